Background: an optimization exercise with open tools, aiming at small area. Do not read the settings as production practice. At most, simulation tests tie the RTL to the original design; equivalence was not proved. The runs stand in the order in which they began. Some may have run side by side, so a run need not build on the results above it, and the first need not be the original design. Not every run is shown, and edits may drop behaviour that the tests do not exercise. For runs 3 to 6, only the layout was checked, not whether the RTL still works. Power figures rest on the tool's default switching activity, not on a simulated workload. The flow treats the clock pin as an ideal source, which a real chip does not have.

==> design/flow/design.v <==
module XHndSk #(parameter D_WIDTH = 16)
(
  input  logic clk,
  input  logic rstn,
  input  logic vldi,
  input  logic rdyo,
  input  logic [D_WIDTH-1:0] datai,
  output logic vldo,
  output logic rdyi,
  output logic [D_WIDTH-1:0] datao
);
  logic nxt_vldo;
  logic [D_WIDTH-1:0] nxt_datao;
  assign nxt_vldo  = vldo ? ~rdyo : vldi;
  assign nxt_datao = vldo ? datao : datai;
always @(posedge clk or negedge rstn) begin
  if (rstn == 1'b0) begin
		vldo  <= 1'b0;
		datao <= {(D_WIDTH){1'b0}};
	end else begin
		vldo  <= nxt_vldo;
		datao <= nxt_datao;
	end
end
assign rdyi = ~vldo;
endmodule
module XSyncer #(parameter DW = 2, N = 2) (
	input logic clk,
	input logic rstn,
	input  logic [DW-1:0] d,
	output logic [DW-1:0] q
);
logic [DW-1:0] sync_ff [0:N-2];
integer i;
always @(posedge clk or negedge rstn) begin
	if (~rstn) begin
		for (i = 0; i < N-1; i++)
			sync_ff [i] <= {DW{1'b0}};		
		q <= {DW{1'b0}};
	end else begin
		sync_ff [0] <= d;
		for (i = 1; i < N-1; i++)
			sync_ff [i] <= sync_ff [i-1];
		q <= sync_ff [N-2];
	end
end
endmodule
module XArbFirstOneBit #(parameter DW = 8, MASK_OUT = 0) (
  input  logic [DW-1:0] i,
  output logic [DW-1:0] o
);
logic [DW-1:0] mask;
localparam N = $clog2(DW);
logic [DW*(N+1)-1:0] comp_grid;
integer k, l;
always @(*) begin
  comp_grid [DW-1:0] = i;
  for (l = 1; l <=N; l++) begin
    for (k = 0; k < DW; k=k+2)
      if (k < (l == 1 ? 0 : 1 << (l-1))) begin
        comp_grid[DW*l + k]   = comp_grid[(l-1)*DW + k];
        if (k < DW-1)
          comp_grid[DW*l + k+1] = comp_grid[(l-1)*DW + k+1];
      end else begin
        comp_grid[l*DW + k]   = comp_grid[(l-1)*DW + k]   | comp_grid[(l-1)*DW + k -( (1 << (l-1))-1 )];
        if (k < DW-1)
          comp_grid[l*DW + k+1] = comp_grid[(l-1)*DW + k+1] | comp_grid[(l-1)*DW + k -( (1 << (l-1))-1 )];
      end
  end
end
assign mask = comp_grid [(N*DW) +: DW];
assign o = MASK_OUT == 0 ? i & ~(mask << 1) : mask << 1;
endmodule
module XArbiter_RR #(parameter REQ_N = 3) (
    input logic clk
  , input logic rstn
  , input  logic [REQ_N-1:0] req
  , output logic [REQ_N-1:0] gnt
);
logic [REQ_N-1:0] mask, nxt_mask;
logic [REQ_N-1:0] masked_req;
XArbFirstOneBit #(.DW(REQ_N), .MASK_OUT(1)) mask_gen (.i(gnt), .o(nxt_mask));
always @(posedge clk or negedge rstn) begin
  if (~rstn) mask <= {REQ_N{1'b1}};
  else       mask <= |gnt ? nxt_mask : mask;
end
assign masked_req = req & mask;
logic [REQ_N-1:0] pre_gnt, pos_gnt;
XArbFirstOneBit #(.DW(REQ_N), .MASK_OUT(0)) pre_gnt_gen (.i(req), .o(pre_gnt));
XArbFirstOneBit #(.DW(REQ_N), .MASK_OUT(0)) pos_gnt_gen (.i(masked_req), .o(pos_gnt));
assign gnt = |masked_req ? pos_gnt : pre_gnt;
endmodule
module XMem #(parameter DW = 8, DEPTH = 4) (
    input  logic clk
  , input  logic we
  , input  logic [$clog2(DEPTH)-1:0] waddr
  , input  logic [$clog2(DEPTH)-1:0] raddr
  , input  logic [DW-1:0] d
  , output logic [DW-1:0] q
);
reg [DW-1:0] mem [0:DEPTH-1];
always @(posedge clk)
  if (we)
    mem[waddr] <= d;
assign q = mem[raddr];
endmodule
module XFifo #(parameter DW = 8, DEPTH = 4) (
    input  logic clk
  , input  logic rstn
  , input  logic we
  , input  logic re
	, input  [DW-1:0] din
	, output [DW-1:0] dout
  , output logic full_n
  , output logic empty_n
);
localparam AW = DEPTH > 1 ? $clog2(DEPTH) : 1;
logic [AW-1:0] rptr, wptr;
logic          we_ok;
XFifoCtrl #(DEPTH)
	Ctrl (.clk(clk), .rstn(rstn), .we(we), .re(re), .full_n(full_n), .empty_n(empty_n),
				.we_ok(we_ok), .wptr(wptr), .rptr(rptr));
XMem #(.DW(DW), .DEPTH(DEPTH))
	Mem (.clk(clk), .we(we_ok), .waddr(wptr), .raddr(rptr), .d(din), .q(dout));
endmodule
module XFifoCtrl #(parameter DEPTH = 4) (
    input  logic clk
  , input  logic rstn
  , input  logic we
  , input  logic re
	, output logic we_ok
	, output logic [$clog2(DEPTH)-1:0] wptr
	, output logic [$clog2(DEPTH)-1:0] rptr
  , output logic full_n
  , output logic empty_n
);
localparam AW = DEPTH > 1 ? $clog2(DEPTH) : 1;
logic re_ok;
logic [AW-1:0] nxt_rptr;
logic r_ovf, nxt_r_ovf, tmp_nxt_r_ovf;
logic [AW-1:0] nxt_wptr;
logic w_ovf, nxt_w_ovf, tmp_nxt_w_ovf;
assign re_ok                     = re & empty_n;
assign {tmp_nxt_r_ovf, nxt_rptr} = re_ok ? rptr + 1'b1 : {1'b0, rptr}; 
assign nxt_r_ovf                 = r_ovf ^ tmp_nxt_r_ovf;
always @(posedge clk or negedge rstn) begin
  if (rstn == 1'b0) begin
    {r_ovf, rptr} <= {1'b0, {AW{1'b0}}};
    empty_n       <= 1'b0;
  end else begin
    {r_ovf, rptr} <= {nxt_r_ovf, nxt_rptr};
		empty_n       <= {nxt_w_ovf, nxt_wptr} == {nxt_r_ovf, nxt_rptr} ? 1'b0 : 1'b1;
  end
end
assign we_ok                     = we & full_n;
assign {tmp_nxt_w_ovf, nxt_wptr} = we_ok ? wptr + 1'b1 : {1'b0, wptr}; 
assign nxt_w_ovf                 = w_ovf ^ tmp_nxt_w_ovf;
always @(posedge clk or negedge rstn) begin
  if (rstn == 1'b0) begin
    {w_ovf, wptr} <= {1'b0, {AW{1'b0}}};
    full_n        <= 1'b1;
  end else begin
    {w_ovf, wptr} <= {nxt_w_ovf, nxt_wptr};
		full_n        <= {nxt_w_ovf, nxt_wptr} == {~nxt_r_ovf, nxt_rptr} ? 1'b0 : 1'b1;
  end
end
endmodule
module XMstRWSTrans #(parameter AW = 19, DW = 8, VDW = 74, OUTSTANDING_NUM = 2, ID = 0, SYS_AW = 32, SYS_DW = 32) (
    input logic clk
  , input logic rstn
  , input  logic              req_vld
  , output logic              req_gnt
  , input  logic [AW-1:0]     req_adr
  , input  logic [DW-1:0]     req_dat
	, input  logic              req_wr
	, input  logic [(DW/8)-1:0] req_strb
  , output logic           tpkt_vld
  , output logic [VDW-1:0] tpkt_dat  
  , input  logic           tpkt_gnt
  , input  logic                               rpkt_vld
  , output logic                               rpkt_gnt
  , input  logic [VDW-SYS_AW-(SYS_DW/8)-1-1:0] rpkt_dat  
  , output logic           rsp_vld
  , input  logic           rsp_gnt
  , output logic [DW-1:0]  rsp_dat
);
logic [2:0] tgtid;
logic T0_hit, T1_hit, T2_hit, T3_hit, T4_hit;
/*verilator lint_off WIDTH*/
assign T0_hit = (req_adr & 24'hE0_0000) == 24'h20_0000 ? 1'b1 : 1'b0;
assign T1_hit = (req_adr & 24'hE0_0000) == 24'h40_0000 ? 1'b1 : 1'b0;
assign T2_hit = (req_adr & 24'hE0_0000) == 24'h60_0000 ? 1'b1 : 1'b0;
assign T3_hit = (req_adr & 24'hE0_0000) == 24'h00_0000 ? 1'b1 : 1'b0;
assign T4_hit = (req_adr & 24'hE0_0000) == 24'h80_0000 ? 1'b1 : 1'b0;
/*verilator lint_on WIDTH*/
assign tgtid = {3{T0_hit}} & 3'd0 | {3{T1_hit}} & 3'd1 | {3{T2_hit}} & 3'd2 | {3{T3_hit}} & 3'd3 | {3{T4_hit}} & 3'd4;
localparam HIDX = $clog2 (SYS_DW / 8) - 1;
localparam LIDX = $clog2 (DW / 8);
localparam SYS_STRB  = SYS_DW / 8;
localparam LOC_VDW   = AW + SYS_DW + SYS_STRB + 1 + 3;
localparam FB_VDW = VDW - SYS_AW - SYS_STRB - 1;
localparam MUL_DW       = $clog2(DW);
localparam MUL_DW_1_8th = $clog2(DW/8);
logic [LOC_VDW-1:0]  req_pkt, tmp_tpkt_dat;
logic [SYS_DW-1:0]   aligned_req_dat;
logic [SYS_STRB-1:0] aligned_req_strb;
/*verilator lint_off WIDTH*/
always @(*) begin
	aligned_req_strb = {(SYS_STRB){1'b0}};
	aligned_req_dat  = {(SYS_DW){1'b0}};
	aligned_req_strb [(req_adr [HIDX:LIDX] * (DW/8)) +: (DW/8)] = req_strb; 
	aligned_req_dat  [(req_adr [HIDX:LIDX] * DW) +: DW] = req_dat; 
end
/*verilator lint_on WIDTH*/
assign req_pkt = {tgtid, req_adr, req_wr, aligned_req_strb, aligned_req_dat};
logic [HIDX - LIDX : 0] rpkt_dat_idx;
logic wait_rsp;
always @(posedge clk or negedge rstn) begin
	if (rstn == 1'b0) begin
		wait_rsp <= 1'b0;
	end else begin
		if (tpkt_vld & tpkt_gnt)
			wait_rsp <= 1'b1;
		else if (rsp_vld & rsp_gnt)
			wait_rsp <= 1'b0;
		else
			wait_rsp <= wait_rsp;
	end
end
logic tmp_tpkt_vld, tmp_tpkt_gnt;
assign tmp_tpkt_gnt = tpkt_gnt & ~wait_rsp;
assign tpkt_vld     = tmp_tpkt_vld & ~wait_rsp;
XFifo #(.DW(LOC_VDW), .DEPTH(OUTSTANDING_NUM))
  ReqBuff (.clk (clk), .rstn (rstn),
        .din    (req_pkt),      .we      (req_vld),
        .dout   (tmp_tpkt_dat), .re      (tmp_tpkt_gnt),
        .full_n (req_gnt),      .empty_n (tmp_tpkt_vld)
);
assign tpkt_dat = {ID[1:0], tmp_tpkt_dat [(LOC_VDW-1) -: 3], {(SYS_AW-AW){1'b0}}, tmp_tpkt_dat [SYS_DW + SYS_STRB + 1 + AW - 1 : 0]};
always @(posedge clk) begin
	if (tpkt_vld & tpkt_gnt)
		rpkt_dat_idx <= tpkt_dat [(SYS_DW + SYS_STRB + 1 + LIDX) +: (HIDX - LIDX + 1)];
end
XHndSk #(.D_WIDTH (DW))
	RspHndSk (.clk (clk), .rstn (rstn),
					  .vldi  (rpkt_vld), .rdyi (rpkt_gnt),
						.vldo  (rsp_vld),  .rdyo (rsp_gnt),
						/*verilator lint_off WIDTH*/
						.datai (rpkt_dat [(rpkt_dat_idx * DW) +: DW]),
						/*verilator lint_on WIDTH*/
						.datao (rsp_dat)
);
endmodule
module XSlvRWSTrans #(parameter AW = 19, DW = 8, VDW = 74, SYS_AW = 32, SYS_DW = 32, OUTSTANDING_NUM = 2, ID = 0) (
    input logic clk
  , input logic rstn
  , input  logic           tpkt_vld
  , input  logic [VDW-1:0] tpkt_dat  
  , output logic           tpkt_gnt
  , output logic              req_vld
  , input  logic              req_gnt
	, output logic              req_wr
  , output logic [AW-1:0]     req_adr
	, output logic [(DW/8)-1:0] req_strb
  , output logic [DW-1:0]     req_dat
  , input  logic           rsp_vld
  , output logic           rsp_gnt
  , input  logic [DW-1:0]  rsp_dat
  , output logic                               rpkt_vld
  , input  logic                               rpkt_gnt
  , output logic [VDW-SYS_AW-(SYS_DW/8)-1-1:0] rpkt_dat  
);
localparam SYS_STRB  = SYS_DW / 8;
localparam LOC_VDW = AW + DW + 2 + 1 + DW/8;
localparam FB_VDW = VDW - SYS_AW - SYS_STRB - 1;
localparam HIDX = $clog2 (SYS_DW / 8) - 1;
localparam LIDX = $clog2 (DW / 8);
localparam MUL_DW       = $clog2(DW);
localparam MUL_DW_1_8th = $clog2(DW/8);
logic [LOC_VDW-1:0] req_pkt, tmp_req_attr;
logic [DW-1:0]     tmp_req_dat;
logic [(DW/8)-1:0] tmp_req_strb;
logic [AW-1:0]     tmp_req_adr;
logic              tmp_req_wr;
assign tmp_req_adr  = tpkt_dat [(SYS_DW + SYS_STRB + 1) +: AW];
/*verilator lint_off WIDTH*/
assign tmp_req_dat  = tpkt_dat [(tmp_req_adr [HIDX:LIDX] * DW) +: DW];
assign tmp_req_strb = tpkt_dat [(SYS_DW + (tmp_req_adr [HIDX:LIDX] * (DW/8))) +: (DW/8)];
/*verilator lint_on WIDTH*/
assign tmp_req_wr   = tpkt_dat [SYS_DW + SYS_STRB];
assign req_pkt = {tpkt_dat[(VDW-1) -: 2], tmp_req_adr, tmp_req_wr, tmp_req_strb, tmp_req_dat};
XFifo #(.DW(LOC_VDW), .DEPTH(OUTSTANDING_NUM))
  ReqBuff (.clk (clk), .rstn (rstn),
        .din    (req_pkt),     .we      (tpkt_vld),
        .dout   (tmp_req_attr), .re      (req_gnt),
        .full_n (tpkt_gnt),    .empty_n (req_vld)
);
assign {req_adr, req_wr, req_strb, req_dat} = tmp_req_attr [DW + DW/8 + 1 + AW - 1 : 0];
logic [1:0] init_id;
XFifo #(.DW(2), .DEPTH(OUTSTANDING_NUM))
  IdBuff (.clk (clk), .rstn (rstn),
        .din    (tmp_req_attr [(LOC_VDW-1) -: 2]), .we (req_vld & req_gnt),
        .dout   (init_id),                       .re (rsp_vld & rsp_gnt),
        .full_n (), .empty_n ()
);
logic [HIDX - LIDX : 0] rsp_dat_idx;
XFifo #(.DW(HIDX - LIDX + 1), .DEPTH(OUTSTANDING_NUM))
  AdrBuff (.clk (clk), .rstn (rstn),
        .din    (tmp_req_attr [(DW + DW/8 + 1 + LIDX) +: (HIDX - LIDX + 1)]), .we (req_vld & req_gnt),
        .dout   (rsp_dat_idx),                       .re (rsp_vld & rsp_gnt),
        .full_n (), .empty_n ()
);
logic [FB_VDW-1:0] tmp_rpkt_dat;
logic [SYS_DW-1:0] rsp_sys_dat;
always @(*) begin
	rsp_sys_dat = {(SYS_DW){1'b0}};
/*verilator lint_off WIDTH*/
	rsp_sys_dat [(rsp_dat_idx * DW) +: DW] = rsp_dat;
/*verilator lint_on WIDTH*/
end
assign tmp_rpkt_dat = {ID [2:0], init_id, rsp_sys_dat};
XHndSk #(.D_WIDTH (FB_VDW))
	RspHndSk (.clk (clk), .rstn (rstn),
					  .vldi (rsp_vld),  .rdyi (rsp_gnt),
						.vldo (rpkt_vld), .rdyo (rpkt_gnt),
						.datai (tmp_rpkt_dat),
						.datao (rpkt_dat)
);
endmodule
module XMstRWTrans #(parameter AW = 19, VDW = 74, OUTSTANDING_NUM = 2, ID = 0, SYS_AW = 32, SYS_DW = 32) (
    input logic clk
  , input logic rstn
  , input  logic                  req_vld
  , output logic                  req_gnt
  , input  logic [AW-1:0]         req_adr
  , input  logic [SYS_DW-1:0]     req_dat
	, input  logic                  req_wr
	, input  logic [(SYS_DW/8)-1:0] req_strb
  , output logic           tpkt_vld
  , output logic [VDW-1:0] tpkt_dat  
  , input  logic           tpkt_gnt
  , input  logic                               rpkt_vld
  , output logic                               rpkt_gnt
  , input  logic [VDW-SYS_AW-(SYS_DW/8)-1-1:0] rpkt_dat  
  , output logic               rsp_vld
  , input  logic               rsp_gnt
  , output logic [SYS_DW-1:0]  rsp_dat
);
logic [2:0] tgtid;
logic T0_hit, T1_hit, T2_hit, T3_hit, T4_hit;
/*verilator lint_off WIDTH*/
assign T0_hit = (req_adr & 24'hE0_0000) == 24'h20_0000 ? 1'b1 : 1'b0;
assign T1_hit = (req_adr & 24'hE0_0000) == 24'h40_0000 ? 1'b1 : 1'b0;
assign T2_hit = (req_adr & 24'hE0_0000) == 24'h60_0000 ? 1'b1 : 1'b0;
assign T3_hit = (req_adr & 24'hE0_0000) == 24'h00_0000 ? 1'b1 : 1'b0;
assign T4_hit = (req_adr & 24'hE0_0000) == 24'h80_0000 ? 1'b1 : 1'b0;
/*verilator lint_on WIDTH*/
assign tgtid = {3{T0_hit}} & 3'd0 | {3{T1_hit}} & 3'd1 | {3{T2_hit}} & 3'd2 | {3{T3_hit}} & 3'd3 | {3{T4_hit}} & 3'd4;
localparam SYS_STRB  = SYS_DW / 8;
localparam LOC_VDW   = AW + SYS_DW + SYS_STRB + 1 + 3;
localparam FB_VDW = VDW - SYS_AW - SYS_STRB - 1;
logic [LOC_VDW-1:0]  req_pkt, tmp_tpkt_dat;
logic [SYS_DW-1:0]   aligned_req_dat;
logic [SYS_STRB-1:0] aligned_req_strb;
assign aligned_req_strb = req_strb; 
assign aligned_req_dat  = req_dat; 
assign req_pkt = {tgtid, req_adr, req_wr, aligned_req_strb, aligned_req_dat};
logic wait_rsp;
always @(posedge clk or negedge rstn) begin
	if (rstn == 1'b0) begin
		wait_rsp <= 1'b0;
	end else begin
		if (tpkt_vld & tpkt_gnt)
			wait_rsp <= 1'b1;
		else if (rsp_vld & rsp_gnt)
			wait_rsp <= 1'b0;
		else
			wait_rsp <= wait_rsp;
	end
end
logic tmp_tpkt_vld, tmp_tpkt_gnt;
assign tmp_tpkt_gnt = tpkt_gnt & ~wait_rsp;
assign tpkt_vld     = tmp_tpkt_vld & ~wait_rsp;
XFifo #(.DW(LOC_VDW), .DEPTH(OUTSTANDING_NUM))
  ReqBuff (.clk (clk), .rstn (rstn),
        .din    (req_pkt),      .we      (req_vld),
        .dout   (tmp_tpkt_dat), .re      (tmp_tpkt_gnt),
        .full_n (req_gnt),      .empty_n (tmp_tpkt_vld)
);
assign tpkt_dat = {ID[1:0], tmp_tpkt_dat [(LOC_VDW-1) -: 3], {(SYS_AW-AW){1'b0}}, tmp_tpkt_dat [SYS_DW + SYS_STRB + 1 + AW - 1 : 0]};
XHndSk #(.D_WIDTH (SYS_DW))
	RspHndSk (.clk (clk), .rstn (rstn),
					  .vldi  (rpkt_vld), .rdyi (rpkt_gnt),
						.vldo  (rsp_vld),  .rdyo (rsp_gnt),
						.datai (rpkt_dat [SYS_DW-1:0]),
						.datao (rsp_dat)
);
endmodule
module XSlvRWTrans #(parameter AW = 19, VDW = 74, SYS_AW = 32, SYS_DW = 32, OUTSTANDING_NUM = 2, ID = 0) (
    input logic clk
  , input logic rstn
  , input  logic           tpkt_vld
  , input  logic [VDW-1:0] tpkt_dat  
  , output logic           tpkt_gnt
  , output logic                  req_vld
  , input  logic                  req_gnt
	, output logic                  req_wr
  , output logic [AW-1:0]         req_adr
	, output logic [(SYS_DW/8)-1:0] req_strb
  , output logic [SYS_DW-1:0]     req_dat
  , input  logic               rsp_vld
  , output logic               rsp_gnt
  , input  logic [SYS_DW-1:0]  rsp_dat
  , output logic                               rpkt_vld
  , input  logic                               rpkt_gnt
  , output logic [VDW-SYS_AW-(SYS_DW/8)-1-1:0] rpkt_dat  
);
localparam SYS_STRB  = SYS_DW / 8;
localparam LOC_VDW = AW + SYS_DW + 2 + 1 + SYS_DW/8;
localparam FB_VDW = VDW - SYS_AW - SYS_STRB - 1;
logic [LOC_VDW-1:0] req_pkt, tmp_req_attr;
logic [SYS_DW-1:0]     tmp_req_dat;
logic [(SYS_DW/8)-1:0] tmp_req_strb;
logic [AW-1:0]     tmp_req_adr;
logic              tmp_req_wr;
assign tmp_req_adr  = tpkt_dat [(SYS_DW + SYS_STRB + 1) +: AW];
assign tmp_req_dat  = tpkt_dat [SYS_DW-1:0];
assign tmp_req_strb = tpkt_dat [SYS_DW + SYS_STRB - 1 : SYS_DW];
assign tmp_req_wr   = tpkt_dat [SYS_DW + SYS_STRB];
assign req_pkt = {tpkt_dat[(VDW-1) -: 2], tmp_req_adr, tmp_req_wr, tmp_req_strb, tmp_req_dat};
XFifo #(.DW(LOC_VDW), .DEPTH(OUTSTANDING_NUM))
  ReqBuff (.clk (clk), .rstn (rstn),
        .din    (req_pkt),     .we      (tpkt_vld),
        .dout   (tmp_req_attr), .re      (req_gnt),
        .full_n (tpkt_gnt),    .empty_n (req_vld)
);
assign {req_adr, req_wr, req_strb, req_dat} = tmp_req_attr [SYS_DW + SYS_STRB + 1 + AW - 1 : 0];
logic [1:0] init_id;
XFifo #(.DW(2), .DEPTH(OUTSTANDING_NUM))
  IdBuff (.clk (clk), .rstn (rstn),
        .din    (tmp_req_attr [(LOC_VDW-1) -: 2]), .we (req_vld & req_gnt),
        .dout   (init_id),                       .re (rsp_vld & rsp_gnt),
        .full_n (), .empty_n ()
);
logic [FB_VDW-1:0] tmp_rpkt_dat;
assign tmp_rpkt_dat = {ID [2:0], init_id, rsp_dat};
XHndSk #(.D_WIDTH (FB_VDW))
	RspHndSk (.clk (clk), .rstn (rstn),
					  .vldi (rsp_vld),  .rdyi (rsp_gnt),
						.vldo (rpkt_vld), .rdyo (rpkt_gnt),
						.datai (tmp_rpkt_dat),
						.datao (rpkt_dat)
);
endmodule
module req_XArbiter (
    input logic clk
  , input logic rstn
  , input  logic [4:0] I0_req
  , output logic [4:0] I0_vreq
  , input  logic [4:0] I1_req
  , output logic [4:0] I1_vreq
  , input  logic [4:0] I2_req
  , output logic [4:0] I2_vreq
  , input logic [4:0] T_rdy
);
logic [4:0] I0_req_avail;
assign I0_req_avail = I0_req & T_rdy;
logic [4:0] I1_req_avail;
assign I1_req_avail = I1_req & T_rdy;
logic [4:0] I2_req_avail;
assign I2_req_avail = I2_req & T_rdy;
logic [2:0] T0_gnt, req_T0;
assign req_T0 = {I2_req_avail [0], I1_req_avail [0], I0_req_avail [0]};
XArbiter_RR #(3) T0_RR (.clk (clk), .rstn (rstn), .req (req_T0), .gnt (T0_gnt));
logic [2:0] T1_gnt, req_T1;
assign req_T1 = {I2_req_avail [1], I1_req_avail [1], I0_req_avail [1]};
XArbiter_RR #(3) T1_RR (.clk (clk), .rstn (rstn), .req (req_T1), .gnt (T1_gnt));
logic [2:0] T2_gnt, req_T2;
assign req_T2 = {I2_req_avail [2], I1_req_avail [2], I0_req_avail [2]};
XArbiter_RR #(3) T2_RR (.clk (clk), .rstn (rstn), .req (req_T2), .gnt (T2_gnt));
logic [2:0] T3_gnt, req_T3;
assign req_T3 = {I2_req_avail [3], I1_req_avail [3], I0_req_avail [3]};
XArbiter_RR #(3) T3_RR (.clk (clk), .rstn (rstn), .req (req_T3), .gnt (T3_gnt));
logic [2:0] T4_gnt, req_T4;
assign req_T4 = {I2_req_avail [4], I1_req_avail [4], I0_req_avail [4]};
XArbiter_RR #(3) T4_RR (.clk (clk), .rstn (rstn), .req (req_T4), .gnt (T4_gnt));
assign I0_vreq = {T4_gnt [0], T3_gnt [0], T2_gnt [0], T1_gnt [0], T0_gnt [0]};
assign I1_vreq = {T4_gnt [1], T3_gnt [1], T2_gnt [1], T1_gnt [1], T0_gnt [1]};
assign I2_vreq = {T4_gnt [2], T3_gnt [2], T2_gnt [2], T1_gnt [2], T0_gnt [2]};
endmodule
module req_XMatrix #(parameter VDW = 66) (
    input  logic [4:0] I0_req
  , input  logic [4:0] I1_req
  , input  logic [4:0] I2_req
  , input  logic [VDW-1 : 0] I0 
  , input  logic [VDW-1 : 0] I1 
  , input  logic [VDW-1 : 0] I2 
  , output logic [VDW-1 : 0] T0 
  , output logic [VDW-1 : 0] T1 
  , output logic [VDW-1 : 0] T2 
  , output logic [VDW-1 : 0] T3 
  , output logic [VDW-1 : 0] T4 
);
logic  X00_BEN;
logic [VDW-1:0] X00_I0, X00_I1, X00_O0, X00_O1;
logic  X01_BEN;
logic [VDW-1:0] X01_I0, X01_I1, X01_O0, X01_O1;
logic  X02_BEN;
logic [VDW-1:0] X02_I0, X02_I1, X02_O0, X02_O1;
logic  X03_BEN;
logic [VDW-1:0] X03_I0, X03_I1, X03_O0, X03_O1;
logic  X04_BEN;
logic [VDW-1:0] X04_I0, X04_I1, X04_O0, X04_O1;
logic  X10_BEN;
logic [VDW-1:0] X10_I0, X10_I1, X10_O0, X10_O1;
logic  X11_BEN;
logic [VDW-1:0] X11_I0, X11_I1, X11_O0, X11_O1;
logic  X12_BEN;
logic [VDW-1:0] X12_I0, X12_I1, X12_O0, X12_O1;
logic  X13_BEN;
logic [VDW-1:0] X13_I0, X13_I1, X13_O0, X13_O1;
logic  X14_BEN;
logic [VDW-1:0] X14_I0, X14_I1, X14_O0, X14_O1;
logic  X20_BEN;
logic [VDW-1:0] X20_I0, X20_I1, X20_O0, X20_O1;
logic  X21_BEN;
logic [VDW-1:0] X21_I0, X21_I1, X21_O0, X21_O1;
logic  X22_BEN;
logic [VDW-1:0] X22_I0, X22_I1, X22_O0, X22_O1;
logic  X23_BEN;
logic [VDW-1:0] X23_I0, X23_I1, X23_O0, X23_O1;
logic  X24_BEN;
logic [VDW-1:0] X24_I0, X24_I1, X24_O0, X24_O1;
assign X00_I0 = {VDW{1'b0}};
assign X00_I1 = X01_O0;
assign X01_I0 = {VDW{1'b0}};
assign X01_I1 = X02_O0;
assign X02_I0 = {VDW{1'b0}};
assign X02_I1 = X03_O0;
assign X03_I0 = {VDW{1'b0}};
assign X03_I1 = X04_O0;
assign X04_I0 = {VDW{1'b0}};
assign X04_I1 = I0;
assign X10_I0 = X00_O1;
assign X10_I1 = X11_O0;
assign X11_I0 = X01_O1;
assign X11_I1 = X12_O0;
assign X12_I0 = X02_O1;
assign X12_I1 = X13_O0;
assign X13_I0 = X03_O1;
assign X13_I1 = X14_O0;
assign X14_I0 = X04_O1;
assign X14_I1 = I1;
assign X20_I0 = X10_O1;
assign X20_I1 = X21_O0;
assign X21_I0 = X11_O1;
assign X21_I1 = X22_O0;
assign X22_I0 = X12_O1;
assign X22_I1 = X23_O0;
assign X23_I0 = X13_O1;
assign X23_I1 = X24_O0;
assign X24_I0 = X14_O1;
assign X24_I1 = I2;
assign T0 = X20_O1;
assign T1 = X21_O1;
assign T2 = X22_O1;
assign T3 = X23_O1;
assign T4 = X24_O1;
assign X00_BEN = 1'b0;  
assign X01_BEN = I0_req [1];
assign X02_BEN = I0_req [2];
assign X03_BEN = I0_req [3];
assign X04_BEN = 1'b0;  
assign X10_BEN = 1'b0;  
assign X11_BEN = 1'b0;  
assign X12_BEN = 1'b0;  
assign X13_BEN = I1_req [3];
assign X14_BEN = 1'b0;  
assign X20_BEN = I2_req [0];
assign X21_BEN = 1'b0;  
assign X22_BEN = 1'b0;  
assign X23_BEN = I2_req [3];
assign X24_BEN = I2_req [4];
assign X00_O0 =  X00_BEN ? X00_I0 : X00_I1;
assign X00_O1 =  X00_BEN ? X00_I1 : X00_I0;
assign X01_O0 =  X01_BEN ? X01_I0 : X01_I1;
assign X01_O1 =  X01_BEN ? X01_I1 : X01_I0;
assign X02_O0 =  X02_BEN ? X02_I0 : X02_I1;
assign X02_O1 =  X02_BEN ? X02_I1 : X02_I0;
assign X03_O0 =  X03_BEN ? X03_I0 : X03_I1;
assign X03_O1 =  X03_BEN ? X03_I1 : X03_I0;
assign X04_O0 =  X04_BEN ? X04_I0 : X04_I1;
assign X04_O1 =  X04_BEN ? X04_I1 : X04_I0;
assign X10_O0 =  X10_BEN ? X10_I0 : X10_I1;
assign X10_O1 =  X10_BEN ? X10_I1 : X10_I0;
assign X11_O0 =  X11_BEN ? X11_I0 : X11_I1;
assign X11_O1 =  X11_BEN ? X11_I1 : X11_I0;
assign X12_O0 =  X12_BEN ? X12_I0 : X12_I1;
assign X12_O1 =  X12_BEN ? X12_I1 : X12_I0;
assign X13_O0 =  X13_BEN ? X13_I0 : X13_I1;
assign X13_O1 =  X13_BEN ? X13_I1 : X13_I0;
assign X14_O0 =  X14_BEN ? X14_I0 : X14_I1;
assign X14_O1 =  X14_BEN ? X14_I1 : X14_I0;
assign X20_O0 =  X20_BEN ? X20_I0 : X20_I1;
assign X20_O1 =  X20_BEN ? X20_I1 : X20_I0;
assign X21_O0 =  X21_BEN ? X21_I0 : X21_I1;
assign X21_O1 =  X21_BEN ? X21_I1 : X21_I0;
assign X22_O0 =  X22_BEN ? X22_I0 : X22_I1;
assign X22_O1 =  X22_BEN ? X22_I1 : X22_I0;
assign X23_O0 =  X23_BEN ? X23_I0 : X23_I1;
assign X23_O1 =  X23_BEN ? X23_I1 : X23_I0;
assign X24_O0 =  X24_BEN ? X24_I0 : X24_I1;
assign X24_O1 =  X24_BEN ? X24_I1 : X24_I0;
endmodule
module req_XRouter #(parameter VDW = 66, DW = 61) (
    input logic clk
  , input logic rstn
  , input  logic           I0_vld
  , input  logic [VDW-1:0] I0_pkt  
  , output logic           I0_gnt
  , input  logic           I1_vld
  , input  logic [VDW-1:0] I1_pkt  
  , output logic           I1_gnt
  , input  logic           I2_vld
  , input  logic [VDW-1:0] I2_pkt  
  , output logic           I2_gnt
  , input  logic           T0_rdy
  , output logic           T0_vld
  , output logic [VDW-1:0] T0_pkt  
  , input  logic           T1_rdy
  , output logic           T1_vld
  , output logic [VDW-1:0] T1_pkt  
  , input  logic           T2_rdy
  , output logic           T2_vld
  , output logic [VDW-1:0] T2_pkt  
  , input  logic           T3_rdy
  , output logic           T3_vld
  , output logic [VDW-1:0] T3_pkt  
  , input  logic           T4_rdy
  , output logic           T4_vld
  , output logic [VDW-1:0] T4_pkt  
);
logic [4:0] I0_req, I0_vreq;
logic [4:0] I1_req, I1_vreq;
logic [4:0] I2_req, I2_vreq;
always @(*) begin
  case (I0_pkt [63:61])
    3'd0    : I0_req = {4'b0, I0_vld};
    3'd1    : I0_req = {3'b0, I0_vld, 1'b0};
    3'd2    : I0_req = {2'b0, I0_vld, 2'b0};
    3'd3    : I0_req = {1'b0, I0_vld, 3'b0};
    3'd4    : I0_req = { I0_vld, 4'b0};
    default : I0_req = 5'b0;
  endcase
end
always @(*) begin
  case (I1_pkt [63:61])
    3'd0    : I1_req = {4'b0, I1_vld};
    3'd1    : I1_req = {3'b0, I1_vld, 1'b0};
    3'd2    : I1_req = {2'b0, I1_vld, 2'b0};
    3'd3    : I1_req = {1'b0, I1_vld, 3'b0};
    3'd4    : I1_req = { I1_vld, 4'b0};
    default : I1_req = 5'b0;
  endcase
end
always @(*) begin
  case (I2_pkt [63:61])
    3'd0    : I2_req = {4'b0, I2_vld};
    3'd1    : I2_req = {3'b0, I2_vld, 1'b0};
    3'd2    : I2_req = {2'b0, I2_vld, 2'b0};
    3'd3    : I2_req = {1'b0, I2_vld, 3'b0};
    3'd4    : I2_req = { I2_vld, 4'b0};
    default : I2_req = 5'b0;
  endcase
end
assign I0_gnt = |I0_vreq;
assign I1_gnt = |I1_vreq;
assign I2_gnt = |I2_vreq;
logic [4:0] T_rdy;
assign T_rdy = {T4_rdy, T3_rdy, T2_rdy, T1_rdy, T0_rdy};
logic [VDW:0] I0_pkt_ex;
assign I0_pkt_ex = {I0_pkt, I0_vld};
logic [VDW:0] I1_pkt_ex;
assign I1_pkt_ex = {I1_pkt, I1_vld};
logic [VDW:0] I2_pkt_ex;
assign I2_pkt_ex = {I2_pkt, I2_vld};
logic [VDW:0] T0_pkt_ex;
assign {T0_pkt, T0_vld} = T0_pkt_ex;
logic [VDW:0] T1_pkt_ex;
assign {T1_pkt, T1_vld} = T1_pkt_ex;
logic [VDW:0] T2_pkt_ex;
assign {T2_pkt, T2_vld} = T2_pkt_ex;
logic [VDW:0] T3_pkt_ex;
assign {T3_pkt, T3_vld} = T3_pkt_ex;
logic [VDW:0] T4_pkt_ex;
assign {T4_pkt, T4_vld} = T4_pkt_ex;
req_XArbiter XArbiter (.clk (clk), .rstn (rstn)
                   , .T_rdy   (T_rdy)
                   , .I0_req  (I0_req)
                   , .I0_vreq (I0_vreq)
                   , .I1_req  (I1_req)
                   , .I1_vreq (I1_vreq)
                   , .I2_req  (I2_req)
                   , .I2_vreq (I2_vreq)
                  );
req_XMatrix #(VDW+1) XMatrix (
                          .T0 (T0_pkt_ex)
                        , .T1 (T1_pkt_ex)
                        , .T2 (T2_pkt_ex)
                        , .T3 (T3_pkt_ex)
                        , .T4 (T4_pkt_ex)
                        , .I0_req (I0_vreq)
                        , .I0     (I0_pkt_ex)
                        , .I1_req (I1_vreq)
                        , .I1     (I1_pkt_ex)
                        , .I2_req (I2_vreq)
                        , .I2     (I2_pkt_ex)
                       );
endmodule
module rsp_XArbiter (
    input logic clk
  , input logic rstn
  , input  logic [2:0] I0_req
  , output logic [2:0] I0_vreq
  , input  logic [2:0] I1_req
  , output logic [2:0] I1_vreq
  , input  logic [2:0] I2_req
  , output logic [2:0] I2_vreq
  , input  logic [2:0] I3_req
  , output logic [2:0] I3_vreq
  , input  logic [2:0] I4_req
  , output logic [2:0] I4_vreq
  , input logic [2:0] T_rdy
);
logic [2:0] I0_req_avail;
assign I0_req_avail = I0_req & T_rdy;
logic [2:0] I1_req_avail;
assign I1_req_avail = I1_req & T_rdy;
logic [2:0] I2_req_avail;
assign I2_req_avail = I2_req & T_rdy;
logic [2:0] I3_req_avail;
assign I3_req_avail = I3_req & T_rdy;
logic [2:0] I4_req_avail;
assign I4_req_avail = I4_req & T_rdy;
logic [4:0] T0_gnt, req_T0;
assign req_T0 = {I4_req_avail [0], I3_req_avail [0], I2_req_avail [0], I1_req_avail [0], I0_req_avail [0]};
XArbiter_RR #(5) T0_RR (.clk (clk), .rstn (rstn), .req (req_T0), .gnt (T0_gnt));
logic [4:0] T1_gnt, req_T1;
assign req_T1 = {I4_req_avail [1], I3_req_avail [1], I2_req_avail [1], I1_req_avail [1], I0_req_avail [1]};
XArbiter_RR #(5) T1_RR (.clk (clk), .rstn (rstn), .req (req_T1), .gnt (T1_gnt));
logic [4:0] T2_gnt, req_T2;
assign req_T2 = {I4_req_avail [2], I3_req_avail [2], I2_req_avail [2], I1_req_avail [2], I0_req_avail [2]};
XArbiter_RR #(5) T2_RR (.clk (clk), .rstn (rstn), .req (req_T2), .gnt (T2_gnt));
assign I0_vreq = {T2_gnt [0], T1_gnt [0], T0_gnt [0]};
assign I1_vreq = {T2_gnt [1], T1_gnt [1], T0_gnt [1]};
assign I2_vreq = {T2_gnt [2], T1_gnt [2], T0_gnt [2]};
assign I3_vreq = {T2_gnt [3], T1_gnt [3], T0_gnt [3]};
assign I4_vreq = {T2_gnt [4], T1_gnt [4], T0_gnt [4]};
endmodule
module rsp_XMatrix #(parameter VDW = 37) (
    input  logic [2:0] I0_req
  , input  logic [2:0] I1_req
  , input  logic [2:0] I2_req
  , input  logic [2:0] I3_req
  , input  logic [2:0] I4_req
  , input  logic [VDW-1 : 0] I0 
  , input  logic [VDW-1 : 0] I1 
  , input  logic [VDW-1 : 0] I2 
  , input  logic [VDW-1 : 0] I3 
  , input  logic [VDW-1 : 0] I4 
  , output logic [VDW-1 : 0] T0 
  , output logic [VDW-1 : 0] T1 
  , output logic [VDW-1 : 0] T2 
);
logic  X00_BEN;
logic [VDW-1:0] X00_I0, X00_I1, X00_O0, X00_O1;
logic  X01_BEN;
logic [VDW-1:0] X01_I0, X01_I1, X01_O0, X01_O1;
logic  X02_BEN;
logic [VDW-1:0] X02_I0, X02_I1, X02_O0, X02_O1;
logic  X10_BEN;
logic [VDW-1:0] X10_I0, X10_I1, X10_O0, X10_O1;
logic  X11_BEN;
logic [VDW-1:0] X11_I0, X11_I1, X11_O0, X11_O1;
logic  X12_BEN;
logic [VDW-1:0] X12_I0, X12_I1, X12_O0, X12_O1;
logic  X20_BEN;
logic [VDW-1:0] X20_I0, X20_I1, X20_O0, X20_O1;
logic  X21_BEN;
logic [VDW-1:0] X21_I0, X21_I1, X21_O0, X21_O1;
logic  X22_BEN;
logic [VDW-1:0] X22_I0, X22_I1, X22_O0, X22_O1;
logic  X30_BEN;
logic [VDW-1:0] X30_I0, X30_I1, X30_O0, X30_O1;
logic  X31_BEN;
logic [VDW-1:0] X31_I0, X31_I1, X31_O0, X31_O1;
logic  X32_BEN;
logic [VDW-1:0] X32_I0, X32_I1, X32_O0, X32_O1;
logic  X40_BEN;
logic [VDW-1:0] X40_I0, X40_I1, X40_O0, X40_O1;
logic  X41_BEN;
logic [VDW-1:0] X41_I0, X41_I1, X41_O0, X41_O1;
logic  X42_BEN;
logic [VDW-1:0] X42_I0, X42_I1, X42_O0, X42_O1;
assign X00_I0 = {VDW{1'b0}};
assign X00_I1 = X01_O0;
assign X01_I0 = {VDW{1'b0}};
assign X01_I1 = X02_O0;
assign X02_I0 = {VDW{1'b0}};
assign X02_I1 = I0;
assign X10_I0 = X00_O1;
assign X10_I1 = X11_O0;
assign X11_I0 = X01_O1;
assign X11_I1 = X12_O0;
assign X12_I0 = X02_O1;
assign X12_I1 = I1;
assign X20_I0 = X10_O1;
assign X20_I1 = X21_O0;
assign X21_I0 = X11_O1;
assign X21_I1 = X22_O0;
assign X22_I0 = X12_O1;
assign X22_I1 = I2;
assign X30_I0 = X20_O1;
assign X30_I1 = X31_O0;
assign X31_I0 = X21_O1;
assign X31_I1 = X32_O0;
assign X32_I0 = X22_O1;
assign X32_I1 = I3;
assign X40_I0 = X30_O1;
assign X40_I1 = X41_O0;
assign X41_I0 = X31_O1;
assign X41_I1 = X42_O0;
assign X42_I0 = X32_O1;
assign X42_I1 = I4;
assign T0 = X40_O1;
assign T1 = X41_O1;
assign T2 = X42_O1;
assign X00_BEN = 1'b0;  
assign X01_BEN = 1'b0;  
assign X02_BEN = I0_req [2];
assign X10_BEN = I1_req [0];
assign X11_BEN = 1'b0;  
assign X12_BEN = 1'b0;  
assign X20_BEN = I2_req [0];
assign X21_BEN = 1'b0;  
assign X22_BEN = 1'b0;  
assign X30_BEN = I3_req [0];
assign X31_BEN = I3_req [1];
assign X32_BEN = I3_req [2];
assign X40_BEN = 1'b0;  
assign X41_BEN = 1'b0;  
assign X42_BEN = I4_req [2];
assign X00_O0 =  X00_BEN ? X00_I0 : X00_I1;
assign X00_O1 =  X00_BEN ? X00_I1 : X00_I0;
assign X01_O0 =  X01_BEN ? X01_I0 : X01_I1;
assign X01_O1 =  X01_BEN ? X01_I1 : X01_I0;
assign X02_O0 =  X02_BEN ? X02_I0 : X02_I1;
assign X02_O1 =  X02_BEN ? X02_I1 : X02_I0;
assign X10_O0 =  X10_BEN ? X10_I0 : X10_I1;
assign X10_O1 =  X10_BEN ? X10_I1 : X10_I0;
assign X11_O0 =  X11_BEN ? X11_I0 : X11_I1;
assign X11_O1 =  X11_BEN ? X11_I1 : X11_I0;
assign X12_O0 =  X12_BEN ? X12_I0 : X12_I1;
assign X12_O1 =  X12_BEN ? X12_I1 : X12_I0;
assign X20_O0 =  X20_BEN ? X20_I0 : X20_I1;
assign X20_O1 =  X20_BEN ? X20_I1 : X20_I0;
assign X21_O0 =  X21_BEN ? X21_I0 : X21_I1;
assign X21_O1 =  X21_BEN ? X21_I1 : X21_I0;
assign X22_O0 =  X22_BEN ? X22_I0 : X22_I1;
assign X22_O1 =  X22_BEN ? X22_I1 : X22_I0;
assign X30_O0 =  X30_BEN ? X30_I0 : X30_I1;
assign X30_O1 =  X30_BEN ? X30_I1 : X30_I0;
assign X31_O0 =  X31_BEN ? X31_I0 : X31_I1;
assign X31_O1 =  X31_BEN ? X31_I1 : X31_I0;
assign X32_O0 =  X32_BEN ? X32_I0 : X32_I1;
assign X32_O1 =  X32_BEN ? X32_I1 : X32_I0;
assign X40_O0 =  X40_BEN ? X40_I0 : X40_I1;
assign X40_O1 =  X40_BEN ? X40_I1 : X40_I0;
assign X41_O0 =  X41_BEN ? X41_I0 : X41_I1;
assign X41_O1 =  X41_BEN ? X41_I1 : X41_I0;
assign X42_O0 =  X42_BEN ? X42_I0 : X42_I1;
assign X42_O1 =  X42_BEN ? X42_I1 : X42_I0;
endmodule
module rsp_XRouter #(parameter VDW = 37, DW = 32) (
    input logic clk
  , input logic rstn
  , input  logic           I0_vld
  , input  logic [VDW-1:0] I0_pkt  
  , output logic           I0_gnt
  , input  logic           I1_vld
  , input  logic [VDW-1:0] I1_pkt  
  , output logic           I1_gnt
  , input  logic           I2_vld
  , input  logic [VDW-1:0] I2_pkt  
  , output logic           I2_gnt
  , input  logic           I3_vld
  , input  logic [VDW-1:0] I3_pkt  
  , output logic           I3_gnt
  , input  logic           I4_vld
  , input  logic [VDW-1:0] I4_pkt  
  , output logic           I4_gnt
  , input  logic           T0_rdy
  , output logic           T0_vld
  , output logic [VDW-1:0] T0_pkt  
  , input  logic           T1_rdy
  , output logic           T1_vld
  , output logic [VDW-1:0] T1_pkt  
  , input  logic           T2_rdy
  , output logic           T2_vld
  , output logic [VDW-1:0] T2_pkt  
);
logic [2:0] I0_req, I0_vreq;
logic [2:0] I1_req, I1_vreq;
logic [2:0] I2_req, I2_vreq;
logic [2:0] I3_req, I3_vreq;
logic [2:0] I4_req, I4_vreq;
always @(*) begin
  case (I0_pkt [33:32])
    2'd0    : I0_req = {2'b0, I0_vld};
    2'd1    : I0_req = {1'b0, I0_vld, 1'b0};
    2'd2    : I0_req = { I0_vld, 2'b0};
    default : I0_req = 3'b0;
  endcase
end
always @(*) begin
  case (I1_pkt [33:32])
    2'd0    : I1_req = {2'b0, I1_vld};
    2'd1    : I1_req = {1'b0, I1_vld, 1'b0};
    2'd2    : I1_req = { I1_vld, 2'b0};
    default : I1_req = 3'b0;
  endcase
end
always @(*) begin
  case (I2_pkt [33:32])
    2'd0    : I2_req = {2'b0, I2_vld};
    2'd1    : I2_req = {1'b0, I2_vld, 1'b0};
    2'd2    : I2_req = { I2_vld, 2'b0};
    default : I2_req = 3'b0;
  endcase
end
always @(*) begin
  case (I3_pkt [33:32])
    2'd0    : I3_req = {2'b0, I3_vld};
    2'd1    : I3_req = {1'b0, I3_vld, 1'b0};
    2'd2    : I3_req = { I3_vld, 2'b0};
    default : I3_req = 3'b0;
  endcase
end
always @(*) begin
  case (I4_pkt [33:32])
    2'd0    : I4_req = {2'b0, I4_vld};
    2'd1    : I4_req = {1'b0, I4_vld, 1'b0};
    2'd2    : I4_req = { I4_vld, 2'b0};
    default : I4_req = 3'b0;
  endcase
end
assign I0_gnt = |I0_vreq;
assign I1_gnt = |I1_vreq;
assign I2_gnt = |I2_vreq;
assign I3_gnt = |I3_vreq;
assign I4_gnt = |I4_vreq;
logic [2:0] T_rdy;
assign T_rdy = {T2_rdy, T1_rdy, T0_rdy};
logic [VDW:0] I0_pkt_ex;
assign I0_pkt_ex = {I0_pkt, I0_vld};
logic [VDW:0] I1_pkt_ex;
assign I1_pkt_ex = {I1_pkt, I1_vld};
logic [VDW:0] I2_pkt_ex;
assign I2_pkt_ex = {I2_pkt, I2_vld};
logic [VDW:0] I3_pkt_ex;
assign I3_pkt_ex = {I3_pkt, I3_vld};
logic [VDW:0] I4_pkt_ex;
assign I4_pkt_ex = {I4_pkt, I4_vld};
logic [VDW:0] T0_pkt_ex;
assign {T0_pkt, T0_vld} = T0_pkt_ex;
logic [VDW:0] T1_pkt_ex;
assign {T1_pkt, T1_vld} = T1_pkt_ex;
logic [VDW:0] T2_pkt_ex;
assign {T2_pkt, T2_vld} = T2_pkt_ex;
rsp_XArbiter XArbiter (.clk (clk), .rstn (rstn)
                   , .T_rdy   (T_rdy)
                   , .I0_req  (I0_req)
                   , .I0_vreq (I0_vreq)
                   , .I1_req  (I1_req)
                   , .I1_vreq (I1_vreq)
                   , .I2_req  (I2_req)
                   , .I2_vreq (I2_vreq)
                   , .I3_req  (I3_req)
                   , .I3_vreq (I3_vreq)
                   , .I4_req  (I4_req)
                   , .I4_vreq (I4_vreq)
                  );
rsp_XMatrix #(VDW+1) XMatrix (
                          .T0 (T0_pkt_ex)
                        , .T1 (T1_pkt_ex)
                        , .T2 (T2_pkt_ex)
                        , .I0_req (I0_vreq)
                        , .I0     (I0_pkt_ex)
                        , .I1_req (I1_vreq)
                        , .I1     (I1_pkt_ex)
                        , .I2_req (I2_vreq)
                        , .I2     (I2_pkt_ex)
                        , .I3_req (I3_vreq)
                        , .I3     (I3_pkt_ex)
                        , .I4_req (I4_vreq)
                        , .I4     (I4_pkt_ex)
                       );
endmodule
module XSwitch (
    input logic clk
  , input logic rstn
  , input  logic           CPUm_req_vld
  , input  logic [65:0] CPUm_req_pkt
  , output logic           CPUm_req_gnt
  , output logic           CPUm_rsp_vld
  , output logic [36:0] CPUm_rsp_pkt
  , input  logic           CPUm_rsp_gnt
  , input  logic           SCRm_req_vld
  , input  logic [65:0] SCRm_req_pkt
  , output logic           SCRm_req_gnt
  , output logic           SCRm_rsp_vld
  , output logic [36:0] SCRm_rsp_pkt
  , input  logic           SCRm_rsp_gnt
  , input  logic           BRUm_req_vld
  , input  logic [65:0] BRUm_req_pkt
  , output logic           BRUm_req_gnt
  , output logic           BRUm_rsp_vld
  , output logic [36:0] BRUm_rsp_pkt
  , input  logic           BRUm_rsp_gnt
  , output logic           CPUs_req_vld
  , output logic [65:0] CPUs_req_pkt
  , input  logic           CPUs_req_gnt
  , input  logic           CPUs_rsp_vld
  , input  logic [36:0] CPUs_rsp_pkt
  , output logic           CPUs_rsp_gnt
  , output logic           SCRs_req_vld
  , output logic [65:0] SCRs_req_pkt
  , input  logic           SCRs_req_gnt
  , input  logic           SCRs_rsp_vld
  , input  logic [36:0] SCRs_rsp_pkt
  , output logic           SCRs_rsp_gnt
  , output logic           KBDs_req_vld
  , output logic [65:0] KBDs_req_pkt
  , input  logic           KBDs_req_gnt
  , input  logic           KBDs_rsp_vld
  , input  logic [36:0] KBDs_rsp_pkt
  , output logic           KBDs_rsp_gnt
  , output logic           RAMs_req_vld
  , output logic [65:0] RAMs_req_pkt
  , input  logic           RAMs_req_gnt
  , input  logic           RAMs_rsp_vld
  , input  logic [36:0] RAMs_rsp_pkt
  , output logic           RAMs_rsp_gnt
  , output logic           ROMs_req_vld
  , output logic [65:0] ROMs_req_pkt
  , input  logic           ROMs_req_gnt
  , input  logic           ROMs_rsp_vld
  , input  logic [36:0] ROMs_rsp_pkt
  , output logic           ROMs_rsp_gnt
);
req_XRouter req_route (  .clk (clk), .rstn (rstn)
                 , .I0_vld (CPUm_req_vld)
                 , .I0_pkt (CPUm_req_pkt)
                 , .I0_gnt (CPUm_req_gnt)
                 , .I1_vld (SCRm_req_vld)
                 , .I1_pkt (SCRm_req_pkt)
                 , .I1_gnt (SCRm_req_gnt)
                 , .I2_vld (BRUm_req_vld)
                 , .I2_pkt (BRUm_req_pkt)
                 , .I2_gnt (BRUm_req_gnt)
                 , .T0_vld (CPUs_req_vld)
                 , .T0_pkt (CPUs_req_pkt)
                 , .T0_rdy (CPUs_req_gnt)
                 , .T1_vld (SCRs_req_vld)
                 , .T1_pkt (SCRs_req_pkt)
                 , .T1_rdy (SCRs_req_gnt)
                 , .T2_vld (KBDs_req_vld)
                 , .T2_pkt (KBDs_req_pkt)
                 , .T2_rdy (KBDs_req_gnt)
                 , .T3_vld (RAMs_req_vld)
                 , .T3_pkt (RAMs_req_pkt)
                 , .T3_rdy (RAMs_req_gnt)
                 , .T4_vld (ROMs_req_vld)
                 , .T4_pkt (ROMs_req_pkt)
                 , .T4_rdy (ROMs_req_gnt)
                );
rsp_XRouter rsp_route (  .clk (clk), .rstn (rstn)
                 , .I0_vld (CPUs_rsp_vld)
                 , .I0_pkt (CPUs_rsp_pkt)
                 , .I0_gnt (CPUs_rsp_gnt)
                 , .I1_vld (SCRs_rsp_vld)
                 , .I1_pkt (SCRs_rsp_pkt)
                 , .I1_gnt (SCRs_rsp_gnt)
                 , .I2_vld (KBDs_rsp_vld)
                 , .I2_pkt (KBDs_rsp_pkt)
                 , .I2_gnt (KBDs_rsp_gnt)
                 , .I3_vld (RAMs_rsp_vld)
                 , .I3_pkt (RAMs_rsp_pkt)
                 , .I3_gnt (RAMs_rsp_gnt)
                 , .I4_vld (ROMs_rsp_vld)
                 , .I4_pkt (ROMs_rsp_pkt)
                 , .I4_gnt (ROMs_rsp_gnt)
                 , .T0_vld (CPUm_rsp_vld)
                 , .T0_pkt (CPUm_rsp_pkt)
                 , .T0_rdy (CPUm_rsp_gnt)
                 , .T1_vld (SCRm_rsp_vld)
                 , .T1_pkt (SCRm_rsp_pkt)
                 , .T1_rdy (SCRm_rsp_gnt)
                 , .T2_vld (BRUm_rsp_vld)
                 , .T2_pkt (BRUm_rsp_pkt)
                 , .T2_rdy (BRUm_rsp_gnt)
                );
endmodule
module XFabric (
    input logic clk
  , input logic rstn
  , input  logic           CPUm_req_vld
  , input  logic           CPUm_req_wr
  , input  logic [23:0] CPUm_req_adr
  , input  logic [3:0] CPUm_req_strb
  , input  logic [31:0] CPUm_req_dat
  , output logic           CPUm_req_gnt
  , output logic           CPUm_rsp_vld
  , output logic [31:0] CPUm_rsp_dat
  , input  logic           CPUm_rsp_gnt
  , input  logic           SCRm_req_vld
  , input  logic           SCRm_req_wr
  , input  logic [23:0] SCRm_req_adr
  , input  logic [3:0] SCRm_req_strb
  , input  logic [31:0] SCRm_req_dat
  , output logic           SCRm_req_gnt
  , output logic           SCRm_rsp_vld
  , output logic [31:0] SCRm_rsp_dat
  , input  logic           SCRm_rsp_gnt
  , input  logic           BRUm_req_vld
  , input  logic           BRUm_req_wr
  , input  logic [23:0] BRUm_req_adr
  , input  logic [1:0] BRUm_req_strb
  , input  logic [15:0] BRUm_req_dat
  , output logic           BRUm_req_gnt
  , output logic           BRUm_rsp_vld
  , output logic [15:0] BRUm_rsp_dat
  , input  logic           BRUm_rsp_gnt
  , output logic           CPUs_req_vld
  , output logic           CPUs_req_wr
  , output logic [15:0] CPUs_req_adr
  , output logic [1:0] CPUs_req_strb
  , output logic [15:0] CPUs_req_dat
  , input  logic      CPUs_req_gnt
  , input  logic      CPUs_rsp_vld
  , input  logic [15:0] CPUs_rsp_dat
  , output logic           CPUs_rsp_gnt
  , output logic           SCRs_req_vld
  , output logic           SCRs_req_wr
  , output logic [15:0] SCRs_req_adr
  , output logic [1:0] SCRs_req_strb
  , output logic [15:0] SCRs_req_dat
  , input  logic      SCRs_req_gnt
  , input  logic      SCRs_rsp_vld
  , input  logic [15:0] SCRs_rsp_dat
  , output logic           SCRs_rsp_gnt
  , output logic           KBDs_req_vld
  , output logic           KBDs_req_wr
  , output logic [15:0] KBDs_req_adr
  , output logic [0:0] KBDs_req_strb
  , output logic [7:0] KBDs_req_dat
  , input  logic      KBDs_req_gnt
  , input  logic      KBDs_rsp_vld
  , input  logic [7:0] KBDs_rsp_dat
  , output logic           KBDs_rsp_gnt
  , output logic           RAMs_req_vld
  , output logic           RAMs_req_wr
  , output logic [20:0] RAMs_req_adr
  , output logic [3:0] RAMs_req_strb
  , output logic [31:0] RAMs_req_dat
  , input  logic      RAMs_req_gnt
  , input  logic      RAMs_rsp_vld
  , input  logic [31:0] RAMs_rsp_dat
  , output logic           RAMs_rsp_gnt
  , output logic           ROMs_req_vld
  , output logic           ROMs_req_wr
  , output logic [14:0] ROMs_req_adr
  , output logic [1:0] ROMs_req_strb
  , output logic [15:0] ROMs_req_dat
  , input  logic      ROMs_req_gnt
  , input  logic      ROMs_rsp_vld
  , input  logic [15:0] ROMs_rsp_dat
  , output logic           ROMs_rsp_gnt
);
logic           CPUm_tpkt_vld;
logic [65:0] CPUm_tpkt_pld;
logic           CPUm_tpkt_gnt;
logic           CPUm_rpkt_vld;
logic [36:0] CPUm_rpkt_pld;
logic           CPUm_rpkt_gnt;
logic           SCRm_tpkt_vld;
logic [65:0] SCRm_tpkt_pld;
logic           SCRm_tpkt_gnt;
logic           SCRm_rpkt_vld;
logic [36:0] SCRm_rpkt_pld;
logic           SCRm_rpkt_gnt;
logic           BRUm_tpkt_vld;
logic [65:0] BRUm_tpkt_pld;
logic           BRUm_tpkt_gnt;
logic           BRUm_rpkt_vld;
logic [36:0] BRUm_rpkt_pld;
logic           BRUm_rpkt_gnt;
logic           CPUs_tpkt_vld;
logic [65:0] CPUs_tpkt_pld;
logic           CPUs_tpkt_gnt;
logic           CPUs_rpkt_vld;
logic [36:0] CPUs_rpkt_pld;
logic           CPUs_rpkt_gnt;
logic           SCRs_tpkt_vld;
logic [65:0] SCRs_tpkt_pld;
logic           SCRs_tpkt_gnt;
logic           SCRs_rpkt_vld;
logic [36:0] SCRs_rpkt_pld;
logic           SCRs_rpkt_gnt;
logic           KBDs_tpkt_vld;
logic [65:0] KBDs_tpkt_pld;
logic           KBDs_tpkt_gnt;
logic           KBDs_rpkt_vld;
logic [36:0] KBDs_rpkt_pld;
logic           KBDs_rpkt_gnt;
logic           RAMs_tpkt_vld;
logic [65:0] RAMs_tpkt_pld;
logic           RAMs_tpkt_gnt;
logic           RAMs_rpkt_vld;
logic [36:0] RAMs_rpkt_pld;
logic           RAMs_rpkt_gnt;
logic           ROMs_tpkt_vld;
logic [65:0] ROMs_tpkt_pld;
logic           ROMs_tpkt_gnt;
logic           ROMs_rpkt_vld;
logic [36:0] ROMs_rpkt_pld;
logic           ROMs_rpkt_gnt;
XSwitch Switch ( .clk (clk), .rstn (rstn)
		  , .CPUm_req_vld (CPUm_tpkt_vld)
 		  , .CPUm_req_pkt (CPUm_tpkt_pld)
 		  , .CPUm_req_gnt (CPUm_tpkt_gnt)
 		  , .CPUm_rsp_vld (CPUm_rpkt_vld)
 		  , .CPUm_rsp_pkt (CPUm_rpkt_pld)
 		  , .CPUm_rsp_gnt (CPUm_rpkt_gnt)
		  , .SCRm_req_vld (SCRm_tpkt_vld)
 		  , .SCRm_req_pkt (SCRm_tpkt_pld)
 		  , .SCRm_req_gnt (SCRm_tpkt_gnt)
 		  , .SCRm_rsp_vld (SCRm_rpkt_vld)
 		  , .SCRm_rsp_pkt (SCRm_rpkt_pld)
 		  , .SCRm_rsp_gnt (SCRm_rpkt_gnt)
		  , .BRUm_req_vld (BRUm_tpkt_vld)
 		  , .BRUm_req_pkt (BRUm_tpkt_pld)
 		  , .BRUm_req_gnt (BRUm_tpkt_gnt)
 		  , .BRUm_rsp_vld (BRUm_rpkt_vld)
 		  , .BRUm_rsp_pkt (BRUm_rpkt_pld)
 		  , .BRUm_rsp_gnt (BRUm_rpkt_gnt)
		  , .CPUs_req_vld (CPUs_tpkt_vld)
 		  , .CPUs_req_pkt (CPUs_tpkt_pld)
 		  , .CPUs_req_gnt (CPUs_tpkt_gnt)
 		  , .CPUs_rsp_vld (CPUs_rpkt_vld)
 		  , .CPUs_rsp_pkt (CPUs_rpkt_pld)
 		  , .CPUs_rsp_gnt (CPUs_rpkt_gnt)
		  , .SCRs_req_vld (SCRs_tpkt_vld)
 		  , .SCRs_req_pkt (SCRs_tpkt_pld)
 		  , .SCRs_req_gnt (SCRs_tpkt_gnt)
 		  , .SCRs_rsp_vld (SCRs_rpkt_vld)
 		  , .SCRs_rsp_pkt (SCRs_rpkt_pld)
 		  , .SCRs_rsp_gnt (SCRs_rpkt_gnt)
		  , .KBDs_req_vld (KBDs_tpkt_vld)
 		  , .KBDs_req_pkt (KBDs_tpkt_pld)
 		  , .KBDs_req_gnt (KBDs_tpkt_gnt)
 		  , .KBDs_rsp_vld (KBDs_rpkt_vld)
 		  , .KBDs_rsp_pkt (KBDs_rpkt_pld)
 		  , .KBDs_rsp_gnt (KBDs_rpkt_gnt)
		  , .RAMs_req_vld (RAMs_tpkt_vld)
 		  , .RAMs_req_pkt (RAMs_tpkt_pld)
 		  , .RAMs_req_gnt (RAMs_tpkt_gnt)
 		  , .RAMs_rsp_vld (RAMs_rpkt_vld)
 		  , .RAMs_rsp_pkt (RAMs_rpkt_pld)
 		  , .RAMs_rsp_gnt (RAMs_rpkt_gnt)
		  , .ROMs_req_vld (ROMs_tpkt_vld)
 		  , .ROMs_req_pkt (ROMs_tpkt_pld)
 		  , .ROMs_req_gnt (ROMs_tpkt_gnt)
 		  , .ROMs_rsp_vld (ROMs_rpkt_vld)
 		  , .ROMs_rsp_pkt (ROMs_rpkt_pld)
 		  , .ROMs_rsp_gnt (ROMs_rpkt_gnt)
);
XMstRWTrans #(.AW(24), .VDW(66), .OUTSTANDING_NUM(4),
													 .ID(0), .SYS_AW (24), .SYS_DW(32))
		CPUm_trans ( .clk (clk), .rstn (rstn)
					, .req_vld  (CPUm_req_vld)
					, .req_gnt  (CPUm_req_gnt)
					, .req_wr   (CPUm_req_wr)
					, .req_strb (CPUm_req_strb)
					, .req_adr  (CPUm_req_adr)
					, .req_dat  (CPUm_req_dat)
					, .tpkt_vld (CPUm_tpkt_vld)
					, .tpkt_dat (CPUm_tpkt_pld)
					, .tpkt_gnt (CPUm_tpkt_gnt)
					, .rpkt_vld (CPUm_rpkt_vld)
					, .rpkt_gnt (CPUm_rpkt_gnt)
					, .rpkt_dat (CPUm_rpkt_pld)
					, .rsp_vld (CPUm_rsp_vld)
					, .rsp_gnt (CPUm_rsp_gnt)
					, .rsp_dat (CPUm_rsp_dat)
				);
XMstRWTrans #(.AW(24), .VDW(66), .OUTSTANDING_NUM(4),
													 .ID(1), .SYS_AW (24), .SYS_DW(32))
		SCRm_trans ( .clk (clk), .rstn (rstn)
					, .req_vld  (SCRm_req_vld)
					, .req_gnt  (SCRm_req_gnt)
					, .req_wr   (SCRm_req_wr)
					, .req_strb (SCRm_req_strb)
					, .req_adr  (SCRm_req_adr)
					, .req_dat  (SCRm_req_dat)
					, .tpkt_vld (SCRm_tpkt_vld)
					, .tpkt_dat (SCRm_tpkt_pld)
					, .tpkt_gnt (SCRm_tpkt_gnt)
					, .rpkt_vld (SCRm_rpkt_vld)
					, .rpkt_gnt (SCRm_rpkt_gnt)
					, .rpkt_dat (SCRm_rpkt_pld)
					, .rsp_vld (SCRm_rsp_vld)
					, .rsp_gnt (SCRm_rsp_gnt)
					, .rsp_dat (SCRm_rsp_dat)
				);
XMstRWSTrans #(.AW(24), .DW(16), .VDW(66), .OUTSTANDING_NUM(4),
													 .ID(2), .SYS_AW (24), .SYS_DW(32))
		BRUm_trans ( .clk (clk), .rstn (rstn)
					, .req_vld  (BRUm_req_vld)
					, .req_gnt  (BRUm_req_gnt)
					, .req_wr   (BRUm_req_wr)
					, .req_strb (BRUm_req_strb)
					, .req_adr  (BRUm_req_adr)
					, .req_dat  (BRUm_req_dat)
					, .tpkt_vld (BRUm_tpkt_vld)
					, .tpkt_dat (BRUm_tpkt_pld)
					, .tpkt_gnt (BRUm_tpkt_gnt)
					, .rpkt_vld (BRUm_rpkt_vld)
					, .rpkt_gnt (BRUm_rpkt_gnt)
					, .rpkt_dat (BRUm_rpkt_pld)
					, .rsp_vld (BRUm_rsp_vld)
					, .rsp_gnt (BRUm_rsp_gnt)
					, .rsp_dat (BRUm_rsp_dat)
				);
XSlvRWSTrans #(.AW(16), .DW(16), .VDW(66), .OUTSTANDING_NUM(2),
													 .ID(0), .SYS_AW (24), .SYS_DW(32))
		CPUs_trans ( .clk (clk), .rstn (rstn)
					, .tpkt_vld (CPUs_tpkt_vld)
					, .tpkt_dat (CPUs_tpkt_pld)
					, .tpkt_gnt (CPUs_tpkt_gnt)
					, .req_vld  (CPUs_req_vld)
					, .req_gnt  (CPUs_req_gnt)
					, .req_adr  (CPUs_req_adr)
					, .req_wr   (CPUs_req_wr)
					, .req_strb (CPUs_req_strb)
					, .req_dat  (CPUs_req_dat)
					, .rsp_vld (CPUs_rsp_vld)
					, .rsp_gnt (CPUs_rsp_gnt)
					, .rsp_dat (CPUs_rsp_dat)
					, .rpkt_vld (CPUs_rpkt_vld)
					, .rpkt_gnt (CPUs_rpkt_gnt)
					, .rpkt_dat (CPUs_rpkt_pld)
				);
XSlvRWSTrans #(.AW(16), .DW(16), .VDW(66), .OUTSTANDING_NUM(2),
													 .ID(1), .SYS_AW (24), .SYS_DW(32))
		SCRs_trans ( .clk (clk), .rstn (rstn)
					, .tpkt_vld (SCRs_tpkt_vld)
					, .tpkt_dat (SCRs_tpkt_pld)
					, .tpkt_gnt (SCRs_tpkt_gnt)
					, .req_vld  (SCRs_req_vld)
					, .req_gnt  (SCRs_req_gnt)
					, .req_adr  (SCRs_req_adr)
					, .req_wr   (SCRs_req_wr)
					, .req_strb (SCRs_req_strb)
					, .req_dat  (SCRs_req_dat)
					, .rsp_vld (SCRs_rsp_vld)
					, .rsp_gnt (SCRs_rsp_gnt)
					, .rsp_dat (SCRs_rsp_dat)
					, .rpkt_vld (SCRs_rpkt_vld)
					, .rpkt_gnt (SCRs_rpkt_gnt)
					, .rpkt_dat (SCRs_rpkt_pld)
				);
XSlvRWSTrans #(.AW(16), .DW(8), .VDW(66), .OUTSTANDING_NUM(2),
													 .ID(2), .SYS_AW (24), .SYS_DW(32))
		KBDs_trans ( .clk (clk), .rstn (rstn)
					, .tpkt_vld (KBDs_tpkt_vld)
					, .tpkt_dat (KBDs_tpkt_pld)
					, .tpkt_gnt (KBDs_tpkt_gnt)
					, .req_vld  (KBDs_req_vld)
					, .req_gnt  (KBDs_req_gnt)
					, .req_adr  (KBDs_req_adr)
					, .req_wr   (KBDs_req_wr)
					, .req_strb (KBDs_req_strb)
					, .req_dat  (KBDs_req_dat)
					, .rsp_vld (KBDs_rsp_vld)
					, .rsp_gnt (KBDs_rsp_gnt)
					, .rsp_dat (KBDs_rsp_dat)
					, .rpkt_vld (KBDs_rpkt_vld)
					, .rpkt_gnt (KBDs_rpkt_gnt)
					, .rpkt_dat (KBDs_rpkt_pld)
				);
XSlvRWTrans #(.AW(21), .VDW(66), .OUTSTANDING_NUM(2),
													 .ID(3), .SYS_AW (24), .SYS_DW(32))
		RAMs_trans ( .clk (clk), .rstn (rstn)
					, .tpkt_vld (RAMs_tpkt_vld)
					, .tpkt_dat (RAMs_tpkt_pld)
					, .tpkt_gnt (RAMs_tpkt_gnt)
					, .req_vld  (RAMs_req_vld)
					, .req_gnt  (RAMs_req_gnt)
					, .req_adr  (RAMs_req_adr)
					, .req_wr   (RAMs_req_wr)
					, .req_strb (RAMs_req_strb)
					, .req_dat  (RAMs_req_dat)
					, .rsp_vld (RAMs_rsp_vld)
					, .rsp_gnt (RAMs_rsp_gnt)
					, .rsp_dat (RAMs_rsp_dat)
					, .rpkt_vld (RAMs_rpkt_vld)
					, .rpkt_gnt (RAMs_rpkt_gnt)
					, .rpkt_dat (RAMs_rpkt_pld)
				);
XSlvRWSTrans #(.AW(15), .DW(16), .VDW(66), .OUTSTANDING_NUM(2),
													 .ID(4), .SYS_AW (24), .SYS_DW(32))
		ROMs_trans ( .clk (clk), .rstn (rstn)
					, .tpkt_vld (ROMs_tpkt_vld)
					, .tpkt_dat (ROMs_tpkt_pld)
					, .tpkt_gnt (ROMs_tpkt_gnt)
					, .req_vld  (ROMs_req_vld)
					, .req_gnt  (ROMs_req_gnt)
					, .req_adr  (ROMs_req_adr)
					, .req_wr   (ROMs_req_wr)
					, .req_strb (ROMs_req_strb)
					, .req_dat  (ROMs_req_dat)
					, .rsp_vld (ROMs_rsp_vld)
					, .rsp_gnt (ROMs_rsp_gnt)
					, .rsp_dat (ROMs_rsp_dat)
					, .rpkt_vld (ROMs_rpkt_vld)
					, .rpkt_gnt (ROMs_rpkt_gnt)
					, .rpkt_dat (ROMs_rpkt_pld)
				);
endmodule
==> design/flow/run.sh <==
#!/bin/bash
# synth_recipe.tcl (not shown) runs the flow's synth.tcl, then flattens the netlist and writes it again
# the make line also repeats each setting of config.mk as NAME=value (left out here)
make -C /OpenROAD-flow-scripts/flow DESIGN_CONFIG=/design/flow/config.mk WORK_HOME=/design/flow/orfs CLKGATE_MAP_FILE= SYNTH_SCRIPT=/design/flow/synth_recipe.tcl finish
==> design/flow/config.mk <==
export PLATFORM = sky130hd
export DESIGN_NAME = XFabric
export DESIGN_NICKNAME = XFabric
export VERILOG_FILES = /design/flow/design.v
export SDC_FILE = /design/flow/constraint.sdc
export NUM_CORES = 4
export LEC_CHECK = 0
export CAP_MARGIN = 20
export CORE_MARGIN = 2
export CORE_UTILIZATION = 40
export SLEW_MARGIN = 20
==> design/flow/constraint.sdc <==
create_clock -name core_clock -period 6.0 [get_ports {clk}]
set_input_delay 1.2000 -clock core_clock [delete_from_list [all_inputs] [get_ports {clk}]]
set_output_delay 1.2000 -clock core_clock [all_outputs]
set_load 0.01 [all_outputs]
==> results of run 1 <==
## layer usage
layer	global-route usage	vias to the layer above	wire length [microns]
met3	0.0626	295	14300
li1	-	15100	-
met4	0.0619	48	4220
met5	0	-	310
met2	0.378	1258	87700
met1	0.274	17700	65800
## tightest hold or removal path: stages, from the launching register on
cell	delay [ps]
dfstp_2	360
nand2_1	40
nand2_1	50
## how the worst max path moves through the flow
stage | start | endpoint | slack, ps | depth (start not counted)
final | BRUm_trans.ReqBuff.Ctrl.rptr[0] | CPUs_trans.ReqBuff.Ctrl.full_n | 1490 | 10
after global routing | BRUm_trans.ReqBuff.Ctrl.rptr[0] | CPUs_trans.ReqBuff.Ctrl.full_n | 1150 | 10
after CTS | BRUm_trans.ReqBuff.Ctrl.rptr[0] | CPUs_trans.ReqBuff.Ctrl.full_n | 1400 | 10
after detailed placement | BRUm_trans.ReqBuff.Ctrl.rptr[0] | CPUs_trans.ReqBuff.Ctrl.full_n | 1410 | 10
after global placement | BRUm_trans.ReqBuff.Ctrl.rptr[0] | CPUs_trans.ReqBuff.Ctrl.full_n | 1430 | 10
after floorplan | BRUm_trans.ReqBuff.Ctrl.rptr[0] | CPUs_trans.ReqBuff.Ctrl.full_n | 1970 | 12
## cell usage after synthesis (all sizes together) (14+ instances only)
cell type	number	share of area
a22oi	60	0.0075
buf	36	0.0028
nand2	396	0.025
a21oi	107	0.0089
edfxtp	1139	0.57
and3	39	0.0040
nand2b	22	0.0023
inv	121	0.0075
nor2	91	0.0057
clkbuf	156	0.0097
dfstp	40	0.017
a22o	68	0.0099
dfrtp	337	0.14
nand4	14	0.0017
mux2i	35	0.0058
mux4	190	0.071
and2	50	0.0052
nand3	29	0.0024
a222oi	33	0.0055
xor2	52	0.0075
mux2	236	0.044
a221o	48	0.0079
o21ai	116	0.0097
ha	52	0.011
xnor2	24	0.0035
nor2b	66	0.0068
## layout by cell type, fill, tap and decap left out, types with 11 or more instances in the layout
| master | count |
|---|---|
| dfrtp_1 | 329 |
| and3_1 | 27 |
| o21ai_0 | 107 |
| clkinv_2 | 18 |
| inv_1 | 116 |
| and2_1 | 50 |
| nand2_1 | 396 |
| a22o_1 | 68 |
| ha_1 | 45 |
| mux2i_1 | 33 |
| a222oi_1 | 33 |
| a21oi_1 | 106 |
| a22oi_1 | 60 |
| clkinv_1 | 18 |
| nand2b_1 | 22 |
| xnor2_1 | 24 |
| bufinv_16 | 11 |
| clkdlybuf4s50_1 | 552 |
| and3_2 | 12 |
| xor2_1 | 52 |
| clkbuf_8 | 13 |
| clkbuf_16 | 160 |
| mux4_2 | 190 |
| clkbuf_1 | 42 |
| buf_4 | 63 |
| dfstp_2 | 40 |
| mux2_2 | 234 |
| nand3_1 | 29 |
| nor2b_1 | 64 |
| a221o_1 | 48 |
| edfxtp_1 | 1139 |
| diode_2 | 11 |
| nand4_1 | 13 |
| nor2_1 | 90 |
## power by group
group | internal, W | switching, W
combinational | 0.00559 | 0.00789
sequential | 0.0143 | 0.00136
clock | 0.00559 | 0.00417
total | 0.0254 | 0.0134
## final cells by class
type | count | area (sq um) | area share
Timing Repair Buffer | 620 | 6080 | 0.0826
Sequential cell | 1516 | 43700 | 0.594
Clock inverter | 64 | 838 | 0.0114
Multi-Input combinational cell | 1814 | 15700 | 0.213
Tap cell | 2016 | 2520 | 0.0343
Clock buffer | 215 | 4340 | 0.0589
Inverter | 121 | 454 | 0.00617
Antenna cell | 11 | 27.5 | 0.000374
## sequential cells by signal (all words and copies together) (netlist names), 4 cells and up
register                              cells
CPUs_trans.RspHndSk.datao                34
SCRm_trans.ReqBuff.Mem.mem              244
SCRm_trans.RspHndSk.datao                32
KBDs_trans.ReqBuff.Mem.mem               52
BRUm_trans.RspHndSk.datao                16
Switch.rsp_route.XArbiter.T0_RR.mask      5
CPUm_trans.ReqBuff.Mem.mem              244
ROMs_trans.ReqBuff.Mem.mem               70
SCRs_trans.RspHndSk.datao                32
BRUm_trans.ReqBuff.Mem.mem              244
CPUs_trans.ReqBuff.Mem.mem               74
KBDs_trans.RspHndSk.datao                32
ROMs_trans.RspHndSk.datao                33
RAMs_trans.ReqBuff.Mem.mem              120
KBDs_trans.AdrBuff.Mem.mem                4
RAMs_trans.IdBuff.Mem.mem                 4
CPUm_trans.RspHndSk.datao                32
RAMs_trans.RspHndSk.datao                34
CPUs_trans.IdBuff.Mem.mem                 4
SCRs_trans.ReqBuff.Mem.mem               70
## cell families (layout without fill, tap and decap cells)
family | after synthesis | count (layout) | synth area share
flip-flops | 1516 | 1516 | 0.723
buffers and inverters | 313 | 1020 | 0.0200
multiplexers | 461 | 461 | 0.121
other | 1 | 13 | 0.0000620
AND/OR/NAND/NOR | 740 | 740 | 0.0576
XOR/XNOR | 77 | 77 | 0.0114
adder cells (fa/ha/maj) | 52 | 52 | 0.0108
AO/OA/AOI/OAI | 482 | 482 | 0.0567
## through the flow
step | setup WS (ps) | hold WS [ps] | util | instances | cell area [sq um]
global placement | 1430 | 447 | 0.456 | 6086 | 68400
finish | 1490 | 464 | 0.491 | 6377 | 73600
global route | 1150 | 480 | 0.491 | 6370 | 73600
CTS | 1400 | 463 | 0.491 | 6365 | 73600
detailed placement | 1410 | 454 | 0.456 | 6086 | 68400
floorplan | 1970 | 439 | - | 3643 | 60400
==> results.txt, run 1 <==
wire per inst 27.0 microns; antenna-violating nets left 0; Seq/Total Area, Yosys 0.723; number of flops mapped to enable cells by yosys 1139; # Max-Cap Violations 0; min Tclk post-route 4510 ps; max-slew violations 0; Power Density 528 nW/um^2; H-tree depth 4; Hold Crit Class reg2reg; leak pwr ~27 nW; die height slightly below 400 microns; total CTS buffers 159; critical path launch point type register; CP Data Arrival Time approximately 5200 ps; # hold bufs at CTS 0; Starting Density 0.403; R2R cell count 10; Yosys cell types between 70 and 80; Rel. slew slack 0.299; synthesized instance count 3642; CP peak stage delay between 900 and 1000 ps; DRT Pass-1 Iters 7; vias in the first global route 34300; DRC errors left 0; actual slew at the worst max-slew pin ~1100 ps; hold path start Switch.rsp_route.XArbiter.T1_RR.mask[3]; TritonCTS clock tree built; top cell family by delay on the critical path simple AND/OR/NAND/NOR gates; Warnings, synthesis 27; iteration-0 DRC count of the detailed router 3019; core footprint between 100000 and 150000 sq um; clock latency (worst-skew pair) 800 ps; Clock Tree Root clkbuf_16; Peak VDD IR 0.000308 V; antenna violations before repair between 40 and 50; share of cells above drive strength 1 0.186; quantity of gates resized following cts 0; Rows roughly 140; FILL cells 12800; final setup fails 0; unrepaired setup endpoints after global routing no; Crit path buffers/inverters 2; post-CTS setup buffers 0; Synth Cell Area between 60000 and 70000 sq um; largest net degree at the start of global routing 116; status timing/DRC/antenna clean; Power Total roughly 0.039 W; Crit-path slowest cell ha_2; Routed WL approximately 170 mm; R2R Setup Slk 1490 ps; Main synth FF type edfxtp_1; crit path cell chain mux4_2 > nor2_1 > nand3_1 > or4_1 > buf_4 > inv_2 > ha_2 > xor2_1 > xor2_1 > nand2b_1; RR Endpoint CPUs_trans.ReqBuff.Ctrl.full_n; Nets 4555; GRT Total Usage 0.221; Fin. Hold Viols 0; flops & latches, synth 1516; clock buffer depth 3; Area growth syn-to-layout 21.8%; reg2reg start BRUm_trans.ReqBuff.Ctrl.rptr[0]; Sinks on Clock Net 1516; Final HPWL DP between 100 and 150 mm; GP Congestion 0.826; Hold EP Switch.rsp_route.XArbiter.T1_RR.mask[3]; # port buffers ~550; WS Path Type reg2reg; setup total negative slack 0 ps; syn avg cell area between 15 and 20 sq um; Vias per Instance 5.39; CP most frequent cell xor2_1; Fin Clk Skew 51.0 ps; Worst Path Required 6690 ps; chip width 393 microns; total die area 154000 sq um; Clk pin slew, worst setup/hold paths approximately 60 ps; # IOs 555; first-pass GRT wire length about 240 mm; fin crit share 0.751; WHS Path Cells 2; GRT overflow 0; Achievable Freq 222 MHz; Synth async-reset ratio 0.249; vias after detailed routing 34400; CP max FO 38; CP Capture Type register
==> inputs of run 2 (changes only) <==
==> design/flow/design.v (replaced) <==
module XMq #(parameter W = 60, DW = 32) (
    input  logic          clk
  , input  logic          rstn
  , input  logic          in_vld
  , input  logic [W-1:0]  in_pld
  , output logic          in_gnt
  , output logic          hd_vld    
  , output logic [W-1:0]  hd_pld
  , input  logic          send
  , output logic [W-1:0]  fl_pld    
  , input  logic          rsp_we
  , input  logic [DW-1:0] rsp_d
  , input  logic          rsp_set   
  , output logic          rsp_vld
  , input  logic          rsp_gnt
);
logic [W-1:0] mem [0:3];
logic [1:0]   wptr, rptr;
logic         full_n, empty_n, wait_rsp;
logic         we_ok;
assign in_gnt = full_n;
assign we_ok  = in_vld & full_n;
assign hd_pld = mem[rptr];
assign hd_vld = empty_n & ~wait_rsp;
always @(posedge clk)
  if (we_ok)
    mem[wptr] <= in_pld;
always @(posedge clk) begin
  if (send)
    fl_pld <= hd_pld;
  else if (rsp_we)
    fl_pld[DW-1:0] <= rsp_d;
end
always @(posedge clk or negedge rstn) begin
  if (~rstn) begin
    wptr     <= 2'd0;
    rptr     <= 2'd0;
    full_n   <= 1'b1;
    empty_n  <= 1'b0;
    wait_rsp <= 1'b0;
    rsp_vld  <= 1'b0;
  end else begin
    if (we_ok) wptr <= wptr + 2'd1;
    if (send)  rptr <= rptr + 2'd1;
    if (we_ok & ~send) begin
      empty_n <= 1'b1;
      full_n  <= (wptr + 2'd1) != rptr;
    end else if (~we_ok & send) begin
      full_n  <= 1'b1;
      empty_n <= (rptr + 2'd1) != wptr;
    end
    if (send)
      wait_rsp <= 1'b1;
    else if (rsp_vld & rsp_gnt)
      wait_rsp <= 1'b0;
    rsp_vld <= rsp_vld ? ~rsp_gnt : rsp_set;
  end
end
endmodule
module XFabric (
    input logic clk
  , input logic rstn
  , input  logic           CPUm_req_vld
  , input  logic           CPUm_req_wr
  , input  logic [23:0] CPUm_req_adr
  , input  logic [3:0] CPUm_req_strb
  , input  logic [31:0] CPUm_req_dat
  , output logic           CPUm_req_gnt
  , output logic           CPUm_rsp_vld
  , output logic [31:0] CPUm_rsp_dat
  , input  logic           CPUm_rsp_gnt
  , input  logic           SCRm_req_vld
  , input  logic           SCRm_req_wr
  , input  logic [23:0] SCRm_req_adr
  , input  logic [3:0] SCRm_req_strb
  , input  logic [31:0] SCRm_req_dat
  , output logic           SCRm_req_gnt
  , output logic           SCRm_rsp_vld
  , output logic [31:0] SCRm_rsp_dat
  , input  logic           SCRm_rsp_gnt
  , input  logic           BRUm_req_vld
  , input  logic           BRUm_req_wr
  , input  logic [23:0] BRUm_req_adr
  , input  logic [1:0] BRUm_req_strb
  , input  logic [15:0] BRUm_req_dat
  , output logic           BRUm_req_gnt
  , output logic           BRUm_rsp_vld
  , output logic [15:0] BRUm_rsp_dat
  , input  logic           BRUm_rsp_gnt
  , output logic           CPUs_req_vld
  , output logic           CPUs_req_wr
  , output logic [15:0] CPUs_req_adr
  , output logic [1:0] CPUs_req_strb
  , output logic [15:0] CPUs_req_dat
  , input  logic      CPUs_req_gnt
  , input  logic      CPUs_rsp_vld
  , input  logic [15:0] CPUs_rsp_dat
  , output logic           CPUs_rsp_gnt
  , output logic           SCRs_req_vld
  , output logic           SCRs_req_wr
  , output logic [15:0] SCRs_req_adr
  , output logic [1:0] SCRs_req_strb
  , output logic [15:0] SCRs_req_dat
  , input  logic      SCRs_req_gnt
  , input  logic      SCRs_rsp_vld
  , input  logic [15:0] SCRs_rsp_dat
  , output logic           SCRs_rsp_gnt
  , output logic           KBDs_req_vld
  , output logic           KBDs_req_wr
  , output logic [15:0] KBDs_req_adr
  , output logic [0:0] KBDs_req_strb
  , output logic [7:0] KBDs_req_dat
  , input  logic      KBDs_req_gnt
  , input  logic      KBDs_rsp_vld
  , input  logic [7:0] KBDs_rsp_dat
  , output logic           KBDs_rsp_gnt
  , output logic           RAMs_req_vld
  , output logic           RAMs_req_wr
  , output logic [20:0] RAMs_req_adr
  , output logic [3:0] RAMs_req_strb
  , output logic [31:0] RAMs_req_dat
  , input  logic      RAMs_req_gnt
  , input  logic      RAMs_rsp_vld
  , input  logic [31:0] RAMs_rsp_dat
  , output logic           RAMs_rsp_gnt
  , output logic           ROMs_req_vld
  , output logic           ROMs_req_wr
  , output logic [14:0] ROMs_req_adr
  , output logic [1:0] ROMs_req_strb
  , output logic [15:0] ROMs_req_dat
  , input  logic      ROMs_req_gnt
  , input  logic      ROMs_rsp_vld
  , input  logic [15:0] ROMs_rsp_dat
  , output logic           ROMs_rsp_gnt
);
localparam WC = 60, WS = 58, WB = 42;
logic          c_hv, s_hv, b_hv;
logic [WC-1:0] c_hd, c_fl;
logic [WS-1:0] s_hd, s_fl;
logic [WB-1:0] b_hd, b_fl;
logic          c_send, s_send, b_send;
logic          c_rwe, s_rwe, b_rwe;
logic [31:0]   c_rd, s_rd;
logic [15:0]   b_rd;
logic          c_rset, s_rset, b_rset;
XMq #(.W(WC), .DW(32)) CPUm_q (.clk(clk), .rstn(rstn),
  .in_vld(CPUm_req_vld), .in_pld({CPUm_req_adr[22:0], CPUm_req_wr, CPUm_req_strb, CPUm_req_dat}),
  .in_gnt(CPUm_req_gnt), .hd_vld(c_hv), .hd_pld(c_hd), .send(c_send), .fl_pld(c_fl),
  .rsp_we(c_rwe), .rsp_d(c_rd), .rsp_set(c_rset), .rsp_vld(CPUm_rsp_vld), .rsp_gnt(CPUm_rsp_gnt));
XMq #(.W(WS), .DW(32)) SCRm_q (.clk(clk), .rstn(rstn),
  .in_vld(SCRm_req_vld), .in_pld({SCRm_req_adr[20:0], SCRm_req_wr, SCRm_req_strb, SCRm_req_dat}),
  .in_gnt(SCRm_req_gnt), .hd_vld(s_hv), .hd_pld(s_hd), .send(s_send), .fl_pld(s_fl),
  .rsp_we(s_rwe), .rsp_d(s_rd), .rsp_set(s_rset), .rsp_vld(SCRm_rsp_vld), .rsp_gnt(SCRm_rsp_gnt));
XMq #(.W(WB), .DW(16)) BRUm_q (.clk(clk), .rstn(rstn),
  .in_vld(BRUm_req_vld), .in_pld({BRUm_req_adr[23], BRUm_req_adr[21:0], BRUm_req_wr, BRUm_req_strb, BRUm_req_dat}),
  .in_gnt(BRUm_req_gnt), .hd_vld(b_hv), .hd_pld(b_hd), .send(b_send), .fl_pld(b_fl),
  .rsp_we(b_rwe), .rsp_d(b_rd), .rsp_set(b_rset), .rsp_vld(BRUm_rsp_vld), .rsp_gnt(BRUm_rsp_gnt));
assign CPUm_rsp_dat = c_fl[31:0];
assign SCRm_rsp_dat = s_fl[31:0];
assign BRUm_rsp_dat = b_fl[15:0];
logic [22:0] c_adr;  logic c_wr;  logic [3:0] c_strb;  logic [31:0] c_dat;
logic [20:0] s_adr;  logic s_wr;  logic [3:0] s_strb;  logic [31:0] s_dat;
logic [21:0] b_adr;  logic b_a23; logic b_wr; logic [1:0] b_strb; logic [15:0] b_dat;
assign {c_adr, c_wr, c_strb, c_dat} = c_fl;
assign {s_adr, s_wr, s_strb, s_dat} = s_fl;
assign {b_a23, b_adr, b_wr, b_strb, b_dat} = b_fl;
logic c_to_ram, b_to_ram;
assign c_to_ram = c_hv & ~c_hd[WC-1];
assign b_to_ram = b_hv & ~b_hd[WB-1] & ~b_hd[WB-2];
logic       l0, l1, ram_rdy;
logic [2:0] ram_req, ram_mreq, ram_gnt;
assign ram_req  = {b_to_ram, s_hv, c_to_ram} & {3{ram_rdy}};
assign ram_mreq = ram_req & {1'b1, ~l1, ~(l0 | l1)};
always @(*) begin
  if (|ram_mreq)
    ram_gnt = ram_mreq[0] ? 3'b001 : ram_mreq[1] ? 3'b010 : 3'b100;
  else
    ram_gnt = ram_req[0] ? 3'b001 : ram_req[1] ? 3'b010 : {ram_req[2], 2'b00};
end
always @(posedge clk or negedge rstn)
  if (~rstn) begin
    l0 <= 1'b0;
    l1 <= 1'b0;
  end else if (|ram_gnt) begin
    l0 <= ram_gnt[0];
    l1 <= ram_gnt[1];
  end
logic scr_send, kbd_send, cpu_send, rom_send, ram_send;
assign scr_send = c_hv & c_hd[WC-1] & ~c_hd[WC-2];
assign kbd_send = c_hv & c_hd[WC-1] &  c_hd[WC-2];
assign rom_send = b_hv & b_hd[WB-1];
assign cpu_send = b_hv & ~b_hd[WB-1] & b_hd[WB-2];
assign ram_send = |ram_gnt;
assign c_send = scr_send | kbd_send | ram_gnt[0];
assign s_send = ram_gnt[1];
assign b_send = rom_send | cpu_send | ram_gnt[2];
logic scr_rv, kbd_rv, cpu_rv, rom_rv;
logic scr_tsv, kbd_tsv, cpu_tsv, rom_tsv, ram_tsv;
logic scr_hs, kbd_hs, cpu_hs, rom_hs, ram_hs;
assign scr_hs = SCRs_rsp_vld & ~scr_tsv;
assign kbd_hs = KBDs_rsp_vld & ~kbd_tsv;
assign cpu_hs = CPUs_rsp_vld & ~cpu_tsv;
assign rom_hs = ROMs_rsp_vld & ~rom_tsv;
assign ram_hs = RAMs_rsp_vld & ~ram_tsv;
logic [1:0] rq0, rq1, iq0, iq1, rid;
logic       rq_e, rq_f, iq_w, iq_r;
logic [1:0] ram_gid, iq_hd;
assign ram_rdy = ~rq_f;
assign ram_gid = {ram_gnt[2], ram_gnt[1]};
assign iq_hd   = iq_r ? iq1 : iq0;
logic ram_take;
assign ram_take = rq_e & RAMs_req_gnt;
always @(posedge clk or negedge rstn) begin
  if (~rstn) begin
    scr_rv  <= 1'b0; kbd_rv  <= 1'b0; cpu_rv  <= 1'b0; rom_rv  <= 1'b0;
    scr_tsv <= 1'b0; kbd_tsv <= 1'b0; cpu_tsv <= 1'b0; rom_tsv <= 1'b0; ram_tsv <= 1'b0;
    rq_e <= 1'b0; rq_f <= 1'b0; iq_w <= 1'b0; iq_r <= 1'b0;
  end else begin
    scr_rv <= scr_send | (scr_rv & ~SCRs_req_gnt);
    kbd_rv <= kbd_send | (kbd_rv & ~KBDs_req_gnt);
    cpu_rv <= cpu_send | (cpu_rv & ~CPUs_req_gnt);
    rom_rv <= rom_send | (rom_rv & ~ROMs_req_gnt);
    scr_tsv <= scr_hs;
    kbd_tsv <= kbd_hs;
    cpu_tsv <= cpu_hs;
    rom_tsv <= rom_hs;
    ram_tsv <= ram_hs;
    if (ram_send & ~ram_take) begin
      rq_e <= 1'b1;
      rq_f <= rq_e;
    end else if (~ram_send & ram_take) begin
      rq_f <= 1'b0;
      rq_e <= rq_f;
    end
    if (ram_take) iq_w <= ~iq_w;
    if (ram_hs)   iq_r <= ~iq_r;
  end
end
always @(posedge clk) begin
  if (ram_send & (~rq_e | (rq_e & ~rq_f & ram_take)))
    rq0 <= ram_gid;
  else if (ram_take)
    rq0 <= rq1;
  if (ram_send & rq_e & ~ram_take)
    rq1 <= ram_gid;
  if (ram_take & ~iq_w) iq0 <= rq0;
  if (ram_take &  iq_w) iq1 <= rq0;
  if (ram_hs) rid <= iq_hd;
end
assign SCRs_rsp_gnt = ~scr_tsv;
assign KBDs_rsp_gnt = ~kbd_tsv;
assign CPUs_rsp_gnt = ~cpu_tsv;
assign ROMs_rsp_gnt = ~rom_tsv;
assign RAMs_rsp_gnt = ~ram_tsv;
assign c_rset = scr_tsv | kbd_tsv | (ram_tsv & rid == 2'd0);
assign s_rset = ram_tsv & rid == 2'd1;
assign b_rset = cpu_tsv | rom_tsv | (ram_tsv & rid == 2'd2);
assign c_rwe = scr_hs | kbd_hs | (ram_hs & iq_hd == 2'd0);
assign s_rwe = ram_hs & iq_hd == 2'd1;
assign b_rwe = cpu_hs | rom_hs | (ram_hs & iq_hd == 2'd2);
always @(*) begin
  if (~c_adr[22])
    c_rd = RAMs_rsp_dat;
  else if (~c_adr[21])
    c_rd = c_adr[1] ? {SCRs_rsp_dat, 16'h0} : {16'h0, SCRs_rsp_dat};
  else
    c_rd = {24'h0, KBDs_rsp_dat} << {c_adr[1:0], 3'b000};
end
assign s_rd = RAMs_rsp_dat;
assign b_rd = b_a23 ? ROMs_rsp_dat : b_adr[21] ? CPUs_rsp_dat :
              b_adr[1] ? RAMs_rsp_dat[31:16] : RAMs_rsp_dat[15:0];
assign SCRs_req_vld  = scr_rv;
assign SCRs_req_wr   = c_wr;
assign SCRs_req_adr  = c_adr[15:0];
assign SCRs_req_strb = c_adr[1] ? c_strb[3:2] : c_strb[1:0];
assign SCRs_req_dat  = c_adr[1] ? c_dat[31:16] : c_dat[15:0];
assign KBDs_req_vld  = kbd_rv;
assign KBDs_req_wr   = c_wr;
assign KBDs_req_adr  = c_adr[15:0];
assign KBDs_req_strb = c_strb[c_adr[1:0]];
assign KBDs_req_dat  = c_dat[{c_adr[1:0], 3'b000} +: 8];
assign CPUs_req_vld  = cpu_rv;
assign CPUs_req_wr   = b_wr;
assign CPUs_req_adr  = b_adr[15:0];
assign CPUs_req_strb = b_strb;
assign CPUs_req_dat  = b_dat;
assign ROMs_req_vld  = rom_rv;
assign ROMs_req_wr   = b_wr;
assign ROMs_req_adr  = b_adr[14:0];
assign ROMs_req_strb = b_strb;
assign ROMs_req_dat  = b_dat;
assign RAMs_req_vld  = rq_e;
always @(*) begin
  if (rq0[1]) begin
    RAMs_req_wr   = b_wr;
    RAMs_req_adr  = b_adr[20:0];
    RAMs_req_strb = b_adr[1] ? {b_strb, 2'b00} : {2'b00, b_strb};
    RAMs_req_dat  = b_adr[1] ? {b_dat, 16'h0} : {16'h0, b_dat};
  end else if (rq0[0]) begin
    RAMs_req_wr   = s_wr;
    RAMs_req_adr  = s_adr;
    RAMs_req_strb = s_strb;
    RAMs_req_dat  = s_dat;
  end else begin
    RAMs_req_wr   = c_wr;
    RAMs_req_adr  = c_adr[20:0];
    RAMs_req_strb = c_strb;
    RAMs_req_dat  = c_dat;
  end
end
endmodule
==> results.txt, run 2 <==
status timing/DRC/antenna clean; flops & latches, synth 849 (-44%); Yosys cell types 46 (-42%); synthesized instance count 1937 (-47%); register share of total power 0.398 (-0.004); count leader, synth edfxtp_1; gr busiest metal met2; crit path to RAMs_req_strb[1]; Top reg by flops CPUm_q.mem; WS Path Type reg2out; final setup fails 0 (unchanged); Setup crit start rq0[1]; number of flops mapped to enable cells by yosys 810 (-29%); fin crit share 0.778 (+0.0267); min Tclk post-route 4670 ps (+160 ps); share of cells above drive strength 1 0.195 (+0.00897); Net Sw Frac 0.335 (-0.0108); leak pwr 15.1 nW (-43%); Comb pwr share 0.367 (+0.020); Seq/Total Area, Yosys 0.717 (-0.00566); M2 GR Usage 0.345 (-0.0333); Rows 108 (-24%); worst hold slack 472 ps (+7.97 ps); Power Density 570 nW/um^2 (+7.9%); quantity of gates resized following cts 0 (unchanged); Worst Path Required 4800 ps (-1890 ps); max-slew violations 0 (unchanged); RR Endpoint CPUm_q.fl_pld[31]; iteration-0 DRC count of the detailed router 1806 (-40%); Fin Clk Skew 50.9 ps (-0.154 ps); Peak VDD IR 0.000308 V (+0.11%); critical path launch point type register; actual slew at the worst max-slew pin 1060 ps (+10.6 ps); first-pass GRT wire length 144 mm (-41%); syn avg cell area 18.2 sq um (+9.8%); CP max FO 32 (-16%); # Max-Cap Violations 0 (unchanged); Vias per Instance 5.32 (-1.3%); post-synth top area share 0.689 (+0.123); vias in the first global route 19400 (-44%); die height 301 microns (-23%); FILL cells 7159 (-44%); largest net degree at the start of global routing 63 (-46%); Int Pwr 0.0167 W (-34%); GRT overflow 0 (unchanged); WHS Path Cells 1 (-1); Placement Setup Slack 1940 ps (+536 ps); R2R Setup Slk 2170 ps (+680 ps); Achievable Freq 214 MHz (-3.4%); Starting Density 0.405 (+0.00238); Rel. slew slack 0.292 (-0.00709); commonest non-fill, non-tap cell in the layout edfxtp_1; # hold bufs at CTS 0 (unchanged); Sinks on Clock Net 849 (-44%); R2R cell count 6 (-4); met3 Resource Use GR 0.0515 (-0.0111); GP Congestion 0.897 (+8.6%); core footprint 87000 sq um (-42%); antenna-violating nets left 0 (unchanged); max reg flops 240; setup total negative slack 0 ps (unchanged); # port buffers 549 (-0.90%); Nets 2629 (-42%); area leader, netlist edfxtp_1; GRT Total Usage 0.227 (+0.00598); most frequent cells in the layout 810 x edfxtp_1, 548 x clkdlybuf4s50_1, 161 x mux4_2; antenna violations before repair 35 (-27%); clock latency (worst-skew pair) 650 ps (-150 ps); clock buffer depth 3 (unchanged); post-CTS setup buffers 0 (unchanged); Clock power frac 0.235 (-0.016); CP Data Arrival Time 3470 ps (-1730 ps); chip width 301 microns (-23%); largest registers CPUm_q.mem (240), SCRm_q.mem (232), BRUm_q.mem (168); Clock Tree Root clkbuf_16; total CTS buffers 91 (-43%); Synth Cell Area 35300 sq um (-42%); Final HPWL DP 72.4 mm (-40%); main area contributors after synthesis edfxtp_1 69%, mux4_2 10%, buf_4 3.9%, mux2_2 2.7%, dfrtp_1 2.6%; met1 usage 0.329 (+0.0546); # IOs 555 (unchanged); Area growth syn-to-layout 24.9%; wire per inst 29.1 microns (+7.7%); Power Total 0.0251 W (-35%); unrepaired setup endpoints after global routing no; TritonCTS clock tree built; reg2reg start CPUm_q.rptr[0]; total die area 90600 sq um (-41%); Clk pin slew, worst setup/hold paths 60 ps (about the same); DRT Pass-1 Iters 5 (-2); Sw Pwr 0.00839 W (-37%); Routed WL 104 mm (-39%); Fin. Hold Viols 0 (unchanged); vias after detailed routing 19100 (-44%); DRC errors left 0 (unchanged); Main synth FF type edfxtp_1; Synth top cells by count 810 x edfxtp_1, 184 x buf_4, 161 x mux4_2; CP Capture Type primary output; setup ws final 1330 ps (-160 ps); H-tree depth 3 (-1); Warnings, synthesis 4 (-85%); Hold Crit Class reg2reg; Synth async-reset ratio 0.0459 (-0.203)
run 2: cell types whose count changed after synthesis, moves of 48 or more:
| cell | previous run | this run |
|---|---|---|
| edfxtp_1 | 1139 | 810 |
| dfrtp_1 | 337 | 36 |
| nand2_1 | 396 | 98 |
| buf_4 | 3 | 184 |
| mux2_2 | 234 | 86 |
| clkbuf_1 | 156 | 58 |
| a21oi_1 | 106 | 37 |
| a22o_1 | 68 | 1 |
| nor2_1 | 91 | 30 |
| a22oi_1 | 60 | 2 |
| inv_1 | 117 | 60 |
| a221o_1 | 48 | 0 |
run 2: metrics by stage:
step                instances   util  area [sq um]
floorplan                1937      -         35300
global placement         3402  0.469         40800
detailed placement       3403  0.469         40800
CTS                      3570  0.505         44000
global route             3585  0.506         44000
finish                   3588  0.506         44000
run 2: cells by family after synthesis:
kind of cell / Yosys count / share of synthesized area
compound gates: 179 / 0.0284
simple gates: 195 / 0.0254
xor+xnor: 17 / 0.00422
fa+ha+maj: 16 / 0.00567
buf+inv: 330 / 0.0558
mux: 351 / 0.163
flops: 849 / 0.717
run 2: final cells by class:
cell class / instances / area [sq um] / area share
timing repair buffer: 582 / 5760 / 0.131
tap: 1155 / 1450 / 0.0328
clock inverter: 55 / 779 / 0.0177
inverter: 60 / 225 / 0.00511
multi-input combinational: 758 / 8080 / 0.183
sequential: 849 / 25300 / 0.575
antenna: 17 / 42.5 / 0.000966
clock buffer: 112 / 2400 / 0.0544
run 2: critical path, cell delays in order (launching register included):
cell and delay (ps):
edfxtp_1 340, buf_4 390, nor2b_2 930, buf_4 350, nand2_1 60, o21ai_0 90
clkdlybuf4s50_1 640
run 2: power by group through the flow:
stage               sequential (W)  combinational [W]  clock (W)
global placement            0.0101            0.00918          0
global route                0.0101            0.00976    0.00626
CTS                         0.0100            0.00930    0.00602
finish                     0.00999            0.00920    0.00590
detailed placement          0.0101            0.00927          0
floorplan                  0.00915            0.00600          0
run 2: worst min-delay path by stage:
stage	startpoint	to
CTS	scr_tsv	scr_tsv
floorplan	rom_tsv	rom_tsv
detailed placement	scr_tsv	scr_tsv
global placement	kbd_tsv	kbd_tsv
global route	scr_tsv	scr_tsv
finish	scr_tsv	scr_tsv
run 2: layer usage:
layer,wire length (microns),vias up
li1,-,8211
met1,45600,10000
met2,49000,694
met3,7650,138
met4,2020,22
met5,146,-
==> inputs of run 3 (changes only) <==
--- a/design/flow/design.v
+++ b/design/flow/design.v
@@ -17,3 +17,4 @@
 logic [W-1:0] mem [0:3];
-logic [1:0]   wptr, rptr;
+logic [1:0]   wptr;
+logic [3:0]   rsel;     
 logic         full_n, empty_n, wait_rsp;
@@ -22,3 +23,4 @@
 assign we_ok  = in_vld & full_n;
-assign hd_pld = mem[rptr];
+assign hd_pld = ({W{rsel[0]}} & mem[0]) | ({W{rsel[1]}} & mem[1]) |
+                ({W{rsel[2]}} & mem[2]) | ({W{rsel[3]}} & mem[3]);
 assign hd_vld = empty_n & ~wait_rsp;
@@ -36,3 +38,3 @@
     wptr     <= 2'd0;
-    rptr     <= 2'd0;
+    rsel     <= 4'b0001;
     full_n   <= 1'b1;
@@ -43,9 +45,9 @@
     if (we_ok) wptr <= wptr + 2'd1;
-    if (send)  rptr <= rptr + 2'd1;
+    if (send)  rsel <= {rsel[2:0], rsel[3]};
     if (we_ok & ~send) begin
       empty_n <= 1'b1;
-      full_n  <= (wptr + 2'd1) != rptr;
+      full_n  <= ~rsel[wptr + 2'd1];
     end else if (~we_ok & send) begin
       full_n  <= 1'b1;
-      empty_n <= (rptr + 2'd1) != wptr;
+      empty_n <= ~rsel[wptr - 2'd1];
     end
--- a/design/flow/config.mk
+++ b/design/flow/config.mk
@@ -9,3 +9,4 @@
 export CORE_MARGIN = 2
-export CORE_UTILIZATION = 40
+export CORE_UTILIZATION = 70
+export PLACE_DENSITY = 0.8
 export SLEW_MARGIN = 20
==> results.txt, run 3 <==
critical path launch point type register; die height 227 microns (-24%); DRC errors left 0 (unchanged); Post-Layout Inst Area 42400 sq um (-3.6%); flops & latches, synth 855 (+0.71%); CP Data Arrival Time 3400 ps (-70 ps); share of cells above drive strength 1 0.0970 (-0.0980); Synth Area in Simple Gates 0.0345 (+0.00905); Sw Pwr 0.00691 W (-18%); quantity of gates resized following cts 0 (unchanged); antenna violations before repair 28 (-20%); Rows 81 (-25%); Comb pwr share 0.303 (-0.064); syn avg cell area 15.8 sq um (-13%); post-layout util 0.864 (+0.357); Warnings, synthesis 4 (unchanged); Power Density 497 nW/um^2 (-13%); largest net degree at the start of global routing 64 (+1.6%); Int Pwr 0.0142 W (-15%); Clock Tree Root clkbuf_16; main area contributors after synthesis edfxtp_1 70%, a22oi_1 5.4%, mux2i_1 4.1%, buf_4 3.9%, dfrtp_1 2.8%; Seq/Total Area, Yosys 0.728 (+0.0112); Yosys cell types 58 (+26%); antenna-violating nets left 0 (unchanged); worst hold slack 483 ps (+11.2 ps); max-slew violations 0 (unchanged); max reg flops 240 (unchanged); setup total negative slack 0 ps (unchanged); GP Congestion 0.998 (+11%); # port buffers 549 (unchanged); first-pass GRT wire length 150 mm (+4.1%); # hold bufs at CTS 0 (unchanged); CP max FO 19 (-41%); Synth top cells by count 810 x edfxtp_1, 251 x a22oi_1, 224 x nand2_1; vias after detailed routing 22400 (+17%); unrepaired setup endpoints after global routing no; Synth Cell Area 35000 sq um (-0.93%); DRT Pass-1 Iters 7 (+2); GRT Total Usage 0.419 (+0.192); WS Path Type reg2out; Net Sw Frac 0.328 (-0.00694); Main synth FF type edfxtp_1; complex-gate fraction of the synthesized area 0.101 (+0.0721); mux contribution to synthesized area 0.0703 (-0.0930); CP Capture Type primary output; Fin. Hold Viols 0 (unchanged); chip width 227 microns (-24%); dpl cell area 39700 sq um (-2.7%); Hold Crit Class reg2reg; commonest non-fill, non-tap cell in the layout edfxtp_1; Final HPWL DP 70.8 mm (-2.2%); Top reg by flops CPUm_q.mem; Clock power frac 0.246 (+0.011); most frequent cells in the layout 810 x edfxtp_1, 548 x clkdlybuf4s50_1, 251 x a22oi_1; Fin Clk Skew 26.6 ps (-24.3 ps); Peak VDD IR 0.000417 V (+35%); final setup fails 0 (unchanged); count leader, synth edfxtp_1; post-synthesis xor/xnor area fraction 0.00125 (-0.00297); Achievable Freq 217 MHz (+1.3%); post-CTS setup buffers 0 (unchanged); GRT overflow 0 (unchanged); actual slew at the worst max-slew pin 1100 ps (+41.4 ps); H-tree depth 3 (unchanged); iteration-0 DRC count of the detailed router 3199 (+77%); vias in the first global route 21600 (+11%); register share of total power 0.451 (+0.053); total die area 51700 sq um (-43%); Starting Density 0.711 (+0.306); # IOs 555 (unchanged); area leader, netlist edfxtp_1; Adder-Cell Fraction of Synth Area 0.00573 (+0.0000534); leak pwr 15.0 nW (-0.61%); Routed WL 109 mm (+4.4%); post-synth top area share 0.696 (+0.00649); Area growth syn-to-layout 21.4%; Vias per Instance 6.73 (+26%); total CTS buffers 82 (-9.9%); Worst Path Required 4800 ps (about the same); Sinks on Clock Net 855 (+0.71%); Synth async-reset ratio 0.0526 (+0.00670); status timing/DRC/antenna clean; Rel. slew slack 0.261 (-0.0303); Clk pin slew, worst setup/hold paths 60 ps (about the same); core footprint 49200 sq um (-44%); TritonCTS clock tree built; clock latency (worst-skew pair) 630 ps (-20 ps); fin crit share 0.767 (-0.0103); # Max-Cap Violations 0 (unchanged); largest family of logic cells by synthesized area compound AO/OA/AOI/OAI gates; number of flops mapped to enable cells by yosys 810 (unchanged); clock buffer depth 3 (unchanged); Nets 2861 (+8.8%); synthesized instance count 2213 (+14%); wire per inst 32.7 microns (+13%); largest registers CPUm_q.mem (240), SCRm_q.mem (232), BRUm_q.mem (168); min Tclk post-route 4600 ps (-62.0 ps)
## run 3: cell count changes in the layout (fill, tap and decap cells not counted), sizes merged, moves of 32 or more
cell    delta
a221oi    +47
a22o      +47
a22oi    +253
mux2      -32
mux2i     +63
mux4     -161
nand2    +127
## run 3: area by class of cell
class | instances | area [sq um]
clock inverter | 45 | 399
tap | 664 | 831
inverter | 40 | 153
clock buffer | 105 | 2250
antenna | 25 | 62.6
timing repair buffer | 584 | 5800
sequential | 855 | 25500
multi-input combinational | 1011 | 7480
fill | 2212 | 6710
## run 3: power by group through the flow
| stage | Combinational (W) | Clock [W] | Sequential [W] |
|---|---|---|---|
| 2_1_floorplan | 0.00373 | 0 | 0.00890 |
| 3_3_place_gp | 0.00608 | 0 | 0.00945 |
| 3_5_place_dp | 0.00619 | 0 | 0.00953 |
| 4_1_cts | 0.00627 | 0.00515 | 0.00945 |
| 5_1_grt | 0.00667 | 0.00537 | 0.00957 |
| 6_report | 0.00639 | 0.00518 | 0.00951 |
## run 3: final timing paths
check / from / endpoint / slack [ps] / cells after the start
min in group asynchronous: rstn / rom_tsv / 700 / 2
worst max register to register: BRUm_q.rsel[1] / CPUm_q.fl_pld[30] / 2350 / 7
max in group asynchronous: rstn / SCRm_q.rsel[1] / 4760 / 2
worst min register to register: cpu_tsv / cpu_tsv / 480 / 1
worst max-delay path: BRUm_q.fl_pld[20] / RAMs_req_dat[30] / 1400 / 4
worst min-delay path: cpu_tsv / cpu_tsv / 480 / 1
## run 3: worst max-delay path, cell delays in order (launching register included)
cell	delay [ps]
edfxtp_1	820
and2_1	920
nand2_1	100
o21ai_0	110
clkdlybuf4s50_1	820
## run 3: metrics by stage
step	total power [W]	cells	setup WS (ps)
after floorplan	0.0126	2213	2360
after global placement	0.0155	3152	2220
after detailed placement	0.0157	3153	2250
final	0.0211	3329	1400
after global routing	0.0216	3325	1440
after CTS	0.0209	3303	1590
## run 3: logic make-up (layout without fill, tap and decap cells)
kind of cell    count (synthesis)  after routing
compound gates                483            483
flops                         855            855
xor+xnor                        5              5
fa+ha+maj                      16             16
buf+inv                       347            774
other cells                     0             25
mux                           221            221
simple gates                  286            286
## run 3: layer usage
| metal | track usage | share of wire | up-vias |
|---|---|---|---|
| met2 | 0.665 | 0.48 | 1759 |
| li1 | - | - | 9149 |
| met4 | 0.293 | 0.076 | 10 |
| met1 | 0.509 | 0.32 | 11100 |
| met5 | 0 | 0.00054 | - |
| met3 | 0.108 | 0.12 | 350 |
==> inputs of run 4 (changes only) <==
==> design/flow/flow/run.sh (new file) <==
#!/bin/bash
# Own layout flow: the standard ORFS flow, with two changes in how the layout is made:
#  - port buffers use the smallest buffer cell (sky130_fd_sc_hd__buf_1) instead of the
#    tool's default pick; every input and output port still gets its own buffer;
#  - clock tree synthesis does not add dummy loads.
# Each tool's full output goes to the ORFS logs under orfs/logs and to flow_make.log here.
set -euo pipefail
export BUFFER_PORTS_ARGS="-buffer_cell sky130_fd_sc_hd__buf_1"
export CTS_ARGS="-sink_clustering_enable -repair_clock_nets -dont_use_dummy_load"
bash standard.sh > flow_make.log 2>&1
==> design/flow/standard.sh (new file) <==
#!/bin/bash
# synth_recipe.tcl (not shown) runs the flow's synth.tcl, then flattens the netlist and writes it again
# the make line also repeats each setting of config.mk as NAME=value (left out here)
make -C /OpenROAD-flow-scripts/flow DESIGN_CONFIG=/design/flow/config.mk WORK_HOME=/design/flow/orfs CLKGATE_MAP_FILE= SYNTH_SCRIPT=/design/flow/synth_recipe.tcl "${@:-finish}"
--- a/design/flow/config.mk
+++ b/design/flow/config.mk
@@ -9,4 +9,3 @@
 export CORE_MARGIN = 2
-export CORE_UTILIZATION = 70
-export PLACE_DENSITY = 0.8
+export CORE_UTILIZATION = 40
 export SLEW_MARGIN = 20
removed: design/flow/run.sh
==> results.txt, run 4 <==
iteration-0 DRC count of the detailed router 2439 (-24%); post-layout util 0.452 (-0.411); area leader, netlist edfxtp_1; commonest non-fill, non-tap cell in the layout edfxtp_1; Yosys cell types 58 (unchanged); Power Total 0.0191 W (-9.3%); largest net degree at the start of global routing 63 (-1.6%); antenna violations before repair 27 (-3.6%); Rows 108 (+33%); chip width 300 microns (+32%); post-synth top area share 0.696 (unchanged); Clock Tree Root clkbuf_16; total CTS buffers 90 (+9.8%); Hold Crit Class reg2reg; number of flops mapped to enable cells by yosys 810 (unchanged); Main synth FF type edfxtp_1; # port buffers 549 (unchanged); CP max FO 37 (+18); Worst Path Required 4800 ps (about the same); status timing/DRC/antenna clean; Synth async-reset ratio 0.0526 (unchanged); # Max-Cap Violations 0 (unchanged); Rel. slew slack 0.244 (-0.0172); actual slew at the worst max-slew pin 1130 ps (+29.9 ps); Sinks on Clock Net 855 (unchanged); total die area 89800 sq um (+73%); Power Density 488 nW/um^2 (-1.7%); unrepaired setup endpoints after global routing no; syn avg cell area 15.8 sq um (unchanged); share of cells above drive strength 1 0.0922 (-0.00479); Nets 2871 (+0.35%); first-pass GRT wire length 153 mm (+1.6%); vias in the first global route 20600 (-4.4%); Starting Density 0.404 (-0.308); Top reg by flops CPUm_q.mem; CP Data Arrival Time 3130 ps (-270 ps); Fin. Hold Viols 0 (unchanged); Peak VDD IR 0.000303 V (-27%); core footprint 86600 sq um (+76%); leak pwr 13.3 nW (-11%); # hold bufs at CTS 0 (unchanged); Routed WL 110 mm (+1.3%); DRT Pass-1 Iters 5 (-2); Fin Clk Skew 76.1 ps (+49.5 ps); main area contributors after synthesis edfxtp_1 70%, a22oi_1 5.4%, mux2i_1 4.1%, buf_4 3.9%, dfrtp_1 2.8%; Synth Cell Area 35000 sq um (unchanged); Achievable Freq 231 MHz (+6.3%); H-tree depth 3 (unchanged); most frequent cells in the layout 810 x edfxtp_1, 548 x buf_1, 251 x a22oi_1; critical path launch point type register; GRT overflow 0 (unchanged); Vias per Instance 5.59 (-17%); DRC errors left 0 (unchanged); Synth top cells by count 810 x edfxtp_1, 251 x a22oi_1, 224 x nand2_1; die height 300 microns (+32%); Clk pin slew, worst setup/hold paths 60 ps (about the same); vias after detailed routing 21000 (-6.4%); final setup fails 0 (unchanged); GRT Total Usage 0.241 (-0.179); setup total negative slack 0 ps (unchanged); largest registers CPUm_q.mem (240), SCRm_q.mem (232), BRUm_q.mem (168); Seq/Total Area, Yosys 0.728 (unchanged); max reg flops 240 (unchanged); count leader, synth edfxtp_1; antenna-violating nets left 0 (unchanged); clock latency (worst-skew pair) 650 ps (+20 ps); fin crit share 0.722 (-0.0454); wire per inst 29.4 microns (-10%); TritonCTS clock tree built; FILL cells 7614 (+240%); Area growth syn-to-layout 12.1%; # IOs 555 (unchanged); Warnings, synthesis 4 (unchanged); Final HPWL DP 76.1 mm (+7.4%); flops & latches, synth 855 (unchanged); GP Congestion 1.01 (+1.6%); WS Path Type reg2out; post-CTS setup buffers 0 (unchanged); quantity of gates resized following cts 0 (unchanged); min Tclk post-route 4330 ps (-273 ps); synthesized instance count 2213 (unchanged); CP Capture Type primary output; clock buffer depth 3 (unchanged); max-slew violations 0 (unchanged)
[run 4: cell counts after synthesis]
Identical to the previous run, type by type.
[run 4: path summary, 6_finish.rpt]
kind / start / end / slack [ps] / cells past startpoint
max: rq0[1] / RAMs_req_dat[0] / 1670 / 5
max in group asynchronous: rstn / CPUm_q.rsel[2] / 4670 / 2
min reg2reg: kbd_tsv / kbd_tsv / 470 / 1
max reg2reg: BRUm_q.rsel[0] / BRUm_q.full_n / 2430 / 8
min in group asynchronous: rstn / cpu_tsv / 730 / 2
min: kbd_tsv / kbd_tsv / 470 / 1
[run 4: power by group]
part	leakage [nW]	internal [W]	switching, W
Clock	1.11	0.00262	0.00204
Combinational	4.10	0.00154	0.00354
Sequential	8.10	0.00835	0.00103
Total	13.3	0.0125	0.00662
[run 4: cells by family after synthesis]
group                    Yosys count  share of synthesized area
AO/OA/AOI/OAI                    483                      0.101
multiplexers                     221                     0.0703
flip-flops                       855                      0.728
AND/OR/NAND/NOR                  286                     0.0345
XOR/XNOR                           5                    0.00125
adder cells (fa/ha/maj)           16                    0.00573
buffers and inverters            347                     0.0594
[run 4: per-stage QoR]
stage               hold slack (ps)  std cells  setup slack [ps]  instance area (sq um)
global route                    505       3743              1620                  39200
floorplan                       438       2213              2360                  35000
CTS                             479       3736              1560                  39100
finish                          474       3748              1670                  39200
detailed placement              470       3646              2240                  36900
global placement                463       3646              2230                  36900
[run 4: area by class of cell]
cell class	count	area, sq um	share of cell area
sequential	855	25500	0.650
multi-input combinational	1011	7480	0.191
timing repair buffer	586	2350	0.0599
clock buffer	90	2250	0.0575
tap	1155	1450	0.0369
inverter	40	153	0.00390
antenna	11	27.5	0.000703
[run 4: metal layers]
metal / global-route usage / part of all wire / wire length (microns) / vias to the layer above
met5: 0 / 0.0011 / 119 / -
met4: 0.109 / 0.046 / 5070 / 20
met3: 0.0529 / 0.079 / 8670 / 199
met2: 0.404 / 0.49 / 53900 / 996
met1: 0.298 / 0.39 / 42600 / 10600
li1: - / - / - / 9095
[run 4: critical path, stage by stage (launching register included)]
cell      delay (ps)
edfxtp_1        1090
nor2b_2          600
buf_4            340
nand2_1           70
o21ai_0          180
buf_1            210
==> inputs of run 5 (changes only) <==
--- a/design/flow/flow/run.sh
+++ b/design/flow/flow/run.sh
@@ -8,3 +8,3 @@
 export BUFFER_PORTS_ARGS="-buffer_cell sky130_fd_sc_hd__buf_1"
-export CTS_ARGS="-sink_clustering_enable -repair_clock_nets -dont_use_dummy_load"
+export CTS_ARGS="-sink_clustering_enable -repair_clock_nets -dont_use_dummy_load -sink_clustering_size 30 -sink_clustering_max_diameter 100 -buf_list sky130_fd_sc_hd__clkbuf_16"
 bash standard.sh > flow_make.log 2>&1
==> results.txt, run 5 <==
Fin. Hold Viols 0 (unchanged); Seq/Total Area, Yosys 0.728 (unchanged); Rows 108 (unchanged); main area contributors after synthesis edfxtp_1 70%, a22oi_1 5.4%, mux2i_1 4.1%, buf_4 3.9%, dfrtp_1 2.8%; FILL cells 7728 (+1.5%); fin crit share 0.747 (+0.0245); Power Density 457 nW/um^2 (-6.3%); Yosys cell types 58 (unchanged); largest registers CPUm_q.mem (240), SCRm_q.mem (232), BRUm_q.mem (168); quantity of gates resized following cts 0 (unchanged); setup ws final 1520 ps (-147 ps); CP max FO 37 (unchanged); Routed WL 109 mm (-1.1%); die height 300 microns (unchanged); core footprint 86600 sq um (unchanged); max reg flops 240 (unchanged); top cell family by delay on the critical path simple AND/OR/NAND/NOR gates; syn avg cell area 15.8 sq um (unchanged); Rel. slew slack 0.228 (-0.0161); iteration-0 DRC count of the detailed router 2459 (+0.82%); Fin Clk Skew 89.6 ps (+13.5 ps); Warnings, synthesis 4 (unchanged); wire length on met1 42.3 mm (-0.64%); unrepaired setup endpoints after global routing no; Nets 2820 (-1.8%); Top reg by flops CPUm_q.mem; area leader, netlist edfxtp_1; Clk pin slew, worst setup/hold paths 100 ps (+40 ps); leak pwr 12.7 nW (-4.7%); Crit path buffers/inverters 1 (-1); post-CTS setup buffers 0 (unchanged); post-layout util 0.437 (-0.0149); share of cells above drive strength 1 0.0739 (-0.0183); Power Total 0.0173 W (-9.4%); antenna violations before repair 28 (+3.7%); Vias per Instance 5.55 (-0.77%); total CTS buffers 39 (-57%); GRT Total Usage 0.237 (-0.00391); Starting Density 0.404 (unchanged); CP Data Arrival Time 3280 ps (+150 ps); synthesized instance count 2213 (unchanged); DRT Pass-1 Iters 6 (+1); Synth async-reset ratio 0.0526 (unchanged); min Tclk post-route 4480 ps (+147 ps); WS Path Type reg2out; Peak VDD IR 0.000347 V (+15%); commonest non-fill, non-tap cell in the layout edfxtp_1; Clock Tree Root clkbuf_16; status timing/DRC/antenna clean; number of flops mapped to enable cells by yosys 810 (unchanged); GP Congestion 1.01 (unchanged); flops & latches, synth 855 (unchanged); # hold bufs at CTS 0 (unchanged); wire per inst 29.5 microns (+0.25%); setup total negative slack 0 ps (unchanged); # IOs 555 (unchanged); first-pass GRT wire length 151 mm (-1.3%); count leader, synth edfxtp_1; Area growth syn-to-layout 8.41%; # port buffers 549 (unchanged); largest net degree at the start of global routing 63 (unchanged); total die area 89800 sq um (unchanged); actual slew at the worst max-slew pin 1160 ps (+24.1 ps); Placement Setup Slack 2240 ps (unchanged); WL met2 54.1 mm (+0.31%); clock latency (worst-skew pair) 620 ps (-30 ps); Synth Cell Area 35000 sq um (unchanged); Achievable Freq 223 MHz (-3.3%); worst hold slack 482 ps (+8.37 ps); GRT overflow 0 (unchanged); Hold Crit Class reg2reg; CP Capture Type primary output; Final HPWL DP 76.1 mm (unchanged); final setup fails 0 (unchanged); Worst Path Required 4800 ps (about the same); H-tree depth 2 (-1); Sinks on Clock Net 855 (unchanged); vias in the first global route 20200 (-2.2%); most frequent cells in the layout 810 x edfxtp_1, 548 x buf_1, 251 x a22oi_1; Main synth FF type edfxtp_1; met3 WL post-DR 8.26 mm (-4.7%); CP peak stage delay 1110 ps (+20 ps); Synth top cells by count 810 x edfxtp_1, 251 x a22oi_1, 224 x nand2_1; crit path cell chain and2_1 > nand2_1 > o21ai_0 > buf_1; chip width 300 microns (unchanged); max layer used met5; antenna-violating nets left 0 (unchanged); critical path launch point type register; DRC errors left 0 (unchanged); # Max-Cap Violations 0 (unchanged); TritonCTS clock tree built; Crit-path slowest cell edfxtp_1; post-synth top area share 0.696 (unchanged); max-slew violations 0 (unchanged); clock buffer depth 3 (unchanged); vias after detailed routing 20500 (-2.1%)
run 5: layout make-up:
| cell class | instances | area (sq um) | share of cell area |
|---|---|---|---|
| Tap cell | 1155 | 1450 | 0.0381 |
| Inverter | 40 | 153 | 0.00403 |
| Multi-Input combinational cell | 1011 | 7480 | 0.198 |
| Antenna cell | 10 | 25.0 | 0.000660 |
| Clock buffer | 39 | 976 | 0.0258 |
| Timing Repair Buffer | 586 | 2340 | 0.0617 |
| Sequential cell | 855 | 25500 | 0.672 |
run 5: power by group:
part	switching, W	total (W)	internal [W]
combinational	0.00354	0.00507	0.00153
sequential	0.00103	0.00936	0.00833
clock	0.00172	0.00290	0.00117
run 5: worst paths after layout:
| kind | from | cells after the start | to | slack [ps] |
|---|---|---|---|---|
| max in group asynchronous | rstn | 2 | CPUm_q.rsel[2] | 4680 |
| worst min-delay path | kbd_tsv | 1 | kbd_tsv | 480 |
| worst min register to register | kbd_tsv | 1 | kbd_tsv | 480 |
| worst max register to register | BRUm_q.rsel[0] | 8 | BRUm_q.full_n | 2410 |
| min in group asynchronous | rstn | 2 | cpu_tsv | 740 |
| worst max-delay path | rq0[1] | 4 | RAMs_req_dat[28] | 1520 |
run 5: kinds of logic after synthesis:
group,synth area share
DFF,0.728
xor gates and xnor gates,0.00125
adders and majority gates,0.00573
buffers and inverters,0.0594
muxes,0.0703
AOI/OAI and AO/OA,0.101
and+or+nand+nor,0.0345
run 5: routing by layer:
layer	track usage	up-vias
met5	0	-
met3	0.0481	155
met4	0.0923	18
li1	-	8972
met2	0.404	950
met1	0.296	10400
run 5: stage by stage:
step | std cells | cell area (sq um)
2_1_floorplan | 2213 | 35000
3_3_place_gp | 3646 | 36900
3_5_place_dp | 3646 | 36900
4_1_cts | 3685 | 37900
5_1_grt | 3693 | 37900
6_report | 3696 | 37900
run 5: worst register-to-register path, delay by kind of cell, from the launching register on:
family	cells	cell delay (ps)
buffers and inverters	2	730
and+or+nand+nor	2	310
adders and majority gates	1	330
muxes	1	330
AOI/OAI and AO/OA	2	590
DFF	1	1240
==> inputs of run 6 (changes only) <==
--- a/design/flow/flow/run.sh
+++ b/design/flow/flow/run.sh
@@ -8,3 +8,3 @@
 export BUFFER_PORTS_ARGS="-buffer_cell sky130_fd_sc_hd__buf_1"
-export CTS_ARGS="-sink_clustering_enable -repair_clock_nets -dont_use_dummy_load -sink_clustering_size 30 -sink_clustering_max_diameter 100 -buf_list sky130_fd_sc_hd__clkbuf_16"
+export CTS_ARGS="-sink_clustering_enable -repair_clock_nets -dont_use_dummy_load -sink_clustering_size 16 -sink_clustering_max_diameter 60 -buf_list sky130_fd_sc_hd__clkbuf_8"
 bash standard.sh > flow_make.log 2>&1
==> results.txt, run 6 <==
antenna violations before repair 25 (-11%); Seq/Total Area, Yosys 0.728 (unchanged); die height 300 microns (unchanged); total die area 89800 sq um (unchanged); antenna-violating nets left 0 (unchanged); Main synth FF type edfxtp_1; Vias per Instance 5.54 (-0.11%); Warnings, synthesis 4 (unchanged); Fin. Hold Viols 0 (unchanged); FF/Latch Area 25500 sq um (unchanged); clock latency (worst-skew pair) 710 ps (+90 ps); vias after detailed routing 20700 (+0.89%); Area growth syn-to-layout 8.57%; FILL cells 7767 (+0.50%); iteration-0 DRC count of the detailed router 2380 (-3.2%); Placement Setup Slack 2240 ps (unchanged); flops & latches, synth 855 (unchanged); post-CTS setup buffers 0 (unchanged); Fin Clk Skew 121 ps (+31.5 ps); Power Density 457 nW/um^2 (about the same); syn avg cell area 15.8 sq um (unchanged); Crit-path slowest cell edfxtp_1; Top reg by flops CPUm_q.mem; area leader, netlist edfxtp_1; clock buffer depth 3 (unchanged); min Tclk post-route 4500 ps (+24.3 ps); largest registers CPUm_q.mem (240), SCRm_q.mem (232), BRUm_q.mem (168); DRC errors left 0 (unchanged); number of flops mapped to enable cells by yosys 810 (unchanged); CP peak stage delay 1100 ps (about the same); # hold bufs at CTS 0 (unchanged); # IOs 555 (unchanged); Rel. slew slack 0.243 (+0.0147); Routed WL 110 mm (+0.58%); Power Total 0.0174 W (+0.15%); Synth top cells by count 810 x edfxtp_1, 251 x a22oi_1, 224 x nand2_1; Clock Tree Root clkbuf_8; Clk pin slew, worst setup/hold paths 100 ps (about the same); Starting Density 0.404 (unchanged); post-synth top area share 0.696 (unchanged); critical path launch point type register; core footprint 86600 sq um (unchanged); most frequent cells in the layout 810 x edfxtp_1, 548 x buf_1, 251 x a22oi_1; share of cells above drive strength 1 0.0865 (+0.0126); GRT overflow 0 (unchanged); Hold Crit Class reg2reg; CP Capture Type primary output; post-layout util 0.438 (+0.000621); Finished Layout Cells 3733 (+1.0%); placed cells 3646 (unchanged); chip width 300 microns (unchanged); Rows 108 (unchanged); count leader, synth edfxtp_1; Yosys cell types 58 (unchanged); actual slew at the worst max-slew pin 1140 ps (-22.1 ps); vias in the first global route 20400 (+0.99%); # Max-Cap Violations 0 (unchanged); Synth Cell Area 35000 sq um (unchanged); TritonCTS clock tree built; CP Data Arrival Time 3300 ps (+20 ps); Worst Path Required 4800 ps (about the same); commonest non-fill, non-tap cell in the layout edfxtp_1; first-pass GRT wire length 152 mm (+0.95%); Final HPWL DP 76.1 mm (unchanged); status timing/DRC/antenna clean; largest net degree at the start of global routing 63 (unchanged); DRT Pass-1 Iters 5 (-1); Achievable Freq 222 MHz (-0.54%); GRT Total Usage 0.239 (+0.00271); Synth async-reset ratio 0.0526 (unchanged); setup total negative slack 0 ps (unchanged); Sinks on Clock Net 855 (unchanged); max-slew violations 0 (unchanged); H-tree depth 3 (+1); setup ws final 1500 ps (-24.3 ps); Multi-input gate area 7480 sq um (unchanged); CP max FO 37 (unchanged); fin crit share 0.751 (+0.00405); WS Path Type reg2out; final setup fails 0 (unchanged); total CTS buffers 75 (+92%); # port buffers 549 (unchanged); GP Congestion 1.01 (unchanged); synthesized instance count 2213 (unchanged); R2R Setup Slk 2370 ps (-40 ps); crit path cell chain and2_1 > nand2_1 > o21ai_0 > buf_1; unrepaired setup endpoints after global routing no; main area contributors after synthesis edfxtp_1 70%, a22oi_1 5.4%, mux2i_1 4.1%, buf_4 3.9%, dfrtp_1 2.8%; max reg flops 240 (unchanged); Nets 2855 (+1.2%); quantity of gates resized following cts 0 (unchanged); leak pwr 12.7 nW (+0.43%); Peak VDD IR 0.000286 V (-18%); wire per inst 29.4 microns (-0.42%)
## run 6: cell counts after synthesis
No cell type changed its count.
## run 6: layout make-up
type                    count  share of cell area
well taps                1155              0.0381
inverters                  40             0.00402
diodes                     12            0.000791
repair buffers            585              0.0615
flip-flops and latches    855               0.671
multi-input cells        1011               0.197
clock buffers              75              0.0272
## run 6: worst max-delay path, delay by kind of cell, from the launching register on
kind	cells	cell delay, ps
AO/OA/AOI/OAI	1	240
buffers and inverters	1	200
AND/OR/NAND/NOR	2	1090
flip-flops	1	1100
## run 6: logic make-up after synthesis
group | count (synthesis) | share of synthesized area
simple gates | 286 | 0.0345
mux | 221 | 0.0703
flops | 855 | 0.728
buf+inv | 347 | 0.0594
fa+ha+maj | 16 | 0.00573
compound gates | 483 | 0.101
xor+xnor | 5 | 0.00125
## run 6: worst paths after layout
kind | from | endpoint | cells after the start
worst max register to register | BRUm_q.rsel[0] | BRUm_q.full_n | 8
min in group asynchronous | rstn | cpu_tsv | 2
worst min-delay path | kbd_tsv | kbd_tsv | 1
worst max-delay path | rq0[1] | RAMs_req_dat[16] | 4
max in group asynchronous | rstn | BRUm_q.rsel[2] | 2
worst min register to register | kbd_tsv | kbd_tsv | 1
## run 6: metal layers
layer / up-vias / track usage / routed length, microns
met1: 10500 / 0.297 / 41800
met4: 18 / 0.0964 / 4730
met5: - / 0 / 114
met3: 201 / 0.0532 / 9250
met2: 977 / 0.406 / 53900
li1: 9028 / - / -
## run 6: through the flow
step | hold slack [ps] | instance area, sq um
finish | 480 | 37900
floorplan | 438 | 35000
CTS | 485 | 37900
global route | 509 | 37900
global placement | 463 | 36900
detailed placement | 470 | 36900
## run 6: power breakdown
group | switching (W) | internal (W) | leakage (nW) | total (W)
combinational | 0.00353 | 0.00153 | 4.09 | 0.00506
sequential | 0.00103 | 0.00833 | 8.10 | 0.00936
clock | 0.00181 | 0.00112 | 0.539 | 0.00293
total | 0.00637 | 0.0110 | 12.7 | 0.0174
==> inputs of run 7 (changes only) <==
--- a/design/flow/design.v
+++ b/design/flow/design.v
@@ -11,3 +11,4 @@
   , input  logic          rsp_we
-  , input  logic [DW-1:0] rsp_d
+  , input  logic [DW-1:0] rsp_d     
+  , output logic          busy      
   , input  logic          rsp_set   
@@ -29,7 +30,8 @@
     mem[wptr] <= in_pld;
+assign busy = wait_rsp;
 always @(posedge clk) begin
   if (send)
-    fl_pld <= hd_pld;
-  else if (rsp_we)
-    fl_pld[DW-1:0] <= rsp_d;
+    fl_pld[W-1:DW] <= hd_pld[W-1:DW];
+  if (send | rsp_we)
+    fl_pld[DW-1:0] <= ({DW{send}} & hd_pld[DW-1:0]) | rsp_d;
 end
@@ -147,2 +149,3 @@
 logic          c_rset, s_rset, b_rset;
+logic          c_busy, s_busy, b_busy;
 XMq #(.W(WC), .DW(32)) CPUm_q (.clk(clk), .rstn(rstn),
@@ -150,3 +153,3 @@
   .in_gnt(CPUm_req_gnt), .hd_vld(c_hv), .hd_pld(c_hd), .send(c_send), .fl_pld(c_fl),
-  .rsp_we(c_rwe), .rsp_d(c_rd), .rsp_set(c_rset), .rsp_vld(CPUm_rsp_vld), .rsp_gnt(CPUm_rsp_gnt));
+  .rsp_we(c_rwe), .rsp_d(c_rd), .busy(c_busy), .rsp_set(c_rset), .rsp_vld(CPUm_rsp_vld), .rsp_gnt(CPUm_rsp_gnt));
 XMq #(.W(WS), .DW(32)) SCRm_q (.clk(clk), .rstn(rstn),
@@ -154,3 +157,3 @@
   .in_gnt(SCRm_req_gnt), .hd_vld(s_hv), .hd_pld(s_hd), .send(s_send), .fl_pld(s_fl),
-  .rsp_we(s_rwe), .rsp_d(s_rd), .rsp_set(s_rset), .rsp_vld(SCRm_rsp_vld), .rsp_gnt(SCRm_rsp_gnt));
+  .rsp_we(s_rwe), .rsp_d(s_rd), .busy(s_busy), .rsp_set(s_rset), .rsp_vld(SCRm_rsp_vld), .rsp_gnt(SCRm_rsp_gnt));
 XMq #(.W(WB), .DW(16)) BRUm_q (.clk(clk), .rstn(rstn),
@@ -158,3 +161,3 @@
   .in_gnt(BRUm_req_gnt), .hd_vld(b_hv), .hd_pld(b_hd), .send(b_send), .fl_pld(b_fl),
-  .rsp_we(b_rwe), .rsp_d(b_rd), .rsp_set(b_rset), .rsp_vld(BRUm_rsp_vld), .rsp_gnt(BRUm_rsp_gnt));
+  .rsp_we(b_rwe), .rsp_d(b_rd), .busy(b_busy), .rsp_set(b_rset), .rsp_vld(BRUm_rsp_vld), .rsp_gnt(BRUm_rsp_gnt));
 assign CPUm_rsp_dat = c_fl[31:0];
@@ -206,7 +209,7 @@
 assign ram_hs = RAMs_rsp_vld & ~ram_tsv;
-logic [1:0] rq0, rq1, iq0, iq1, rid;
+logic [2:0] rq0, rq1;    
+logic [1:0] iq0, iq1, rid;
 logic       rq_e, rq_f, iq_w, iq_r;
-logic [1:0] ram_gid, iq_hd;
+logic [1:0] iq_hd;
 assign ram_rdy = ~rq_f;
-assign ram_gid = {ram_gnt[2], ram_gnt[1]};
 assign iq_hd   = iq_r ? iq1 : iq0;
@@ -242,3 +245,3 @@
   if (ram_send & (~rq_e | (rq_e & ~rq_f & ram_take)))
-    rq0 <= ram_gid;
+    rq0 <= ram_gnt;
   else if (ram_take)
@@ -246,5 +249,5 @@
   if (ram_send & rq_e & ~ram_take)
-    rq1 <= ram_gid;
-  if (ram_take & ~iq_w) iq0 <= rq0;
-  if (ram_take &  iq_w) iq1 <= rq0;
+    rq1 <= ram_gnt;
+  if (ram_take & ~iq_w) iq0 <= rq0[2:1];
+  if (ram_take &  iq_w) iq1 <= rq0[2:1];
   if (ram_hs) rid <= iq_hd;
@@ -262,13 +265,20 @@
 assign b_rwe = cpu_hs | rom_hs | (ram_hs & iq_hd == 2'd2);
-always @(*) begin
-  if (~c_adr[22])
-    c_rd = RAMs_rsp_dat;
-  else if (~c_adr[21])
-    c_rd = c_adr[1] ? {SCRs_rsp_dat, 16'h0} : {16'h0, SCRs_rsp_dat};
-  else
-    c_rd = {24'h0, KBDs_rsp_dat} << {c_adr[1:0], 3'b000};
-end
-assign s_rd = RAMs_rsp_dat;
-assign b_rd = b_a23 ? ROMs_rsp_dat : b_adr[21] ? CPUs_rsp_dat :
-              b_adr[1] ? RAMs_rsp_dat[31:16] : RAMs_rsp_dat[15:0];
+logic c_sr, c_sh, c_sl;
+logic [3:0] c_sk;
+assign c_sr = c_busy & ~c_adr[22];
+assign c_sh = c_busy & c_adr[22] & ~c_adr[21] &  c_adr[1];
+assign c_sl = c_busy & c_adr[22] & ~c_adr[21] & ~c_adr[1];
+assign c_sk = {4{c_busy & c_adr[22] & c_adr[21]}} & (4'b0001 << c_adr[1:0]);
+assign c_rd = ({32{c_sr}} & RAMs_rsp_dat) |
+              {{16{c_sh}} & SCRs_rsp_dat, {16{c_sl}} & SCRs_rsp_dat} |
+              {{8{c_sk[3]}} & KBDs_rsp_dat, {8{c_sk[2]}} & KBDs_rsp_dat,
+               {8{c_sk[1]}} & KBDs_rsp_dat, {8{c_sk[0]}} & KBDs_rsp_dat};
+assign s_rd = {32{s_busy}} & RAMs_rsp_dat;
+logic b_sm, b_sc, b_sh, b_sl;
+assign b_sm = b_busy & b_a23;
+assign b_sc = b_busy & ~b_a23 & b_adr[21];
+assign b_sh = b_busy & ~b_a23 & ~b_adr[21] &  b_adr[1];
+assign b_sl = b_busy & ~b_a23 & ~b_adr[21] & ~b_adr[1];
+assign b_rd = ({16{b_sm}} & ROMs_rsp_dat) | ({16{b_sc}} & CPUs_rsp_dat) |
+              ({16{b_sh}} & RAMs_rsp_dat[31:16]) | ({16{b_sl}} & RAMs_rsp_dat[15:0]);
 assign SCRs_req_vld  = scr_rv;
@@ -294,20 +304,8 @@
 assign RAMs_req_vld  = rq_e;
-always @(*) begin
-  if (rq0[1]) begin
-    RAMs_req_wr   = b_wr;
-    RAMs_req_adr  = b_adr[20:0];
-    RAMs_req_strb = b_adr[1] ? {b_strb, 2'b00} : {2'b00, b_strb};
-    RAMs_req_dat  = b_adr[1] ? {b_dat, 16'h0} : {16'h0, b_dat};
-  end else if (rq0[0]) begin
-    RAMs_req_wr   = s_wr;
-    RAMs_req_adr  = s_adr;
-    RAMs_req_strb = s_strb;
-    RAMs_req_dat  = s_dat;
-  end else begin
-    RAMs_req_wr   = c_wr;
-    RAMs_req_adr  = c_adr[20:0];
-    RAMs_req_strb = c_strb;
-    RAMs_req_dat  = c_dat;
-  end
-end
+assign RAMs_req_wr   = (c_wr & rq0[0]) | (s_wr & rq0[1]) | (b_wr & rq0[2]);
+assign RAMs_req_adr  = ({21{rq0[0]}} & c_adr[20:0]) | ({21{rq0[1]}} & s_adr) | ({21{rq0[2]}} & b_adr[20:0]);
+assign RAMs_req_strb = ({4{rq0[0]}} & c_strb) | ({4{rq0[1]}} & s_strb) |
+                       {{2{rq0[2] & b_adr[1]}} & b_strb, {2{rq0[2] & ~b_adr[1]}} & b_strb};
+assign RAMs_req_dat  = ({32{rq0[0]}} & c_dat) | ({32{rq0[1]}} & s_dat) |
+                       {{16{rq0[2] & b_adr[1]}} & b_dat, {16{rq0[2] & ~b_adr[1]}} & b_dat};
 endmodule
==> design/flow/flow/run.sh (replaced) <==
#!/bin/bash
# Own layout flow: the standard ORFS flow, with two changes in how the layout is made:
#  - port buffers use the smallest buffer cell (sky130_fd_sc_hd__buf_1) instead of the
#    tool's default pick; every input and output port still gets its own buffer;
#  - clock tree synthesis does not add dummy loads, and clusters up to 30 sinks within
#    100 um under each clkbuf_16.
# Each tool's full output goes to the ORFS logs under orfs/logs and to flow_make.log here.
set -euo pipefail
export BUFFER_PORTS_ARGS="-buffer_cell sky130_fd_sc_hd__buf_1"
export CTS_ARGS="-sink_clustering_enable -repair_clock_nets -dont_use_dummy_load -sink_clustering_size 30 -sink_clustering_max_diameter 100 -buf_list sky130_fd_sc_hd__clkbuf_16"
bash standard.sh > flow_make.log 2>&1
==> results.txt, run 7 <==
area leader, netlist edfxtp_1; iteration-0 DRC count of the detailed router 3204 (+35%); post-CTS setup buffers 0 (unchanged); first-pass GRT wire length 154 mm (+1.0%); Fin. Hold Viols 0 (unchanged); total CTS buffers 36 (-52%); GRT Total Usage 0.253 (+0.0133); fin crit share 0.670 (-0.0807); flops & latches, synth 857 (+0.23%); unrepaired setup endpoints after global routing no; status timing/DRC/antenna clean; # port buffers 549 (unchanged); count leader, synth edfxtp_1; top cell family by delay on the critical path buffers and inverters; FILL cells 7529 (-3.1%); CP Data Arrival Time 2820 ps (-480 ps); # IOs 555 (unchanged); vias in the first global route 20200 (-1.1%); synthesized instance count 2088 (-5.6%); chip width 295 microns (-1.5%); most frequent cells in the layout 812 x edfxtp_1, 548 x buf_1, 158 x a22oi_1, 158 x nand2_1, 105 x a222oi_1; WS Path Type reg2out; Seq/Total Area, Yosys 0.752 (+0.0239); Yosys cell types 60 (+3.4%); post-synth top area share 0.719 (+0.0229); WHS Path Cells 1 (unchanged); Synth Cell Area 33900 sq um (-2.9%); setup ws final 1980 ps (+484 ps); quantity of gates resized following cts 0 (unchanged); crit path cell chain buf_4 > a222oi_1 > buf_2 > inv_1 > buf_1; antenna-violating nets left 0 (unchanged); Vias per Instance 5.90 (+6.4%); Worst Path Required 4800 ps (about the same); CP peak stage delay 790 ps (-310 ps); max reg flops 240 (unchanged); CP max FO 43 (+16%); # Max-Cap Violations 0 (unchanged); Rel. slew slack 0.287 (+0.0444); Clock Tree Root clkbuf_16; Crit-path slowest cell edfxtp_1; Synth async-reset ratio 0.0525 (-0.000123); actual slew at the worst max-slew pin 1070 ps (-66.6 ps); setup total negative slack 0 ps (unchanged); min Tclk post-route 4020 ps (-484 ps); critical path launch point type register; syn avg cell area 16.2 sq um (+2.9%); commonest non-fill, non-tap cell in the layout edfxtp_1; main area contributors after synthesis edfxtp_1 72%, buf_4 4.0%, a22oi_1 3.5%, a222oi_1 3.1%, dfrtp_1 2.9%; GRT overflow 0 (unchanged); largest registers CPUm_q.mem (240), SCRm_q.mem (232), BRUm_q.mem (168); antenna violations before repair 26 (+4.0%); H-tree depth 2 (-1); Fin Clk Skew 72.6 ps (-48.4 ps); DRC errors left 0 (unchanged); share of cells above drive strength 1 0.0712 (-0.0153); largest net degree at the start of global routing 64 (+1.6%); Top reg by flops CPUm_q.mem; number of flops mapped to enable cells by yosys 812 (+0.25%); clock latency (worst-skew pair) 620 ps (-90 ps); Crit. path cell count 5 (+1); leak pwr 12.2 nW (-4.5%); core footprint 83800 sq um (-3.2%); Warnings, synthesis 4 (unchanged); CP Capture Type primary output; TritonCTS clock tree built; Hold Crit Class reg2reg; Routed WL 113 mm (+3.3%); final setup fails 0 (unchanged); total die area 87200 sq um (-2.9%); Achievable Freq 249 MHz (+12%); Clk pin slew, worst setup/hold paths 120 ps (+20 ps); Sinks on Clock Net 857 (+0.23%); wire per inst 31.8 microns (+8.2%); # hold bufs at CTS 0 (unchanged); DRT Pass-1 Iters 10 (+5); Main synth FF type edfxtp_1; max-slew violations 0 (unchanged); Peak VDD IR 0.000211 V (-26%); clock buffer depth 3 (unchanged); Rows 106 (-1.9%); vias after detailed routing 21000 (+1.6%); R2R cell count 7 (-1); Nets 2704 (-5.3%); Final HPWL DP 79.3 mm (+4.3%); Area growth syn-to-layout 8.87%; Synth top cells by count 812 x edfxtp_1, 183 x buf_4, 158 x a22oi_1, 158 x nand2_1, 105 x a222oi_1; die height 295 microns (-1.5%); Placement Setup Slack 2240 ps (+1.63 ps); Power Density 446 nW/um^2 (-2.5%); Starting Density 0.405 (+0.00120); GP Congestion 0.864 (-15%); Crit path buffers/inverters 4 (+3)
run 7: path summary, 6_finish.rpt:
check                               start                 to  slack, ps
hold reg to reg                   kbd_tsv            kbd_tsv        500
min in group asynchronous            rstn     BRUm_q.rsel[2]        760
hold / removal                    kbd_tsv            kbd_tsv        500
setup reg to reg           BRUm_q.rsel[0]  CPUm_q.fl_pld[48]       2400
setup / recovery                   rq0[1]   RAMs_req_dat[28]       1980
max in group asynchronous            rstn     CPUm_q.rsel[1]       4630
run 7: cell families (layout without fill, tap and decap cells):
kind of cell | count (synthesis) | in the layout | synth area share
other cells | 0 | 14 | 0
compound gates | 544 | 544 | 0.130
simple gates | 218 | 218 | 0.0284
mux | 51 | 51 | 0.0172
fa+ha+maj | 16 | 16 | 0.00590
buf+inv | 397 | 724 | 0.0652
xor+xnor | 5 | 5 | 0.00129
flops | 857 | 857 | 0.752
run 7: cell type report:
class                      count  area (sq um)  area share
antenna                       14          35.0    0.000949
multi-input combinational    834          6280       0.170
tap                         1134          1420      0.0384
clock buffer                  36           901      0.0244
timing repair buffer         597          2420      0.0655
sequential                   857         25500       0.691
inverter                      91           342     0.00925
run 7: report_power, final:
group	leakage (nW)	internal, W	switching [W]
logic	3.58	0.00118	0.00310
clock network	0.444	0.00109	0.00173
registers	8.13	0.00823	0.00115
total	12.2	0.0105	0.00597
run 7: routing by layer:
metal	track usage	vias to the layer above	wire length [microns]
met1	0.357	10700	46200
met3	0.0567	203	11700
met5	0	-	92
met2	0.388	1314	51100
li1	-	8791	-
met4	0.0834	14	4160
run 7: metrics by stage:
step / hold WS, ps / instances / utilization / total power (W) / cell area, sq um
final: 497 / 3563 / 0.441 / 0.0165 / 36900
after floorplan: 437 / 2088 / - / 0.0118 / 33900
after global routing: 520 / 3556 / 0.440 / 0.0171 / 36900
after CTS: 494 / 3548 / 0.440 / 0.0165 / 36900
after detailed placement: 471 / 3512 / 0.429 / 0.0138 / 36000
after global placement: 457 / 3512 / 0.429 / 0.0136 / 36000
==> inputs of run 8 (changes only) <==
--- a/design/flow/config.mk
+++ b/design/flow/config.mk
@@ -9,3 +9,4 @@
 export CORE_MARGIN = 2
-export CORE_UTILIZATION = 40
+export CORE_UTILIZATION = 60
+export PLACE_DENSITY = 0.72
 export SLEW_MARGIN = 20
==> results.txt, run 8 <==
actual slew at the worst max-slew pin 1230 ps (+163 ps); Hold Crit Class reg2reg; met3 Resource Use GR 0.0916 (+0.0349); vias in the first global route 20200 (+0.035%); clock buffer depth 3 (unchanged); critical path launch point type register; Clk pin slew, worst setup/hold paths 110 ps (about the same); post-CTS setup buffers 0 (unchanged); Final HPWL DP 68.9 mm (-13%); max reg flops 240 (unchanged); Nets 2696 (-0.30%); Peak VDD IR 0.000275 V (+30%); DRC errors left 0 (unchanged); Crit path buffers/inverters 2 (-2); Seq/Total Area, Yosys 0.752 (unchanged); Fin. Hold Viols 0 (unchanged); fin crit share 0.722 (+0.0526); FF/Latch Area 25500 sq um (about the same); Synth async-reset ratio 0.0525 (unchanged); Clock Tree Root clkbuf_16; commonest non-fill, non-tap cell in the layout edfxtp_1; vias after detailed routing 21300 (+1.4%); # IOs 555 (unchanged); post-synth top area share 0.719 (unchanged); setup ws final 1670 ps (-315 ps); Rel. slew slack 0.174 (-0.113); Post-Layout Inst Area 36400 sq um (-1.5%); wire per inst 32.0 microns (+0.49%); CP Capture Type primary output; DRT Pass-1 Iters 12 (+2); Synth top cells by count 812 x edfxtp_1, 183 x buf_4, 158 x a22oi_1, 158 x nand2_1, 105 x a222oi_1; gr busiest metal met2; WS Path Type reg2out; Multi-input gate area 6280 sq um (about the same); setup total negative slack 0 ps (unchanged); quantity of gates resized following cts 0 (unchanged); Yosys cell types 60 (unchanged); Synth Cell Area 33900 sq um (unchanged); iteration-0 DRC count of the detailed router 3423 (+6.8%); synthesized instance count 2088 (unchanged); Achievable Freq 231 MHz (-7.3%); CP max FO 25 (-42%); # port buffers 549 (unchanged); Crit-path slowest cell edfxtp_1; area leader, netlist edfxtp_1; crit path cell chain and2_2 > a222oi_1 > inv_1 > buf_1; min Tclk post-route 4330 ps (+315 ps); met1 usage 0.469 (+0.112); largest net degree at the start of global routing 64 (unchanged); leak pwr 12.1 nW (-0.34%); TritonCTS clock tree built; antenna violations before repair 19 (-27%); die height 242 microns (-18%); Area growth syn-to-layout 7.20%; # hold bufs at CTS 0 (unchanged); main area contributors after synthesis edfxtp_1 72%, buf_4 4.0%, a22oi_1 3.5%, a222oi_1 3.1%, dfrtp_1 2.9%; core footprint 56200 sq um (-33%); Sinks on Clock Net 857 (unchanged); # Max-Cap Violations 0 (unchanged); H-tree depth 2 (unchanged); Rows 87 (-18%); dpl cell area 35500 sq um (-1.5%); status timing/DRC/antenna clean; Fin Clk Skew 54.2 ps (-18.4 ps); share of cells above drive strength 1 0.0681 (-0.00309); Main synth FF type edfxtp_1; antenna-violating nets left 0 (unchanged); Top reg by flops CPUm_q.mem; Vias per Instance 6.72 (+14%); syn avg cell area 16.2 sq um (unchanged); total CTS buffers 34 (-5.6%); most frequent cells in the layout 812 x edfxtp_1, 548 x buf_1, 158 x a22oi_1, 158 x nand2_1, 105 x a222oi_1; Placement Setup Slack 2320 ps (+75.6 ps); Routed WL 101 mm (-11%); count leader, synth edfxtp_1; flops & latches, synth 857 (unchanged); unrepaired setup endpoints after global routing no; chip width 242 microns (-18%); clock latency (worst-skew pair) 600 ps (-20 ps); placed cells 3127 (-11%); max-slew violations 0 (unchanged); M2 GR Usage 0.514 (+0.126); FILL cells 4043 (-46%); GP Congestion 0.974 (+13%); final setup fails 0 (unchanged); top cell family by delay on the critical path flip-flops; CP peak stage delay 1160 ps (+370 ps); largest registers CPUm_q.mem (240), SCRm_q.mem (232), BRUm_q.mem (168); CP Data Arrival Time 3130 ps (+310 ps); first-pass GRT wire length 142 mm (-7.9%); Finished Layout Cells 3172 (-11%); GRT overflow 0 (unchanged); Power Density 444 nW/um^2 (-0.37%); Starting Density 0.604 (+0.199); Worst Path Required 4800 ps (about the same); Warnings, synthesis 4 (unchanged); number of flops mapped to enable cells by yosys 812 (unchanged); GRT Total Usage 0.340 (+0.0871); total die area 58500 sq um (-33%)
==> run 8: cell count changes in the layout (fill, tap and decap cells not counted), sizes merged <==
cell,previous run,this run
buf,596,590
clkbuf,37,35
clkinv,1,0
diode,14,9
inv,90,91
==> run 8: kinds of logic (layout without fill, tap and decap cells) <==
logic type	count (synthesis)	in the layout	synth area share
xor gates and xnor gates	5	5	0.00129
muxes	51	51	0.0172
buffers and inverters	397	716	0.0652
other	0	9	0
AOI/OAI and AO/OA	544	544	0.130
and+or+nand+nor	218	218	0.0284
adders and majority gates	16	16	0.00590
DFF	857	857	0.752
==> run 8: layer usage <==
layer	wire length, microns	up-vias
li1	-	8768
met1	36700	10600
met2	45800	1633
met4	5180	14
met5	106	-
met3	13600	263
==> run 8: cell type report <==
cell class | count | share of cell area
sequential | 857 | 0.702
inverter | 91 | 0.00939
timing repair buffer | 591 | 0.0659
clock buffer | 34 | 0.0234
tap | 756 | 0.0260
antenna | 9 | 0.000619
multi-input combinational | 834 | 0.173
==> run 8: path summary, 6_finish.rpt <==
path / start / endpoint / slack [ps] / depth (start not counted)
worst max-delay path: rq0[2] / RAMs_req_dat[25] / 1670 / 4
worst min-delay path: kbd_tsv / kbd_tsv / 480 / 1
worst max register to register: CPUm_q.rsel[2] / SCRm_q.fl_pld[40] / 2610 / 7
worst min register to register: kbd_tsv / kbd_tsv / 480 / 1
max in group asynchronous: rstn / CPUm_q.rsel[3] / 4720 / 2
min in group asynchronous: rstn / CPUm_q.rsel[2] / 740 / 2
==> run 8: stage by stage <==
step                utilization  total power [W]  hold slack, ps
CTS                       0.646           0.0161             478
floorplan                     -           0.0118             437
global placement          0.631           0.0134             458
detailed placement        0.631           0.0135             463
global route              0.647           0.0167             500
finish                    0.647           0.0162             478
==> run 8: power breakdown <==
part / switching [W] / internal [W]
clock network: 0.00164 / 0.00103
logic: 0.00298 / 0.00118
registers: 0.00109 / 0.00823
==> inputs of run 9 (changes only) <==
--- a/design/flow/flow/run.sh
+++ b/design/flow/flow/run.sh
@@ -9,3 +9,3 @@
 export BUFFER_PORTS_ARGS="-buffer_cell sky130_fd_sc_hd__buf_1"
-export CTS_ARGS="-sink_clustering_enable -repair_clock_nets -dont_use_dummy_load -sink_clustering_size 30 -sink_clustering_max_diameter 100 -buf_list sky130_fd_sc_hd__clkbuf_16"
+export CTS_ARGS="-sink_clustering_enable -repair_clock_nets -dont_use_dummy_load -sink_clustering_size 24 -sink_clustering_max_diameter 80 -buf_list sky130_fd_sc_hd__clkbuf_16"
 bash standard.sh > flow_make.log 2>&1
--- a/design/flow/config.mk
+++ b/design/flow/config.mk
@@ -9,4 +9,3 @@
 export CORE_MARGIN = 2
-export CORE_UTILIZATION = 60
-export PLACE_DENSITY = 0.72
+export CORE_UTILIZATION = 40
 export SLEW_MARGIN = 20
==> results.txt, run 9 <==
Crit-path slowest cell edfxtp_1; TritonCTS clock tree built; largest registers CPUm_q.mem (240), SCRm_q.mem (232), BRUm_q.mem (168); final setup fails 0 (unchanged); area leader, netlist edfxtp_1; Nets 2714 (+0.67%); vias in the first global route 20300 (+0.46%); Top reg by flops CPUm_q.mem; Synth Cell Area 33900 sq um (unchanged); Final HPWL DP 79.3 mm (+15%); Fin Clk Skew 68.7 ps (+14.5 ps); commonest non-fill, non-tap cell in the layout edfxtp_1; GRT overflow 0 (unchanged); Placement Setup Slack 2240 ps (-75.6 ps); # hold bufs at CTS 0 (unchanged); total die area 87200 sq um (+49%); Rows 106 (+22%); main area contributors after synthesis edfxtp_1 72%, buf_4 4.0%, a22oi_1 3.5%, a222oi_1 3.1%, dfrtp_1 2.9%; Synth async-reset ratio 0.0525 (unchanged); Achievable Freq 251 MHz (+8.7%); hold path start kbd_tsv; Starting Density 0.405 (-0.199); Routed WL 114 mm (+12%); Synth top cells by count 812 x edfxtp_1, 183 x buf_4, 158 x a22oi_1, 158 x nand2_1, 105 x a222oi_1; GP Congestion 0.864 (-11%); CP max FO 43 (+72%); actual slew at the worst max-slew pin 1080 ps (-154 ps); first-pass GRT wire length 154 mm (+9.0%); Vias per Instance 5.92 (-12%); Yosys cell types 60 (unchanged); Clock power frac 0.188 (+0.023); # port buffers 549 (unchanged); Area growth syn-to-layout 9.63%; setup total negative slack 0 ps (unchanged); critical path launch point type register; vias after detailed routing 21200 (-0.67%); quantity of gates resized following cts 0 (unchanged); Net Sw Frac 0.360 (+0.00605); unrepaired setup endpoints after global routing no; Clk pin slew, worst setup/hold paths 70 ps (-40 ps); antenna violations before repair 30 (+11); Post-Layout Inst Area 37200 sq um (+2.3%); placed cells 3512 (+12%); Peak VDD IR 0.000280 V (+1.8%); CP Data Arrival Time 2790 ps (-340 ps); Setup crit start rq0[1]; Hold Crit Class reg2reg; WS Path Type reg2out; max-slew violations 0 (unchanged); Finished Layout Cells 3576 (+13%); met3 WL post-DR 11.4 mm (-16%); total CTS buffers 46 (+35%); Warnings, synthesis 4 (unchanged); iteration-0 DRC count of the detailed router 2948 (-14%); wire per inst 31.8 microns (-0.42%); H-tree depth 2 (unchanged); min Tclk post-route 3990 ps (-347 ps); post-CTS setup buffers 0 (unchanged); WL met2 51.8 mm (+13%); Worst Path Required 4800 ps (about the same); fin crit share 0.665 (-0.0579); core footprint 83800 sq um (+49%); register share of total power 0.558 (-0.019); Main synth FF type edfxtp_1; most frequent cells in the layout 812 x edfxtp_1, 548 x buf_1, 158 x a22oi_1, 158 x nand2_1, 105 x a222oi_1; # IOs 555 (unchanged); dpl cell area 36000 sq um (+1.5%); number of flops mapped to enable cells by yosys 812 (unchanged); Comb pwr share 0.254 (-0.003); reg2reg start BRUm_q.rsel[0]; GRT Total Usage 0.253 (-0.0863); share of cells above drive strength 1 0.0751 (+0.00692); count leader, synth edfxtp_1; flops & latches, synth 857 (unchanged); leak pwr 12.3 nW (+1.4%); wire length on met1 46.3 mm (+26%); Sw Pwr 0.00606 W (+6.0%); die height 295 microns (+22%); Int Pwr 0.0108 W (+3.2%); post-synth top area share 0.719 (unchanged); DRT Pass-1 Iters 7 (-5); antenna-violating nets left 0 (unchanged); Rel. slew slack 0.281 (+0.107); max layer used met5; clock latency (worst-skew pair) 620 ps (+20 ps); Sinks on Clock Net 857 (unchanged); Fin. Hold Viols 0 (unchanged); # Max-Cap Violations 0 (unchanged); crit path cell chain buf_4 > a222oi_1 > buf_2 > inv_1 > buf_1; DRC errors left 0 (unchanged); CP peak stage delay 790 ps (-370 ps); setup ws final 2010 ps (+347 ps); Clock Tree Root clkbuf_16; CP Capture Type primary output; Seq/Total Area, Yosys 0.752 (unchanged); largest net degree at the start of global routing 64 (unchanged); max reg flops 240 (unchanged); FILL cells 7517 (+86%); syn avg cell area 16.2 sq um (unchanged); synthesized instance count 2088 (unchanged); chip width 295 microns (+22%); clock buffer depth 3 (unchanged); Power Density 453 nW/um^2 (+1.9%); status timing/DRC/antenna clean
-- run 9: cell counts after synthesis --
Identical to the previous run, type by type.
-- run 9: stage by stage --
stage | hold WS (ps) | total power (W) | util
after floorplan | 437 | 0.0118 | -
after detailed placement | 471 | 0.0138 | 0.429
after CTS | 487 | 0.0169 | 0.443
after global placement | 457 | 0.0136 | 0.429
final | 488 | 0.0168 | 0.444
after global routing | 518 | 0.0174 | 0.443
-- run 9: worst max-delay path, delay by kind of cell, from the launching register on --
family                 cells  cell delay, ps
flip-flops                 1             790
AO/OA/AOI/OAI              1             210
buffers and inverters      4            1170
-- run 9: area by class of cell --
class                           count  area, sq um  area share
Tap cell                         1134         1420      0.0382
Inverter                           91          342     0.00918
Clock buffer                       46         1150      0.0310
Multi-Input combinational cell    834         6280       0.169
Sequential cell                   857        25500       0.687
Timing Repair Buffer              597         2420      0.0651
Antenna cell                       17         42.5     0.00114
-- run 9: cell families (layout without fill, tap and decap cells) --
kind of cell    after synthesis  after routing  synth area share
mux                          51             51            0.0172
fa+ha+maj                    16             16           0.00590
compound gates              544            544             0.130
flops                       857            857             0.752
simple gates                218            218            0.0284
xor+xnor                      5              5           0.00129
buf+inv                     397            734            0.0652
other cells                   0             17                 0
-- run 9: path summary, 6_finish.rpt --
path                                          end  slack (ps)  cells past startpoint
worst min-delay path                      kbd_tsv         490                      1
max in group asynchronous          CPUm_q.rsel[2]        4630                      2
worst max-delay path             RAMs_req_dat[28]        2010                      5
worst max register to register  CPUm_q.fl_pld[45]        2410                      7
min in group asynchronous          BRUm_q.rsel[1]         750                      2
worst min register to register            kbd_tsv         490                      1
-- run 9: power groups by stage --
stage	Clock (W)	Sequential, W	Combinational (W)
floorplan	0	0.00881	0.00298
global placement	0	0.00944	0.00420
detailed placement	0	0.00950	0.00426
CTS	0.00322	0.00938	0.00428
global route	0.00338	0.00949	0.00457
finish	0.00316	0.00940	0.00428
-- run 9: layer usage --
metal / track usage / vias to the layer above
li1: - / 8815
met5: 0 / -
met4: 0.0903 / 18
met1: 0.357 / 10900
met3: 0.0562 / 201
met2: 0.387 / 1269
==> inputs of run 10 (changes only) <==
--- a/design/flow/flow/run.sh
+++ b/design/flow/flow/run.sh
@@ -4,4 +4,4 @@
 #    tool's default pick; every input and output port still gets its own buffer;
-#  - clock tree synthesis does not add dummy loads, and clusters up to 30 sinks within
-#    100 um under each clkbuf_16.
+#  - clock tree synthesis does not add dummy loads, and clusters up to 24 sinks within
+#    80 um under each clkbuf_16.
 # Each tool's full output goes to the ORFS logs under orfs/logs and to flow_make.log here.
==> results.txt, run 10 <==
area leader, netlist edfxtp_1; Hold EP kbd_tsv; # hold bufs at CTS 0 (unchanged); # IOs 555 (unchanged); main area contributors after synthesis edfxtp_1 72%, buf_4 4.0%, a22oi_1 3.5%, a222oi_1 3.1%, dfrtp_1 2.9%; number of flops mapped to enable cells by yosys 812 (unchanged); clock buffer depth 3 (unchanged); WHS Path Cells 1 (unchanged); CP Data Arrival Time 2790 ps (about the same); synthesized instance count 2088 (unchanged); antenna-violating nets left 0 (unchanged); # Max-Cap Violations 0 (unchanged); DRT Pass-1 Iters 7 (unchanged); Area growth syn-to-layout 9.63% (unchanged); antenna violations before repair 30 (unchanged); GRT overflow 0 (unchanged); commonest non-fill, non-tap cell in the layout edfxtp_1; worst hold slack 488 ps (unchanged); syn avg cell area 16.2 sq um (unchanged); post-CTS setup buffers 0 (unchanged); Peak VDD IR 0.000280 V (unchanged); unrepaired setup endpoints after global routing no; first-pass GRT wire length 154 mm (unchanged); Setup crit start rq0[1]; die height 295 microns (unchanged); H-tree depth 2 (unchanged); leak pwr 12.3 nW (unchanged); Main synth FF type edfxtp_1; actual slew at the worst max-slew pin 1080 ps (unchanged); GRT Total Usage 0.253 (unchanged); setup ws final 2010 ps (unchanged); Fin. Hold Viols 0 (unchanged); Sinks on Clock Net 857 (unchanged); critical path launch point type register; Clock Tree Root clkbuf_16; chip width 295 microns (unchanged); DRC errors left 0 (unchanged); CP max FO 43 (unchanged); Worst Path Required 4800 ps (about the same); WS Path Type reg2out; flops & latches, synth 857 (unchanged); Synth Cell Area 33900 sq um (unchanged); dpl cell area 36000 sq um (unchanged); Seq/Total Area, Yosys 0.752 (unchanged); Top reg by flops CPUm_q.mem; R2R Setup Slk 2410 ps (about the same); core footprint 83800 sq um (unchanged); wire per inst 31.8 microns (unchanged); vias in the first global route 20300 (unchanged); CP Capture Type primary output; # port buffers 549 (unchanged); Warnings, synthesis 4 (unchanged); post-synth top area share 0.719 (unchanged); Synth async-reset ratio 0.0525 (unchanged); final setup fails 0 (unchanged); Power Density 453 nW/um^2 (unchanged); Fin Clk Skew 68.7 ps (unchanged); Starting Density 0.405 (unchanged); max-slew violations 0 (unchanged); setup total negative slack 0 ps (unchanged); count leader, synth edfxtp_1; clock latency (worst-skew pair) 620 ps (about the same); RR Endpoint CPUm_q.fl_pld[45]; vias after detailed routing 21200 (unchanged); Hold Crit Class reg2reg; Yosys cell types 60 (unchanged); most frequent cells in the layout 812 x edfxtp_1, 548 x buf_1, 158 x a22oi_1, 158 x nand2_1, 105 x a222oi_1; max reg flops 240 (unchanged); Synth top cells by count 812 x edfxtp_1, 183 x buf_4, 158 x a22oi_1, 158 x nand2_1, 105 x a222oi_1; total die area 87200 sq um (unchanged); Vias per Instance 5.92 (unchanged); Rel. slew slack 0.281 (unchanged); quantity of gates resized following cts 0 (unchanged); largest registers CPUm_q.mem (240), SCRm_q.mem (232), BRUm_q.mem (168); iteration-0 DRC count of the detailed router 2948 (unchanged); Rows 106 (unchanged); TritonCTS clock tree built; reg2reg start BRUm_q.rsel[0]; Placement Setup Slack 2240 ps (unchanged); Routed WL 114 mm (unchanged); R2R cell count 7 (unchanged); min Tclk post-route 3990 ps (unchanged); Achievable Freq 251 MHz (unchanged); GP Congestion 0.864 (unchanged); share of cells above drive strength 1 0.0751 (unchanged); Final HPWL DP 79.3 mm (unchanged); Nets 2714 (unchanged); Post-Layout Inst Area 37200 sq um (unchanged); largest net degree at the start of global routing 64 (unchanged); status timing/DRC/antenna clean; fin crit share 0.665 (unchanged); total CTS buffers 46 (unchanged); Clk pin slew, worst setup/hold paths 70 ps (about the same); hold path start kbd_tsv
==> run 10: cell counts after synthesis <==
No cell type changed its count.
==> run 10: layout make-up <==
cell class	count	area (sq um)
Sequential cell	857	25500
Inverter	91	342
Tap cell	1134	1420
Clock buffer	46	1150
Antenna cell	17	42.5
Timing Repair Buffer	597	2420
Fill cell	7517	46600
Multi-Input combinational cell	834	6280
==> run 10: power by group <==
part | total, W | switching [W] | leakage (nW) | internal [W]
Combinational | 0.00428 | 0.00311 | 3.58 | 0.00118
Clock | 0.00316 | 0.00179 | 0.567 | 0.00137
Sequential | 0.00940 | 0.00116 | 8.13 | 0.00824
Total | 0.0168 | 0.00606 | 12.3 | 0.0108
==> run 10: worst max path at each step <==
stage          depth (start not counted)          endpoint  slack, ps
2_1_floorplan                          2  CPUm_q.fl_pld[0]        430
3_3_place_gp                           5  RAMs_req_dat[28]       2340
3_5_place_dp                           5  RAMs_req_dat[28]       2240
4_1_cts                                5  RAMs_req_dat[28]       1550
5_1_grt                                5  RAMs_req_dat[28]       1910
6_report                               5  RAMs_req_dat[28]       2010
==> run 10: logic make-up after synthesis <==
| group | synth area share |
|---|---|
| multiplexers | 0.0172 |
| AND/OR/NAND/NOR | 0.0284 |
| flip-flops | 0.752 |
| XOR/XNOR | 0.00129 |
| AO/OA/AOI/OAI | 0.130 |
| buffers and inverters | 0.0652 |
| adder cells (fa/ha/maj) | 0.00590 |
==> run 10: routing by layer <==
metal,share of wire,global-route usage,vias to the layer above
li1,-,-,8815
met1,0.41,0.357,10900
met2,0.46,0.387,1269
met3,0.10,0.0562,201
met4,0.037,0.0903,18
met5,0.00098,0,-
==> run 10: metrics by stage <==
step,std cells,total power [W],utilization
2_1_floorplan,2088,0.0118,-
3_3_place_gp,3512,0.0136,0.429
3_5_place_dp,3512,0.0138,0.429
4_1_cts,3558,0.0169,0.443
5_1_grt,3567,0.0174,0.443
6_report,3576,0.0168,0.444
==> run 10: critical path, cell delays in order (launching register included) <==
cell and delay, ps:
edfxtp_1 790, buf_4 710, a222oi_1 210, buf_2 240, inv_1 70, buf_1 150
==> inputs of run 11 (changes only) <==
--- a/design/flow/flow/run.sh
+++ b/design/flow/flow/run.sh
@@ -9,3 +9,3 @@
 export BUFFER_PORTS_ARGS="-buffer_cell sky130_fd_sc_hd__buf_1"
-export CTS_ARGS="-sink_clustering_enable -repair_clock_nets -dont_use_dummy_load -sink_clustering_size 24 -sink_clustering_max_diameter 80 -buf_list sky130_fd_sc_hd__clkbuf_16"
+export CTS_ARGS="-sink_clustering_enable -repair_clock_nets -dont_use_dummy_load -sink_clustering_size 24 -sink_clustering_max_diameter 80 -buf_list \"sky130_fd_sc_hd__clkbuf_8 sky130_fd_sc_hd__clkbuf_16\""
 bash standard.sh > flow_make.log 2>&1
==> results.txt, run 11 <==
status timing/DRC/antenna clean; Main synth FF type edfxtp_1; flops & latches, synth 857 (unchanged); commonest non-fill, non-tap cell in the layout edfxtp_1; count leader, synth edfxtp_1; Area growth syn-to-layout 9.63% (unchanged); Fin. Hold Viols 0 (unchanged); Warnings, synthesis 4 (unchanged); Sw Pwr 0.00606 W (unchanged); Synth top cells by count 812 x edfxtp_1, 183 x buf_4, 158 x a22oi_1, 158 x nand2_1, 105 x a222oi_1; R2R Setup Slk 2410 ps (about the same); actual slew at the worst max-slew pin 1080 ps (unchanged); synthesized instance count 2088 (unchanged); unrepaired setup endpoints after global routing no; Top reg by flops CPUm_q.mem; clock latency (worst-skew pair) 620 ps (about the same); Int Pwr 0.0108 W (unchanged); chip width 295 microns (unchanged); Final HPWL DP 79.3 mm (unchanged); Peak VDD IR 0.000280 V (unchanged); fin crit share 0.665 (unchanged); vias in the first global route 20300 (unchanged); GRT overflow 0 (unchanged); total CTS buffers 46 (unchanged); min Tclk post-route 3990 ps (unchanged); syn avg cell area 16.2 sq um (unchanged); Power Density 453 nW/um^2 (unchanged); max-slew violations 0 (unchanged); die height 295 microns (unchanged); Setup crit start rq0[1]; wire per inst 31.8 microns (unchanged); Sinks on Clock Net 857 (unchanged); quantity of gates resized following cts 0 (unchanged); Achievable Freq 251 MHz (unchanged); clock buffer depth 3 (unchanged); most frequent cells in the layout 812 x edfxtp_1, 548 x buf_1, 158 x a22oi_1, 158 x nand2_1, 105 x a222oi_1; Routed WL 114 mm (unchanged); Synth Cell Area 33900 sq um (unchanged); post-CTS setup buffers 0 (unchanged); setup total negative slack 0 ps (unchanged); Rel. slew slack 0.281 (unchanged); DRT Pass-1 Iters 7 (unchanged); # port buffers 549 (unchanged); Yosys cell types 60 (unchanged); vias after detailed routing 21200 (unchanged); GP Congestion 0.864 (unchanged); # hold bufs at CTS 0 (unchanged); number of flops mapped to enable cells by yosys 812 (unchanged); Clock Tree Root clkbuf_16; post-layout util 0.444 (unchanged); critical path launch point type register; iteration-0 DRC count of the detailed router 2948 (unchanged); CP peak stage delay 790 ps (about the same); Starting Density 0.405 (unchanged); reg2reg start BRUm_q.rsel[0]; Comb pwr share 0.254 (about the same); Crit-path slowest cell edfxtp_1; max reg flops 240 (unchanged); CP Capture Type primary output; crit path cell chain buf_4 > a222oi_1 > buf_2 > inv_1 > buf_1; largest net degree at the start of global routing 64 (unchanged); antenna violations before repair 30 (unchanged); Clock power frac 0.188 (about the same); area leader, netlist edfxtp_1; first-pass GRT wire length 154 mm (unchanged); Nets 2714 (unchanged); hold path start kbd_tsv; WS Path Type reg2out; # IOs 555 (unchanged); Net Sw Frac 0.360 (unchanged); core footprint 83800 sq um (unchanged); H-tree depth 2 (unchanged); Vias per Instance 5.92 (unchanged); register share of total power 0.558 (about the same); share of cells above drive strength 1 0.0751 (unchanged); FILL cells 7517 (unchanged); Hold Crit Class reg2reg; antenna-violating nets left 0 (unchanged); CP Data Arrival Time 2790 ps (about the same); Rows 106 (unchanged); leak pwr 12.3 nW (unchanged); GRT Total Usage 0.253 (unchanged); post-synth top area share 0.719 (unchanged); Worst Path Required 4800 ps (about the same); # Max-Cap Violations 0 (unchanged); Synth async-reset ratio 0.0525 (unchanged); CP max FO 43 (unchanged); largest registers CPUm_q.mem (240), SCRm_q.mem (232), BRUm_q.mem (168); total die area 87200 sq um (unchanged); main area contributors after synthesis edfxtp_1 72%, buf_4 4.0%, a22oi_1 3.5%, a222oi_1 3.1%, dfrtp_1 2.9%; Seq/Total Area, Yosys 0.752 (unchanged); DRC errors left 0 (unchanged); Fin Clk Skew 68.7 ps (unchanged); Clk pin slew, worst setup/hold paths 70 ps (about the same); final setup fails 0 (unchanged); TritonCTS clock tree built
## run 11: cell counts in the layout (fill, tap and decap cells not counted)
Identical to the previous run, type by type.
## run 11: metrics by stage
step                      total power, W  hold slack, ps  instance area (sq um)  worst slack (ps)  cells
final                             0.0168             488                  37200              2010   3576
after global routing              0.0174             518                  37200              1910   3567
after CTS                         0.0169             487                  37100              1550   3558
after detailed placement          0.0138             471                  36000              2240   3512
after global placement            0.0136             457                  36000              2340   3512
after floorplan                   0.0118             437                  33900               430   2088
## run 11: worst paths after layout
| path | end | depth (start not counted) |
|---|---|---|
| hold / removal | kbd_tsv | 1 |
| setup reg to reg | CPUm_q.fl_pld[45] | 7 |
| hold reg to reg | kbd_tsv | 1 |
| setup / recovery | RAMs_req_dat[28] | 5 |
| min in group asynchronous | BRUm_q.rsel[1] | 2 |
| max in group asynchronous | CPUm_q.rsel[2] | 2 |
## run 11: logic make-up (layout without fill, tap and decap cells)
| logic type | Yosys count | in the layout | share of synthesized area |
|---|---|---|---|
| AO/OA/AOI/OAI | 544 | 544 | 0.130 |
| XOR/XNOR | 5 | 5 | 0.00129 |
| adder cells (fa/ha/maj) | 16 | 16 | 0.00590 |
| buffers and inverters | 397 | 734 | 0.0652 |
| flip-flops | 857 | 857 | 0.752 |
| multiplexers | 51 | 51 | 0.0172 |
| other | 0 | 17 | 0 |
| AND/OR/NAND/NOR | 218 | 218 | 0.0284 |
## run 11: area by class of cell
| type | count | area [sq um] | share of cell area |
|---|---|---|---|
| antenna | 17 | 42.5 | 0.00114 |
| clock buffer | 46 | 1150 | 0.0310 |
| inverter | 91 | 342 | 0.00918 |
| multi-input combinational | 834 | 6280 | 0.169 |
| sequential | 857 | 25500 | 0.687 |
| tap | 1134 | 1420 | 0.0382 |
| timing repair buffer | 597 | 2420 | 0.0651 |
## run 11: power groups by stage
stage,clock network (W),logic (W),registers (W)
final,0.00316,0.00428,0.00940
after global routing,0.00338,0.00457,0.00949
after CTS,0.00322,0.00428,0.00938
after detailed placement,0,0.00426,0.00950
after global placement,0,0.00420,0.00944
after floorplan,0,0.00298,0.00881
## run 11: critical path: cells and delay by family (launching register included)
kind | cells | cell delay (ps)
buffers and inverters | 4 | 1170
flip-flops | 1 | 790
AO/OA/AOI/OAI | 1 | 210
## run 11: layer usage
layer	wire length, microns	global-route usage
met4	4200	0.0903
met2	51800	0.387
met5	111	0
met1	46300	0.357
met3	11400	0.0562
==> inputs of run 12 (changes only) <==
--- a/design/flow/design.v
+++ b/design/flow/design.v
@@ -31,8 +31,13 @@
 assign busy = wait_rsp;
-always @(posedge clk) begin
-  if (send)
-    fl_pld[W-1:DW] <= hd_pld[W-1:DW];
-  if (send | rsp_we)
-    fl_pld[DW-1:0] <= ({DW{send}} & hd_pld[DW-1:0]) | rsp_d;
-end
+logic [W-1:0] fl_nxt;
+logic [3:0]   ssel;
+logic         hold_a, hold_d;
+assign ssel   = {4{send}} & rsel;
+assign hold_a = ~send;
+assign hold_d = ~(send | rsp_we);
+assign fl_nxt = ({W{ssel[0]}} & mem[0]) | ({W{ssel[1]}} & mem[1]) |
+                ({W{ssel[2]}} & mem[2]) | ({W{ssel[3]}} & mem[3]) |
+                {{(W-DW){hold_a}} & fl_pld[W-1:DW], ({DW{hold_d}} & fl_pld[DW-1:0]) | rsp_d};
+always @(posedge clk)
+  fl_pld <= fl_nxt;
 always @(posedge clk or negedge rstn) begin
@@ -267,6 +272,6 @@
 logic [3:0] c_sk;
-assign c_sr = c_busy & ~c_adr[22];
-assign c_sh = c_busy & c_adr[22] & ~c_adr[21] &  c_adr[1];
-assign c_sl = c_busy & c_adr[22] & ~c_adr[21] & ~c_adr[1];
-assign c_sk = {4{c_busy & c_adr[22] & c_adr[21]}} & (4'b0001 << c_adr[1:0]);
+assign c_sr = c_rwe & ~c_adr[22];
+assign c_sh = c_rwe & c_adr[22] & ~c_adr[21] &  c_adr[1];
+assign c_sl = c_rwe & c_adr[22] & ~c_adr[21] & ~c_adr[1];
+assign c_sk = {4{c_rwe & c_adr[22] & c_adr[21]}} & (4'b0001 << c_adr[1:0]);
 assign c_rd = ({32{c_sr}} & RAMs_rsp_dat) |
@@ -275,8 +280,8 @@
                {8{c_sk[1]}} & KBDs_rsp_dat, {8{c_sk[0]}} & KBDs_rsp_dat};
-assign s_rd = {32{s_busy}} & RAMs_rsp_dat;
+assign s_rd = {32{s_rwe}} & RAMs_rsp_dat;
 logic b_sm, b_sc, b_sh, b_sl;
-assign b_sm = b_busy & b_a23;
-assign b_sc = b_busy & ~b_a23 & b_adr[21];
-assign b_sh = b_busy & ~b_a23 & ~b_adr[21] &  b_adr[1];
-assign b_sl = b_busy & ~b_a23 & ~b_adr[21] & ~b_adr[1];
+assign b_sm = b_rwe & b_a23;
+assign b_sc = b_rwe & ~b_a23 & b_adr[21];
+assign b_sh = b_rwe & ~b_a23 & ~b_adr[21] &  b_adr[1];
+assign b_sl = b_rwe & ~b_a23 & ~b_adr[21] & ~b_adr[1];
 assign b_rd = ({16{b_sm}} & ROMs_rsp_dat) | ({16{b_sc}} & CPUs_rsp_dat) |
==> design/flow/flow/run.sh (replaced) <==
#!/bin/bash
# Own layout flow: the standard ORFS flow (standard.sh), with these changes in how the
# layout is made:
#  - synthesis: the standard flow's synthesis script unchanged, except that Yosys's abc step maps the
#    combinational logic with Yosys's default ABC script instead of ORFS's speed script.
#    Flip-flops are mapped by dfflibmap before abc, so the registers (names, count, cell
#    types) are exactly those of the standard synthesis; fsm/share stay off, the design is
#    flattened and renamed by synth_recipe.tcl as before.
#  - port buffers use the smallest buffer cell (sky130_fd_sc_hd__buf_1) instead of the
#    tool's default pick; every input and output port still gets its own buffer;
#  - clock tree synthesis adds no dummy loads, and clusters up to 24 sinks within 80 um
#    under each clkbuf_16.
# Each tool's full output goes to the ORFS logs under orfs/logs; make's output goes to
# flow_make.log here.
set -euo pipefail
W=$(pwd)
cat > "$W/own_synth.tcl" <<EOS
proc abc {args} {
  set i [lsearch -exact \$args -script]
  if { \$i >= 0 } { set args [lreplace \$args \$i [expr {\$i + 1}]] }
  yosys abc {*}\$args
}
source {$W/synth_recipe.tcl}
EOS
sed "s|SYNTH_SCRIPT=[^ ]*|SYNTH_SCRIPT=$W/own_synth.tcl|" standard.sh > own_standard.sh
if ! grep -q "SYNTH_SCRIPT=$W/own_synth.tcl " own_standard.sh; then
  echo "could not point standard.sh at own_synth.tcl; using standard.sh as is" > own_flow_note.log
  cp standard.sh own_standard.sh
fi
export BUFFER_PORTS_ARGS="-buffer_cell sky130_fd_sc_hd__buf_1"
export CTS_ARGS="-sink_clustering_enable -repair_clock_nets -dont_use_dummy_load -sink_clustering_size 24 -sink_clustering_max_diameter 80 -buf_list sky130_fd_sc_hd__clkbuf_16"
bash own_standard.sh > flow_make.log 2>&1
==> results.txt, run 12 <==
clock latency (worst-skew pair) 620 ps (about the same); RR Endpoint CPUm_q.fl_pld[22]; largest registers CPUm_q.mem (240), SCRm_q.mem (232), BRUm_q.mem (168); TritonCTS clock tree built; Power Density 407 nW/um^2 (-10%); Nets 2745 (+1.1%); max reg flops 240 (unchanged); GP Congestion 0.928 (+7.5%); largest family of logic cells by synthesized area compound AO/OA/AOI/OAI gates; Final HPWL DP 76.3 mm (-3.8%); fin crit share 0.678 (+0.0130); area leader, netlist edfxtp_1; Starting Density 0.405 (about the same); FILL cells 7222 (-3.9%); Clock Tree Root clkbuf_16; critical path launch point type register; iteration-0 DRC count of the detailed router 3684 (+25%); number of flops mapped to enable cells by yosys 652 (-20%); post-synth top area share 0.601 (-0.118); CP max FO 14 (-67%); quantity of gates resized following cts 0 (unchanged); chip width 289 microns (-2.0%); post-synthesis xor/xnor area fraction 0.00134 (+0.0000529); Worst Path Required 4800 ps (about the same); Synth top cells by count 652 x edfxtp_1, 275 x a222oi_1, 220 x nand2_1; H-tree depth 2 (unchanged); leak pwr 12.5 nW (+1.8%); # Max-Cap Violations 0 (unchanged); status timing/DRC/antenna clean; Finished Layout Cells 3528 (-1.3%); DRC errors left 0 (unchanged); DRT Pass-1 Iters 14 (+7); Synth Area in Simple Gates 0.0453 (+0.0168); # hold bufs at CTS 0 (unchanged); Vias per Instance 6.03 (+1.8%); # port buffers 549 (unchanged); worst hold slack 437 ps (-51.3 ps); # IOs 555 (unchanged); actual slew at the worst max-slew pin 1120 ps (+43.6 ps); GRT Total Usage 0.255 (+0.00159); met1 usage 0.367 (+0.00966); Fin Clk Skew 63.9 ps (-4.76 ps); Hold Crit Class reg2reg; unrepaired setup endpoints after global routing no; Synth Cell Area 32600 sq um (-3.9%); M2 GR Usage 0.388 (about the same); hold path start CPUm_q.mem[3][52]; synthesized instance count 2125 (+1.8%); Fin. Hold Viols 0 (unchanged); count leader, synth edfxtp_1; mux contribution to synthesized area 0.0115 (-0.00567); Achievable Freq 246 MHz (-1.9%); R2R Setup Slk 1950 ps (-460 ps); placed cells 3470 (-1.2%); first-pass GRT wire length 151 mm (-1.9%); GRT overflow 0 (unchanged); reg2reg start CPUm_q.rsel[1]; Area growth syn-to-layout 9.60% (about the same); antenna violations before repair 24 (-20%); gr busiest metal met2; Routed WL 111 mm (-2.7%); WS Path Type reg2out; most frequent cells in the layout 652 x edfxtp_1, 548 x buf_1, 275 x a222oi_1; main area contributors after synthesis edfxtp_1 60%, dfxtp_1 9.8%, a222oi_1 8.4%, buf_4 4.2%, dfrtp_1 3.0%; R2R cell count 8 (+1); Seq/Total Area, Yosys 0.734 (-0.0183); CP Capture Type primary output; final setup fails 0 (unchanged); share of cells above drive strength 1 0.0688 (-0.00624); total die area 83800 sq um (-3.9%); Warnings, synthesis 4 (unchanged); Power Total 0.0145 W (-14%); flops & latches, synth 857 (unchanged); met3 Resource Use GR 0.0661 (+0.00983); Peak VDD IR 0.000295 V (+5.5%); post-CTS setup buffers 0 (unchanged); vias in the first global route 20200 (-0.26%); complex-gate fraction of the synthesized area 0.132 (+0.00233); antenna-violating nets left 0 (unchanged); Rel. slew slack 0.252 (-0.0290); die height 289 microns (-2.0%); largest net degree at the start of global routing 59 (-7.8%); Synth async-reset ratio 0.0525 (unchanged); Yosys cell types 52 (-13%); commonest non-fill, non-tap cell in the layout edfxtp_1; max-slew violations 0 (unchanged); Sinks on Clock Net 857 (unchanged); Rows 104 (-1.9%); syn avg cell area 15.3 sq um (-5.6%); Clk pin slew, worst setup/hold paths 90 ps (+20 ps); Top reg by flops CPUm_q.mem; CP Data Arrival Time 2870 ps (+80 ps); setup total negative slack 0 ps (unchanged); Setup crit start rq0[2]; Main synth FF type edfxtp_1; clock buffer depth 3 (unchanged); core footprint 80500 sq um (-3.9%); wire per inst 31.4 microns (-1.4%); min Tclk post-route 4070 ps (+78.3 ps); crit path to RAMs_req_dat[28]; vias after detailed routing 21300 (+0.45%); Adder-Cell Fraction of Synth Area 0.00614 (+0.000242); total CTS buffers 46 (unchanged)
-- run 12: changes by cell type after synthesis, sizes merged, moves of 61 or more --
cell,before,now
a222oi,105,275
nand2,158,220
a22o,81,8
edfxtp,812,652
a221oi,80,15
dfxtp,0,160
o21ai,73,12
-- run 12: routing by layer --
layer / wire length, microns / up-vias
met5: 165 / -
met4: 2290 / 24
met3: 11800 / 151
met2: 50300 / 1199
met1: 46200 / 10900
li1: - / 8993
-- run 12: final cells by class --
type                    count  area (sq um)  area share
flip-flops and latches    857         23900       0.670
diodes                     12          30.0    0.000841
inverters                  88           330     0.00925
repair buffers            596          2410      0.0676
well taps                1060          1330      0.0371
multi-input cells         869          6550       0.183
clock buffers              46          1150      0.0322
-- run 12: worst min path at each step --
stage	end	slack (ps)	depth (start not counted)
global route	CPUm_q.fl_pld[52]	470	2
finish	CPUm_q.fl_pld[52]	440	2
floorplan	CPUm_q.fl_pld[29]	420	2
global placement	CPUm_q.fl_pld[8]	430	2
CTS	BRUm_q.fl_pld[17]	440	2
detailed placement	CPUm_q.fl_pld[12]	440	2
-- run 12: cell families (layout without fill, tap and decap cells) --
family / Yosys count / in the layout
flip-flops: 857 / 857
other: 0 / 12
adder cells (fa/ha/maj): 16 / 16
AND/OR/NAND/NOR: 331 / 331
AO/OA/AOI/OAI: 483 / 483
buffers and inverters: 399 / 730
multiplexers: 34 / 34
XOR/XNOR: 5 / 5
-- run 12: critical path, stage by stage, from the launching register on --
cell      delay (ps)
edfxtp_1         440
and2_1           360
buf_4            330
a222oi_1         800
inv_1            140
buf_1            170
-- run 12: where the power goes --
part | switching [W] | total [W] | internal [W]
logic | 0.00229 | 0.00309 | 0.000802
clock network | 0.00179 | 0.00316 | 0.00137
registers | 0.000704 | 0.00828 | 0.00758
total | 0.00479 | 0.0145 | 0.00975
-- run 12: through the flow --
step,area (sq um),worst slack (ps),utilization
after CTS,35700,1970,0.443
after detailed placement,34500,2020,0.429
final,35700,1930,0.443
after floorplan,32600,2850,-
after global placement,34500,2060,0.429
after global routing,35700,1730,0.443
==> inputs of run 13 (changes only) <==
--- a/design/flow/flow/run.sh
+++ b/design/flow/flow/run.sh
@@ -10,3 +10,3 @@
 #    tool's default pick; every input and output port still gets its own buffer;
-#  - clock tree synthesis adds no dummy loads, and clusters up to 24 sinks within 80 um
+#  - clock tree synthesis adds no dummy loads, and clusters up to 30 sinks within 100 um
 #    under each clkbuf_16.
@@ -30,3 +30,3 @@
 export BUFFER_PORTS_ARGS="-buffer_cell sky130_fd_sc_hd__buf_1"
-export CTS_ARGS="-sink_clustering_enable -repair_clock_nets -dont_use_dummy_load -sink_clustering_size 24 -sink_clustering_max_diameter 80 -buf_list sky130_fd_sc_hd__clkbuf_16"
+export CTS_ARGS="-sink_clustering_enable -repair_clock_nets -dont_use_dummy_load -sink_clustering_size 30 -sink_clustering_max_diameter 100 -buf_list sky130_fd_sc_hd__clkbuf_16"
 bash own_standard.sh > flow_make.log 2>&1
==> results.txt, run 13 <==
fin crit share 0.679 (+0.00122); critical path launch point type register; Rel. slew slack 0.237 (-0.0154); post-synth top area share 0.601 (unchanged); final setup fails 0 (unchanged); share of cells above drive strength 1 0.0650 (-0.00381); unrepaired setup endpoints after global routing no; most frequent cells in the layout 652 x edfxtp_1, 548 x buf_1, 275 x a222oi_1; Yosys cell types 52 (unchanged); CP Data Arrival Time 4580 ps (+1710 ps); total die area 83800 sq um (unchanged); clock latency (worst-skew pair) 600 ps (-20 ps); # port buffers 549 (unchanged); DRC errors left 0 (unchanged); R2R Setup Slk 1930 ps (-20 ps); Synth top cells by count 652 x edfxtp_1, 275 x a222oi_1, 220 x nand2_1; Top reg by flops CPUm_q.mem; antenna-violating nets left 0 (unchanged); GRT overflow 0 (unchanged); CP max FO 40 (+26); Hold Crit Class reg2reg; Area growth syn-to-layout 8.85%; Net Sw Frac 0.334 (+0.00414); register share of total power 0.583 (+0.013); min Tclk post-route 4070 ps (+7.33 ps); leak pwr 12.4 nW (-0.99%); CP Capture Type register; CP most frequent cell a222oi_1; Starting Density 0.405 (unchanged); FF/Latch Area 23900 sq um (unchanged); Main synth FF type edfxtp_1; Routed WL 111 mm (about the same); total CTS buffers 36 (-22%); commonest non-fill, non-tap cell in the layout edfxtp_1; # Max-Cap Violations 0 (unchanged); crit path cell chain a222oi_1 > nand3_1 > or3_1 > o311a_2 > nor2b_4 > buf_4 > a222oi_1 > nand4_1; H-tree depth 2 (unchanged); DRT Pass-1 Iters 14 (unchanged); CP peak stage delay 730 ps (-70 ps); Power Density 400 nW/um^2 (-1.6%); iteration-0 DRC count of the detailed router 4042 (+9.7%); core footprint 80500 sq um (unchanged); first-pass GRT wire length 151 mm (-0.36%); flops & latches, synth 857 (unchanged); Final HPWL DP 76.3 mm (unchanged); Clock power frac 0.199 (-0.018); Clock Tree Root clkbuf_16; count leader, synth edfxtp_1; Synth Cell Area 32600 sq um (unchanged); quantity of gates resized following cts 0 (unchanged); largest registers CPUm_q.mem (240), SCRm_q.mem (232), BRUm_q.mem (168); Peak VDD IR 0.000310 V (+4.9%); largest net degree at the start of global routing 59 (unchanged); # IOs 555 (unchanged); Comb pwr share 0.218 (+0.005); vias in the first global route 20100 (-0.36%); main area contributors after synthesis edfxtp_1 60%, dfxtp_1 9.8%, a222oi_1 8.4%, buf_4 4.2%, dfrtp_1 3.0%; GP Congestion 0.928 (unchanged); max-slew violations 0 (unchanged); vias after detailed routing 21300 (+0.024%); clock buffer depth 3 (unchanged); Warnings, synthesis 4 (unchanged); area leader, netlist edfxtp_1; Worst Path Required 6510 ps (+1710 ps); GRT Total Usage 0.254 (-0.000792); Achievable Freq 246 MHz (-0.18%); Fin. Hold Viols 0 (unchanged); Multi-input gate area 6550 sq um (unchanged); syn avg cell area 15.3 sq um (unchanged); Nets 2735 (-0.36%); Int Pwr 0.00947 W (-2.9%); Sinks on Clock Net 857 (unchanged); die height 289 microns (unchanged); actual slew at the worst max-slew pin 1140 ps (+23.1 ps); number of flops mapped to enable cells by yosys 652 (unchanged); R2R cell count 8 (unchanged); Rows 104 (unchanged); status timing/DRC/antenna clean; setup ws final 1930 ps (-7.33 ps); max reg flops 240 (unchanged); setup total negative slack 0 ps (unchanged); Fin Clk Skew 58.5 ps (-5.39 ps); Clk pin slew, worst setup/hold paths 110 ps (+20 ps); RR Endpoint CPUm_q.fl_pld[25]; Sw Pwr 0.00474 W (-1.0%); Crit-path slowest cell a222oi_1; synthesized instance count 2125 (unchanged); FILL cells 7248 (+0.36%); Synth async-reset ratio 0.0525 (unchanged); Setup crit start CPUm_q.rsel[1]; # hold bufs at CTS 0 (unchanged); Vias per Instance 6.04 (+0.25%); post-CTS setup buffers 0 (unchanged); Placement Setup Slack 2020 ps (unchanged); reg2reg start CPUm_q.rsel[1]; antenna violations before repair 30 (+25%); crit path to CPUm_q.fl_pld[25]; TritonCTS clock tree built; chip width 289 microns (unchanged); Seq/Total Area, Yosys 0.734 (unchanged); wire per inst 31.5 microns (+0.31%); WS Path Type reg2reg
## run 13: cell types whose count changed in the layout (fill, tap and decap cells not counted)
cell and change:
diode_2 +2, clkbuf_16 -10
## run 13: power groups by stage
stage	Combinational [W]	Sequential (W)	Clock, W
2_1_floorplan	0.00200	0.00806	0
3_3_place_gp	0.00305	0.00834	0
3_5_place_dp	0.00309	0.00839	0
4_1_cts	0.00310	0.00825	0.00290
5_1_grt	0.00332	0.00836	0.00308
6_report	0.00310	0.00828	0.00283
## run 13: stage by stage
stage               std cells  area [sq um]   util  total power [W]  hold slack, ps
floorplan                2125         32600      -           0.0101             418
global placement         3470         34500  0.429           0.0114             430
detailed placement       3470         34500  0.429           0.0115             439
CTS                      3506         35400  0.440           0.0142             435
global route             3513         35500  0.440           0.0148             449
finish                   3520         35500  0.440           0.0142             431
## run 13: cell type report
type,instances,area share
Sequential cell,857,0.674
Tap cell,1060,0.0374
Clock buffer,36,0.0254
Antenna cell,14,0.000988
Multi-Input combinational cell,869,0.185
Timing Repair Buffer,596,0.0681
Inverter,88,0.00931
## run 13: how the worst min path moves through the flow
stage | depth (start not counted) | slack, ps | endpoint | startpoint
floorplan | 2 | 420 | CPUm_q.fl_pld[29] | CPUm_q.mem[3][29]
global placement | 2 | 430 | CPUm_q.fl_pld[8] | CPUm_q.mem[0][8]
detailed placement | 2 | 440 | CPUm_q.fl_pld[12] | CPUm_q.mem[1][12]
CTS | 2 | 440 | CPUm_q.fl_pld[20] | CPUm_q.mem[0][20]
global route | 2 | 450 | CPUm_q.fl_pld[20] | CPUm_q.mem[0][20]
finish | 2 | 430 | CPUm_q.fl_pld[20] | CPUm_q.mem[0][20]
## run 13: critical path, delay by kind of cell, from the launching register on
kind,cells,cell delay (ps)
buffers and inverters,1,610
AND/OR/NAND/NOR,4,1540
AO/OA/AOI/OAI,3,1360
flip-flops,1,450
## run 13: kinds of logic after synthesis
kind of cell / after synthesis / synth area share
multiplexers: 34 / 0.0115
AND/OR/NAND/NOR: 331 / 0.0453
AO/OA/AOI/OAI: 483 / 0.132
buffers and inverters: 399 / 0.0697
flip-flops: 857 / 0.734
adder cells (fa/ha/maj): 16 / 0.00614
XOR/XNOR: 5 / 0.00134
## run 13: layer usage
layer | up-vias | routed length [microns] | GRT usage
met1 | 10900 | 46400 | 0.371
met3 | 141 | 11500 | 0.0587
met4 | 26 | 2190 | 0.0586
met2 | 1200 | 50500 | 0.387
li1 | 8968 | - | -
met5 | - | 182 | 0

## static timing again, ports no longer ideal
The results above use ideal ports. As a check the final layouts listed here were re-extracted and re-timed, cells and wires unchanged.
Step 1 (the two cells are an assumption about what drives the block):
set clk [get_ports {clk}]
set_driving_cell -lib_cell sky130_fd_sc_hd__clkbuf_16 $clk
set_driving_cell -lib_cell sky130_fd_sc_hd__buf_2 [delete_from_list [all_inputs] $clk]
Step 2, shift: input delay + t, output delay - t, t = (earliest + latest rising clock arrival at the registers) / 2. This alone moves slack from input paths to output paths.
Three values: no drivers, after step 1, after step 2; two values: the first two.
run | t (ns) | setup WS [ns] | hold WS [ns] | worst slew at a driven data input, ns
run 1 | 0.860 | 1.494 / 1.494 / 1.494 | 0.464 / 0.439 / 0.464 | 0.25
run 2 | 0.689 | 1.333 / 1.272 / 1.961 | 0.472 / 0.472 / 0.472 | 0.13
run 3 | 0.679 | 1.395 / 1.335 / 2.014 | 0.483 / 0.483 / 0.483 | 0.20
run 4 | 0.670 | 1.668 / 1.608 / 2.278 | 0.474 / 0.474 / 0.474 | 0.18
run 5 | 0.632 | 1.521 / 1.462 / 2.094 | 0.482 / 0.482 / 0.482 | 0.17
run 6 | 0.702 | 1.496 / 1.440 / 2.142 | 0.480 / 0.480 / 0.480 | 0.17
run 7 | 0.645 | 1.981 / 1.915 / 2.396 | 0.497 / 0.497 / 0.497 | 0.17
run 8 | 0.635 | 1.666 / 1.606 / 2.240 | 0.478 / 0.478 / 0.478 | 0.15
run 9 | 0.654 | 2.013 / 1.948 / 2.406 | 0.488 / 0.488 / 0.488 | 0.17
run 10 | 0.654 | 2.013 / 1.948 / 2.406 | 0.488 / 0.488 / 0.488 | 0.17
run 11 | 0.654 | 2.013 / 1.948 / 2.406 | 0.488 / 0.488 / 0.488 | 0.17
run 12 | 0.654 | 1.934 / 1.867 / 1.949 | 0.437 / 0.437 / 0.437 | 0.15
run 13 | 0.639 | 1.927 / 1.921 / 1.927 | 0.431 / 0.431 / 0.431 | 0.15
After both steps every run listed still meets setup and hold.
